This design comes from an exercise in tuning for small area on the open sky130 flow, not from production work.
At most, simulation tests tie the RTL to the original design; equivalence was not proved.
The runs stand in the order in which they began. Some may have run side by side, so a run need not build on the results above it, and the first need not be the original design.
Some runs may be left out. An edit can pass the tests and still lose a function that they never use.
Function not checked in runs 4 and 5: the RTL went through the layout flow alone.
The flow treats the clock pin as an ideal source, which a real chip does not have.
Power is estimated from default activity; no workload was simulated.

--- flow/config.mk ---
export PLATFORM = sky130hd
export DESIGN_NAME = sd_card_controller
export DESIGN_NICKNAME = sd_card_controller
export VERILOG_FILES = /design/flow/design.v
export SDC_FILE = /design/flow/constraint.sdc
export NUM_CORES = 4
export LEC_CHECK = 0
export CAP_MARGIN = 20
export CORE_MARGIN = 2
export CORE_UTILIZATION = 40
export SLEW_MARGIN = 20
--- flow/constraint.sdc ---
create_clock -name core_clock -period 10.0 [get_ports {i_clk}]
set_input_delay 2.0000 -clock core_clock [delete_from_list [all_inputs] [get_ports {i_clk}]]
set_output_delay 2.0000 -clock core_clock [all_outputs]
set_load 0.01 [all_outputs]
--- flow/design.v ---
module clock_divider(
  input i_clk,
  input i_rst,
  output o_clk,
  output o_tick,
  input i_mode
);
localparam Clk_200KHz = 1'b0, Clk_12_5Mhz = 1'b1;
reg [7:0] r_counter_400KHz;
reg [7:0] r_counter_12_5MHz;
reg r_clk_out;
assign o_clk = r_clk_out;
assign o_tick = !r_clk_out && ((i_mode == Clk_200KHz) ? (r_counter_400KHz == 8'd125) : (r_counter_12_5MHz == 8'd1));
always @(posedge i_clk) begin
  if (i_rst) begin
    r_counter_400KHz <= 8'b0;
    r_counter_12_5MHz <= 8'b0;
    r_clk_out <= 1'b0;
  end
  else
  case (i_mode)
    Clk_200KHz: begin
      if (r_counter_400KHz == 8'd125) begin
        r_counter_400KHz <= 8'd1;
        r_clk_out <= ~r_clk_out;
      end
      else r_counter_400KHz <= r_counter_400KHz + 1'b1;
    end
    Clk_12_5Mhz: begin
      if (r_counter_12_5MHz == 8'd1) begin
        r_counter_12_5MHz <= 8'd0;
        r_clk_out <= ~r_clk_out;
      end
      else r_counter_12_5MHz <= r_counter_12_5MHz + 1'b1;
    end
  endcase
end
endmodule
module sd_card_cmd(
  input i_clk,
  input i_rst,
  input i_en,
  input i_send_cmd,
  input [2:0] i_cmd_select,
  input [31:0] i_cmd_arg,
  input io_sd_response,
  output o_confirm_pin,
  output o_CMD_OUTPUT,
  output [7:0] o_response_status
);
  reg [7:0] r_state;
  reg [47:0] r_cmd_code;
  reg [7:0] r_bit_counter;
  reg r_confirm_pin;
  reg [7:0] r_R1_response;
  reg [39:0] r_R3_response;
  reg [7:0] r_response_status;
  reg [7:0] r_rsp_type;
  reg [7:0] r_saved_rsp;
  reg r_cmd_sending;
  wire [47:0] w_cmd0 = { 2'b01, 6'd0, 32'h0 , 8'h95};
  wire [47:0] w_cmd16 = { 2'b01, 6'd16, i_cmd_arg , 8'h95};
  wire [47:0] w_cmd17 = { 2'b01, 6'd17, i_cmd_arg , 8'h95};
  wire [47:0] w_cmd41 = { 2'b01, 6'd41, 32'h0 , 8'h95};
  wire [47:0] w_cmd55 = { 2'b01, 6'd55, 32'h0 , 8'h95};
  wire [47:0] w_cmd24 = { 2'b01, 6'd24, i_cmd_arg , 8'h95};
  wire [47:0] w_cmd58 = { 2'b01, 6'd58, 32'h0 , 8'h95};
  localparam NO_CMD = 3'h0, CMD0 = 3'h1, CMD16 = 3'h2, CMD17 = 3'h3, CMD24 = 3'h4, CMD55 = 3'h5, CMD58 = 3'h6, CMD41 = 3'h7;
  localparam rsp_R1 = 8'd1, rsp_R3 = 8'd2;
  localparam Idle = 8'd0, Select_Cmd = 8'd1, Send_Cmd = 8'd2, Get_Rsp = 8'd3, Good_Rsp = 8'd4, Error = 8'd5;
  localparam No_rsp = 8'd0, No_error = 8'd1, Idle_error = 8'd2, Parameter_error = 8'd3, Address_error = 8'd4, Erase_sequence_error = 8'd5, Crc_error = 8'd6, Illegal_Command = 8'd7, Erase_reset = 8'd8;
  assign o_confirm_pin = r_confirm_pin;
  assign o_CMD_OUTPUT = r_cmd_sending ? r_cmd_code[47] : 1'b1;
  assign o_response_status = r_response_status;
  always @(posedge i_clk) begin
    if (i_rst) begin
      r_state <= 8'b0;
      r_cmd_code <= 48'b0;
      r_bit_counter <= 8'b0;
      r_confirm_pin <= 1'b0;
      r_R1_response <= 8'hFF;
      r_R3_response <= 40'hFFFFFFFFFF;
      r_response_status <= 8'b0;
      r_rsp_type <= 8'b0;
      r_saved_rsp <= 8'b0;
      r_cmd_sending <= 1'b0;
    end
    else if (i_en) begin
    if (r_confirm_pin) r_confirm_pin <= 1'b0;
    r_R1_response <= { r_R1_response[6:0], io_sd_response };
    r_R3_response <= { r_R3_response[38:0], io_sd_response };
    case (r_state)
      Idle: begin
        if (i_send_cmd) r_state <= Select_Cmd;
      end
      Select_Cmd: begin
        case (i_cmd_select)
          CMD0: begin
            r_cmd_code <= w_cmd0;
            r_rsp_type <= rsp_R1;
          end
          CMD16: begin
            r_cmd_code <= w_cmd16;
            r_rsp_type <= rsp_R1;
          end
          CMD17: begin
            r_cmd_code <= w_cmd17;
            r_rsp_type <= rsp_R1;
          end
          CMD24: begin
            r_cmd_code <= w_cmd24;
            r_rsp_type <= rsp_R1;
          end
          CMD55: begin
            r_cmd_code <= w_cmd55;
            r_rsp_type <= rsp_R1;
          end
          CMD58: begin
            r_cmd_code <= w_cmd58;
            r_rsp_type <= rsp_R3;
          end
          CMD41: begin
            r_cmd_code <= w_cmd41;
            r_rsp_type <= rsp_R1;
          end
        endcase
        r_state <= Send_Cmd;
        r_cmd_sending <= 1'b1;
      end
      Send_Cmd: begin
        if (r_bit_counter == 8'd47) begin
          r_bit_counter <= 8'b0;
          r_cmd_sending <= 1'b0;
          r_state <= Get_Rsp;
        end
        else begin
          r_bit_counter <= r_bit_counter + 1;
          r_cmd_code <= { r_cmd_code[46:0] , 1'b0};
        end
        if (r_bit_counter == 8'd46)  r_confirm_pin <= 1'b1;
      end
      Get_Rsp: begin
        case (r_rsp_type)
          rsp_R1: begin  
            if (!r_R1_response[7]) begin
              if (r_R1_response[6] || r_R1_response[5] || r_R1_response[4] || r_R1_response[3] || r_R1_response[2] || r_R1_response[1] || r_R1_response[0]) begin
                r_saved_rsp <= r_R1_response;
                r_state <= Error;
              end
              else r_state <= Good_Rsp;
              r_R1_response <= 8'hFF;
            end
          end
          rsp_R3: begin
            if (!r_R3_response[39]) begin
              if (r_R3_response[38] || r_R3_response[37] || r_R3_response[36] || r_R3_response[35] || r_R3_response[34] || r_R3_response[33] || r_R3_response[32]) begin 
                r_saved_rsp <= r_R3_response [7:0];
                r_state <= Error;  
              end
              else r_state <= Good_Rsp;
              r_R3_response <= 40'hFFFFFFFFFF;
            end
          end
        endcase
      end
      Good_Rsp: begin
        r_confirm_pin <= 1'b1;
        r_response_status <= No_error;
        r_state <= Idle;
      end
      Error: begin
        r_confirm_pin <= 1'b1;
        r_state <= Idle;
        if (r_saved_rsp[0]) r_response_status <= Idle_error;
        else if (r_saved_rsp[1]) r_response_status <= Erase_reset;
        else if (r_saved_rsp[2]) r_response_status <= Illegal_Command;
        else if (r_saved_rsp[3]) r_response_status <= Crc_error;
        else if (r_saved_rsp[4]) r_response_status <= Erase_sequence_error;
        else if (r_saved_rsp[5]) r_response_status <= Address_error;
        else if (r_saved_rsp[6]) r_response_status <= Parameter_error;
      end
    endcase
  end
  end
endmodule
module sd_card_init(
  input i_clk,
  input i_rst,
  input i_en,
  output o_init_finished,
  output o_sd_cs,
  output o_send_cmd,
  output [2:0] o_cmd_select,
  output [31:0] o_cmd_arg,
  input i_confirm_pin,
  input [7:0] i_response_status
);
  reg [7:0] r_state;
  localparam Asertcs = 8'd0, Delay75 = 8'd1, Delay16 = 8'd2, CMD0_send = 8'd3, CMD55_send = 8'd4, CMD41_send = 8'd5, CMD58_send = 8'd6, Set_clk_max = 8'd7, Init_done = 8'd8, Ups = 8'hFF;
  reg r_init_finished;
  reg r_sd_cs;
  reg [7:0] r_delay_counter; 
  reg [7:0] r_error_code;
  reg [7:0] r_cmd_send_sub_state;
  localparam Cmd_send_select = 8'd0, Cmd_send_drive_pin = 8'd2, Cmd_send_confirm_wait = 8'd3, Cmd_send_response = 8'd4, Cmd_send_done = 8'd5, Cmd_send_error = 8'd6;
  reg [2:0] r_cmd;
  reg [31:0] r_cmd_arg;
  reg r_send_cmd;
  localparam NO_CMD = 3'h0, CMD0 = 3'h1, CMD16 = 3'h2, CMD17 = 3'h3, CMD24 = 3'h4, CMD55 = 3'h5, CMD58 = 3'h6, CMD41 = 3'h7;
  localparam Rsp_no_rsp = 8'd0, Rsp_no_error = 8'd1, Rsp_idle_error = 8'd2, Rsp_Parameter_error = 8'd3, Rsp_address_error = 8'd4, Rsp_erase_sequence_error = 8'd5, Rsp_crc_error = 8'd6, Rsp_illegal_command = 8'd7, Rsp_erase_reset = 8'd8;
  assign o_init_finished = r_init_finished;
  assign o_sd_cs = r_sd_cs;
  assign o_cmd_arg = r_cmd_arg;
  assign o_send_cmd = r_send_cmd;
  assign o_cmd_select = r_cmd;
  always @(posedge i_clk) begin
    if (i_rst) begin
      r_state <= 8'd0;
      r_init_finished <= 1'b0;
      r_sd_cs <= 1'b0;
      r_delay_counter <= 8'b0;
      r_error_code <= 8'd0;
      r_cmd_send_sub_state <= 8'b0;
      r_cmd <= 3'b0;
      r_cmd_arg <= 32'b0;
      r_send_cmd <= 1'b0;
    end
    else if (i_en) begin
    case (r_state)
          Asertcs: begin
            r_sd_cs <= 1'b1;
            r_delay_counter <= 8'b0;
            r_state <= Delay75;
          end
          Delay75: begin
            if (r_delay_counter == 8'd75) begin
              r_delay_counter <= 8'b0;
              r_sd_cs <= 1'b0;
              r_state <= Delay16;
            end
            else r_delay_counter <= r_delay_counter + 8'd1;
          end
          Delay16: begin
            if (r_delay_counter == 8'd15) begin
              r_delay_counter <= 8'b0;
              r_state <= CMD0_send;
            end
            else r_delay_counter <= r_delay_counter + 8'd1;
          end
          CMD0_send: begin
            case (r_cmd_send_sub_state)
              Cmd_send_select: begin
                r_cmd <= CMD0;  
                r_cmd_arg <= 32'b0;  
                r_send_cmd <=  1'b1;
                r_cmd_send_sub_state <= Cmd_send_drive_pin;
              end
              Cmd_send_drive_pin: begin
                r_send_cmd <= 1'b0;
                r_cmd_send_sub_state <= Cmd_send_confirm_wait;
              end
              Cmd_send_confirm_wait: begin
                if (i_confirm_pin) begin
                  r_cmd <= NO_CMD;
                  r_cmd_send_sub_state <= Cmd_send_response;
                end
              end
              Cmd_send_response: begin
                if (i_confirm_pin) begin
                  if (i_response_status == Rsp_no_error) r_cmd_send_sub_state <= Cmd_send_done;
                  else begin
                    r_error_code <= i_response_status;
                    r_cmd_send_sub_state <= Cmd_send_error;
                  end
                end
              end
              Cmd_send_error: begin
                r_sd_cs <= 1'b1;
                r_cmd_send_sub_state <= Cmd_send_select;
                case (r_error_code) 
                  Rsp_idle_error: r_state <= CMD55_send;
                  Rsp_erase_reset: r_state <= Ups;
                  Rsp_illegal_command: r_state <= Ups;
                  Rsp_crc_error: r_state <= Ups;
                  Rsp_erase_sequence_error: r_state <= Ups;
                  Rsp_address_error: r_state <= Ups;
                  Rsp_Parameter_error: r_state <= Ups;
                endcase
              end
              Cmd_send_done: begin
                r_sd_cs <= 1'b1;
                r_cmd_send_sub_state <= Cmd_send_select;
                r_state <= CMD55_send;  
              end
            endcase
          end
          CMD55_send: begin
            case (r_cmd_send_sub_state)
              Cmd_send_select: begin
                r_sd_cs <= 1'b0;
                r_cmd <= CMD55;  
                r_cmd_arg <= 32'b0;  
                r_send_cmd <=  1'b1;
                r_cmd_send_sub_state <= Cmd_send_drive_pin;
              end
              Cmd_send_drive_pin: begin
                r_send_cmd <= 1'b0;
                r_cmd_send_sub_state <= Cmd_send_confirm_wait;
              end
              Cmd_send_confirm_wait: begin
                if (i_confirm_pin) begin
                  r_cmd <= NO_CMD;
                  r_cmd_send_sub_state <= Cmd_send_response;
                end
              end
              Cmd_send_response: begin
                if (i_confirm_pin) begin
                  if (i_response_status == Rsp_no_error) r_cmd_send_sub_state <= Cmd_send_done;
                  else begin
                    r_error_code <= i_response_status;
                    r_cmd_send_sub_state <= Cmd_send_error;
                  end
                end
              end
              Cmd_send_error: begin
                r_sd_cs <= 1'b1;
                r_cmd_send_sub_state <= Cmd_send_select;
                case (r_error_code) 
                  Rsp_idle_error: r_state <= CMD41_send;
                  Rsp_erase_reset: r_state <= Ups;
                  Rsp_illegal_command: r_state <= Ups;
                  Rsp_crc_error: r_state <= Ups;
                  Rsp_erase_sequence_error: r_state <= Ups;
                  Rsp_address_error: r_state <= Ups;
                  Rsp_Parameter_error: r_state <= Ups;
                endcase
              end
              Cmd_send_done: begin
                r_sd_cs <= 1'b1;
                r_cmd_send_sub_state <= Cmd_send_select;
                r_state <= CMD41_send;  
              end
            endcase
          end
          CMD41_send: begin
            case (r_cmd_send_sub_state)
              Cmd_send_select: begin
                r_sd_cs <= 1'b0;
                r_cmd <= CMD41;  
                r_cmd_arg <= 32'b0;  
                r_send_cmd <=  1'b1;
                r_cmd_send_sub_state <= Cmd_send_drive_pin;
              end
              Cmd_send_drive_pin: begin
                r_send_cmd <= 1'b0;
                r_cmd_send_sub_state <= Cmd_send_confirm_wait;
              end
              Cmd_send_confirm_wait: begin
                if (i_confirm_pin) begin
                  r_cmd <= NO_CMD;
                  r_cmd_send_sub_state <= Cmd_send_response;
                end
              end
              Cmd_send_response: begin
                if (i_confirm_pin) begin
                  if (i_response_status == Rsp_no_error) r_cmd_send_sub_state <= Cmd_send_done;
                  else begin
                    r_error_code <= i_response_status;
                    r_cmd_send_sub_state <= Cmd_send_error;
                  end
                end
              end
              Cmd_send_error: begin
                r_sd_cs <= 1'b1;
                r_cmd_send_sub_state <= Cmd_send_select;
                case (r_error_code) 
                  Rsp_idle_error: r_state <= CMD55_send;
                  Rsp_erase_reset: r_state <= Ups;
                  Rsp_illegal_command: r_state <= Ups;
                  Rsp_crc_error: r_state <= Ups;
                  Rsp_erase_sequence_error: r_state <= Ups;
                  Rsp_address_error: r_state <= Ups;
                  Rsp_Parameter_error: r_state <= Ups;
                endcase
              end
              Cmd_send_done: begin
                r_sd_cs <= 1'b1;
                r_cmd_send_sub_state <= Cmd_send_select;
                r_state <= CMD58_send;  
              end
            endcase
          end
          CMD58_send: begin
            case (r_cmd_send_sub_state)
              Cmd_send_select: begin
                r_sd_cs <= 1'b0;
                r_cmd <= CMD58;  
                r_cmd_arg <= 32'b0;  
                r_send_cmd <=  1'b1;
                r_cmd_send_sub_state <= Cmd_send_drive_pin;
              end
              Cmd_send_drive_pin: begin
                r_send_cmd <= 1'b0;
                r_cmd_send_sub_state <= Cmd_send_confirm_wait;
              end
              Cmd_send_confirm_wait: begin
                if (i_confirm_pin) begin
                  r_cmd <= NO_CMD;
                  r_cmd_send_sub_state <= Cmd_send_response;
                end
              end
              Cmd_send_response: begin
                if (i_confirm_pin) begin
                  if (i_response_status == Rsp_no_error) r_cmd_send_sub_state <= Cmd_send_done;
                  else begin
                    r_error_code <= i_response_status;
                    r_cmd_send_sub_state <= Cmd_send_error;
                  end
                end
              end
              Cmd_send_error: begin
                r_sd_cs <= 1'b1;
                r_cmd_send_sub_state <= Cmd_send_select;
                case (r_error_code) 
                  Rsp_idle_error: r_state <= Ups;
                  Rsp_erase_reset: r_state <= Ups;
                  Rsp_illegal_command: r_state <= Ups;
                  Rsp_crc_error: r_state <= Ups;
                  Rsp_erase_sequence_error: r_state <= Ups;
                  Rsp_address_error: r_state <= Ups;
                  Rsp_Parameter_error: r_state <= Ups;
                endcase
              end
              Cmd_send_done: begin
                r_sd_cs <= 1'b1;
                r_cmd_send_sub_state <= Cmd_send_select;
                r_state <= Set_clk_max;  
              end
            endcase
          end
          Set_clk_max: begin
            r_init_finished <= 1'b1;
            r_state <= Init_done;
          end
          Ups: begin
            r_state <= Ups;
          end
          Init_done: r_state <= Init_done;
    endcase
  end
  end
endmodule
module sd_card_read(
  input i_clk,
  input i_rst,
  input i_en,
  input [31:0] i_addr,
  input [7:0] i_accept_register,
  output [7:0] o_status,
  output [7:0] o_data,
  output [31:0] o_addr,
  output o_wr_nrd,
  input i_start_read,
  output o_read_done,
  output o_send_cmd,
  output [2:0] o_cmd_select,
  output [31:0] o_cmd_arg,
  input i_confirm_pin,
  input [7:0] i_response_status
);
  reg [7:0] r_statusreg;
  reg r_read_done;
  reg [7:0] r_data;
  reg [31:0] r_addr;
  reg r_wr_nrd;
  reg [7:0] r_cmd_send_sub_state;
  localparam Cmd_send_select = 8'd0, Cmd_send_drive_pin = 8'd2, Cmd_send_confirm_wait = 8'd3, Cmd_send_response = 8'd4, Cmd_send_done = 8'd5, Cmd_send_error = 8'd6;
  reg r_send_cmd;
  reg [2:0] r_cmd;
  reg [31:0] r_cmd_arg;
  localparam NO_CMD = 3'h0, CMD0 = 3'h1, CMD16 = 3'h2, CMD17 = 3'h3, CMD24 = 3'h4, CMD55 = 3'h5, CMD58 = 3'h6, CMD41 = 3'h7;
  localparam Rsp_no_rsp = 8'd0, Rsp_no_error = 8'd1, Rsp_idle_error = 8'd2, Rsp_Parameter_error = 8'd3, Rsp_address_error = 8'd4, Rsp_erase_sequence_error = 8'd5, Rsp_crc_error = 8'd6, Rsp_illegal_command = 8'd7, Rsp_erase_reset = 8'd8;
  reg [31:0] r_byte_counter;
  reg [7:0] r_shifting_one;
  reg [7:0] r_error_code;
  reg [7:0] r_error_save_register;
  reg [7:0] r_status;
  localparam R_error_card_locked = 8'd1, R_error_out_of_range = 8'd2, R_error_card_ECC_failed = 8'd3, R_error_card_controller_error = 8'd4, R_error_unspecified_error = 8'd5;
  reg [7:0] r_state;
  localparam Read_Idle = 8'd0, Read_CMD17_send = 8'd1, Read_data = 8'd2, Read_data_accept = 8'd3, Read_done = 8'd4, Read_status_done = 8'd5, Read_error = 8'hFF;
  reg [7:0] r_read_accept_state;
  assign o_status = r_status;
  assign o_data = r_data;
  assign o_addr = r_addr;
  assign o_wr_nrd = r_wr_nrd;
  assign o_send_cmd = r_send_cmd;
  assign o_cmd_arg = r_cmd_arg;
  assign o_cmd_select = r_cmd;
  assign o_read_done = r_read_done;
  always @(posedge i_clk) begin
    if (i_rst) begin
      r_statusreg <= 8'b0;
      r_read_done <= 8'b0;
      r_data <= 8'b0;
      r_addr <= 32'b0;
      r_wr_nrd <= 1'b0;
      r_cmd_send_sub_state <= 8'b0;
      r_send_cmd <= 1'b0;
      r_cmd <= 3'b0;
      r_cmd_arg <= 32'b0;
      r_byte_counter <= 32'd0;
      r_shifting_one <= 8'd0;
      r_error_code <= 8'd0;
      r_error_save_register <= 8'd0;
      r_status <= 8'd0;
      r_state <= 8'd0;
      r_read_accept_state <= 8'd0;
    end
    else if (i_en) begin
    r_shifting_one <= {r_shifting_one[6:0], r_shifting_one[7]};
    case (r_state)
      Read_Idle: begin
        if (i_start_read) r_state <= Read_CMD17_send;
      end
      Read_CMD17_send: begin
        case (r_cmd_send_sub_state)
          Cmd_send_select: begin
            r_cmd <= CMD17;  
            r_cmd_arg <= i_addr;  
            r_send_cmd <=  1'b1;
            r_cmd_send_sub_state <= Cmd_send_drive_pin;
          end
          Cmd_send_drive_pin: begin
            r_send_cmd <= 1'b0;
            r_cmd_send_sub_state <= Cmd_send_confirm_wait;
          end
          Cmd_send_confirm_wait: begin
            if (i_confirm_pin) begin
              r_cmd <= NO_CMD;
              r_cmd_send_sub_state <= Cmd_send_response;
            end
          end
          Cmd_send_response: begin
            if (i_confirm_pin) begin
              r_shifting_one <= 8'h04;
              if (i_response_status == Rsp_no_error) r_cmd_send_sub_state <= Cmd_send_done;
              else begin
                r_error_code <= i_response_status;
                r_cmd_send_sub_state <= Cmd_send_error;
              end
            end
          end
          Cmd_send_error: begin
            r_cmd_send_sub_state <= Cmd_send_select;
            case (r_error_code)  
              Rsp_idle_error: r_state <= Read_error;
              Rsp_erase_reset: r_state <= Read_error;
              Rsp_illegal_command: r_state <= Read_error;
              Rsp_crc_error: r_state <= Read_error;
              Rsp_erase_sequence_error: r_state <= Read_error;
              Rsp_address_error: r_state <= Read_error;
              Rsp_Parameter_error: r_state <= Read_error;
            endcase
          end
          Cmd_send_done: begin
            r_cmd_send_sub_state <= Cmd_send_select;
            r_state <= Read_data_accept;  
          end
        endcase
      end
      Read_data_accept: begin
        case (r_read_accept_state)
          8'd0: begin
            if (r_shifting_one[7]) begin
              if (i_accept_register == 8'hFE) begin
                r_shifting_one <= 8'd0;
                r_read_accept_state <= 8'd1;
              end
              else if (i_accept_register[7] == 1'b0 && i_accept_register[6] == 1'b0 && i_accept_register[5] == 1'b0) begin 
                r_shifting_one <= 8'd0;
                r_error_save_register <= i_accept_register;
                r_read_accept_state <= 8'd29;
              end
            end
          end
          8'd1, 8'd2, 8'd3, 8'd4, 8'd5, 8'd6, 8'd7: begin
            r_wr_nrd <= 1'b0;
            r_read_accept_state <= r_read_accept_state + 8'd1;
          end
          8'd8: begin
            r_data <= i_accept_register;
            r_addr <= r_byte_counter;
            r_wr_nrd <= 1'b1;
            if (r_byte_counter == 32'd511) begin
              r_byte_counter <= 32'd0;
              r_read_accept_state <= 8'd10;
            end
            else begin
              r_byte_counter <= r_byte_counter + 32'd1;
              r_read_accept_state <= 8'd1;
            end
          end
          8'd10: begin
            r_wr_nrd <= 1'b0;
            r_read_accept_state <= r_read_accept_state + 8'd1;
          end
          8'd11, 8'd12, 8'd13, 8'd14, 8'd15, 8'd16, 8'd17, 8'd18, 8'd19, 8'd20, 8'd21, 8'd22, 8'd23, 8'd24, 8'd25: r_read_accept_state <= r_read_accept_state + 8'd1; 
          8'd26: begin
            r_read_accept_state <= 8'd0;
            r_state <= Read_done;
          end
          8'd29: begin  
            r_error_code <= 8'd0;
            r_read_accept_state <= 8'd0;
            r_state <= Read_error;
            if (r_error_save_register[4]) r_error_code <= R_error_card_locked;
            else if (r_error_save_register[3]) r_error_code <= R_error_out_of_range;
            else if (r_error_save_register[2]) r_error_code <= R_error_card_ECC_failed;
            else if (r_error_save_register[1]) r_error_code <= R_error_card_controller_error;
            else if (r_error_save_register[0]) r_error_code <= R_error_unspecified_error;
          end
        endcase
      end
      Read_done: begin
        r_status <= 8'd1;  
        r_read_done <= 1'b1;
        r_state <= Read_status_done;
      end
      Read_status_done: begin
        r_read_done <= 1'b0;
        r_state <= Read_Idle;
      end
      Read_error: r_state <= Read_error;
    endcase
  end
  end
endmodule
module sd_card_write(
  input i_clk,
  input i_rst,
  input i_en,
  input [31:0] i_addr,
  output [7:0] o_status,
  output [31:0] o_addr,
  output o_wr_nrd,
  input [7:0] i_data,
  input [7:0] i_accept_register,
  output o_cmd_line_select,
  output o_write_data_output,
  input i_sd_DO,
  input i_start_write,
  output o_write_done,
  output o_send_cmd,
  output [2:0] o_cmd_select,
  output [31:0] o_cmd_arg,
  input i_confirm_pin,
  input [7:0] i_response_status
);
  reg [7:0] r_state;
  localparam Write_Idle = 8'd0, Write_CMD24_send = 8'd1, Write_send_data = 8'd2, Write_busy_wait = 8'd3, Write_status_done = 8'd4, Write_Error = 8'hFF;
  reg r_cmd_line_select;
  reg [7:0] r_write_data_output;
  reg [7:0] r_cmd_send_sub_state;
  localparam Cmd_send_select = 8'd0, Cmd_send_drive_pin = 8'd2, Cmd_send_confirm_wait = 8'd3, Cmd_send_response = 8'd4, Cmd_send_done = 8'd5, Cmd_send_error = 8'd6;
  reg [2:0] r_cmd;
  reg [31:0] r_cmd_arg;
  reg r_send_cmd;
  localparam NO_CMD = 3'h0, CMD0 = 3'h1, CMD16 = 3'h2, CMD17 = 3'h3, CMD24 = 3'h4, CMD55 = 3'h5, CMD58 = 3'h6, CMD41 = 3'h7;
  localparam Rsp_no_rsp = 8'd0, Rsp_no_error = 8'd1, Rsp_idle_error = 8'd2, Rsp_Parameter_error = 8'd3, Rsp_address_error = 8'd4, Rsp_erase_sequence_error = 8'd5, Rsp_crc_error = 8'd6, Rsp_illegal_command = 8'd7, Rsp_erase_reset = 8'd8;
  reg [7:0] r_error_code;
  reg [7:0] r_error_save_register;
  reg [7:0] r_status;
  localparam R_error_card_locked = 8'd1, R_error_out_of_range = 8'd2, R_error_card_ECC_failed = 8'd3, R_error_card_controller_error = 8'd4, R_error_unspecified_error = 8'd5;
  reg [31:0] r_byte_counter;
  reg [7:0] r_shifting_one;
  reg [7:0] r_statusreg;
  reg r_write_done;
  reg [7:0] r_data;
  reg [31:0] r_addr;
  reg r_wr_nrd;
  localparam Status_read_complete = 8'd1, Status_write_complete = 8'd2, Status_write_error = 8'd3;
  reg [7:0] r_write_send_data_state;
  reg [7:0] r_write_data_response_token;
  assign o_status = r_status;
  assign o_addr = r_addr;
  assign o_wr_nrd = r_wr_nrd;
  assign o_send_cmd = r_send_cmd;
  assign o_cmd_arg = r_cmd_arg;
  assign o_cmd_select = r_cmd;
  assign o_write_done = r_write_done;
  assign o_cmd_line_select = r_cmd_line_select;
  assign o_write_data_output = r_write_data_output[7];
  always @(posedge i_clk) begin
    if (i_rst) begin
      r_state <= 8'b0;
      r_cmd_line_select <= 1'b0;
      r_write_data_output <= 8'b0;
      r_cmd_send_sub_state <= 8'b0;
      r_cmd <= 3'b0;
      r_cmd_arg <= 32'b0;
      r_send_cmd <= 1'b0;
      r_error_code <= 8'd0;
      r_error_save_register <= 8'd0;
      r_status <= 8'd0;
      r_byte_counter <= 32'd0;
      r_shifting_one <= 8'd0;
      r_statusreg <= 8'b0;
      r_write_done <= 8'b0;
      r_data <= 8'b0;
      r_addr <= 32'b0;
      r_wr_nrd <= 1'b0;
      r_write_send_data_state <= 8'd0;
      r_write_data_response_token <= 8'd0;
    end
    else if (i_en) begin
    if (r_cmd_line_select) r_write_data_output <= {r_write_data_output[6:0] , r_write_data_output[7]};
    r_shifting_one <= {r_shifting_one[6:0], r_shifting_one[7]};
    case (r_state)
      Write_Idle: begin
        if (i_start_write) r_state <= Write_CMD24_send;
      end
      Write_CMD24_send: begin
        case (r_cmd_send_sub_state)
          Cmd_send_select: begin
            r_cmd <= CMD24;  
            r_cmd_arg <= i_addr;  
            r_send_cmd <=  1'b1;
            r_cmd_send_sub_state <= Cmd_send_drive_pin;
          end
          Cmd_send_drive_pin: begin
            r_send_cmd <= 1'b0;
            r_cmd_send_sub_state <= Cmd_send_confirm_wait;
          end
          Cmd_send_confirm_wait: begin
            if (i_confirm_pin) begin
              r_cmd <= NO_CMD;
              r_cmd_send_sub_state <= Cmd_send_response;
            end
          end
          Cmd_send_response: begin
            if (i_confirm_pin) begin
              r_shifting_one <= 8'h04;
              if (i_response_status == Rsp_no_error) r_cmd_send_sub_state <= Cmd_send_done;
              else begin
                r_error_code <= i_response_status;
                r_cmd_send_sub_state <= Cmd_send_error;
              end
            end
          end
          Cmd_send_error: begin
            r_cmd_send_sub_state <= Cmd_send_select;
            case (r_error_code) 
              Rsp_idle_error: r_state <= Write_Error;
              Rsp_erase_reset: r_state <= Write_Error;
              Rsp_illegal_command: r_state <= Write_Error;
              Rsp_crc_error: r_state <= Write_Error;
              Rsp_erase_sequence_error: r_state <= Write_Error;
              Rsp_address_error: r_state <= Write_Error;
              Rsp_Parameter_error: r_state <= Write_Error;
            endcase
          end
          Cmd_send_done: begin
            r_cmd_send_sub_state <= Cmd_send_select;
            r_state <= Write_send_data;  
          end
        endcase
      end
      Write_send_data: begin
        case (r_write_send_data_state)
          8'd0: begin
            if (r_shifting_one[6]) begin
              r_cmd_line_select <= 1'b1;
              r_write_data_output <= 8'hFE;
              r_write_send_data_state <= 8'd1;
              r_byte_counter <= 32'd0;
            end
          end
          8'd1: begin
            if (r_shifting_one[5]) begin
              if (r_byte_counter == 32'd512) begin  
                r_byte_counter <= 32'd0;
                r_write_send_data_state <= 8'd2;
              end
              else begin
                r_addr <= r_byte_counter;
                r_byte_counter <= r_byte_counter + 32'd1;
              end
            end
            else if (r_shifting_one[6]) r_write_data_output <= i_data;
          end
          8'd2: begin
            r_write_data_output <= 8'hFF;
            r_write_send_data_state <= 8'd3;
          end
          8'd3: if (r_shifting_one[6]) r_write_send_data_state <= 8'd4;
          8'd4: if (r_shifting_one[6]) r_write_send_data_state <= 8'd5;
          8'd5: begin
            if (r_shifting_one[6]) begin
              r_shifting_one <= 8'd0;
              r_write_data_output <= 8'd0;
              r_cmd_line_select <= 1'b0;
              r_write_send_data_state <= 8'd6;
            end
          end
          8'd6: begin
            r_write_data_response_token <= i_accept_register;
            r_write_send_data_state <= 8'd7;
          end
          8'd7: begin
            case (r_write_data_response_token[3:1])
              3'b010: begin  
                r_write_send_data_state <= 8'd0;
                r_statusreg <= Status_write_complete;
                r_state <= Write_busy_wait;
              end
              3'b101: begin  
                r_write_send_data_state <= 8'd0;
                r_statusreg <= Status_write_error;
                r_state <= Write_busy_wait;
              end
              3'b110: begin  
                r_write_send_data_state <= 8'd0;
                r_statusreg <= Status_write_error;
                r_state <= Write_busy_wait;
              end
              default: begin
                r_write_send_data_state <= 8'd0;
                r_statusreg <= Status_write_error;
                r_state <= Write_busy_wait;
              end
            endcase
          end
        endcase
      end
      Write_busy_wait: begin
        if (i_sd_DO) begin
          r_write_done <= 1'b1;
          r_state <= Write_status_done;
        end
      end
      Write_status_done: begin
        r_write_done <= 1'b0;
        r_state <= Write_Idle;
      end
      Write_Error: r_state <= Write_Error;
    endcase
  end
  end
endmodule
module sd_card_controller(
  input i_clk,
  input i_rst,
  input [31:0] i_addr,
  input [7:0] i_controlreg,
  input [7:0] i_data,
  output [7:0] o_statusreg,
  output o_write_statusreg,
  output [7:0] o_data,
  output [31:0] o_addr,
  output o_wr_nrd,
  output o_req,
  input i_SD_DAT0_DO,
  output o_SD_DAT3_nCS,
  output o_SD_DAT3_nCS_oe,
  output o_SD_CMD_DI,
  output o_SD_CMD_DI_oe,
  output o_SD_CLK,
  input i_SD_WP_N
);
  reg [7:0] r_state;
  reg [7:0] r_sub_states;
  localparam Init = 8'b0, Idle = 8'h01, Read = 8'h02, Write = 8'h03; 
  localparam ctrlreg_no_operation = 8'd0, ctrlreg_read_operation = 8'd1, ctrlreg_write_operation = 8'd2;
  wire w_cmd_line_select;
  wire w_write_data_output;
  wire w_CMD_OUTPUT;
  wire w_send_cmd;
  wire w_send_cmd_Read;
  wire w_send_cmd_Write;
  wire w_send_cmd_Init;
  wire [7:0] w_response_status;
  wire [2:0] w_cmd_select;
  wire [2:0] w_cmd_select_Read;
  wire [2:0] w_cmd_select_Write;
  wire [2:0] w_cmd_select_Init;
  wire [31:0] w_cmd_arg;
  wire [31:0] w_cmd_arg_Read;
  wire [31:0] w_cmd_arg_Write;
  wire [31:0] w_cmd_arg_Init;
  wire [7:0] w_data_Read;
  wire [7:0] w_status_Read;
  wire [7:0] w_status_Write;
  wire [31:0] w_addr_Read;
  wire [31:0] w_addr_Write;
  wire w_wr_nrd;
  wire w_wr_nrd_Read;
  wire w_wr_nrd_Write;
  wire w_mode;
  wire w_sd_tick;
  wire w_confirm_pin;
  wire w_read_done;
  wire w_write_done;
  wire w_SD_CD_init_module;
  assign o_req = 1'b1;
  assign w_send_cmd = (r_state == Init) ? w_send_cmd_Init :
                      (r_state == Read) ? w_send_cmd_Read :
                      (r_state == Write) ? w_send_cmd_Write :
                      1'b0;
  assign w_cmd_select = (r_state == Init) ? w_cmd_select_Init :
                        (r_state == Read) ? w_cmd_select_Read :
                        (r_state == Write) ? w_cmd_select_Write :
                        3'b0;
  assign w_cmd_arg = (r_state == Init) ? w_cmd_arg_Init :
                     (r_state == Read) ? w_cmd_arg_Read:
                     (r_state == Write) ? w_cmd_arg_Write :
                      32'b0;
  assign o_statusreg = (r_state == Read) ? w_status_Read :
                       (r_state == Write) ? w_status_Write :
                       8'b0;
  assign o_data = w_data_Read;
  assign o_addr = (r_state == Read) ? w_addr_Read :
                  (r_state == Write) ? w_addr_Write :
                  32'b0;
  assign o_wr_nrd = (r_state == Read) ? w_wr_nrd_Read :
                    (r_state == Write) ? w_wr_nrd_Write :
                    1'b0;
  reg r_drive_SD_DI;
  reg r_drive_SD_CS;
  wire w_SD_DI;
  wire w_SD_CS;
  assign o_SD_CMD_DI = w_SD_DI;
  assign o_SD_CMD_DI_oe = r_drive_SD_DI;
  assign o_SD_DAT3_nCS = w_SD_CS;
  assign o_SD_DAT3_nCS_oe = r_drive_SD_CS;
  assign w_SD_DI = w_cmd_line_select ? w_write_data_output : w_CMD_OUTPUT;
  assign w_SD_CS = (r_state == Init) ? w_SD_CD_init_module : 1'b0;
  reg [7:0] r_accept_register;
  reg r_start_read;
  reg r_start_write;
  reg r_write_statusreg;
  wire [7:0] w_accept_register = r_accept_register;
  wire w_start_read = r_start_read;
  wire w_start_write = r_start_write;
  assign o_write_statusreg = r_write_statusreg;
  clock_divider cd(.i_clk(i_clk),.i_rst(i_rst),.o_clk(o_SD_CLK),.o_tick(w_sd_tick),.i_mode(w_mode));
  sd_card_init sci(
    .i_clk(i_clk),
    .i_rst(i_rst),
    .i_en(w_sd_tick),
    .o_init_finished(w_mode),
    .o_sd_cs(w_SD_CD_init_module),
    .o_send_cmd(w_send_cmd_Init),
    .o_cmd_select(w_cmd_select_Init),
    .o_cmd_arg(w_cmd_arg_Init),
    .i_confirm_pin(w_confirm_pin),
    .i_response_status(w_response_status)
  );
  sd_card_read scr(
    .i_clk(i_clk),
    .i_rst(i_rst),
    .i_en(w_sd_tick),
    .i_addr(i_addr),
    .i_accept_register(w_accept_register),
    .o_status(w_status_Read),
    .o_data(w_data_Read),
    .o_addr(w_addr_Read),
    .o_wr_nrd(w_wr_nrd_Read),
    .i_start_read(w_start_read),
    .o_read_done(w_read_done),
    .o_send_cmd(w_send_cmd_Read),
    .o_cmd_select(w_cmd_select_Read),
    .o_cmd_arg(w_cmd_arg_Read),
    .i_confirm_pin(w_confirm_pin),
    .i_response_status(w_response_status)
  );
  sd_card_write scw(
    .i_clk(i_clk),
    .i_rst(i_rst),
    .i_en(w_sd_tick),
    .i_addr(i_addr),
    .o_status(w_status_Write),
    .o_addr(w_addr_Write),
    .o_wr_nrd(w_wr_nrd_Write),
    .i_data(i_data),
    .i_accept_register(w_accept_register),
    .o_cmd_line_select(w_cmd_line_select),
    .o_write_data_output(w_write_data_output),
    .i_sd_DO(i_SD_DAT0_DO),
    .i_start_write(w_start_write),
    .o_write_done(w_write_done),
    .o_send_cmd(w_send_cmd_Write),
    .o_cmd_select(w_cmd_select_Write),
    .o_cmd_arg(w_cmd_arg_Write),
    .i_confirm_pin(w_confirm_pin),
    .i_response_status(w_response_status)
  );
  sd_card_cmd scc(
    .i_clk(i_clk),
    .i_rst(i_rst),
    .i_en(w_sd_tick),
    .i_send_cmd(w_send_cmd),
    .i_cmd_select(w_cmd_select),
    .i_cmd_arg(w_cmd_arg),
    .io_sd_response(i_SD_DAT0_DO),
    .o_confirm_pin(w_confirm_pin),
    .o_CMD_OUTPUT(w_CMD_OUTPUT),
    .o_response_status(w_response_status)
  );
  always @(posedge i_clk) begin
    if (i_rst) begin
      r_state <= 8'd0;
      r_sub_states <= 8'd0;
      r_drive_SD_DI <= 1'b0;
      r_drive_SD_CS <= 1'b0;
      r_accept_register <= 8'd0;
      r_start_read <= 1'b0;
      r_start_write <= 1'b0;
      r_write_statusreg <= 1'b0;
    end
    else if (w_sd_tick) begin
    r_accept_register <= { r_accept_register[6:0], i_SD_DAT0_DO };
    case (r_state)
      Init: begin
        r_drive_SD_CS <= 1'b1;
        r_drive_SD_DI <= 1'b1;
        if (w_mode) begin
          r_drive_SD_CS <= 1'b0;
          r_drive_SD_DI <= 1'b0;
          r_state <= Idle;
        end
      end
      Idle: begin
        if (i_controlreg == ctrlreg_read_operation) r_state <= Read;
        else if(i_controlreg == ctrlreg_write_operation) r_state <= Write;
      end
      Read: begin
        case (r_sub_states)
          8'd0: begin
            r_drive_SD_CS <= 1'b1;
            r_drive_SD_DI <= 1'b1;
            r_start_read <= 1'b1;
            r_sub_states <= r_sub_states + 8'd1;
          end
          8'd1: begin
            r_start_read <= 1'b0;
            if (w_read_done) begin
              r_write_statusreg <= 1'b1;
              r_sub_states <= r_sub_states + 8'd1;
            end
          end
          8'd2: begin
            r_drive_SD_CS <= 1'b0;
            r_drive_SD_DI <= 1'b0;
            r_write_statusreg <= 1'b0;
            r_sub_states <= 8'd0;
            r_state <= Idle;
          end
        endcase
      end
      Write: begin
        case (r_sub_states)
          8'd0: begin
            r_drive_SD_CS <= 1'b1;
            r_drive_SD_DI <= 1'b1;
            r_start_write <= 1'b1;
            r_sub_states <= r_sub_states + 8'd1;
          end
          8'd1: begin
            r_start_write <= 1'b0;
            if (w_write_done) begin
              r_write_statusreg <= 1'b1;
              r_sub_states <= r_sub_states + 8'd1;
            end
          end
          8'd2: begin
            r_drive_SD_CS <= 1'b0;
            r_drive_SD_DI <= 1'b0;
            r_write_statusreg <= 1'b0;
            r_sub_states <= 8'd0;
            r_state <= Idle;
          end
        endcase
      end
    endcase
  end
  end
endmodule
--- flow/run.sh ---
#!/bin/bash
# synth_recipe.tcl (not shown) runs the flow's synth.tcl, then flattens the netlist and writes it again
# the make line also repeats each setting of config.mk as NAME=value (left out here)
make -C /OpenROAD-flow-scripts/flow DESIGN_CONFIG=/design/flow/config.mk WORK_HOME=/design/flow/orfs CLKGATE_MAP_FILE= SYNTH_SCRIPT=/design/flow/synth_recipe.tcl finish
==> results of run 1 <==
-- per-layer routing --
metal  vias up  track usage  part of all wire
met5         -            0                 0
met4         0       0.0633             0.026
met3        97       0.0294             0.046
met2       417        0.335              0.46
met1      8972        0.265              0.46
li1       9387            -                 -
-- worst max-delay path: cells and delay by family, from the launching register on --
| kind | cells | cell delay, ns |
|---|---|---|
| buffers and inverters | 2 | 1.18 |
| AND/OR/NAND/NOR | 1 | 0.09 |
| flip-flops | 1 | 0.76 |
| multiplexers | 1 | 0.43 |
-- cell usage in the layout, fill, tap and decap left out, types with 19 or more instances in the layout --
cell             instances
xnor2_1                 43
a22oi_1                 22
o21ai_0                102
mux2i_1                 96
nand2_1                391
nand4_1                 34
nand3_1                 66
a211oi_1                65
buf_4                   26
dfxtp_1                460
ha_1                    24
clkdlybuf4s50_1         97
inv_1                   41
nor4_1                  38
nor3_1                 110
a21oi_1                328
clkbuf_16               49
and3_1                  21
nor2b_1                 19
xor2_1                  38
nor2_1                 324
-- final cells by class --
type,instances,area [sq um],area share
timing repair buffer,125,1200,0.0490
sequential,461,9230,0.377
clock inverter,25,297,0.0121
clock buffer,66,1390,0.0567
inverter,44,165,0.00674
tap,688,861,0.0351
multi-input combinational,1991,11400,0.464
-- power groups by stage --
stage	clock, W	sequential, W	combinational (W)
after floorplan	0	0.00188	0.0000390
after global routing	0.00200	0.00184	0.0000755
after detailed placement	0	0.00188	0.0000696
final	0.00188	0.00184	0.0000697
after global placement	0	0.00188	0.0000688
after CTS	0.00193	0.00184	0.0000700
-- sequential cells by signal, summed over array words and instances (netlist names), 8 cells and up --
register,flops
scr.r_cmd_arg,32
scr.r_read_accept_state,8
scw.r_write_data_output,8
scr.r_data,8
scc.r_R3_response,40
scw.r_byte_counter,32
scr.r_addr,32
scc.r_bit_counter,8
scc.r_cmd_code,48
scw.r_shifting_one,8
scc.r_R1_response,8
r_sub_states,8
scr.r_shifting_one,8
scw.r_addr,32
cd.r_counter_400KHz,8
r_accept_register,8
cd.r_counter_12_5MHz,8
sci.r_delay_counter,8
scw.r_cmd_arg,32
sci.r_state,8
scr.r_byte_counter,32
-- through the flow --
| step | util | power (W) | cells |
|---|---|---|---|
| global route | 0.464 | 0.00391 | 3400 |
| global placement | 0.431 | 0.00195 | 3308 |
| CTS | 0.463 | 0.00384 | 3399 |
| detailed placement | 0.431 | 0.00195 | 3308 |
| finish | 0.464 | 0.00379 | 3400 |
| floorplan | - | 0.00192 | 2694 |
-- cells by family (layout without fill, tap and decap cells) --
group / Yosys count / after routing
AND/OR/NAND/NOR: 1126 / 1126
AO/OA/AOI/OAI: 648 / 648
flip-flops: 461 / 461
buffers and inverters: 242 / 260
multiplexers: 104 / 104
XOR/XNOR: 81 / 81
adder cells (fa/ha/maj): 24 / 24
other: 2 / 8
-- worst min-delay path by stage --
stage | start | to | slack (ns) | cells past startpoint
after floorplan | r_sub_states[3]$_SDFFE_PP0P_ | r_sub_states[3]$_SDFFE_PP0P_ | 0.42 | 1
after global placement | r_sub_states[3]$_SDFFE_PP0P_ | r_sub_states[3]$_SDFFE_PP0P_ | 0.44 | 1
after detailed placement | scr.r_addr[19]$_SDFFE_PP0P_ | scr.r_addr[19]$_SDFFE_PP0P_ | 0.45 | 2
after CTS | scr.r_cmd_arg[8]$_SDFFE_PP0P_ | scr.r_cmd_arg[8]$_SDFFE_PP0P_ | 0.45 | 2
after global routing | scr.r_cmd_arg[18]$_SDFFE_PP0P_ | scr.r_cmd_arg[18]$_SDFFE_PP0P_ | 0.47 | 2
final | scr.r_cmd_arg[18]$_SDFFE_PP0P_ | scr.r_cmd_arg[18]$_SDFFE_PP0P_ | 0.45 | 2
==> impl_metrics.py, run 1 <==
metrics = {
    "power": {
        "seqPwrFrac": 0.485,
        "switching_share": 0.217,
        "power.leakage_nw": 7.52,
        "p_per_area_mw_per_mm2": 155,
        "clockPowerShare": 0.497,
        "p_comb_frac": 0.018,
        "peakVddDrop_v": 0.000137,
        "p_int_w": 0.00297,
        "p_sw_w": 0.000822,
    },
    "die": {
        "core-area_sq_mm": 0.0529,
        "num_rows": 84,
        "die_width_microns": 236,
        "io_pins": 108,
        "die_h_microns": 236,
        "start_util": 0.406,
        "die-area_sq_mm": 0.0556,
    },
    "timing": {
        "period_share": 0.509,
        "rsz0062_at_grt": "false",
        "setup_violations": 0,
        "worst_pin_slew_ns": 1.08,
        "fin_tns_setup_ns": 0,
        "fin_ws_ns": 4.91,
        "fin_crit_ns": 5.09,
        "skew_ns": 0.0116,
        "clock.fmax_mhz": 196,
        "whs_ns": 0.452,
        "hold_viol": 0,
        "drv_slew": 0,
        "maxSlewHeadroom": 0.279,
    },
    "global_route": {
        "grt_max_degree": 137,
        "grt_pass1_wl_microns": 92800,
        "antenna_found_initial": 0,
        "grt_pass1_vias": 18000,
        "grt_overflow": 0,
        "grtUsageTotal": 0.200,
    },
    "setup_path": {
        "ff2ff_path_depth": 7,
        "r2r-start": "sci.r_init_finished$_SDFFE_PP0P_",
        "crit_fanout": 43,
        "endpoint": "o_addr[0]",
        "end_kind": "output pin",
        "arrival_ns": 3.09,
        "startpoint": "r_state[0]$_SDFFE_PP0P_",
        "crit_path_cell_trace": "buf_4 -> mux2i_1 -> nor2_1 -> clkdlybuf4s50_1",
        "crit_type": "flop to output pin",
        "cp_slowest_cell": "dfxtp_4",
        "rrSetupSlack_ns": 6.04,
        "cp-start-kind": "flop",
        "r2r_end": "scw.r_state[1]$_SDFFE_PP0P_",
        "cpPeakStageDelay_ns": 0.76,
        "cp.required_ns": 8.00,
    },
    "yosys": {
        "synth.most_common_cell": "dfxtp_1",
        "yosys.area_share.adder": 0.0140,
        "syn_inst": 2688,
        "ys_ff_latch": 461,
        "synth-edff-count": 0,
        "synthArstFlopShare": 0,
        "ys_warn_count": 6,
        "synth_top_family_by_area": "simple AND/OR/NAND/NOR gates",
        "synth-xor-area-share": 0.0330,
        "yosysSeqAreaShare": 0.430,
        "synth_simple_gate_area_frac": 0.243,
        "ys_top_cells_by_area": "dfxtp_1 (43%), a21oi_1 (7.7%), nand2_1 (6.8%)",
        "synthDistinctLibCells": 88,
        "synth_compound_area_frac": 0.186,
        "synth_area_per_cell_sq_um": 7.99,
        "synth_common_cells": "dfxtp_1 (461), nand2_1 (391), a21oi_1 (329), nor2_1 (325), clkbuf_1 (154)",
        "synth.largest_area_cell": "dfxtp_1",
        "synth_area_sq_mm": 0.0215,
        "synth_mux_area_frac": 0.0489,
        "synthFlopType": "dfxtp_1",
        "synth_top_area_frac": 0.430,
    },
    "clocking": {
        "clockBufferDepth": 3,
        "cts.sinks": 461,
        "clk_pin_slew_worst_paths_ns": 0.06,
        "clkLatencyLatePin_ns": 0.59,
        "cts_made_buffers": 49,
        "cts_tree": "yes",
        "cts-hold-fix-buffers": 0,
        "cts_root_buf": "clkbuf_16",
        "h-tree-depth": 2,
        "post_cts_buffers": 0,
        "cts_resized": 0,
    },
    "route": {
        "ant_nets": 0,
        "vias": 18900,
        "first_pass_iters": 5,
        "drc": 0,
        "vias_per_cell": 5.55,
        "avgRoutedWirePerCell_microns": 16.7,
        "first_iter_violations": 1559,
        "drt_wl_total_microns": 56800,
    },
    "run": {
        "max-cap-violations": 0,
    },
    "layout": {
        "drive_gt1_frac": 0.0631,
        "stdcell_area_sq_mm": 0.0245,
        "n_fill_cell": 5233,
        "final_nets": 2748,
        "area_growth_pct": 14.1,
        "insertedDiodeCount": 0,
    },
    "place": {
        "finalWeightedCongestion": 0.858,
        "hpwl_microns": 37300,
        "place_area_sq_mm": 0.0228,
        "dpl_worst_slack_ns": 5.43,
        "port_buffers": 98,
    },
    "status": {
        "status": "complete, no violations",
    },
    "worst_hold_path": {
        "hp-class": "flop to flop",
    },
}
==> run 2: changes to the inputs <==
==> flow/design.v (replaced) <==
module sd_card_controller(
  input i_clk,
  input i_rst,
  input [31:0] i_addr,
  input [7:0] i_controlreg,
  input [7:0] i_data,
  output [7:0] o_statusreg,
  output o_write_statusreg,
  output [7:0] o_data,
  output [31:0] o_addr,
  output o_wr_nrd,
  output o_req,
  input i_SD_DAT0_DO,
  output o_SD_DAT3_nCS,
  output o_SD_DAT3_nCS_oe,
  output o_SD_CMD_DI,
  output o_SD_CMD_DI_oe,
  output o_SD_CLK,
  input i_SD_WP_N
);
  reg r_sclk;
  reg [6:0] r_div;
  reg r_mode;                  
  wire w_tick = !r_sclk && (r_mode ? !r_div[0] : (&r_div[6:2] && r_div[0]));
  always @(posedge i_clk) begin
    if (i_rst) begin
      r_sclk <= 1'b0;
      r_div <= 7'd0;
    end
    else if (r_mode) begin
      r_div[0] <= ~r_div[0];
      if (!r_div[0]) r_sclk <= ~r_sclk;
    end
    else if (&r_div[6:2] && r_div[0]) begin
      r_div <= 7'd1;
      r_sclk <= ~r_sclk;
    end
    else r_div <= r_div + 7'd1;
  end
  assign o_SD_CLK = r_sclk;
  assign o_req = 1'b1;
  localparam S_DELAY = 5'd0, S_XACT = 5'd1, S_RSP = 5'd2, S_POST = 5'd3, S_SETCLK = 5'd4,
             S_INITDONE = 5'd5, S_IDLE = 5'd6, S_ACCEPT = 5'd7, S_RDATA = 5'd8, S_RTAIL = 5'd9,
             S_WSTART = 5'd10, S_WDATA = 5'd11, S_WTAIL = 5'd12, S_BUSY = 5'd13, S_FIN1 = 5'd14,
             S_FIN2 = 5'd15, S_STALL = 5'd16;
  reg [4:0] r_st;
  reg [11:0] r_cnt;
  reg [7:0] r_sr;           
  reg [31:0] r_a;           
  reg [7:0] r_data;
  reg [8:0] r_oaddr;
  reg r_rd_flag, r_wr_flag;
  reg r_drive, r_cs, r_wr_nrd;
  reg r_op;                 
  reg [1:0] r_ic;           
  reg r_cls_idle, r_cls_fatal;
  wire w_r3 = !r_mode && (r_ic == 2'd3);
  wire w_det = w_r3 ? !r_a[31] : !r_sr[7];
  wire w_err = w_r3 ? |r_a[30:24] : 1'b1;
  reg [5:0] w_idx;
  always @(*) begin
    if (r_mode) w_idx = r_op ? 6'd24 : 6'd17;
    else case (r_ic)
      2'd0: w_idx = 6'd0;
      2'd1: w_idx = 6'd55;
      2'd2: w_idx = 6'd41;
      default: w_idx = 6'd58;
    endcase
  end
  wire [7:0] w_hdr = {2'b01, w_idx};
  wire [7:0] w_trl = 8'h95;
  reg w_frame;
  always @(*) begin
    case (r_cnt[5:3])
      3'd1: w_frame = w_hdr[~r_cnt[2:0]];
      3'd2, 3'd3, 3'd4, 3'd5: w_frame = r_a[31];
      3'd6: w_frame = w_trl[~r_cnt[2:0]];
      default: w_frame = 1'b1;
    endcase
  end
  wire w_wline = (r_st == S_WDATA) || (r_st == S_WTAIL && r_cnt[11:3] == 9'd0);
  assign o_SD_CMD_DI = (r_st == S_XACT) ? w_frame : w_wline ? r_sr[7] : 1'b1;
  assign o_SD_CMD_DI_oe = r_drive;
  assign o_SD_DAT3_nCS = r_cs;
  assign o_SD_DAT3_nCS_oe = r_drive;
  wire w_inop = r_mode && (r_st != S_IDLE) && (r_st != S_INITDONE);
  assign o_statusreg = {7'd0, w_inop && !r_op && r_rd_flag};
  assign o_write_statusreg = (r_st == S_FIN2);
  assign o_data = r_data;
  assign o_addr = {23'd0, r_oaddr};
  assign o_wr_nrd = r_wr_nrd;
  wire w_go_rd = (i_controlreg == 8'd1);
  wire w_go_wr = (i_controlreg == 8'd2);
  always @(posedge i_clk) begin
    if (i_rst) begin
      r_st <= S_DELAY;
      r_cnt <= 12'd0;
      r_data <= 8'd0;
      r_oaddr <= 9'd0;
      r_rd_flag <= 1'b0;
      r_wr_flag <= 1'b0;
      r_drive <= 1'b0;
      r_cs <= 1'b0;
      r_wr_nrd <= 1'b0;
      r_ic <= 2'd0;
      r_mode <= 1'b0;
    end
    else if (w_tick) begin
      r_cnt <= r_cnt + 12'd1;
      r_sr <= {r_sr[6:0], i_SD_DAT0_DO};
      case (r_st)
        S_DELAY: begin
          r_drive <= 1'b1;
          if (r_cnt == 12'd0) r_cs <= 1'b1;
          if (r_cnt == 12'd76) r_cs <= 1'b0;
          if (r_cnt == 12'd92) begin
            r_cnt <= 12'd5;
            r_st <= S_XACT;
          end
        end
        S_XACT: begin
          r_drive <= 1'b1;
          if (r_cnt == 12'd5) begin
            r_a <= r_mode ? i_addr : 32'd0;
            if (!r_mode) r_cs <= 1'b0;
          end
          if (r_cnt[5] || r_cnt[4]) r_a <= {r_a[30:0], r_sr[7]};
          if (r_cnt == 12'd55) r_st <= S_RSP;
        end
        S_RSP: begin
          r_cnt <= 12'd2;
          r_a <= {r_a[30:0], r_sr[7]};
          if (w_det) begin
            r_cls_idle <= w_err && r_sr[0];
            r_cls_fatal <= w_err && !r_sr[0] && |r_sr[6:1];
            r_st <= S_POST;
          end
        end
        S_POST: begin
          if (r_cnt == 12'd4) begin
            if (!r_mode) begin
              r_cs <= 1'b1;
              if (r_cls_fatal) r_st <= S_STALL;
              else case (r_ic)
                2'd0: begin r_ic <= 2'd1; r_st <= S_XACT; end
                2'd1: begin r_ic <= 2'd2; r_st <= S_XACT; end
                2'd2: begin r_ic <= r_cls_idle ? 2'd1 : 2'd3; r_st <= S_XACT; end
                default: r_st <= r_cls_idle ? S_STALL : S_SETCLK;
              endcase
            end
            else if (r_cls_idle || r_cls_fatal) r_st <= S_STALL;
            else r_st <= r_op ? S_WSTART : S_ACCEPT;
          end
        end
        S_SETCLK: begin
          r_mode <= 1'b1;
          r_st <= S_INITDONE;
        end
        S_INITDONE: begin
          r_drive <= 1'b0;
          r_cs <= 1'b0;
          r_st <= S_IDLE;
        end
        S_IDLE: begin
          r_cnt <= 12'd3;
          if (w_go_rd) begin
            r_op <= 1'b0;
            r_oaddr <= {9{r_rd_flag}};
            r_st <= S_XACT;
          end
          else if (w_go_wr) begin
            r_op <= 1'b1;
            r_oaddr <= {9{r_wr_flag}};
            r_st <= S_XACT;
          end
        end
        S_ACCEPT: begin
          if (r_cnt[2:0] == 3'd1) begin
            if (r_sr == 8'hFE) begin
              r_cnt <= 12'd0;
              r_st <= S_RDATA;
            end
            else if (r_sr[7:5] == 3'b000) r_st <= S_STALL;
          end
        end
        S_RDATA: begin
          r_wr_nrd <= 1'b0;
          if (r_cnt[2:0] == 3'd7) begin
            r_data <= r_sr;
            r_oaddr <= r_cnt[11:3];
            r_wr_nrd <= 1'b1;
            if (r_cnt[11:3] == 9'd511) r_st <= S_RTAIL;
          end
        end
        S_RTAIL: begin
          r_wr_nrd <= 1'b0;
          if (r_cnt == 12'd17) begin
            r_rd_flag <= 1'b1;
            r_st <= S_FIN1;
          end
        end
        S_WSTART: begin
          if (r_cnt[2:0] == 3'd0) begin
            r_sr <= 8'hFE;
            r_cnt <= 12'd0;
            r_st <= S_WDATA;
          end
        end
        S_WDATA: begin
          if (r_cnt[2:0] == 3'd6) r_oaddr <= r_cnt[11:3];
          if (r_cnt[2:0] == 3'd7) begin
            r_sr <= i_data;
            if (r_cnt[11:3] == 9'd511) r_st <= S_WTAIL;
          end
        end
        S_WTAIL: begin
          if (r_cnt == 12'd33) r_st <= S_BUSY;
        end
        S_BUSY: begin
          if (i_SD_DAT0_DO) begin
            r_wr_flag <= 1'b1;
            r_st <= S_FIN1;
          end
        end
        S_FIN1: r_st <= S_FIN2;
        S_FIN2: begin
          r_drive <= 1'b0;
          r_oaddr <= 9'd0;
          r_st <= S_IDLE;
        end
        default: ;   
      endcase
    end
  end
endmodule
==> impl_metrics.py, run 2 <==
metrics = {
    "layout": {
        "n_fill_cell": 1353,
        "area_growth_pct": 16.8,
        "regMostFlops": "r_a",
        "final_common_cell": "nand2_1",
        "largest_reg_flops": 32,
        "final_nets": 749,
        "insertedDiodeCount": 0,
        "multi_input_area_sq_mm": 0.00293,
        "regArea_sq_mm": 0.00229,
        "reg_top3": "r_a (32), r_cnt (12), r_oaddr (9)",
        "drive_gt1_frac": 0.0670,
        "mostFrequentLayoutCells": "nand2_1 (95), clkdlybuf4s50_1 (75), nor2_1 (67)",
    },
    "setup_path": {
        "arrival_ns": 3.02,
        "cp.required_ns": 8.00,
        "cp_slowest_cell": "clkdlybuf4s50_1",
        "rrSetupSlack_ns": 6.70,
        "ff2ff_path_depth": 6,
        "r2r-start": "r_mode$_SDFFE_PP0P_",
        "crit_type": "flop to output pin",
        "end_kind": "output pin",
        "cpPeakStageDelay_ns": 0.59,
        "crit_fanout": 46,
        "cp-start-kind": "flop",
        "r2r_end": "r_a[7]$_DFFE_PP_",
        "crit_path_cell_trace": "buf_4 -> inv_1 -> nor3_1 -> a311oi_1 -> o22a_1 -> a311o_1 -> a32oi_1 -> clkdlybuf4s50_1",
    },
    "route": {
        "vias": 4599,
        "avgRoutedWirePerCell_microns": 15.6,
        "first_iter_violations": 397,
        "first_pass_iters": 5,
        "vias_per_cell": 5.30,
        "drt_wl_total_microns": 13500,
        "ant_nets": 0,
        "drc": 0,
    },
    "clocking": {
        "cts_root_buf": "clkbuf_16",
        "clkLatencyLatePin_ns": 0.36,
        "cts_tree": "yes",
        "h-tree-depth": 3,
        "clockBufferDepth": 2,
        "post_cts_buffers": 0,
        "clk_pin_slew_worst_paths_ns": 0.06,
        "cts_made_buffers": 9,
        "cts.sinks": 93,
        "cts-hold-fix-buffers": 0,
        "cts_resized": 0,
    },
    "die": {
        "die_h_microns": 123,
        "io_pins": 108,
        "core-area_sq_mm": 0.0139,
        "num_rows": 43,
        "die-area_sq_mm": 0.0151,
        "start_util": 0.408,
        "die_width_microns": 123,
    },
    "place": {
        "port_buffers": 75,
        "dpl_worst_slack_ns": 5.31,
        "hpwl_microns": 9340,
        "finalWeightedCongestion": 0.914,
    },
    "worst_hold_path": {
        "min_from": "r_wr_nrd$_SDFFE_PP0P_",
        "min_to": "r_wr_nrd$_SDFFE_PP0P_",
        "holdPathStages": 2,
        "hp-class": "flop to flop",
    },
    "yosys": {
        "ys_top_cells_by_area": "edfxtp_1 (23%), dfxtp_1 (18%), nand2_1 (6.4%)",
        "ys_warn_count": 1,
        "ys_ff_latch": 93,
        "syn_inst": 632,
        "synth.largest_area_cell": "edfxtp_1",
        "synth-edff-count": 43,
        "synth_area_sq_mm": 0.00566,
        "synthFlopType": "dfxtp_1",
        "synthDistinctLibCells": 78,
        "synth_common_cells": "nand2_1 (96), nor2_1 (67), dfxtp_1 (50), o21ai_0 (46), edfxtp_1 (43)",
        "synth.most_common_cell": "nand2_1",
        "synthArstFlopShare": 0,
        "yosysSeqAreaShare": 0.405,
        "synth_top_area_frac": 0.228,
        "synth_area_per_cell_sq_um": 8.96,
    },
    "power": {
        "peakVddDrop_v": 0.0000682,
        "p_per_area_mw_per_mm2": 123,
        "power.leakage_nw": 2.46,
        "total_power_w": 0.000812,
    },
    "timing": {
        "clock.fmax_mhz": 199,
        "worst_pin_slew_ns": 0.959,
        "hold_viol": 0,
        "setup_violations": 0,
        "maxSlewHeadroom": 0.359,
        "period_share": 0.502,
        "fin_crit_ns": 5.02,
        "drv_slew": 0,
        "fin_ws_ns": 4.98,
        "skew_ns": 0.0102,
        "rsz0062_at_grt": "false",
        "fin_tns_setup_ns": 0,
    },
    "global_route": {
        "grtUsageTotal": 0.183,
        "grt_pass1_wl_microns": 21800,
        "grt_overflow": 0,
        "antenna_found_initial": 0,
        "grt_pass1_vias": 4365,
        "grt_max_degree": 65,
    },
    "run": {
        "max-cap-violations": 0,
    },
    "status": {
        "status": "complete, no violations",
    },
}
-- run 2: metal layers --
metal,wire length (microns),GRT usage,vias up
met2,6340,0.287,135
met1,6160,0.248,2151
met5,0,0,-
met3,709,0.0291,22
met4,297,0.0866,0
li1,-,-,2291
-- run 2: critical path, delay by kind of cell (launching register included) --
kind / cells / cell delay (ns)
buffers and inverters: 3 / 1.26
flip-flops: 1 / 0.30
AO/OA/AOI/OAI: 4 / 0.88
AND/OR/NAND/NOR: 1 / 0.23
-- run 2: power breakdown --
part | switching (W) | internal, W
Clock | 0.000153 | 0.000228
Sequential | 0.00000162 | 0.000395
Combinational | 0.0000144 | 0.0000200
Total | 0.000169 | 0.000643
-- run 2: kinds of logic (layout without fill, tap and decap cells) --
logic type      count (synthesis)  in the layout  share of synthesized area
fa+ha+maj                      15             15                     0.0331
mux                            27             27                     0.0479
compound gates                128            128                      0.147
simple gates                  271            271                      0.248
other cells                     2             31                    0.00133
flops                          93             93                      0.405
buf+inv                        83            109                     0.0979
xor+xnor                       13             13                     0.0201
-- run 2: final cells by class --
class,instances,share of cell area
multi-input combinational,485,0.443
sequential,93,0.347
timing repair buffer,80,0.119
clock buffer,10,0.0361
tap,180,0.0341
clock inverter,6,0.0138
inverter,13,0.00738
-- run 2: through the flow --
| stage | instances | area (sq um) | util | hold slack [ns] |
|---|---|---|---|---|
| 5_1_grt | 867 | 6610 | 0.476 | 0.518 |
| 3_3_place_gp | 851 | 6280 | 0.453 | 0.473 |
| 4_1_cts | 867 | 6610 | 0.476 | 0.491 |
| 3_5_place_dp | 851 | 6280 | 0.453 | 0.481 |
| 2_1_floorplan | 661 | 5770 | - | 0.441 |
| 6_report | 867 | 6610 | 0.476 | 0.485 |
-- run 2: how the worst max path moves through the flow --
stage                        startpoint          endpoint  cells past startpoint
floorplan                         i_rst  r_a[0]$_DFFE_PP_                      3
global route        r_mode$_SDFFE_PP0P_       o_SD_CMD_DI                      8
finish              r_mode$_SDFFE_PP0P_       o_SD_CMD_DI                      8
global placement    r_mode$_SDFFE_PP0P_       o_SD_CMD_DI                      8
CTS                 r_mode$_SDFFE_PP0P_       o_SD_CMD_DI                      8
detailed placement  r_mode$_SDFFE_PP0P_       o_SD_CMD_DI                      8
==> run 3: changes to the inputs <==
--- a/flow/design.v
+++ b/flow/design.v
@@ -48,7 +48,6 @@
   reg [7:0] r_sr;           
   reg [31:0] r_a;           
   reg [7:0] r_data;
-  reg [8:0] r_oaddr;
   reg r_rd_flag, r_wr_flag;
   reg r_drive, r_cs, r_wr_nrd;
   reg r_op;                 
@@ -73,21 +72,26 @@
   always @(*) begin
     case (r_cnt[5:3])
       3'd1: w_frame = w_hdr[~r_cnt[2:0]];
-      3'd2, 3'd3, 3'd4, 3'd5: w_frame = r_a[31];
+      3'd2, 3'd3, 3'd4, 3'd5: w_frame = r_a[31] & r_mode;
       3'd6: w_frame = w_trl[~r_cnt[2:0]];
       default: w_frame = 1'b1;
     endcase
   end
-  wire w_wline = (r_st == S_WDATA) || (r_st == S_WTAIL && r_cnt[11:3] == 9'd0);
+  wire w_wline = (r_st == S_WDATA) || (r_st == S_WTAIL);
   assign o_SD_CMD_DI = (r_st == S_XACT) ? w_frame : w_wline ? r_sr[7] : 1'b1;
   assign o_SD_CMD_DI_oe = r_drive;
   assign o_SD_DAT3_nCS = r_cs;
   assign o_SD_DAT3_nCS_oe = r_drive;
   wire w_inop = r_mode && (r_st != S_IDLE) && (r_st != S_INITDONE);
+  wire w_flag = r_op ? r_wr_flag : r_rd_flag;
+  wire w_all1 = &r_cnt[11:3];
+  wire w_dp = (r_st == S_RDATA) || (r_st == S_WDATA);
+  wire [8:0] w_oaddr = w_dp ? (r_cnt[11:3] & {9{r_flag_or}}) : {9{(r_st == S_RTAIL) || (w_inop && w_flag)}};
+  wire r_flag_or = w_flag || !w_all1;
   assign o_statusreg = {7'd0, w_inop && !r_op && r_rd_flag};
   assign o_write_statusreg = (r_st == S_FIN2);
   assign o_data = r_data;
-  assign o_addr = {23'd0, r_oaddr};
+  assign o_addr = {23'd0, w_oaddr};
   assign o_wr_nrd = r_wr_nrd;
   wire w_go_rd = (i_controlreg == 8'd1);
   wire w_go_wr = (i_controlreg == 8'd2);
@@ -96,7 +100,6 @@
       r_st <= S_DELAY;
       r_cnt <= 12'd0;
       r_data <= 8'd0;
-      r_oaddr <= 9'd0;
       r_rd_flag <= 1'b0;
       r_wr_flag <= 1'b0;
       r_drive <= 1'b0;
@@ -107,25 +110,23 @@
     end
     else if (w_tick) begin
       r_cnt <= r_cnt + 12'd1;
-      r_sr <= {r_sr[6:0], i_SD_DAT0_DO};
+      r_sr <= {r_sr[6:0], w_wline | i_SD_DAT0_DO};
       case (r_st)
         S_DELAY: begin
           r_drive <= 1'b1;
-          if (r_cnt == 12'd0) r_cs <= 1'b1;
-          if (r_cnt == 12'd76) r_cs <= 1'b0;
-          if (r_cnt == 12'd92) begin
+          if (!r_cnt[6]) r_cs <= 1'b1;
+          else if (r_cnt[3] && r_cnt[2]) r_cs <= 1'b0;        
+          if (r_cnt[6] && r_cnt[4] && r_cnt[3] && r_cnt[2]) begin    
             r_cnt <= 12'd5;
             r_st <= S_XACT;
           end
         end
         S_XACT: begin
           r_drive <= 1'b1;
-          if (r_cnt == 12'd5) begin
-            r_a <= r_mode ? i_addr : 32'd0;
-            if (!r_mode) r_cs <= 1'b0;
-          end
+          r_cs <= 1'b0;
+          if (r_cnt[5:0] == 6'd5) r_a <= i_addr;
           if (r_cnt[5] || r_cnt[4]) r_a <= {r_a[30:0], r_sr[7]};
-          if (r_cnt == 12'd55) r_st <= S_RSP;
+          if (r_cnt[5] && r_cnt[4] && r_cnt[2] && r_cnt[1] && r_cnt[0]) r_st <= S_RSP;    
         end
         S_RSP: begin
           r_cnt <= 12'd2;
@@ -137,7 +138,7 @@
           end
         end
         S_POST: begin
-          if (r_cnt == 12'd4) begin
+          if (r_cnt[2]) begin
             if (!r_mode) begin
               r_cs <= 1'b1;
               if (r_cls_fatal) r_st <= S_STALL;
@@ -163,21 +164,13 @@
         end
         S_IDLE: begin
           r_cnt <= 12'd3;
-          if (w_go_rd) begin
-            r_op <= 1'b0;
-            r_oaddr <= {9{r_rd_flag}};
-            r_st <= S_XACT;
-          end
-          else if (w_go_wr) begin
-            r_op <= 1'b1;
-            r_oaddr <= {9{r_wr_flag}};
-            r_st <= S_XACT;
-          end
+          r_op <= !w_go_rd;
+          if (w_go_rd || w_go_wr) r_st <= S_XACT;
         end
         S_ACCEPT: begin
           if (r_cnt[2:0] == 3'd1) begin
             if (r_sr == 8'hFE) begin
-              r_cnt <= 12'd0;
+              r_cnt <= 12'd4088;
               r_st <= S_RDATA;
             end
             else if (r_sr[7:5] == 3'b000) r_st <= S_STALL;
@@ -187,14 +180,13 @@
           r_wr_nrd <= 1'b0;
           if (r_cnt[2:0] == 3'd7) begin
             r_data <= r_sr;
-            r_oaddr <= r_cnt[11:3];
             r_wr_nrd <= 1'b1;
-            if (r_cnt[11:3] == 9'd511) r_st <= S_RTAIL;
+            if (r_cnt[11:3] == 9'd510) r_st <= S_RTAIL;
           end
         end
         S_RTAIL: begin
           r_wr_nrd <= 1'b0;
-          if (r_cnt == 12'd17) begin
+          if (!r_cnt[11] && r_cnt[3] && r_cnt[0]) begin    
             r_rd_flag <= 1'b1;
             r_st <= S_FIN1;
           end
@@ -202,30 +194,26 @@
         S_WSTART: begin
           if (r_cnt[2:0] == 3'd0) begin
             r_sr <= 8'hFE;
-            r_cnt <= 12'd0;
+            r_cnt <= 12'd4089;
             r_st <= S_WDATA;
           end
         end
         S_WDATA: begin
-          if (r_cnt[2:0] == 3'd6) r_oaddr <= r_cnt[11:3];
-          if (r_cnt[2:0] == 3'd7) begin
+          if (r_cnt[2:0] == 3'd7 && r_cnt[11:3] == 9'd510) r_wr_flag <= 1'b1;    
+          if (r_cnt[2:0] == 3'd0) begin
             r_sr <= i_data;
-            if (r_cnt[11:3] == 9'd511) r_st <= S_WTAIL;
+            if (w_all1) r_st <= S_WTAIL;
           end
         end
         S_WTAIL: begin
-          if (r_cnt == 12'd33) r_st <= S_BUSY;
+          if (!r_cnt[11] && r_cnt[4] && r_cnt[3] && r_cnt[1]) r_st <= S_BUSY;    
         end
         S_BUSY: begin
-          if (i_SD_DAT0_DO) begin
-            r_wr_flag <= 1'b1;
-            r_st <= S_FIN1;
-          end
+          if (i_SD_DAT0_DO) r_st <= S_FIN1;
         end
         S_FIN1: r_st <= S_FIN2;
         S_FIN2: begin
           r_drive <= 1'b0;
-          r_oaddr <= 9'd0;
           r_st <= S_IDLE;
         end
         default: ;   
==> impl_metrics.py, run 3 <==
metrics = {
    "timing": {
        "period_share": 0.525,
        "skew_ns": 0.0101,
        "clock.fmax_mhz": 191,
        "fin_tns_setup_ns": 0,
        "hold_viol": 0,
        "fin_crit_ns": 5.25,
        "setup_violations": 0,
        "rsz0062_at_grt": "false",
        "drv_slew": 0,
        "maxSlewHeadroom": 0.321,
        "worst_pin_slew_ns": 1.01,
    },
    "setup_path": {
        "cp_slowest_cell": "dfxtp_1",
        "cp-start-kind": "flop",
        "end_kind": "output pin",
        "endpoint": "o_addr[5]",
        "crit_family": "simple AND/OR/NAND/NOR gates",
        "cpPeakStageDelay_ns": 0.82,
        "crit_fanout": 19,
        "cp.required_ns": 8.00,
        "cp.depth": 6,
        "arrival_ns": 3.25,
        "crit_buf_inv": 1,
        "startpoint": "r_st[1]$_SDFFE_PP0P_",
        "ff2ff_path_depth": 5,
        "crit_path_cell_trace": "or3b_1 -> nor2_1 -> nor2_1 -> a31oi_2 -> a21o_2 -> clkdlybuf4s50_1",
        "cp_common_cell": "nor2_1",
        "r2r-start": "r_st[1]$_SDFFE_PP0P_",
        "r2r_end": "r_a[17]$_DFFE_PP_",
        "crit_type": "flop to output pin",
        "rrSetupSlack_ns": 7.10,
    },
    "power": {
        "power.leakage_nw": 2.24,
        "peakVddDrop_v": 0.0000707,
        "p_per_area_mw_per_mm2": 123,
    },
    "clocking": {
        "h-tree-depth": 3,
        "cts_made_buffers": 9,
        "cts_tree": "yes",
        "clockBufferDepth": 2,
        "cts_resized": 0,
        "clkLatencyLatePin_ns": 0.35,
        "clk_pin_slew_worst_paths_ns": 0.07,
        "post_cts_buffers": 0,
        "cts-hold-fix-buffers": 0,
        "cts.sinks": 84,
        "cts_root_buf": "clkbuf_16",
    },
    "layout": {
        "largest_reg_flops": 32,
        "insertedDiodeCount": 0,
        "n_fill_cell": 1220,
        "reg_top3": "r_a (32), r_cnt (12)",
        "final_util": 0.490,
        "drive_gt1_frac": 0.129,
        "final_common_cell": "clkdlybuf4s50_1",
        "regMostFlops": "r_a",
        "final_nets": 653,
        "mostFrequentLayoutCells": "clkdlybuf4s50_1 (75), nor2_1 (52), edfxtp_1 (43)",
        "fin_cells": 768,
        "area_growth_pct": 19.3,
    },
    "die": {
        "num_rows": 41,
        "core-area_sq_mm": 0.0127,
        "start_util": 0.411,
        "io_pins": 108,
        "die_width_microns": 118,
        "die-area_sq_mm": 0.0140,
        "die_h_microns": 118,
    },
    "yosys": {
        "synthDistinctLibCells": 83,
        "syn_inst": 533,
        "synth_top_area_frac": 0.248,
        "synthFlopType": "edfxtp_1",
        "synth_area_sq_mm": 0.00521,
        "synth.most_common_cell": "nor2_1",
        "yosysSeqAreaShare": 0.405,
        "synth.largest_area_cell": "edfxtp_1",
        "synth-edff-count": 43,
        "synth_area_per_cell_sq_um": 9.78,
        "ys_ff_latch": 84,
        "synthArstFlopShare": 0,
        "ys_top_cells_by_area": "edfxtp_1 (25%), dfxtp_1 (16%), mux2_2 (6.7%)",
        "synth_common_cells": "nor2_1 (53), edfxtp_1 (43), dfxtp_1 (41), buf_4 (33), mux2_2 (31)",
        "ys_warn_count": 1,
    },
    "route": {
        "vias": 4256,
        "drc": 0,
        "drt_wl_total_microns": 13200,
        "first_pass_iters": 4,
        "ant_nets": 0,
        "vias_per_cell": 5.54,
        "first_iter_violations": 329,
        "avgRoutedWirePerCell_microns": 17.2,
    },
    "place": {
        "port_buffers": 75,
        "finalWeightedCongestion": 0.931,
        "placedCellCount": 752,
        "hpwl_microns": 9170,
    },
    "run": {
        "max-cap-violations": 0,
    },
    "global_route": {
        "grt_overflow": 0,
        "grt_max_degree": 39,
        "grtUsageTotal": 0.191,
        "grt_pass1_wl_microns": 21500,
        "antenna_found_initial": 0,
        "grt_pass1_vias": 4230,
    },
    "status": {
        "status": "complete, no violations",
    },
    "worst_hold_path": {
        "hp-class": "flop to flop",
        "holdPathStages": 2,
    },
}
-- run 3: area by class of cell --
type	instances	area, sq um	area share
multi-input combinational	398	2710	0.435
sequential	84	2110	0.340
inverter	17	63.8	0.0103
timing repair buffer	81	796	0.128
tap	172	215	0.0346
clock buffer	9	225	0.0362
clock inverter	7	97.6	0.0157
-- run 3: worst min path at each step --
stage,startpoint,end,slack [ns]
2_1_floorplan,r_wr_flag$_SDFFE_PP0P_,r_wr_flag$_SDFFE_PP0P_,0.44
3_3_place_gp,r_div[5]$_SDFFE_PP0N_,r_div[5]$_SDFFE_PP0N_,0.46
3_5_place_dp,r_wr_flag$_SDFFE_PP0P_,r_wr_flag$_SDFFE_PP0P_,0.47
4_1_cts,r_wr_flag$_SDFFE_PP0P_,r_wr_flag$_SDFFE_PP0P_,0.49
5_1_grt,r_div[1]$_SDFFE_PP0N_,r_div[1]$_SDFFE_PP0N_,0.53
6_report,r_wr_flag$_SDFFE_PP0P_,r_wr_flag$_SDFFE_PP0P_,0.49
-- run 3: kinds of logic after synthesis --
| kind of cell | after synthesis | synth area share |
|---|---|---|
| mux | 43 | 0.0900 |
| fa+ha+maj | 10 | 0.0240 |
| compound gates | 123 | 0.170 |
| buf+inv | 80 | 0.0996 |
| flops | 84 | 0.405 |
| simple gates | 183 | 0.196 |
| other cells | 2 | 0.00144 |
| xor+xnor | 8 | 0.0134 |
-- run 3: where the power goes --
part	switching (W)	total (W)	internal, W
Combinational	0.0000142	0.0000379	0.0000237
Clock	0.000144	0.000364	0.000220
Sequential	0.00000124	0.000363	0.000362
-- run 3: metal layers --
metal / part of all wire / global-route usage
met1: 0.45 / 0.250
met2: 0.47 / 0.307
met3: 0.054 / 0.0333
met4: 0.023 / 0.0843
met5: 0 / 0
-- run 3: metrics by stage --
step | setup WS, ns | hold slack, ns | instance area [sq um] | power [W]
final | 4.75 | 0.488 | 6210 | 0.000765
after CTS | 4.82 | 0.490 | 6210 | 0.000773
after global placement | 5.23 | 0.464 | 5890 | 0.000408
after floorplan | 5.88 | 0.437 | 5320 | 0.000396
after detailed placement | 5.19 | 0.474 | 5890 | 0.000408
after global routing | 4.58 | 0.530 | 6210 | 0.000791
-- run 3: tightest hold or removal path, cell delays in order, from the launching register on --
cell and delay (ns):
dfxtp_1 0.34, a21oi_1 0.04, nor2_1 0.07
==> run 4: changes to the inputs <==
--- a/flow/design.v
+++ b/flow/design.v
@@ -39,11 +39,10 @@
   end
   assign o_SD_CLK = r_sclk;
   assign o_req = 1'b1;
-  localparam S_DELAY = 5'd0, S_XACT = 5'd1, S_RSP = 5'd2, S_POST = 5'd3, S_SETCLK = 5'd4,
-             S_INITDONE = 5'd5, S_IDLE = 5'd6, S_ACCEPT = 5'd7, S_RDATA = 5'd8, S_RTAIL = 5'd9,
-             S_WSTART = 5'd10, S_WDATA = 5'd11, S_WTAIL = 5'd12, S_BUSY = 5'd13, S_FIN1 = 5'd14,
-             S_FIN2 = 5'd15, S_STALL = 5'd16;
-  reg [4:0] r_st;
+  localparam S_DELAY = 4'd0, S_XACT = 4'd1, S_RSP = 4'd2, S_SETCLK = 4'd3, S_INITDONE = 4'd4,
+             S_IDLE = 4'd5, S_ACCEPT = 4'd6, S_RDATA = 4'd7, S_RTAIL = 4'd8, S_WSTART = 4'd9,
+             S_WDATA = 4'd10, S_WTAIL = 4'd11, S_BUSY = 4'd12, S_FIN = 4'd13, S_STALL = 4'd14;
+  reg [3:0] r_st;
   reg [11:0] r_cnt;
   reg [7:0] r_sr;           
   reg [31:0] r_a;           
@@ -52,10 +51,11 @@
   reg r_drive, r_cs, r_wr_nrd;
   reg r_op;                 
   reg [1:0] r_ic;           
-  reg r_cls_idle, r_cls_fatal;
   wire w_r3 = !r_mode && (r_ic == 2'd3);
   wire w_det = w_r3 ? !r_a[31] : !r_sr[7];
   wire w_err = w_r3 ? |r_a[30:24] : 1'b1;
+  wire w_idle = w_err && r_sr[0];                        
+  wire w_fatal = w_err && !r_sr[0] && |r_sr[6:1];        
   reg [5:0] w_idx;
   always @(*) begin
     if (r_mode) w_idx = r_op ? 6'd24 : 6'd17;
@@ -86,10 +86,10 @@
   wire w_flag = r_op ? r_wr_flag : r_rd_flag;
   wire w_all1 = &r_cnt[11:3];
   wire w_dp = (r_st == S_RDATA) || (r_st == S_WDATA);
-  wire [8:0] w_oaddr = w_dp ? (r_cnt[11:3] & {9{r_flag_or}}) : {9{(r_st == S_RTAIL) || (w_inop && w_flag)}};
-  wire r_flag_or = w_flag || !w_all1;
+  wire w_flag_or = w_flag || !w_all1;
+  wire [8:0] w_oaddr = w_dp ? (r_cnt[11:3] & {9{w_flag_or}}) : {9{(r_st == S_RTAIL) || (w_inop && w_flag)}};
   assign o_statusreg = {7'd0, w_inop && !r_op && r_rd_flag};
-  assign o_write_statusreg = (r_st == S_FIN2);
+  assign o_write_statusreg = (r_st == S_FIN) && r_cnt[0];
   assign o_data = r_data;
   assign o_addr = {23'd0, w_oaddr};
   assign o_wr_nrd = r_wr_nrd;
@@ -103,7 +103,6 @@
       r_rd_flag <= 1'b0;
       r_wr_flag <= 1'b0;
       r_drive <= 1'b0;
-      r_cs <= 1'b0;
       r_wr_nrd <= 1'b0;
       r_ic <= 2'd0;
       r_mode <= 1'b0;
@@ -111,6 +110,7 @@
     else if (w_tick) begin
       r_cnt <= r_cnt + 12'd1;
       r_sr <= {r_sr[6:0], w_wline | i_SD_DAT0_DO};
+      if (!r_mode && r_st != S_DELAY && r_cnt[5:0] == 6'd4) r_cs <= 1'b1;
       case (r_st)
         S_DELAY: begin
           r_drive <= 1'b1;
@@ -123,8 +123,10 @@
         end
         S_XACT: begin
           r_drive <= 1'b1;
-          r_cs <= 1'b0;
-          if (r_cnt[5:0] == 6'd5) r_a <= i_addr;
+          if (r_cnt[5:0] == 6'd5) begin
+            r_a <= i_addr;
+            r_cs <= 1'b0;
+          end
           if (r_cnt[5] || r_cnt[4]) r_a <= {r_a[30:0], r_sr[7]};
           if (r_cnt[5] && r_cnt[4] && r_cnt[2] && r_cnt[1] && r_cnt[0]) r_st <= S_RSP;    
         end
@@ -132,30 +134,24 @@
           r_cnt <= 12'd2;
           r_a <= {r_a[30:0], r_sr[7]};
           if (w_det) begin
-            r_cls_idle <= w_err && r_sr[0];
-            r_cls_fatal <= w_err && !r_sr[0] && |r_sr[6:1];
-            r_st <= S_POST;
-          end
-        end
-        S_POST: begin
-          if (r_cnt[2]) begin
             if (!r_mode) begin
-              r_cs <= 1'b1;
-              if (r_cls_fatal) r_st <= S_STALL;
+              if (w_fatal) r_st <= S_STALL;
               else case (r_ic)
                 2'd0: begin r_ic <= 2'd1; r_st <= S_XACT; end
                 2'd1: begin r_ic <= 2'd2; r_st <= S_XACT; end
-                2'd2: begin r_ic <= r_cls_idle ? 2'd1 : 2'd3; r_st <= S_XACT; end
-                default: r_st <= r_cls_idle ? S_STALL : S_SETCLK;
+                2'd2: begin r_ic <= w_idle ? 2'd1 : 2'd3; r_st <= S_XACT; end
+                default: r_st <= w_idle ? S_STALL : S_SETCLK;
               endcase
             end
-            else if (r_cls_idle || r_cls_fatal) r_st <= S_STALL;
+            else if (w_idle || w_fatal) r_st <= S_STALL;
             else r_st <= r_op ? S_WSTART : S_ACCEPT;
           end
         end
         S_SETCLK: begin
-          r_mode <= 1'b1;
-          r_st <= S_INITDONE;
+          if (r_cnt[2] && r_cnt[0]) begin
+            r_mode <= 1'b1;
+            r_st <= S_INITDONE;
+          end
         end
         S_INITDONE: begin
           r_drive <= 1'b0;
@@ -188,7 +184,7 @@
           r_wr_nrd <= 1'b0;
           if (!r_cnt[11] && r_cnt[3] && r_cnt[0]) begin    
             r_rd_flag <= 1'b1;
-            r_st <= S_FIN1;
+            r_st <= S_FIN;
           end
         end
         S_WSTART: begin
@@ -209,12 +205,14 @@
           if (!r_cnt[11] && r_cnt[4] && r_cnt[3] && r_cnt[1]) r_st <= S_BUSY;    
         end
         S_BUSY: begin
-          if (i_SD_DAT0_DO) r_st <= S_FIN1;
-        end
-        S_FIN1: r_st <= S_FIN2;
-        S_FIN2: begin
-          r_drive <= 1'b0;
-          r_st <= S_IDLE;
+          r_cnt <= 12'd10;
+          if (i_SD_DAT0_DO) r_st <= S_FIN;
+        end
+        S_FIN: begin
+          if (r_cnt[0]) begin
+            r_drive <= 1'b0;
+            r_st <= S_IDLE;
+          end
         end
         default: ;   
       endcase
==> flow/flow/run.sh (new file) <==
#!/bin/bash
# Layout: the standard ORFS flow (standard.sh, standard synthesis unchanged) with two
# changes: port buffers use the smallest buffer cell, and the clock tree is built from
# clkbuf_8 without dummy loads. Each ORFS step keeps its full log under orfs/logs/;
# make's own output goes to orfs_make.log.
set -euo pipefail
bash standard.sh \
  "BUFFER_PORTS_ARGS=-buffer_cell sky130_fd_sc_hd__buf_1" \
  "CTS_ARGS=-sink_clustering_enable -repair_clock_nets -buf_list sky130_fd_sc_hd__clkbuf_8 -dont_use_dummy_load" \
  finish > orfs_make.log 2>&1
==> flow/standard.sh (new file) <==
#!/bin/bash
# synth_recipe.tcl (not shown) runs the flow's synth.tcl, then flattens the netlist and writes it again
# the make line also repeats each setting of config.mk as NAME=value (left out here)
make -C /OpenROAD-flow-scripts/flow DESIGN_CONFIG=/design/flow/config.mk WORK_HOME=/design/flow/orfs CLKGATE_MAP_FILE= SYNTH_SCRIPT=/design/flow/synth_recipe.tcl "${@:-finish}"
removed: flow/run.sh
==> impl_metrics.py, run 4 <==
metrics = {
    "place": {
        "finalWeightedCongestion": 0.946,
        "port_buffers": 75,
        "place_area_sq_mm": 0.00537,
        "dpl_worst_slack_ns": 5.39,
        "hpwl_microns": 9030,
    },
    "yosys": {
        "synth-edff-count": 42,
        "synthFlopType": "edfxtp_1",
        "yosysSeqAreaShare": 0.399,
        "synth_area_sq_mm": 0.00512,
        "ys_warn_count": 1,
        "ys_top_cells_by_area": "edfxtp_1 (25%), dfxtp_1 (15%), mux2_2 (7.3%)",
        "ys_ff_latch": 81,
        "synth_top_area_frac": 0.246,
        "syn_inst": 547,
        "synth_area_per_cell_sq_um": 9.36,
        "synthDistinctLibCells": 66,
        "synth_common_cells": "nor2_1 (52), edfxtp_1 (42), a21oi_1 (40), dfxtp_1 (39), nand2_1 (37)",
        "synth.largest_area_cell": "edfxtp_1",
        "synth.most_common_cell": "nor2_1",
        "synthArstFlopShare": 0,
    },
    "layout": {
        "mostFrequentLayoutCells": "buf_1 (75), nor2_1 (52), edfxtp_1 (42)",
        "largest_reg_flops": 32,
        "multi_input_area_sq_mm": 0.00276,
        "final_common_cell": "buf_1",
        "regArea_sq_mm": 0.00204,
        "area_growth_pct": 7.26,
        "reg_top3": "r_a (32), r_cnt (12)",
        "final_util": 0.437,
        "regMostFlops": "r_a",
        "n_fill_cell": 1244,
        "stdcell_area_sq_mm": 0.00549,
        "drive_gt1_frac": 0.0950,
        "insertedDiodeCount": 0,
        "final_nets": 664,
    },
    "global_route": {
        "grt_pass1_vias": 3986,
        "grtUsageTotal": 0.191,
        "grt_pass1_wl_microns": 20100,
        "grt_overflow": 0,
        "grt_max_degree": 39,
        "antenna_found_initial": 0,
    },
    "setup_path": {
        "arrival_ns": 3.07,
        "crit_buf_inv": 2,
        "startpoint": "r_st[0]$_SDFFE_PP0P_",
        "r2r_end": "r_a[5]$_DFFE_PP_",
        "end_kind": "output pin",
        "crit_path_cell_trace": "clkinv_1 -> nand2_1 -> nor2_1 -> a21oi_1 -> and3_1 -> a21o_1 -> buf_1",
        "crit_type": "flop to output pin",
        "cp_slowest_cell": "dfxtp_1",
        "crit_fanout": 25,
        "rrSetupSlack_ns": 6.94,
        "cp-start-kind": "flop",
        "crit_family": "flip-flops",
        "r2r-start": "r_mode$_SDFFE_PP0P_",
        "cpPeakStageDelay_ns": 0.90,
        "cp.required_ns": 8.00,
        "ff2ff_path_depth": 5,
    },
    "clocking": {
        "cts_made_buffers": 9,
        "cts_tree": "yes",
        "cts.sinks": 81,
        "cts-hold-fix-buffers": 0,
        "h-tree-depth": 3,
        "clkLatencyLatePin_ns": 0.37,
        "cts_root_buf": "clkbuf_8",
        "cts_resized": 0,
        "post_cts_buffers": 0,
        "clk_pin_slew_worst_paths_ns": 0.07,
        "clockBufferDepth": 2,
    },
    "timing": {
        "fin_crit_ns": 5.07,
        "skew_ns": 0.0184,
        "period_share": 0.507,
        "worst_pin_slew_ns": 0.999,
        "setup_violations": 0,
        "maxSlewHeadroom": 0.333,
        "hold_viol": 0,
        "clock.fmax_mhz": 197,
        "drv_slew": 0,
        "fin_tns_setup_ns": 0,
        "whs_ns": 0.457,
        "rsz0062_at_grt": "false",
        "fin_ws_ns": 4.93,
    },
    "die": {
        "num_rows": 41,
        "io_pins": 108,
        "die-area_sq_mm": 0.0137,
        "start_util": 0.407,
        "die_h_microns": 117,
        "core-area_sq_mm": 0.0126,
        "die_width_microns": 117,
    },
    "power": {
        "p_per_area_mw_per_mm2": 104,
        "p_int_w": 0.000443,
        "clockPowerShare": 0.333,
        "p_comb_frac": 0.049,
        "switching_share": 0.222,
        "peakVddDrop_v": 0.0000670,
        "seqPwrFrac": 0.617,
        "p_sw_w": 0.000127,
        "power.leakage_nw": 1.93,
    },
    "route": {
        "drt_wl_total_microns": 12800,
        "ant_nets": 0,
        "avgRoutedWirePerCell_microns": 16.6,
        "vias_per_cell": 5.68,
        "drc": 0,
        "first_iter_violations": 428,
        "first_pass_iters": 5,
        "vias": 4384,
    },
    "run": {
        "max-cap-violations": 0,
    },
    "worst_hold_path": {
        "min_to": "r_wr_nrd$_SDFFE_PP0P_",
        "holdPathStages": 2,
        "hp-class": "flop to flop",
        "min_from": "r_wr_nrd$_SDFFE_PP0P_",
    },
    "status": {
        "status": "complete, no violations",
    },
}
-- run 4: cell types whose count changed in the layout (fill, tap and decap cells not counted), moves of 9 or more --
cell             delta
buf_1              +75
clkdlybuf4s50_1    -75
nand2_1            +14
a21oi_1            +11
inv_1              -10
nand2b_1           +10
clkbuf_16           -9
clkbuf_8            +9
-- run 4: worst max path at each step --
stage,end,slack (ns),cells after the start
after floorplan,r_a[0]$_DFFE_PP_,5.63,3
after global placement,o_addr[2],5.47,7
after detailed placement,o_addr[2],5.39,7
after CTS,o_addr[1],5.01,7
after global routing,o_addr[2],4.64,7
final,o_addr[1],4.93,7
-- run 4: metrics by stage --
step | total power, W | instances
after floorplan | 0.000386 | 576
after global placement | 0.000386 | 763
after detailed placement | 0.000387 | 763
after CTS | 0.000577 | 772
after global routing | 0.000593 | 772
final | 0.000569 | 772
-- run 4: worst reg2reg max path, stage by stage, from the launching register on --
cell and delay (ns):
dfxtp_1 0.88, nor3b_1 0.40, a41o_1 0.15, buf_4 0.27, nand2b_1 0.18, a21oi_4 0.78
-- run 4: cell families after synthesis --
group,count (synthesis),share of synthesized area
AND/OR/NAND/NOR,180,0.186
XOR/XNOR,8,0.0137
other,2,0.00147
multiplexers,47,0.101
flip-flops,81,0.399
buffers and inverters,73,0.0846
adder cells (fa/ha/maj),10,0.0244
AO/OA/AOI/OAI,146,0.190
-- run 4: power by group through the flow --
| stage | registers (W) | clock network [W] | logic [W] |
|---|---|---|---|
| global route | 0.000352 | 0.000209 | 0.0000327 |
| global placement | 0.000359 | 0 | 0.0000276 |
| detailed placement | 0.000359 | 0 | 0.0000282 |
| finish | 0.000351 | 0.000190 | 0.0000282 |
| floorplan | 0.000358 | 0 | 0.0000281 |
| CTS | 0.000351 | 0.000198 | 0.0000284 |
-- run 4: area by class of cell --
type	count	area share
Clock buffer	9	0.0226
Inverter	9	0.00615
Multi-Input combinational cell	422	0.503
Sequential cell	81	0.372
Tap cell	172	0.0392
Timing Repair Buffer	79	0.0567
-- run 4: routing by layer --
layer / global-route usage / vias up / share of wire
met1: 0.254 / 2079 / 0.43
met4: 0.0980 / 0 / 0.034
li1: - / 2059 / -
met5: 0 / - / 0
met2: 0.297 / 211 / 0.47
met3: 0.0355 / 35 / 0.069
==> run 5: changes to the inputs <==
==> flow/flow/run.sh (replaced) <==
#!/bin/bash
# Layout: the standard ORFS flow (standard.sh, standard synthesis unchanged) with two
# changes: port buffers use the smallest buffer cell, and the clock tree is built from
# clkbuf_16 without dummy loads. Each ORFS step keeps its full log under orfs/logs/;
# make's own output goes to orfs_make.log.
set -euo pipefail
bash standard.sh \
  "BUFFER_PORTS_ARGS=-buffer_cell sky130_fd_sc_hd__buf_1" \
  "CTS_ARGS=-sink_clustering_enable -repair_clock_nets -buf_list sky130_fd_sc_hd__clkbuf_16 -dont_use_dummy_load" \
  finish > orfs_make.log 2>&1
==> impl_metrics.py, run 5 <==
metrics = {
    "status": {
        "status": "complete, no violations",
    },
    "layout": {
        "area_growth_pct": 9.24,
        "reg_top3": "r_a (32), r_cnt (12)",
        "final_nets": 664,
        "final_common_cell": "buf_1",
        "mostFrequentLayoutCells": "buf_1 (75), nor2_1 (52), edfxtp_1 (42)",
        "largest_reg_flops": 32,
        "drive_gt1_frac": 0.0950,
        "regMostFlops": "r_a",
        "insertedDiodeCount": 0,
    },
    "yosys": {
        "synthArstFlopShare": 0,
        "synth_common_cells": "nor2_1 (52), edfxtp_1 (42), a21oi_1 (40), dfxtp_1 (39), nand2_1 (37)",
        "ys_top_cells_by_area": "edfxtp_1 (25%), dfxtp_1 (15%), mux2_2 (7.3%)",
        "ys_warn_count": 1,
        "synth_mux_area_frac": 0.101,
        "synth-edff-count": 42,
        "synth_compound_area_frac": 0.190,
        "synth_area_sq_mm": 0.00512,
        "yosysSeqAreaShare": 0.399,
        "synth_area_per_cell_sq_um": 9.36,
        "synth.largest_area_cell": "edfxtp_1",
        "synthFlopType": "edfxtp_1",
        "ys_ff_latch": 81,
        "yosys.area_share.adder": 0.0244,
        "synth_top_family_by_area": "compound AO/OA/AOI/OAI gates",
        "synthDistinctLibCells": 66,
        "syn_inst": 547,
        "synth.most_common_cell": "nor2_1",
        "synth_simple_gate_area_frac": 0.186,
        "synth-xor-area-share": 0.0137,
        "synth_top_area_frac": 0.246,
    },
    "timing": {
        "drv_slew": 0,
        "fin_tns_setup_ns": 0,
        "clock.fmax_mhz": 198,
        "skew_ns": 0.0128,
        "hold_viol": 0,
        "setup_violations": 0,
        "fin_ws_ns": 4.95,
        "worst_pin_slew_ns": 0.999,
        "fin_crit_ns": 5.05,
        "period_share": 0.505,
        "maxSlewHeadroom": 0.332,
        "rsz0062_at_grt": "false",
    },
    "die": {
        "die-area_sq_mm": 0.0137,
        "start_util": 0.407,
        "core-area_sq_mm": 0.0126,
        "die_h_microns": 117,
        "num_rows": 41,
        "io_pins": 108,
        "die_width_microns": 117,
    },
    "global_route": {
        "grtUsageTotal": 0.191,
        "antenna_found_initial": 0,
        "grt_max_degree": 39,
        "grt_pass1_vias": 3969,
        "grt_overflow": 0,
        "grt_pass1_wl_microns": 20100,
    },
    "route": {
        "first_pass_iters": 5,
        "drt_wl_total_microns": 12800,
        "avgRoutedWirePerCell_microns": 16.5,
        "drc": 0,
        "ant_nets": 0,
        "vias": 4318,
        "vias_per_cell": 5.59,
        "first_iter_violations": 418,
    },
    "clocking": {
        "cts_resized": 0,
        "cts_root_buf": "clkbuf_16",
        "h-tree-depth": 3,
        "cts_made_buffers": 9,
        "clkLatencyLatePin_ns": 0.35,
        "clockBufferDepth": 2,
        "post_cts_buffers": 0,
        "cts.sinks": 81,
        "cts-hold-fix-buffers": 0,
        "clk_pin_slew_worst_paths_ns": 0.05,
        "cts_tree": "yes",
    },
    "power": {
        "peakVddDrop_v": 0.0000803,
        "p_per_area_mw_per_mm2": 118,
        "total_power_w": 0.000658,
        "power.leakage_nw": 1.98,
    },
    "run": {
        "max-cap-violations": 0,
    },
    "setup_path": {
        "arrival_ns": 3.05,
        "crit_type": "flop to output pin",
        "cp-start-kind": "flop",
        "cp_slowest_cell": "dfxtp_1",
        "crit_fanout": 25,
        "cpPeakStageDelay_ns": 0.91,
        "cp.required_ns": 8.00,
        "crit_path_cell_trace": "clkinv_1 -> nand2_1 -> nor2_1 -> a21oi_1 -> and3_1 -> a21o_1 -> buf_1",
        "end_kind": "output pin",
    },
    "place": {
        "port_buffers": 75,
        "dpl_worst_slack_ns": 5.39,
        "hpwl_microns": 9030,
        "finalWeightedCongestion": 0.946,
    },
    "worst_hold_path": {
        "hp-class": "flop to flop",
    },
}
==> run 5: cell types whose count changed in the layout (fill, tap and decap cells not counted) <==
cell,delta
clkbuf_16,+9
clkbuf_8,-9
==> run 5: kinds of logic after synthesis <==
kind of cell / after synthesis
and+or+nand+nor: 180
AOI/OAI and AO/OA: 146
DFF: 81
buffers and inverters: 73
muxes: 47
adders and majority gates: 10
xor gates and xnor gates: 8
other: 2
==> run 5: cell type report <==
class / count / area, sq um
inverter: 9 / 33.8
multi-input combinational: 422 / 2760
fill: 1228 / 6980
sequential: 81 / 2040
timing repair buffer: 79 / 312
clock buffer: 9 / 225
tap: 172 / 215
==> run 5: per-layer routing <==
metal | track usage | vias up | wire [microns]
met1 | 0.253 | 2038 | 5610
li1 | - | 2065 | -
met4 | 0.0863 | 0 | 361
met3 | 0.0391 | 29 | 808
met5 | 0 | - | 0
met2 | 0.301 | 186 | 5980
==> run 5: report_power, final <==
group,switching (W),internal (W)
Combinational,0.0000154,0.0000128
Clock,0.000119,0.000158
Sequential,0.00000193,0.000350
Total,0.000137,0.000521
==> run 5: critical path, delay by kind of cell (launching register included) <==
family                 cells  cell delay, ns
buffers and inverters      2            0.70
and+or+nand+nor            3            0.83
DFF                        1            0.91
AOI/OAI and AO/OA          2            0.27
==> run 5: final timing paths <==
check / startpoint / endpoint / slack, ns / depth (start not counted)
worst min-delay path: r_wr_nrd$_SDFFE_PP0P_ / r_wr_nrd$_SDFFE_PP0P_ / 0.45 / 2
worst max register to register: r_mode$_SDFFE_PP0P_ / r_a[0]$_DFFE_PP_ / 6.93 / 5
worst max-delay path: r_st[0]$_SDFFE_PP0P_ / o_addr[1] / 4.95 / 7
worst min register to register: r_wr_nrd$_SDFFE_PP0P_ / r_wr_nrd$_SDFFE_PP0P_ / 0.45 / 2
==> run 5: stage by stage <==
stage | hold WS (ns) | util | instances | area, sq um
floorplan | 0.435 | - | 576 | 5230
global placement | 0.449 | 0.427 | 763 | 5370
detailed placement | 0.451 | 0.427 | 763 | 5370
CTS | 0.459 | 0.445 | 772 | 5590
global route | 0.477 | 0.445 | 772 | 5590
finish | 0.454 | 0.445 | 772 | 5590
==> run 6: changes to the inputs <==
--- a/flow/design.v
+++ b/flow/design.v
@@ -19,31 +19,20 @@
   input i_SD_WP_N
 );
   reg r_sclk;
-  reg [6:0] r_div;
+  reg r_div0, r_div6;
+  reg [4:0] r_p;
+  reg [6:0] r_c;
   reg r_mode;                  
-  wire w_tick = !r_sclk && (r_mode ? !r_div[0] : (&r_div[6:2] && r_div[0]));
-  always @(posedge i_clk) begin
-    if (i_rst) begin
-      r_sclk <= 1'b0;
-      r_div <= 7'd0;
-    end
-    else if (r_mode) begin
-      r_div[0] <= ~r_div[0];
-      if (!r_div[0]) r_sclk <= ~r_sclk;
-    end
-    else if (&r_div[6:2] && r_div[0]) begin
-      r_div <= 7'd1;
-      r_sclk <= ~r_sclk;
-    end
-    else r_div <= r_div + 7'd1;
-  end
+  wire [6:0] w_div = {r_div6, r_p, r_div0};
+  wire w_div_end = r_div6 && (&r_p[4:1]) && r_div0;     
+  wire w_tick = !r_sclk && (r_mode ? !r_div0 : w_div_end);
+  wire [11:0] r_cnt = {r_p, r_c};
   assign o_SD_CLK = r_sclk;
   assign o_req = 1'b1;
   localparam S_DELAY = 4'd0, S_XACT = 4'd1, S_RSP = 4'd2, S_SETCLK = 4'd3, S_INITDONE = 4'd4,
              S_IDLE = 4'd5, S_ACCEPT = 4'd6, S_RDATA = 4'd7, S_RTAIL = 4'd8, S_WSTART = 4'd9,
              S_WDATA = 4'd10, S_WTAIL = 4'd11, S_BUSY = 4'd12, S_FIN = 4'd13, S_STALL = 4'd14;
   reg [3:0] r_st;
-  reg [11:0] r_cnt;
   reg [7:0] r_sr;           
   reg [31:0] r_a;           
   reg [7:0] r_data;
@@ -95,10 +84,15 @@
   assign o_wr_nrd = r_wr_nrd;
   wire w_go_rd = (i_controlreg == 8'd1);
   wire w_go_wr = (i_controlreg == 8'd2);
+  reg [11:0] w_cnt_nx;
   always @(posedge i_clk) begin
     if (i_rst) begin
       r_st <= S_DELAY;
-      r_cnt <= 12'd0;
+      r_sclk <= 1'b0;
+      r_div0 <= 1'b0;
+      r_div6 <= 1'b0;
+      r_p <= 5'd0;
+      r_c <= 7'd0;
       r_data <= 8'd0;
       r_rd_flag <= 1'b0;
       r_wr_flag <= 1'b0;
@@ -107,8 +101,18 @@
       r_ic <= 2'd0;
       r_mode <= 1'b0;
     end
-    else if (w_tick) begin
-      r_cnt <= r_cnt + 12'd1;
+    else begin
+    if (r_mode) begin
+      r_div0 <= ~r_div0;
+      if (!r_div0) r_sclk <= ~r_sclk;
+    end
+    else if (w_div_end) begin
+      {r_div6, r_p, r_div0} <= 7'd1;
+      r_sclk <= ~r_sclk;
+    end
+    else {r_div6, r_p, r_div0} <= w_div + 7'd1;
+    if (w_tick) begin
+      w_cnt_nx = r_cnt + 12'd1;
       r_sr <= {r_sr[6:0], w_wline | i_SD_DAT0_DO};
       if (!r_mode && r_st != S_DELAY && r_cnt[5:0] == 6'd4) r_cs <= 1'b1;
       case (r_st)
@@ -117,7 +121,7 @@
           if (!r_cnt[6]) r_cs <= 1'b1;
           else if (r_cnt[3] && r_cnt[2]) r_cs <= 1'b0;        
           if (r_cnt[6] && r_cnt[4] && r_cnt[3] && r_cnt[2]) begin    
-            r_cnt <= 12'd5;
+            w_cnt_nx = 12'd5;
             r_st <= S_XACT;
           end
         end
@@ -131,7 +135,7 @@
           if (r_cnt[5] && r_cnt[4] && r_cnt[2] && r_cnt[1] && r_cnt[0]) r_st <= S_RSP;    
         end
         S_RSP: begin
-          r_cnt <= 12'd2;
+          w_cnt_nx = 12'd2;
           r_a <= {r_a[30:0], r_sr[7]};
           if (w_det) begin
             if (!r_mode) begin
@@ -159,14 +163,14 @@
           r_st <= S_IDLE;
         end
         S_IDLE: begin
-          r_cnt <= 12'd3;
+          w_cnt_nx = 12'd3;
           r_op <= !w_go_rd;
           if (w_go_rd || w_go_wr) r_st <= S_XACT;
         end
         S_ACCEPT: begin
           if (r_cnt[2:0] == 3'd1) begin
             if (r_sr == 8'hFE) begin
-              r_cnt <= 12'd4088;
+              w_cnt_nx = 12'd4088;
               r_st <= S_RDATA;
             end
             else if (r_sr[7:5] == 3'b000) r_st <= S_STALL;
@@ -190,7 +194,7 @@
         S_WSTART: begin
           if (r_cnt[2:0] == 3'd0) begin
             r_sr <= 8'hFE;
-            r_cnt <= 12'd4089;
+            w_cnt_nx = 12'd4089;
             r_st <= S_WDATA;
           end
         end
@@ -205,7 +209,7 @@
           if (!r_cnt[11] && r_cnt[4] && r_cnt[3] && r_cnt[1]) r_st <= S_BUSY;    
         end
         S_BUSY: begin
-          r_cnt <= 12'd10;
+          w_cnt_nx = 12'd10;
           if (i_SD_DAT0_DO) r_st <= S_FIN;
         end
         S_FIN: begin
@@ -216,6 +220,9 @@
         end
         default: ;   
       endcase
+      r_c <= w_cnt_nx[6:0];
+      if (r_mode) r_p <= w_cnt_nx[11:7];
+    end
     end
   end
 endmodule
==> flow/flow/run.sh (replaced) <==
#!/bin/bash
# Layout: the standard ORFS flow (standard.sh, standard synthesis unchanged) with two
# changes: port buffers use the smallest buffer cell, and the clock tree is built from
# clkbuf_8 without dummy loads. Each ORFS step keeps its full log under orfs/logs/;
# make's own output goes to orfs_make.log.
set -euo pipefail
bash standard.sh \
  "BUFFER_PORTS_ARGS=-buffer_cell sky130_fd_sc_hd__buf_1" \
  "CTS_ARGS=-sink_clustering_enable -repair_clock_nets -buf_list sky130_fd_sc_hd__clkbuf_8 -dont_use_dummy_load" \
  finish > orfs_make.log 2>&1
==> impl_metrics.py, run 6 <==
metrics = {
    "status": {
        "status": "complete, no violations",
    },
    "power": {
        "p_per_area_mw_per_mm2": 100,
        "total_power_w": 0.000541,
        "power.leakage_nw": 1.89,
        "peakVddDrop_v": 0.0000786,
    },
    "die": {
        "die-area_sq_mm": 0.0135,
        "num_rows": 40,
        "die_h_microns": 116,
        "core-area_sq_mm": 0.0122,
        "die_width_microns": 116,
        "io_pins": 108,
        "start_util": 0.413,
    },
    "setup_path": {
        "crit_fanout": 13,
        "rrSetupSlack_ns": 6.47,
        "crit_type": "flop to output pin",
        "end_kind": "output pin",
        "cp.required_ns": 8.00,
        "cp-start-kind": "flop",
        "arrival_ns": 2.53,
    },
    "timing": {
        "rsz0062_at_grt": "false",
        "fin_tns_setup_ns": 0,
        "drv_slew": 0,
        "period_share": 0.453,
        "skew_ns": 0.0284,
        "fin_crit_ns": 4.53,
        "worst_pin_slew_ns": 1.02,
        "setup_violations": 0,
        "maxSlewHeadroom": 0.315,
        "hold_viol": 0,
        "fin_ws_ns": 5.47,
        "clock.fmax_mhz": 221,
    },
    "global_route": {
        "met2_usage": 0.299,
        "grt_max_degree": 36,
        "grt_pass1_vias": 3929,
        "busiest_layer": "met2",
        "use_met1": 0.279,
        "grtUsageTotal": 0.198,
        "antenna_found_initial": 0,
        "grt_pass1_wl_microns": 20600,
        "grtUsageMet3": 0.0343,
        "grt_overflow": 0,
    },
    "yosys": {
        "synth_area_per_cell_sq_um": 9.39,
        "ys_top_cells_by_area": "edfxtp_1 (25%), dfxtp_1 (14%), mux2_2 (7.6%)",
        "synth.largest_area_cell": "edfxtp_1",
        "synth-edff-count": 42,
        "synth.most_common_cell": "nor2_1",
        "yosysSeqAreaShare": 0.386,
        "synth_common_cells": "nor2_1 (48), edfxtp_1 (42), a21oi_1 (37), buf_4 (35)",
        "synthArstFlopShare": 0,
        "synthFlopType": "edfxtp_1",
        "ys_ff_latch": 76,
        "ys_warn_count": 1,
        "synth_area_sq_mm": 0.00503,
        "synth_top_area_frac": 0.251,
        "synthDistinctLibCells": 71,
        "syn_inst": 535,
    },
    "layout": {
        "reg_top3": "r_a (32), r_data (8), r_sr (8)",
        "final_nets": 651,
        "insertedDiodeCount": 0,
        "mostFrequentLayoutCells": "buf_1 (75), nor2_1 (48), edfxtp_1 (42)",
        "regMostFlops": "r_a",
        "stdcell_area_sq_mm": 0.00540,
        "drive_gt1_frac": 0.123,
        "fin_cells": 755,
        "largest_reg_flops": 32,
        "area_growth_pct": 7.49,
        "final_common_cell": "buf_1",
    },
    "route": {
        "first_iter_violations": 360,
        "drc": 0,
        "vias_per_cell": 5.59,
        "first_pass_iters": 6,
        "drt_wl_total_microns": 13100,
        "avgRoutedWirePerCell_microns": 17.3,
        "vias": 4218,
        "ant_nets": 0,
    },
    "place": {
        "place_area_sq_mm": 0.00528,
        "dpl_worst_slack_ns": 5.71,
        "placedCellCount": 746,
        "finalWeightedCongestion": 0.932,
        "hpwl_microns": 9410,
        "port_buffers": 75,
    },
    "clocking": {
        "cts-hold-fix-buffers": 0,
        "post_cts_buffers": 0,
        "cts_resized": 0,
        "clockBufferDepth": 2,
        "cts_tree": "yes",
        "h-tree-depth": 3,
        "cts_made_buffers": 9,
        "clkLatencyLatePin_ns": 0.36,
        "cts.sinks": 76,
        "clk_pin_slew_worst_paths_ns": 0.07,
        "cts_root_buf": "clkbuf_8",
    },
    "run": {
        "max-cap-violations": 0,
    },
    "worst_hold_path": {
        "hp-class": "flop to flop",
    },
}
[run 6: worst paths after layout]
path | to | depth (start not counted) | from
worst max-delay path | o_SD_CMD_DI | 7 | r_c[4]$_SDFFE_PP0N_
worst min-delay path | r_wr_flag$_SDFFE_PP0P_ | 2 | r_wr_flag$_SDFFE_PP0P_
worst max register to register | r_a[7]$_DFFE_PP_ | 6 | r_mode$_SDFFE_PP0P_
worst min register to register | r_wr_flag$_SDFFE_PP0P_ | 2 | r_wr_flag$_SDFFE_PP0P_
[run 6: area by class of cell]
class                   instances  area, sq um
well taps                     168          210
repair buffers                 82          334
multi-input cells             411         2760
flip-flops and latches         76         1940
fillers                      1190         6760
inverters                       9         33.8
clock buffers                   9          124
[run 6: critical path, stage by stage (launching register included)]
cell,delay [ns]
dfxtp_1,0.60
nand2_1,0.29
nor2_1,0.45
nor4_1,0.08
o21ai_0,0.16
o311ai_0,0.15
a31oi_1,0.26
buf_1,0.17
[run 6: logic make-up (layout without fill, tap and decap cells)]
logic type | Yosys count | after routing | synth area share
simple gates | 179 | 179 | 0.197
compound gates | 135 | 135 | 0.185
buf+inv | 77 | 100 | 0.0876
flops | 76 | 76 | 0.386
mux | 46 | 46 | 0.100
fa+ha+maj | 10 | 10 | 0.0249
xor+xnor | 10 | 10 | 0.0174
other cells | 2 | 31 | 0.00149
[run 6: through the flow]
stage / utilization / hold slack [ns]
CTS: 0.444 / 0.491
floorplan: - / 0.440
detailed placement: 0.434 / 0.479
finish: 0.444 / 0.488
global route: 0.444 / 0.521
global placement: 0.434 / 0.461
[run 6: layer usage]
metal	vias up	routed length [microns]
met1	2028	6130
met2	153	5890
met3	21	771
met5	-	0
met4	0	299
li1	2016	-
[run 6: where the power goes]
part           internal, W  switching [W]
sequential        0.000329     0.00000251
combinational    0.0000121      0.0000155
clock            0.0000804       0.000102
==> run 7: changes to the inputs <==
--- a/flow/design.v
+++ b/flow/design.v
@@ -37,7 +37,7 @@
   reg [31:0] r_a;           
   reg [7:0] r_data;
   reg r_rd_flag, r_wr_flag;
-  reg r_drive, r_cs, r_wr_nrd;
+  reg r_cs;
   reg r_op;                 
   reg [1:0] r_ic;           
   wire w_r3 = !r_mode && (r_ic == 2'd3);
@@ -68,9 +68,11 @@
   end
   wire w_wline = (r_st == S_WDATA) || (r_st == S_WTAIL);
   assign o_SD_CMD_DI = (r_st == S_XACT) ? w_frame : w_wline ? r_sr[7] : 1'b1;
-  assign o_SD_CMD_DI_oe = r_drive;
+  wire w_drive = !((r_st == S_IDLE) || (r_st == S_DELAY && r_cnt[6:0] == 7'd40) ||
+                   (r_st == S_XACT && r_mode && r_cnt[5:0] == 6'd3));
+  assign o_SD_CMD_DI_oe = w_drive;
   assign o_SD_DAT3_nCS = r_cs;
-  assign o_SD_DAT3_nCS_oe = r_drive;
+  assign o_SD_DAT3_nCS_oe = w_drive;
   wire w_inop = r_mode && (r_st != S_IDLE) && (r_st != S_INITDONE);
   wire w_flag = r_op ? r_wr_flag : r_rd_flag;
   wire w_all1 = &r_cnt[11:3];
@@ -81,7 +83,7 @@
   assign o_write_statusreg = (r_st == S_FIN) && r_cnt[0];
   assign o_data = r_data;
   assign o_addr = {23'd0, w_oaddr};
-  assign o_wr_nrd = r_wr_nrd;
+  assign o_wr_nrd = (r_cnt[2:0] == 3'd0) && ((r_st == S_RDATA) ? !w_all1 : ((r_st == S_RTAIL) && w_all1));
   wire w_go_rd = (i_controlreg == 8'd1);
   wire w_go_wr = (i_controlreg == 8'd2);
   reg [11:0] w_cnt_nx;
@@ -92,12 +94,10 @@
       r_div0 <= 1'b0;
       r_div6 <= 1'b0;
       r_p <= 5'd0;
-      r_c <= 7'd0;
+      r_c <= 7'd40;
       r_data <= 8'd0;
       r_rd_flag <= 1'b0;
       r_wr_flag <= 1'b0;
-      r_drive <= 1'b0;
-      r_wr_nrd <= 1'b0;
       r_ic <= 2'd0;
       r_mode <= 1'b0;
     end
@@ -117,16 +117,11 @@
       if (!r_mode && r_st != S_DELAY && r_cnt[5:0] == 6'd4) r_cs <= 1'b1;
       case (r_st)
         S_DELAY: begin
-          r_drive <= 1'b1;
-          if (!r_cnt[6]) r_cs <= 1'b1;
-          else if (r_cnt[3] && r_cnt[2]) r_cs <= 1'b0;        
-          if (r_cnt[6] && r_cnt[4] && r_cnt[3] && r_cnt[2]) begin    
-            w_cnt_nx = 12'd5;
-            r_st <= S_XACT;
-          end
+          if (r_cnt[5] && !r_cnt[6]) r_cs <= 1'b1;
+          else if (r_cnt[6] && r_cnt[5] && r_cnt[4] && r_cnt[2]) r_cs <= 1'b0;    
+          if (r_cnt[6:2] == 5'd1) r_st <= S_XACT;     
         end
         S_XACT: begin
-          r_drive <= 1'b1;
           if (r_cnt[5:0] == 6'd5) begin
             r_a <= i_addr;
             r_cs <= 1'b0;
@@ -158,7 +153,6 @@
           end
         end
         S_INITDONE: begin
-          r_drive <= 1'b0;
           r_cs <= 1'b0;
           r_st <= S_IDLE;
         end
@@ -177,15 +171,12 @@
           end
         end
         S_RDATA: begin
-          r_wr_nrd <= 1'b0;
           if (r_cnt[2:0] == 3'd7) begin
             r_data <= r_sr;
-            r_wr_nrd <= 1'b1;
             if (r_cnt[11:3] == 9'd510) r_st <= S_RTAIL;
           end
         end
         S_RTAIL: begin
-          r_wr_nrd <= 1'b0;
           if (!r_cnt[11] && r_cnt[3] && r_cnt[0]) begin    
             r_rd_flag <= 1'b1;
             r_st <= S_FIN;
@@ -214,8 +205,7 @@
         end
         S_FIN: begin
           if (r_cnt[0]) begin
-            r_drive <= 1'b0;
-            r_st <= S_IDLE;
+              r_st <= S_IDLE;
           end
         end
         default: ;   
==> flow/flow/run.sh (replaced) <==
#!/bin/bash
# Layout: the standard ORFS flow (standard.sh), with three changes that leave the design's
# registers exactly as the standard synthesis makes them:
#  - synthesis is synth_recipe.tcl, but ABC maps the combinational logic with an area-oriented
#    script (flow/abc_area.script) instead of ORFS's delay-oriented one;
#  - port buffers use the smallest buffer cell (buf_1);
#  - the clock tree is built from clkbuf_8, without dummy loads.
# Each ORFS step writes its full log under orfs/logs/; make's own output goes to orfs_make.log.
set -euo pipefail
here=$(pwd)
{
  echo 'proc abc {args} {'
  echo '  set i [lsearch -exact $args -script]'
  echo '  if {$i >= 0} { set args [lreplace $args $i [expr {$i + 1}] -script $::env(AREA_ABC_SCRIPT)] }'
  echo '  yosys abc {*}$args'
  echo '}'
  cat synth_recipe.tcl
} > area_synth.tcl
export AREA_ABC_SCRIPT="$here/flow/abc_area.script"
bash standard.sh \
  "SYNTH_SCRIPT=$here/area_synth.tcl" \
  "BUFFER_PORTS_ARGS=-buffer_cell sky130_fd_sc_hd__buf_1" \
  "CTS_ARGS=-sink_clustering_enable -repair_clock_nets -buf_list sky130_fd_sc_hd__clkbuf_8 -dont_use_dummy_load" \
  finish > orfs_make.log 2>&1
==> flow/flow/abc_area.script (new file) <==
strash
dch -f
amap
topo
stime -c
dnsize -c
==> impl_metrics.py, run 7 <==
metrics = {
    "status": {
        "status": "complete, no violations",
    },
    "route": {
        "vias_per_cell": 5.54,
        "ant_nets": 0,
        "first_iter_violations": 324,
        "drc": 0,
        "first_pass_iters": 5,
        "drt_wl_total_microns": 12200,
        "avgRoutedWirePerCell_microns": 16.7,
        "vias": 4053,
    },
    "timing": {
        "maxSlewHeadroom": 0.307,
        "skew_ns": 0.0182,
        "hold_viol": 0,
        "fin_crit_ns": 5.13,
        "fin_tns_setup_ns": 0,
        "clock.fmax_mhz": 195,
        "rsz0062_at_grt": "false",
        "drv_slew": 0,
        "worst_pin_slew_ns": 1.04,
        "setup_violations": 0,
        "period_share": 0.513,
    },
    "power": {
        "p_per_area_mw_per_mm2": 108,
        "p_int_w": 0.000407,
        "power.leakage_nw": 1.61,
        "switching_share": 0.231,
        "seqPwrFrac": 0.605,
        "p_comb_frac": 0.041,
        "p_sw_w": 0.000123,
        "peakVddDrop_v": 0.0000816,
        "clockPowerShare": 0.354,
    },
    "global_route": {
        "grtUsageTotal": 0.215,
        "grt_pass1_wl_microns": 19400,
        "antenna_found_initial": 0,
        "grt_overflow": 0,
        "grt_max_degree": 34,
        "grt_pass1_vias": 3854,
    },
    "worst_hold_path": {
        "hp-class": "flop to flop",
    },
    "setup_path": {
        "crit_type": "flop to output pin",
        "cp-start-kind": "flop",
        "arrival_ns": 3.13,
        "crit_fanout": 13,
        "cp.required_ns": 8.00,
        "end_kind": "output pin",
    },
    "yosys": {
        "synth-edff-count": 42,
        "ys_top_cells_by_area": "edfxtp_1 (28%), dfxtp_1 (14%), nor2_1 (7.3%)",
        "ys_warn_count": 1,
        "synth_common_cells": "nor2_1 (86), clkinv_1 (59), edfxtp_1 (42), o22a_1 (34)",
        "synth.most_common_cell": "nor2_1",
        "synth_area_per_cell_sq_um": 8.77,
        "ys_ff_latch": 74,
        "synthFlopType": "edfxtp_1",
        "syn_inst": 506,
        "synth_area_sq_mm": 0.00444,
        "yosysSeqAreaShare": 0.429,
        "synth_top_area_frac": 0.284,
        "synth.largest_area_cell": "edfxtp_1",
        "synthDistinctLibCells": 41,
        "synthArstFlopShare": 0,
    },
    "clocking": {
        "post_cts_buffers": 0,
        "cts-hold-fix-buffers": 0,
        "h-tree-depth": 3,
        "cts_tree": "yes",
        "clockBufferDepth": 2,
        "clkLatencyLatePin_ns": 0.37,
        "cts_resized": 0,
        "clk_pin_slew_worst_paths_ns": 0.08,
        "cts_root_buf": "clkbuf_8",
        "cts_made_buffers": 9,
        "cts.sinks": 74,
    },
    "die": {
        "die_h_microns": 109,
        "io_pins": 108,
        "core-area_sq_mm": 0.0108,
        "die_width_microns": 109,
        "die-area_sq_mm": 0.0119,
        "num_rows": 38,
        "start_util": 0.409,
    },
    "layout": {
        "multi_input_area_sq_mm": 0.00220,
        "regMostFlops": "r_a",
        "insertedDiodeCount": 0,
        "final_nets": 658,
        "drive_gt1_frac": 0.0254,
        "largest_reg_flops": 32,
        "area_growth_pct": 11.1,
        "reg_top3": "r_a (32), r_data (8), r_sr (8)",
        "final_util": 0.455,
        "final_common_cell": "nor2_1",
        "n_fill_cell": 1131,
        "mostFrequentLayoutCells": "nor2_1 (85), buf_1 (75), clkinv_1 (59)",
        "regArea_sq_mm": 0.00190,
    },
    "place": {
        "port_buffers": 75,
        "finalWeightedCongestion": 0.976,
        "hpwl_microns": 8950,
    },
    "run": {
        "max-cap-violations": 0,
    },
}
[run 7: cell types whose count changed in the layout (fill, tap and decap cells not counted), sizes merged, moves of 10 or more]
cell	delta
a21o	-11
a21oi	-13
clkinv	+59
mux2	-34
mux2i	-12
nand2b	-10
nor2	+37
nor3	+10
o221a	+11
o22a	+26
[run 7: path summary, 6_finish.rpt]
path	from	to	slack, ns	cells past startpoint
max	r_mode$_SDFFE_PP0P_	o_SD_CMD_DI	4.87	12
min	r_sclk$_SDFFE_PP0P_	r_sclk$_SDFFE_PP0P_	0.47	2
max reg2reg	r_mode$_SDFFE_PP0P_	r_a[31]$_DFFE_PP_	5.61	7
min reg2reg	r_sclk$_SDFFE_PP0P_	r_sclk$_SDFFE_PP0P_	0.47	2
[run 7: logic make-up after synthesis]
group,count (synthesis),synth area share
DFF,74,0.429
buffers and inverters,91,0.104
AOI/OAI and AO/OA,146,0.249
other,2,0.00169
adders and majority gates,13,0.0367
and+or+nand+nor,180,0.179
[run 7: layout make-up]
| class | count | area share |
|---|---|---|
| Tap cell | 140 | 0.0355 |
| Inverter | 59 | 0.0449 |
| Timing Repair Buffer | 79 | 0.0632 |
| Multi-Input combinational cell | 370 | 0.445 |
| Clock buffer | 9 | 0.0251 |
| Sequential cell | 74 | 0.386 |
[run 7: per-layer routing]
layer | track usage | vias up | part of all wire
li1 | - | 1993 | -
met1 | 0.285 | 1871 | 0.46
met2 | 0.343 | 159 | 0.45
met3 | 0.0522 | 30 | 0.069
met4 | 0.0778 | 0 | 0.024
met5 | 0 | - | 0
[run 7: critical path: stages, from the launching register on]
cell and delay, ns:
dfxtp_1 0.63, clkinv_1 0.48, nor2_1 0.34, nor3_1 0.10, a2111oi_0 0.33, nor2_1 0.10
o22ai_1 0.16, nor2_1 0.06, a31oi_1 0.14, nand2_1 0.07, nand2_1 0.06, o21ai_0 0.12
buf_1 0.17
[run 7: power by group through the flow]
stage	clock, W	sequential [W]	combinational, W
floorplan	0	0.000327	0.0000201
global placement	0	0.000328	0.0000210
detailed placement	0	0.000328	0.0000215
CTS	0.000191	0.000321	0.0000216
global route	0.000202	0.000321	0.0000253
finish	0.000187	0.000321	0.0000218
[run 7: stage by stage]
step / instances / area, sq um / hold slack, ns / power, W / worst slack [ns]
6_report: 731 / 4930 / 0.473 / 0.000530 / 4.87
5_1_grt: 731 / 4930 / 0.487 / 0.000548 / 4.44
4_1_cts: 731 / 4930 / 0.479 / 0.000533 / 4.86
3_5_place_dp: 722 / 4810 / 0.469 / 0.000349 / 5.28
3_3_place_gp: 722 / 4810 / 0.443 / 0.000349 / 5.31
2_1_floorplan: 535 / 4540 / 0.426 / 0.000347 / 4.29
==> run 8: changes to the inputs <==
--- a/flow/design.v
+++ b/flow/design.v
@@ -31,7 +31,8 @@
   assign o_req = 1'b1;
   localparam S_DELAY = 4'd0, S_XACT = 4'd1, S_RSP = 4'd2, S_SETCLK = 4'd3, S_INITDONE = 4'd4,
              S_IDLE = 4'd5, S_ACCEPT = 4'd6, S_RDATA = 4'd7, S_RTAIL = 4'd8, S_WSTART = 4'd9,
-             S_WDATA = 4'd10, S_WTAIL = 4'd11, S_BUSY = 4'd12, S_FIN = 4'd13, S_STALL = 4'd14;
+             S_WDATA = 4'd10, S_WTAIL = 4'd11, S_BUSY = 4'd12, S_FIN1 = 4'd13, S_FIN2 = 4'd14,
+             S_STALL = 4'd15;
   reg [3:0] r_st;
   reg [7:0] r_sr;           
   reg [31:0] r_a;           
@@ -80,7 +81,7 @@
   wire w_flag_or = w_flag || !w_all1;
   wire [8:0] w_oaddr = w_dp ? (r_cnt[11:3] & {9{w_flag_or}}) : {9{(r_st == S_RTAIL) || (w_inop && w_flag)}};
   assign o_statusreg = {7'd0, w_inop && !r_op && r_rd_flag};
-  assign o_write_statusreg = (r_st == S_FIN) && r_cnt[0];
+  assign o_write_statusreg = (r_st == S_FIN2);
   assign o_data = r_data;
   assign o_addr = {23'd0, w_oaddr};
   assign o_wr_nrd = (r_cnt[2:0] == 3'd0) && ((r_st == S_RDATA) ? !w_all1 : ((r_st == S_RTAIL) && w_all1));
@@ -179,7 +180,7 @@
         S_RTAIL: begin
           if (!r_cnt[11] && r_cnt[3] && r_cnt[0]) begin    
             r_rd_flag <= 1'b1;
-            r_st <= S_FIN;
+            r_st <= S_FIN1;
           end
         end
         S_WSTART: begin
@@ -200,14 +201,10 @@
           if (!r_cnt[11] && r_cnt[4] && r_cnt[3] && r_cnt[1]) r_st <= S_BUSY;    
         end
         S_BUSY: begin
-          w_cnt_nx = 12'd10;
-          if (i_SD_DAT0_DO) r_st <= S_FIN;
-        end
-        S_FIN: begin
-          if (r_cnt[0]) begin
-              r_st <= S_IDLE;
-          end
-        end
+          if (i_SD_DAT0_DO) r_st <= S_FIN1;
+        end
+        S_FIN1: r_st <= S_FIN2;
+        S_FIN2: r_st <= S_IDLE;
         default: ;   
       endcase
       r_c <= w_cnt_nx[6:0];
--- a/flow/flow/run.sh
+++ b/flow/flow/run.sh
@@ -1,10 +1,12 @@
 #!/bin/bash
-# Layout: the standard ORFS flow (standard.sh), with three changes that leave the design's
+# Layout: the standard ORFS flow (standard.sh), with four changes that leave the design's
 # registers exactly as the standard synthesis makes them:
 #  - synthesis is synth_recipe.tcl, but ABC maps the combinational logic with an area-oriented
 #    script (flow/abc_area.script) instead of ORFS's delay-oriented one;
 #  - port buffers use the smallest buffer cell (buf_1);
-#  - the clock tree is built from clkbuf_8, without dummy loads.
+#  - the clock tree is built from clkbuf_8, without dummy loads;
+#  - constant outputs share the tie cells synthesis makes (SKIP_REPAIR_TIE_FANOUT) instead of
+#    getting one tie cell each.
 # Each ORFS step writes its full log under orfs/logs/; make's own output goes to orfs_make.log.
 set -euo pipefail
 here=$(pwd)
@@ -21,4 +23,5 @@
   "SYNTH_SCRIPT=$here/area_synth.tcl" \
   "BUFFER_PORTS_ARGS=-buffer_cell sky130_fd_sc_hd__buf_1" \
   "CTS_ARGS=-sink_clustering_enable -repair_clock_nets -buf_list sky130_fd_sc_hd__clkbuf_8 -dont_use_dummy_load" \
+  SKIP_REPAIR_TIE_FANOUT=1 \
   finish > orfs_make.log 2>&1
==> flow/flow/abc_area.script (replaced) <==
strash
ifraig
dc2
dch -f
amap -m
topo
stime -c
dnsize -c
==> impl_metrics.py, run 8 <==
metrics = {
    "setup_path": {
        "end_kind": "output pin",
        "r2r_end": "r_data[3]$_SDFFE_PP0P_",
        "cp.required_ns": 8.00,
        "arrival_ns": 2.88,
        "rrSetupSlack_ns": 6.23,
        "startpoint": "r_mode$_SDFFE_PP0P_",
        "crit_fanout": 13,
        "r2r-start": "r_p[1]$_SDFF_PP0_",
        "crit_type": "flop to output pin",
        "ff2ff_path_depth": 9,
        "cp-start-kind": "flop",
    },
    "power": {
        "total_power_w": 0.000553,
        "clockPowerShare": 0.326,
        "switching_share": 0.246,
        "p_comb_frac": 0.081,
        "p_per_area_mw_per_mm2": 117,
        "power.leakage_nw": 1.57,
        "seqPwrFrac": 0.594,
        "p_sw_w": 0.000136,
        "peakVddDrop_v": 0.0000771,
        "p_int_w": 0.000416,
    },
    "clocking": {
        "cts_resized": 0,
        "cts-hold-fix-buffers": 0,
        "cts_tree": "yes",
        "clk_pin_slew_worst_paths_ns": 0.07,
        "cts_root_buf": "clkbuf_8",
        "clockBufferDepth": 2,
        "cts.sinks": 74,
        "h-tree-depth": 3,
        "post_cts_buffers": 0,
        "clkLatencyLatePin_ns": 0.37,
        "cts_made_buffers": 9,
    },
    "layout": {
        "largest_reg_flops": 32,
        "area_growth_pct": 8.62,
        "n_fill_cell": 1126,
        "insertedDiodeCount": 0,
        "final_nets": 616,
        "final_common_cell": "nor2_1",
        "regMostFlops": "r_a",
        "fin_cells": 692,
        "mostFrequentLayoutCells": "nor2_1 (77), buf_1 (75), clkinv_1 (60)",
        "drive_gt1_frac": 0.0272,
        "stdcell_area_sq_mm": 0.00473,
        "reg_top3": "r_a (32), r_data (8), r_sr (8)",
    },
    "die": {
        "core-area_sq_mm": 0.0107,
        "die_width_microns": 108,
        "num_rows": 38,
        "start_util": 0.405,
        "die-area_sq_mm": 0.0117,
        "io_pins": 108,
        "die_h_microns": 108,
    },
    "timing": {
        "skew_ns": 0.0219,
        "drv_slew": 0,
        "maxSlewHeadroom": 0.348,
        "setup_violations": 0,
        "worst_pin_slew_ns": 0.978,
        "fin_tns_setup_ns": 0,
        "clock.fmax_mhz": 205,
        "period_share": 0.488,
        "hold_viol": 0,
        "fin_crit_ns": 4.88,
        "rsz0062_at_grt": "false",
    },
    "route": {
        "first_iter_violations": 265,
        "ant_nets": 0,
        "drc": 0,
        "avgRoutedWirePerCell_microns": 17.2,
        "vias_per_cell": 5.61,
        "drt_wl_total_microns": 11900,
        "vias": 3881,
        "first_pass_iters": 5,
    },
    "yosys": {
        "synth.largest_area_cell": "edfxtp_1",
        "syn_inst": 497,
        "synth_top_area_frac": 0.290,
        "synth_area_sq_mm": 0.00435,
        "ys_ff_latch": 74,
        "ys_warn_count": 1,
        "ys_top_cells_by_area": "edfxtp_1 (29%), dfxtp_1 (15%), nor2_1 (6.7%)",
        "synth-edff-count": 42,
        "synthFlopType": "edfxtp_1",
        "synthDistinctLibCells": 39,
        "synthArstFlopShare": 0,
        "yosysSeqAreaShare": 0.437,
        "synth_area_per_cell_sq_um": 8.76,
        "synth.most_common_cell": "nor2_1",
        "synth_common_cells": "nor2_1 (78), clkinv_1 (60), edfxtp_1 (42), buf_4 (32), dfxtp_1 (32)",
    },
    "global_route": {
        "grt_pass1_vias": 3765,
        "grt_max_degree": 35,
        "antenna_found_initial": 0,
        "grt_pass1_wl_microns": 19200,
        "grtUsageTotal": 0.213,
        "grt_overflow": 0,
    },
    "worst_hold_path": {
        "holdPathStages": 2,
        "hp-class": "flop to flop",
        "min_from": "r_sclk$_SDFFE_PP0P_",
        "min_to": "r_sclk$_SDFFE_PP0P_",
    },
    "place": {
        "finalWeightedCongestion": 0.881,
        "place_area_sq_mm": 0.00460,
        "hpwl_microns": 8860,
        "port_buffers": 75,
        "placedCellCount": 683,
    },
    "run": {
        "max-cap-violations": 0,
    },
    "status": {
        "status": "complete, no violations",
    },
}
## run 8: changes by cell type after synthesis, sizes merged, moves of 8 or more
cell   previous run  this run
nor2             86        78
a22o              0        31
o21ai            19        30
o22a             34         0
## run 8: final cells by class
cell class                      count  area [sq um]  share of cell area
Multi-Input combinational cell    331          2000               0.423
Tap cell                          140           175              0.0370
Inverter                           60           225              0.0476
Sequential cell                    74          1900               0.402
Clock buffer                        9           124              0.0262
Timing Repair Buffer               78           304              0.0643
## run 8: worst max-delay path by stage
stage          cells past startpoint          endpoint
2_1_floorplan                      3  r_a[0]$_DFFE_PP_
3_3_place_gp                       9       o_SD_CMD_DI
3_5_place_dp                       9       o_SD_CMD_DI
4_1_cts                            9       o_SD_CMD_DI
5_1_grt                            9         o_addr[3]
6_report                           9       o_SD_CMD_DI
## run 8: cell families (layout without fill, tap and decap cells)
family | after synthesis | count (layout) | synth area share
flops | 74 | 74 | 0.437
compound gates | 154 | 154 | 0.261
buf+inv | 92 | 147 | 0.107
other cells | 2 | 2 | 0.00173
simple gates | 165 | 165 | 0.164
fa+ha+maj | 10 | 10 | 0.0287
## run 8: power groups by stage
stage          Combinational, W  Clock, W  Sequential (W)
2_1_floorplan         0.0000363         0        0.000333
3_3_place_gp          0.0000436         0        0.000335
3_5_place_dp          0.0000440         0        0.000335
4_1_cts               0.0000443  0.000186        0.000328
5_1_grt               0.0000499  0.000198        0.000328
6_report              0.0000445  0.000180        0.000328
## run 8: routing by layer
layer / GRT usage / wire length, microns / vias up
met4: 0.0458 / 106 / 0
met3: 0.0627 / 832 / 9
met5: 0 / 0 / -
met2: 0.327 / 5330 / 136
met1: 0.298 / 5660 / 1805
li1: - / - / 1931
## run 8: critical path, cell delays in order (launching register included)
cell      delay (ns)
dfxtp_1         0.62
clkinv_1        0.56
nor2_1          0.37
nor3_1          0.11
a311oi_1        0.28
o21ai_0         0.12
nand3_1         0.10
o211ai_1        0.10
o21a_1          0.15
buf_1           0.12
## run 8: metrics by stage
stage / hold WS, ns / worst slack (ns) / utilization
floorplan: 0.439 / 4.45 / -
global placement: 0.457 / 5.52 / 0.428
detailed placement: 0.463 / 5.55 / 0.428
CTS: 0.480 / 5.16 / 0.440
global route: 0.497 / 4.94 / 0.440
finish: 0.485 / 5.12 / 0.440
==> run 9: changes to the inputs <==
==> flow/flow/run.sh (replaced) <==
#!/bin/bash
# Layout: the standard ORFS flow (standard.sh), with these changes, none of which touches the
# design's registers as the standard synthesis makes them:
#  - synthesis is synth_recipe.tcl, but ABC maps the combinational logic with an area-oriented
#    script (flow/abc_area.script) instead of ORFS's delay-oriented one;
#  - port buffers use the smallest buffer cell (buf_1);
#  - the clock tree is four clkbuf_16 buffers, each driving the flip-flops of one area of the
#    layout straight from the clock port (flow/clock_buffer.tcl,
#    run as ORFS's PRE_CTS_TCL hook, so TritonCTS finds nothing left to build);
#  - constant outputs share the tie cells synthesis makes (SKIP_REPAIR_TIE_FANOUT) instead of
#    getting one tie cell each.
# Each ORFS step writes its full log under orfs/logs/; make's own output goes to orfs_make.log.
set -euo pipefail
here=$(pwd)
{
  echo 'proc abc {args} {'
  echo '  set i [lsearch -exact $args -script]'
  echo '  if {$i >= 0} { set args [lreplace $args $i [expr {$i + 1}] -script $::env(AREA_ABC_SCRIPT)] }'
  echo '  yosys abc {*}$args'
  echo '}'
  cat synth_recipe.tcl
} > area_synth.tcl
export AREA_ABC_SCRIPT="$here/flow/abc_area.script"
export CLOCK_LEAF_CELL=sky130_fd_sc_hd__clkbuf_16
bash standard.sh \
  "SYNTH_SCRIPT=$here/area_synth.tcl" \
  "BUFFER_PORTS_ARGS=-buffer_cell sky130_fd_sc_hd__buf_1" \
  "PRE_CTS_TCL=$here/flow/clock_buffer.tcl" \
  "CTS_ARGS=-clk_nets i_clk -repair_clock_nets -buf_list sky130_fd_sc_hd__clkbuf_8 -dont_use_dummy_load" \
  SKIP_REPAIR_TIE_FANOUT=1 \
  finish > orfs_make.log 2>&1
==> flow/flow/clock_buffer.tcl (new file) <==
# Clock distribution: the flip-flops are split by position into four groups (k-means), and each
# group gets one clock buffer at its centroid, driven straight from the clock port.
set cell $::env(CLOCK_LEAF_CELL)
set ngroups 4
set block [ord::get_db_block]
set db [ord::get_db]
set clk [$block findNet i_clk]
set m [$db findMaster $cell]
set sinks {}
set xs {}
set ys {}
foreach it [$clk getITerms] {
  set bb [[$it getInst] getBBox]
  lappend sinks $it
  lappend xs [expr {([$bb xMin] + [$bb xMax]) / 2.0}]
  lappend ys [expr {([$bb yMin] + [$bb yMax]) / 2.0}]
}
set n [llength $sinks]
# initial centres: sinks spread through the list sorted by x+y
set order [lsort -real -indices [lmap x $xs y $ys {expr {$x + $y}}]]
set cx {}
set cy {}
for {set g 0} {$g < $ngroups} {incr g} {
  set i [lindex $order [expr {int(($g + 0.5) * $n / $ngroups)}]]
  lappend cx [lindex $xs $i]
  lappend cy [lindex $ys $i]
}
for {set iter 0} {$iter < 30} {incr iter} {
  set assign {}
  for {set i 0} {$i < $n} {incr i} {
    set best 0
    set bd 1e30
    for {set g 0} {$g < $ngroups} {incr g} {
      set d [expr {abs([lindex $xs $i] - [lindex $cx $g]) + abs([lindex $ys $i] - [lindex $cy $g])}]
      if {$d < $bd} { set bd $d; set best $g }
    }
    lappend assign $best
  }
  for {set g 0} {$g < $ngroups} {incr g} {
    set sx 0.0; set sy 0.0; set k 0
    for {set i 0} {$i < $n} {incr i} {
      if {[lindex $assign $i] == $g} {
        set sx [expr {$sx + [lindex $xs $i]}]
        set sy [expr {$sy + [lindex $ys $i]}]
        incr k
      }
    }
    if {$k > 0} { lset cx $g [expr {$sx / $k}]; lset cy $g [expr {$sy / $k}] }
  }
}
for {set g 0} {$g < $ngroups} {incr g} {
  set buf [odb::dbInst_create $block $m clkleaf_buf_$g]
  set net [odb::dbNet_create $block clkleaf_net_$g]
  $net setSigType CLOCK
  set k 0
  for {set i 0} {$i < $n} {incr i} {
    if {[lindex $assign $i] == $g} {
      set it [lindex $sinks $i]
      $it disconnect
      $it connect $net
      incr k
    }
  }
  [$buf findITerm A] connect $clk
  [$buf findITerm X] connect $net
  $buf setLocation [expr {int([lindex $cx $g])}] [expr {int([lindex $cy $g])}]
  $buf setPlacementStatus PLACED
  puts "clock buffer $g ($cell): $k flip-flops"
}
==> impl_metrics.py, run 9 <==
metrics = {
    "status": {
        "status": "complete, no violations",
    },
    "place": {
        "finalWeightedCongestion": 0.881,
        "hpwl_microns": 8860,
        "port_buffers": 75,
    },
    "global_route": {
        "antenna_found_initial": 0,
        "grt_overflow": 0,
        "grtUsageTotal": 0.204,
        "grt_max_degree": 35,
        "grt_pass1_wl_microns": 19100,
        "grt_pass1_vias": 3781,
    },
    "yosys": {
        "synth-edff-count": 42,
        "yosysSeqAreaShare": 0.437,
        "ys_top_cells_by_area": "edfxtp_1 (29%), dfxtp_1 (15%), nor2_1 (6.7%)",
        "synth_area_per_cell_sq_um": 8.76,
        "ys_warn_count": 1,
        "synthArstFlopShare": 0,
        "synthDistinctLibCells": 39,
        "synthFlopType": "edfxtp_1",
        "synth.most_common_cell": "nor2_1",
        "synth_top_area_frac": 0.290,
        "syn_inst": 497,
        "synth_common_cells": "nor2_1 (78), clkinv_1 (60), edfxtp_1 (42), buf_4 (32), dfxtp_1 (32)",
        "synth_area_sq_mm": 0.00435,
        "synth.largest_area_cell": "edfxtp_1",
        "ys_ff_latch": 74,
    },
    "setup_path": {
        "cp.required_ns": 8.00,
        "cp-start-kind": "flop",
        "crit_path_cell_trace": "clkinv_1 -> nor2_1 -> nor3_1 -> a311oi_1 -> o21ai_0 -> nand3_1 -> o211ai_1 -> o21a_1 -> buf_1",
        "crit_type": "flop to output pin",
        "crit_family": "buffers and inverters",
        "cpPeakStageDelay_ns": 0.61,
        "crit_fanout": 13,
        "crit_buf_inv": 2,
        "end_kind": "output pin",
        "cp_slowest_cell": "dfxtp_1",
        "arrival_ns": 2.91,
    },
    "die": {
        "die_h_microns": 108,
        "die_width_microns": 108,
        "core-area_sq_mm": 0.0107,
        "num_rows": 38,
        "die-area_sq_mm": 0.0117,
        "start_util": 0.405,
        "io_pins": 108,
    },
    "layout": {
        "area_growth_pct": 9.03,
        "drive_gt1_frac": 0.0236,
        "regMostFlops": "r_a",
        "final_nets": 614,
        "reg_top3": "r_a (32), r_data (8), r_sr (8)",
        "largest_reg_flops": 32,
        "insertedDiodeCount": 0,
        "final_util": 0.442,
        "final_common_cell": "nor2_1",
        "mostFrequentLayoutCells": "nor2_1 (77), buf_1 (75), clkinv_1 (60)",
    },
    "timing": {
        "fin_crit_ns": 4.91,
        "worst_pin_slew_ns": 0.939,
        "fin_tns_setup_ns": 0,
        "maxSlewHeadroom": 0.374,
        "clock.fmax_mhz": 204,
        "drv_slew": 0,
        "rsz0062_at_grt": "false",
        "period_share": 0.491,
        "hold_viol": 0,
        "whs_ns": 0.484,
        "skew_ns": 0.0362,
        "setup_violations": 0,
    },
    "power": {
        "p_sw_w": 0.000135,
        "p_comb_frac": 0.078,
        "switching_share": 0.237,
        "peakVddDrop_v": 0.0000980,
        "p_per_area_mw_per_mm2": 120,
        "total_power_w": 0.000569,
        "clockPowerShare": 0.346,
        "p_int_w": 0.000434,
        "seqPwrFrac": 0.576,
        "power.leakage_nw": 1.58,
    },
    "run": {
        "max-cap-violations": 0,
    },
    "route": {
        "drt_wl_total_microns": 11800,
        "first_iter_violations": 219,
        "drc": 0,
        "vias": 3909,
        "vias_per_cell": 5.67,
        "ant_nets": 0,
        "first_pass_iters": 5,
        "avgRoutedWirePerCell_microns": 17.2,
    },
    "clocking": {
        "cts_resized": 0,
        "cts-hold-fix-buffers": 0,
        "post_cts_buffers": 0,
        "cts_made_buffers": 3,
        "clkLatencyLatePin_ns": 0.44,
        "cts_tree": "yes",
        "clk_pin_slew_worst_paths_ns": 0.07,
    },
    "worst_hold_path": {
        "hp-class": "flop to flop",
    },
}
## run 9: through the flow
step	instance area, sq um	setup WS, ns	cells
3_3_place_gp	4600	5.52	683
6_report	4750	5.09	690
3_5_place_dp	4600	5.55	683
2_1_floorplan	4350	4.45	497
4_1_cts	4740	5.10	690
5_1_grt	4750	4.89	690
## run 9: kinds of logic after synthesis
kind of cell / Yosys count / share of synthesized area
AO/OA/AOI/OAI: 154 / 0.261
adder cells (fa/ha/maj): 10 / 0.0287
buffers and inverters: 92 / 0.107
flip-flops: 74 / 0.437
other: 2 / 0.00173
AND/OR/NAND/NOR: 165 / 0.164
## run 9: path summary, 6_finish.rpt
kind	from	endpoint	slack, ns	depth (start not counted)
worst min-delay path	r_sclk$_SDFFE_PP0P_	r_sclk$_SDFFE_PP0P_	0.48	2
worst max register to register	r_p[1]$_SDFF_PP0_	r_data[3]$_SDFFE_PP0P_	6.21	9
worst min register to register	r_sclk$_SDFFE_PP0P_	r_sclk$_SDFFE_PP0P_	0.48	2
worst max-delay path	r_mode$_SDFFE_PP0P_	o_SD_CMD_DI	5.09	9
## run 9: layout make-up, without the clock buffers
class | count | area [sq um]
flip-flops and latches | 74 | 1900
inverters | 60 | 225
fillers | 1118 | 6000
well taps | 140 | 175
repair buffers | 78 | 304
plain buffers | 4 | 100
multi-input cells | 331 | 2000
## run 9: metal layers
layer  global-route usage  vias to the layer above  wire length [microns]
met4               0.0394                        0                    189
met2                0.323                      139                   5290
li1                     -                     1933                      -
met5                    0                        -                      0
met1                0.298                     1818                   5650
met3               0.0319                       19                    709
## run 9: tightest hold or removal path, delay by kind of cell (launching register included)
family / cells / cell delay [ns]
AO/OA/AOI/OAI: 1 / 0.05
flip-flops: 1 / 0.33
AND/OR/NAND/NOR: 1 / 0.06
## run 9: power by group through the flow
stage	registers, W	logic (W)	clock network [W]
2_1_floorplan	0.000333	0.0000363	0
3_3_place_gp	0.000335	0.0000436	0
3_5_place_dp	0.000335	0.0000440	0
4_1_cts	0.000328	0.0000443	0.000203
5_1_grt	0.000328	0.0000499	0.000213
6_report	0.000328	0.0000444	0.000197
==> run 10: changes to the inputs <==
==> flow/flow/run.sh (replaced) <==
#!/bin/bash
# Layout: the standard ORFS flow (standard.sh), with four changes that leave the design's
# registers exactly as the standard synthesis makes them:
#  - synthesis is synth_recipe.tcl, but ABC maps the combinational logic with an area-oriented
#    script (flow/abc_area.script: deep AIG optimisation, then area mapping) instead of ORFS's
#    delay-oriented one;
#  - port buffers use the smallest buffer cell (buf_1);
#  - the clock tree is built from clkbuf_8, without dummy loads;
#  - constant outputs share the tie cells synthesis makes (SKIP_REPAIR_TIE_FANOUT) instead of
#    getting one tie cell each.
# Each ORFS step writes its full log under orfs/logs/; make's own output goes to orfs_make.log.
set -euo pipefail
here=$(pwd)
{
  echo 'proc abc {args} {'
  echo '  set i [lsearch -exact $args -script]'
  echo '  if {$i >= 0} { set args [lreplace $args $i [expr {$i + 1}] -script $::env(AREA_ABC_SCRIPT)] }'
  echo '  yosys abc {*}$args'
  echo '}'
  cat synth_recipe.tcl
} > area_synth.tcl
export AREA_ABC_SCRIPT="$here/flow/abc_area.script"
bash standard.sh \
  "SYNTH_SCRIPT=$here/area_synth.tcl" \
  "BUFFER_PORTS_ARGS=-buffer_cell sky130_fd_sc_hd__buf_1" \
  "CTS_ARGS=-sink_clustering_enable -repair_clock_nets -buf_list sky130_fd_sc_hd__clkbuf_8 -dont_use_dummy_load" \
  SKIP_REPAIR_TIE_FANOUT=1 \
  finish > orfs_make.log 2>&1
==> flow/flow/abc_area.script (replaced) <==
strash
&get -n
&deepsyn -J 200 -T 120
&put
dch -f
amap -m
topo
stime -c
dnsize -c
removed: flow/flow/clock_buffer.tcl
==> impl_metrics.py, run 10 <==
metrics = {
    "timing": {
        "period_share": 0.512,
        "rsz0062_at_grt": "false",
        "worst_pin_slew_ns": 0.960,
        "fin_crit_ns": 5.12,
        "maxSlewHeadroom": 0.353,
        "skew_ns": 0.0299,
        "fin_tns_setup_ns": 0,
        "clock.fmax_mhz": 195,
        "hold_viol": 0,
        "drv_slew": 0,
        "setup_violations": 0,
        "whs_ns": 0.439,
    },
    "place": {
        "finalWeightedCongestion": 0.938,
        "port_buffers": 75,
        "hpwl_microns": 8120,
    },
    "setup_path": {
        "cp.required_ns": 8.00,
        "crit_fanout": 9,
        "arrival_ns": 3.12,
        "cp-start-kind": "flop",
        "crit_type": "flop to output pin",
        "end_kind": "output pin",
    },
    "die": {
        "start_util": 0.416,
        "die-area_sq_mm": 0.0111,
        "num_rows": 36,
        "io_pins": 108,
        "die_h_microns": 105,
        "core-area_sq_mm": 0.00986,
        "die_width_microns": 105,
    },
    "route": {
        "vias": 3623,
        "first_iter_violations": 223,
        "ant_nets": 0,
        "avgRoutedWirePerCell_microns": 16.7,
        "vias_per_cell": 5.64,
        "drt_wl_total_microns": 10700,
        "drc": 0,
        "first_pass_iters": 7,
    },
    "clocking": {
        "cts-hold-fix-buffers": 0,
        "cts.sinks": 74,
        "post_cts_buffers": 0,
        "cts_tree": "yes",
        "cts_made_buffers": 9,
        "h-tree-depth": 3,
        "cts_root_buf": "clkbuf_8",
        "clockBufferDepth": 2,
        "cts_resized": 0,
        "clkLatencyLatePin_ns": 0.35,
        "clk_pin_slew_worst_paths_ns": 0.06,
    },
    "layout": {
        "n_fill_cell": 978,
        "regArea_sq_mm": 0.00190,
        "final_common_cell": "buf_1",
        "multi_input_area_sq_mm": 0.00178,
        "reg_top3": "r_a (32), r_data (8), r_sr (8)",
        "regMostFlops": "r_a",
        "drive_gt1_frac": 0.0295,
        "largest_reg_flops": 32,
        "mostFrequentLayoutCells": "buf_1 (75), nor2_1 (57), clkinv_1 (50)",
        "final_nets": 573,
        "insertedDiodeCount": 0,
        "area_growth_pct": 8.93,
    },
    "yosys": {
        "synth_area_sq_mm": 0.00410,
        "synthDistinctLibCells": 41,
        "ys_ff_latch": 74,
        "synth.largest_area_cell": "edfxtp_1",
        "synthArstFlopShare": 0,
        "yosysSeqAreaShare": 0.463,
        "synth_top_area_frac": 0.307,
        "synth-edff-count": 42,
        "synth_common_cells": "nor2_1 (59), clkinv_1 (50), edfxtp_1 (42), o22a_1 (39), o21ai_0 (35)",
        "ys_top_cells_by_area": "edfxtp_1 (31%), dfxtp_1 (16%), o22a_1 (8.3%)",
        "ys_warn_count": 1,
        "synth.most_common_cell": "nor2_1",
        "synth_area_per_cell_sq_um": 9.06,
        "synthFlopType": "edfxtp_1",
        "syn_inst": 453,
    },
    "global_route": {
        "antenna_found_initial": 0,
        "grt_pass1_vias": 3497,
        "grt_pass1_wl_microns": 17400,
        "grtUsageTotal": 0.198,
        "grt_max_degree": 34,
        "grt_overflow": 0,
    },
    "power": {
        "p_per_area_mw_per_mm2": 120,
        "power.leakage_nw": 1.39,
        "peakVddDrop_v": 0.0000607,
    },
    "run": {
        "max-cap-violations": 0,
    },
    "worst_hold_path": {
        "hp-class": "flop to flop",
    },
    "status": {
        "status": "complete, no violations",
    },
}
==> run 10: changes by cell type in the layout (fill, tap and decap cells not counted), moves of 9 or more <==
cell / change
a22o_1: -31
a31o_1: -9
clkinv_1: -10
nor2_1: -20
o22a_1: +39
==> run 10: logic make-up after synthesis <==
logic type | after synthesis | synth area share
xor+xnor | 1 | 0.00213
fa+ha+maj | 10 | 0.0305
simple gates | 148 | 0.162
other cells | 2 | 0.00183
compound gates | 136 | 0.236
buf+inv | 82 | 0.104
flops | 74 | 0.463
==> run 10: worst max-delay path, cell delays in order, from the launching register on <==
cell      delay, ns
dfxtp_1        0.52
clkinv_1       0.30
nor3_1         0.48
clkinv_1       0.19
nor2_1         0.23
nor2_1         0.11
a31oi_1        0.57
o21ai_0        0.21
buf_1          0.17
==> run 10: worst paths after layout <==
kind         depth (start not counted)                     end  slack (ns)                   start
max reg2reg                          9  r_data[6]$_SDFFE_PP0P_        5.84     r_mode$_SDFFE_PP0P_
max                                  8               o_addr[6]        4.88    r_st[1]$_SDFFE_PP0P_
min reg2reg                          2  r_wr_flag$_SDFFE_PP0P_        0.44  r_wr_flag$_SDFFE_PP0P_
min                                  2  r_wr_flag$_SDFFE_PP0P_        0.44  r_wr_flag$_SDFFE_PP0P_
==> run 10: cell type report <==
class	instances	area share
Tap cell	133	0.0372
Sequential cell	74	0.425
Clock buffer	9	0.0277
Inverter	50	0.0420
Multi-Input combinational cell	297	0.398
Timing Repair Buffer	79	0.0697
==> run 10: where the power goes <==
group	switching, W	internal, W	total, W	leakage, nW
registers	0.00000326	0.000321	0.000324	0.636
clock network	0.0000950	0.0000803	0.000175	0.0647
logic	0.0000246	0.0000135	0.0000381	0.693
total	0.000123	0.000415	0.000538	1.39
==> run 10: routing by layer <==
layer  part of all wire  GRT usage  vias up
met5                  0          0        -
li1                   -          -     1762
met2               0.45      0.298      170
met3              0.090     0.0482       22
met4              0.021     0.0762        0
met1               0.44      0.273     1669
==> run 10: stage by stage <==
step / power [W] / setup WS, ns / utilization / std cells / cell area [sq um]
2_1_floorplan: 0.000363 / 5.26 / - / 453 / 4100
3_3_place_gp: 0.000368 / 5.31 / 0.441 / 633 / 4350
3_5_place_dp: 0.000368 / 5.24 / 0.441 / 633 / 4350
4_1_cts: 0.000543 / 4.87 / 0.453 / 642 / 4470
5_1_grt: 0.000559 / 4.52 / 0.453 / 642 / 4470
6_report: 0.000538 / 4.88 / 0.453 / 642 / 4470
==> run 11: changes to the inputs <==
--- a/flow/design.v
+++ b/flow/design.v
@@ -41,7 +41,7 @@
   reg r_cs;
   reg r_op;                 
   reg [1:0] r_ic;           
-  wire w_r3 = !r_mode && (r_ic == 2'd3);
+  wire w_r3 = !r_mode && (r_ic == 2'd2);
   wire w_det = w_r3 ? !r_a[31] : !r_sr[7];
   wire w_err = w_r3 ? |r_a[30:24] : 1'b1;
   wire w_idle = w_err && r_sr[0];                        
@@ -52,7 +52,7 @@
     else case (r_ic)
       2'd0: w_idx = 6'd0;
       2'd1: w_idx = 6'd55;
-      2'd2: w_idx = 6'd41;
+      2'd3: w_idx = 6'd41;
       default: w_idx = 6'd58;
     endcase
   end
@@ -135,13 +135,10 @@
           r_a <= {r_a[30:0], r_sr[7]};
           if (w_det) begin
             if (!r_mode) begin
-              if (w_fatal) r_st <= S_STALL;
-              else case (r_ic)
-                2'd0: begin r_ic <= 2'd1; r_st <= S_XACT; end
-                2'd1: begin r_ic <= 2'd2; r_st <= S_XACT; end
-                2'd2: begin r_ic <= w_idle ? 2'd1 : 2'd3; r_st <= S_XACT; end
-                default: r_st <= w_idle ? S_STALL : S_SETCLK;
-              endcase
+              if (!w_fatal) r_ic <= {r_ic[0] & (!r_ic[1] | !w_idle), !r_ic[1] | w_idle};
+              if (w_fatal || (r_ic == 2'd2 && w_idle)) r_st <= S_STALL;
+              else if (r_ic == 2'd2) r_st <= S_SETCLK;
+              else r_st <= S_XACT;
             end
             else if (w_idle || w_fatal) r_st <= S_STALL;
             else r_st <= r_op ? S_WSTART : S_ACCEPT;
@@ -159,7 +156,7 @@
         end
         S_IDLE: begin
           w_cnt_nx = 12'd3;
-          r_op <= !w_go_rd;
+          r_op <= i_controlreg[1];    
           if (w_go_rd || w_go_wr) r_st <= S_XACT;
         end
         S_ACCEPT: begin
==> impl_metrics.py, run 11 <==
metrics = {
    "status": {
        "status": "complete, no violations",
    },
    "setup_path": {
        "cp-start-kind": "flop",
        "end_kind": "output pin",
        "arrival_ns": 3.12,
        "cp.required_ns": 8.00,
        "crit_fanout": 9,
        "crit_type": "flop to output pin",
    },
    "route": {
        "ant_nets": 0,
        "drt_wl_total_microns": 10500,
        "vias": 3582,
        "drc": 0,
        "first_pass_iters": 5,
        "vias_per_cell": 5.54,
        "avgRoutedWirePerCell_microns": 16.2,
        "first_iter_violations": 234,
    },
    "yosys": {
        "synth_simple_gate_area_frac": 0.165,
        "synth_compound_area_frac": 0.228,
        "synth_area_per_cell_sq_um": 8.93,
        "synth_top_family_by_area": "compound AO/OA/AOI/OAI gates",
        "synthArstFlopShare": 0,
        "yosys.area_share.adder": 0.0306,
        "synth.most_common_cell": "nor2_1",
        "synth.largest_area_cell": "edfxtp_1",
        "synth-xor-area-share": 0,
        "synthDistinctLibCells": 40,
        "synthFlopType": "edfxtp_1",
        "ys_warn_count": 1,
        "ys_ff_latch": 74,
        "synth_top_area_frac": 0.308,
        "syn_inst": 458,
        "synth_area_sq_mm": 0.00409,
        "synth-edff-count": 42,
        "ys_top_cells_by_area": "edfxtp_1 (31%), dfxtp_1 (16%), nor2_1 (6.7%)",
        "synth_common_cells": "nor2_1 (73), clkinv_1 (55), edfxtp_1 (42), nand2_1 (33)",
        "yosysSeqAreaShare": 0.465,
        "synth_mux_area_frac": 0,
    },
    "layout": {
        "mostFrequentLayoutCells": "buf_1 (75), nor2_1 (71), clkinv_1 (55)",
        "insertedDiodeCount": 0,
        "regArea_sq_mm": 0.00190,
        "largest_reg_flops": 32,
        "final_common_cell": "buf_1",
        "area_growth_pct": 8.78,
        "regMostFlops": "r_a",
        "fin_cells": 646,
        "drive_gt1_frac": 0.0273,
        "final_nets": 577,
        "multi_input_area_sq_mm": 0.00175,
        "n_fill_cell": 1027,
        "reg_top3": "r_a (32), r_data (8), r_sr (8)",
    },
    "clocking": {
        "clkLatencyLatePin_ns": 0.35,
        "clk_pin_slew_worst_paths_ns": 0.06,
        "cts_made_buffers": 9,
        "cts_resized": 0,
        "post_cts_buffers": 0,
        "cts-hold-fix-buffers": 0,
        "cts_root_buf": "clkbuf_8",
        "cts_tree": "yes",
        "h-tree-depth": 3,
        "clockBufferDepth": 2,
        "cts.sinks": 74,
    },
    "die": {
        "io_pins": 108,
        "die-area_sq_mm": 0.0110,
        "start_util": 0.415,
        "core-area_sq_mm": 0.00986,
        "die_h_microns": 105,
        "num_rows": 36,
        "die_width_microns": 105,
    },
    "global_route": {
        "grt_pass1_wl_microns": 16800,
        "grt_max_degree": 35,
        "antenna_found_initial": 0,
        "grt_overflow": 0,
        "grtUsageTotal": 0.191,
        "grt_pass1_vias": 3370,
    },
    "power": {
        "power.leakage_nw": 1.53,
        "p_sw_w": 0.000115,
        "peakVddDrop_v": 0.0000666,
        "p_per_area_mw_per_mm2": 117,
        "p_comb_frac": 0.041,
        "p_int_w": 0.000407,
        "switching_share": 0.221,
        "clockPowerShare": 0.346,
        "seqPwrFrac": 0.613,
    },
    "timing": {
        "fin_tns_setup_ns": 0,
        "fin_crit_ns": 5.12,
        "rsz0062_at_grt": "false",
        "skew_ns": 0.0278,
        "worst_pin_slew_ns": 1.01,
        "period_share": 0.512,
        "hold_viol": 0,
        "setup_violations": 0,
        "maxSlewHeadroom": 0.323,
        "drv_slew": 0,
        "clock.fmax_mhz": 195,
    },
    "worst_hold_path": {
        "hp-class": "flop to flop",
    },
    "place": {
        "finalWeightedCongestion": 0.953,
        "hpwl_microns": 7640,
        "port_buffers": 75,
        "placedCellCount": 637,
    },
    "run": {
        "max-cap-violations": 0,
    },
}
[run 11: worst max-delay path, cell delays in order (launching register included)]
cell and delay (ns):
dfxtp_1 0.46, clkinv_1 0.15, nor2_1 0.18, clkinv_1 0.17, nor2_1 0.16, clkinv_1 0.14, or3_1 0.41, nor2_1 0.18
clkinv_1 0.15, o22ai_1 0.45, o21ai_0 0.16, buf_1 0.16
[run 11: routing by layer]
metal / track usage / share of wire / up-vias
met2: 0.291 / 0.45 / 149
met4: 0.0505 / 0.011 / 0
met3: 0.0524 / 0.076 / 14
met1: 0.268 / 0.46 / 1650
li1: - / - / 1769
met5: 0 / 0 / -
[run 11: logic make-up (layout without fill, tap and decap cells)]
kind of cell	Yosys count	count (layout)
AOI/OAI and AO/OA	130	130
other	2	2
adders and majority gates	10	10
DFF	74	74
and+or+nand+nor	155	155
buffers and inverters	87	142
[run 11: area by class of cell]
cell class,instances,area share
Multi-Input combinational cell,297,0.392
Clock buffer,9,0.0278
Sequential cell,74,0.428
Inverter,55,0.0464
Tap cell,133,0.0374
Timing Repair Buffer,78,0.0684
[run 11: path summary, 6_finish.rpt]
check | to | depth (start not counted) | slack [ns] | startpoint
max | o_addr[5] | 11 | 4.88 | r_c[4]$_SDFFE_PP0N_
min | r_div6$_SDFFE_PP0N_ | 1 | 0.47 | r_div6$_SDFFE_PP0N_
min reg2reg | r_div6$_SDFFE_PP0N_ | 1 | 0.47 | r_div6$_SDFFE_PP0N_
max reg2reg | r_data[5]$_SDFFE_PP0P_ | 11 | 5.01 | r_mode$_SDFFE_PP0P_
[run 11: stage by stage]
| step | total power (W) | instance area (sq um) | util | hold WS (ns) | setup WS, ns |
|---|---|---|---|---|---|
| 5_1_grt | 0.000544 | 4450 | 0.451 | 0.506 | 4.54 |
| 4_1_cts | 0.000530 | 4450 | 0.451 | 0.471 | 4.86 |
| 3_3_place_gp | 0.000348 | 4320 | 0.438 | 0.457 | 4.94 |
| 2_1_floorplan | 0.000347 | 4090 | - | 0.432 | 5.41 |
| 6_report | 0.000522 | 4450 | 0.451 | 0.472 | 4.88 |
| 3_5_place_dp | 0.000348 | 4320 | 0.438 | 0.457 | 4.86 |
[run 11: power groups by stage]
stage | Clock, W | Combinational, W | Sequential (W)
after floorplan | 0 | 0.0000200 | 0.000327
after global placement | 0 | 0.0000212 | 0.000327
after detailed placement | 0 | 0.0000215 | 0.000327
after CTS | 0.000188 | 0.0000216 | 0.000320
after global routing | 0.000199 | 0.0000243 | 0.000320
final | 0.000181 | 0.0000216 | 0.000320
==> run 12: changes to the inputs <==
--- a/flow/design.v
+++ b/flow/design.v
@@ -101,6 +101,7 @@
       r_wr_flag <= 1'b0;
       r_ic <= 2'd0;
       r_mode <= 1'b0;
+      r_cs <= 1'b0;
     end
     else begin
     if (r_mode) begin
==> impl_metrics.py, run 12 <==
metrics = {
    "die": {
        "die_width_microns": 105,
        "die-area_sq_mm": 0.0111,
        "num_rows": 36,
        "start_util": 0.415,
        "die_h_microns": 105,
        "core-area_sq_mm": 0.00986,
        "io_pins": 108,
    },
    "setup_path": {
        "crit_path_cell_trace": "clkinv_1 -> nor2_1 -> clkinv_1 -> or4_1 -> or2_0 -> o22ai_1 -> o21ai_0 -> buf_1",
        "cp-start-kind": "flop",
        "end_kind": "output pin",
        "crit_fanout": 9,
        "cp.required_ns": 8.00,
        "cp_common_cell": "clkinv_1",
        "arrival_ns": 3.13,
        "cpPeakStageDelay_ns": 0.59,
        "crit_type": "flop to output pin",
        "cp_slowest_cell": "or4_1",
    },
    "global_route": {
        "antenna_found_initial": 0,
        "grt_max_degree": 34,
        "grtUsageTotal": 0.197,
        "grt_pass1_vias": 3478,
        "grt_overflow": 0,
        "grt_pass1_wl_microns": 17400,
    },
    "yosys": {
        "synth.most_common_cell": "nor2_1",
        "synth_top_area_frac": 0.301,
        "synth_mux_area_frac": 0,
        "synthArstFlopShare": 0,
        "synth_area_per_cell_sq_um": 9.07,
        "synth.largest_area_cell": "edfxtp_1",
        "yosysSeqAreaShare": 0.463,
        "ys_top_cells_by_area": "edfxtp_1 (30%), dfxtp_1 (16%), o22a_1 (8.8%)",
        "syn_inst": 451,
        "synth_compound_area_frac": 0.241,
        "ys_warn_count": 1,
        "synthDistinctLibCells": 40,
        "synth-edff-count": 41,
        "synth_simple_gate_area_frac": 0.163,
        "synth_top_family_by_area": "compound AO/OA/AOI/OAI gates",
        "synth_area_sq_mm": 0.00409,
        "synthFlopType": "edfxtp_1",
        "ys_ff_latch": 74,
        "synth_common_cells": "nor2_1 (77), clkinv_1 (46), edfxtp_1 (41), o22a_1 (41), dfxtp_1 (33)",
        "yosys.area_share.adder": 0.0306,
        "synth-xor-area-share": 0,
    },
    "layout": {
        "mostFrequentLayoutCells": "nor2_1 (76), buf_1 (75), clkinv_1 (46)",
        "reg_top3": "r_a (32), r_data (8), r_sr (8)",
        "stdcell_area_sq_mm": 0.00446,
        "regMostFlops": "r_a",
        "area_growth_pct": 8.99,
        "fin_cells": 639,
        "final_common_cell": "nor2_1",
        "drive_gt1_frac": 0.0277,
        "final_nets": 570,
        "insertedDiodeCount": 0,
        "largest_reg_flops": 32,
    },
    "route": {
        "drc": 0,
        "ant_nets": 0,
        "first_pass_iters": 6,
        "vias": 3605,
        "drt_wl_total_microns": 10400,
        "avgRoutedWirePerCell_microns": 16.3,
        "vias_per_cell": 5.64,
        "first_iter_violations": 191,
    },
    "place": {
        "placedCellCount": 630,
        "hpwl_microns": 7630,
        "port_buffers": 75,
        "dpl_worst_slack_ns": 5.20,
        "finalWeightedCongestion": 0.925,
        "place_area_sq_mm": 0.00433,
    },
    "power": {
        "p_comb_frac": 0.046,
        "power.leakage_nw": 1.38,
        "p_int_w": 0.000408,
        "peakVddDrop_v": 0.0000711,
        "seqPwrFrac": 0.607,
        "clockPowerShare": 0.347,
        "p_per_area_mw_per_mm2": 118,
        "p_sw_w": 0.000120,
        "total_power_w": 0.000528,
        "switching_share": 0.227,
    },
    "timing": {
        "clock.fmax_mhz": 195,
        "maxSlewHeadroom": 0.330,
        "fin_ws_ns": 4.87,
        "drv_slew": 0,
        "worst_pin_slew_ns": 1.00,
        "period_share": 0.513,
        "setup_violations": 0,
        "fin_crit_ns": 5.13,
        "rsz0062_at_grt": "false",
        "fin_tns_setup_ns": 0,
        "skew_ns": 0.0226,
        "hold_viol": 0,
    },
    "clocking": {
        "post_cts_buffers": 0,
        "cts.sinks": 74,
        "cts_made_buffers": 9,
        "cts_resized": 0,
        "clk_pin_slew_worst_paths_ns": 0.07,
        "h-tree-depth": 3,
        "cts_tree": "yes",
        "clockBufferDepth": 2,
        "cts_root_buf": "clkbuf_8",
        "cts-hold-fix-buffers": 0,
        "clkLatencyLatePin_ns": 0.35,
    },
    "run": {
        "max-cap-violations": 0,
    },
    "worst_hold_path": {
        "hp-class": "flop to flop",
    },
    "status": {
        "status": "complete, no violations",
    },
}
-- run 12: cell types whose count changed in the layout (fill, tap and decap cells not counted), sizes merged, moves of 3 or more --
cell / before / now
nor4: 4 / 8
o21a: 1 / 5
nor2: 73 / 77
nand2: 33 / 28
a31oi: 9 / 0
nand4: 7 / 4
o22a: 9 / 41
a22o: 31 / 1
clkinv: 55 / 46
-- run 12: worst paths after layout --
kind | cells after the start | slack, ns | start | endpoint
max reg2reg | 12 | 5.67 | r_mode$_SDFFE_PP0P_ | r_data[2]$_SDFFE_PP0P_
max | 8 | 4.87 | r_c[4]$_SDFFE_PP0N_ | o_addr[7]
min reg2reg | 1 | 0.49 | r_div6$_SDFFE_PP0N_ | r_div6$_SDFFE_PP0N_
min | 1 | 0.49 | r_div6$_SDFFE_PP0N_ | r_div6$_SDFFE_PP0N_
-- run 12: layer usage --
layer	up-vias	share of wire	global-route usage
li1	1747	-	-
met4	0	0.015	0.0619
met3	16	0.079	0.0437
met2	146	0.45	0.309
met1	1696	0.45	0.271
met5	-	0	0
-- run 12: kinds of logic after synthesis --
kind of cell | count (synthesis)
other | 2
flip-flops | 74
AO/OA/AOI/OAI | 133
AND/OR/NAND/NOR | 154
buffers and inverters | 78
adder cells (fa/ha/maj) | 10
-- run 12: power groups by stage --
stage               Combinational [W]  Clock, W  Sequential [W]
global placement            0.0000237         0        0.000327
CTS                         0.0000242  0.000190        0.000320
global route                0.0000277  0.000201        0.000321
detailed placement          0.0000241         0        0.000327
finish                      0.0000241  0.000183        0.000320
floorplan                   0.0000224         0        0.000327
-- run 12: final cells by class --
type | count | area (sq um)
clock buffers | 9 | 124
flip-flops and latches | 74 | 1890
fillers | 995 | 5410
well taps | 133 | 166
repair buffers | 78 | 304
inverters | 46 | 173
multi-input cells | 299 | 1800
-- run 12: critical path: cells and delay by family (launching register included) --
family	cells	cell delay (ns)
simple gates	3	1.19
flops	1	0.46
buf+inv	3	0.53
compound gates	2	0.63
-- run 12: metrics by stage --
step	hold WS, ns	util
finish	0.486	0.452
global route	0.519	0.452
CTS	0.489	0.452
detailed placement	0.475	0.439
global placement	0.462	0.439
floorplan	0.439	-
==> run 13: changes to the inputs <==
--- a/flow/flow/run.sh
+++ b/flow/flow/run.sh
@@ -5,7 +5,9 @@
 #    script (flow/abc_area.script: deep AIG optimisation, then area mapping) instead of ORFS's
 #    delay-oriented one;
 #  - port buffers use the smallest buffer cell (buf_1);
-#  - the clock tree is built from clkbuf_8, without dummy loads;
+#  - the clock tree is one clkbuf_8 root driving 9 clkbuf_4 leaves, each leaf driving the
+#    flip-flops of one area of the layout (flow/clock_buffer.tcl, run as ORFS's PRE_CTS_TCL
+#    hook, so TritonCTS finds nothing left to build);
 #  - constant outputs share the tie cells synthesis makes (SKIP_REPAIR_TIE_FANOUT) instead of
 #    getting one tie cell each.
 # Each ORFS step writes its full log under orfs/logs/; make's own output goes to orfs_make.log.
@@ -20,9 +22,11 @@
   cat synth_recipe.tcl
 } > area_synth.tcl
 export AREA_ABC_SCRIPT="$here/flow/abc_area.script"
+export CLOCK_ROOT_CELL=sky130_fd_sc_hd__clkbuf_8 CLOCK_LEAF_CELL=sky130_fd_sc_hd__clkbuf_4 CLOCK_GROUPS=9
 bash standard.sh \
   "SYNTH_SCRIPT=$here/area_synth.tcl" \
   "BUFFER_PORTS_ARGS=-buffer_cell sky130_fd_sc_hd__buf_1" \
-  "CTS_ARGS=-sink_clustering_enable -repair_clock_nets -buf_list sky130_fd_sc_hd__clkbuf_8 -dont_use_dummy_load" \
+  "PRE_CTS_TCL=$here/flow/clock_buffer.tcl" \
+  "CTS_ARGS=-clk_nets i_clk -repair_clock_nets -buf_list sky130_fd_sc_hd__clkbuf_8 -dont_use_dummy_load" \
   SKIP_REPAIR_TIE_FANOUT=1 \
   finish > orfs_make.log 2>&1
==> flow/flow/clock_buffer.tcl (new file) <==
# Clock distribution: the flip-flops are split by position into groups (k-means); each group
# gets one leaf clock buffer at its centroid, and one root buffer at the centre of the leaves,
# driven from the clock port, drives the leaves.
set cell $::env(CLOCK_LEAF_CELL)
set ngroups $::env(CLOCK_GROUPS)
set block [ord::get_db_block]
set db [ord::get_db]
set clk [$block findNet i_clk]
set m [$db findMaster $cell]
set sinks {}
set xs {}
set ys {}
foreach it [$clk getITerms] {
  set bb [[$it getInst] getBBox]
  lappend sinks $it
  lappend xs [expr {([$bb xMin] + [$bb xMax]) / 2.0}]
  lappend ys [expr {([$bb yMin] + [$bb yMax]) / 2.0}]
}
set n [llength $sinks]
# initial centres: sinks spread through the list sorted by x+y
set order [lsort -real -indices [lmap x $xs y $ys {expr {$x + $y}}]]
set cx {}
set cy {}
for {set g 0} {$g < $ngroups} {incr g} {
  set i [lindex $order [expr {int(($g + 0.5) * $n / $ngroups)}]]
  lappend cx [lindex $xs $i]
  lappend cy [lindex $ys $i]
}
for {set iter 0} {$iter < 30} {incr iter} {
  set assign {}
  for {set i 0} {$i < $n} {incr i} {
    set best 0
    set bd 1e30
    for {set g 0} {$g < $ngroups} {incr g} {
      set d [expr {abs([lindex $xs $i] - [lindex $cx $g]) + abs([lindex $ys $i] - [lindex $cy $g])}]
      if {$d < $bd} { set bd $d; set best $g }
    }
    lappend assign $best
  }
  for {set g 0} {$g < $ngroups} {incr g} {
    set sx 0.0; set sy 0.0; set k 0
    for {set i 0} {$i < $n} {incr i} {
      if {[lindex $assign $i] == $g} {
        set sx [expr {$sx + [lindex $xs $i]}]
        set sy [expr {$sy + [lindex $ys $i]}]
        incr k
      }
    }
    if {$k > 0} { lset cx $g [expr {$sx / $k}]; lset cy $g [expr {$sy / $k}] }
  }
}
set root [odb::dbInst_create $block [$db findMaster $::env(CLOCK_ROOT_CELL)] clkroot_buf]
set rnet [odb::dbNet_create $block clkroot_net]
$rnet setSigType CLOCK
[$root findITerm A] connect $clk
[$root findITerm X] connect $rnet
set rx 0.0
set ry 0.0
for {set g 0} {$g < $ngroups} {incr g} {
  set rx [expr {$rx + [lindex $cx $g] / $ngroups}]
  set ry [expr {$ry + [lindex $cy $g] / $ngroups}]
}
$root setLocation [expr {int($rx)}] [expr {int($ry)}]
$root setPlacementStatus PLACED
for {set g 0} {$g < $ngroups} {incr g} {
  set buf [odb::dbInst_create $block $m clkleaf_buf_$g]
  set net [odb::dbNet_create $block clkleaf_net_$g]
  $net setSigType CLOCK
  set k 0
  for {set i 0} {$i < $n} {incr i} {
    if {[lindex $assign $i] == $g} {
      set it [lindex $sinks $i]
      $it disconnect
      $it connect $net
      incr k
    }
  }
  [$buf findITerm A] connect $rnet
  [$buf findITerm X] connect $net
  $buf setLocation [expr {int([lindex $cx $g])}] [expr {int([lindex $cy $g])}]
  $buf setPlacementStatus PLACED
  puts "clock buffer $g ($cell): $k flip-flops"
}
==> impl_metrics.py, run 13 <==
metrics = {
    "yosys": {
        "synthArstFlopShare": 0,
        "synth_area_sq_mm": 0.00409,
        "synthFlopType": "edfxtp_1",
        "synth.most_common_cell": "nor2_1",
        "synth_top_area_frac": 0.301,
        "synth_area_per_cell_sq_um": 9.07,
        "synth_common_cells": "nor2_1 (77), clkinv_1 (46), edfxtp_1 (41), o22a_1 (41), dfxtp_1 (33)",
        "ys_ff_latch": 74,
        "syn_inst": 451,
        "synth-edff-count": 41,
        "yosysSeqAreaShare": 0.463,
        "ys_warn_count": 1,
        "synth.largest_area_cell": "edfxtp_1",
        "ys_top_cells_by_area": "edfxtp_1 (30%), dfxtp_1 (16%), o22a_1 (8.8%)",
        "synthDistinctLibCells": 40,
    },
    "layout": {
        "final_common_cell": "nor2_1",
        "final_util": 0.448,
        "largest_reg_flops": 32,
        "regMostFlops": "r_a",
        "drive_gt1_frac": 0.0296,
        "area_growth_pct": 7.95,
        "insertedDiodeCount": 0,
        "mostFrequentLayoutCells": "nor2_1 (76), buf_1 (75), clkinv_1 (46)",
        "reg_top3": "r_a (32), r_data (8), r_sr (8)",
        "final_nets": 571,
    },
    "place": {
        "hpwl_microns": 7630,
        "finalWeightedCongestion": 0.925,
        "dpl_worst_slack_ns": 5.20,
        "port_buffers": 75,
    },
    "timing": {
        "fin_crit_ns": 5.19,
        "skew_ns": 0.0247,
        "fin_ws_ns": 4.81,
        "clock.fmax_mhz": 193,
        "hold_viol": 0,
        "worst_pin_slew_ns": 0.996,
        "period_share": 0.519,
        "fin_tns_setup_ns": 0,
        "drv_slew": 0,
        "maxSlewHeadroom": 0.335,
        "rsz0062_at_grt": "false",
        "setup_violations": 0,
    },
    "power": {
        "clockPowerShare": 0.298,
        "power.leakage_nw": 1.36,
        "p_int_w": 0.000378,
        "total_power_w": 0.000491,
        "switching_share": 0.229,
        "peakVddDrop_v": 0.0000659,
        "seqPwrFrac": 0.652,
        "p_per_area_mw_per_mm2": 111,
        "p_sw_w": 0.000113,
        "p_comb_frac": 0.049,
    },
    "global_route": {
        "grtUsageTotal": 0.187,
        "grt_overflow": 0,
        "antenna_found_initial": 0,
        "grt_pass1_wl_microns": 17300,
        "grt_pass1_vias": 3476,
        "grt_max_degree": 34,
    },
    "setup_path": {
        "cp-start-kind": "flop",
        "arrival_ns": 3.19,
        "crit_fanout": 9,
        "cp_slowest_cell": "or4_1",
        "ff2ff_path_depth": 12,
        "cp_common_cell": "clkinv_1",
        "cp.required_ns": 8.00,
        "crit_path_cell_trace": "clkinv_1 -> nor2_1 -> clkinv_1 -> or4_1 -> or2_0 -> o22ai_1 -> o21ai_0 -> buf_1",
        "end_kind": "output pin",
        "crit_type": "flop to output pin",
        "cpPeakStageDelay_ns": 0.59,
    },
    "clocking": {
        "cts_resized": 0,
        "clkLatencyLatePin_ns": 0.38,
        "clk_pin_slew_worst_paths_ns": 0.10,
        "cts-hold-fix-buffers": 0,
        "post_cts_buffers": 0,
    },
    "die": {
        "die_width_microns": 105,
        "die-area_sq_mm": 0.0111,
        "core-area_sq_mm": 0.00986,
        "num_rows": 36,
        "io_pins": 108,
        "start_util": 0.415,
        "die_h_microns": 105,
    },
    "worst_hold_path": {
        "holdPathStages": 1,
        "hp-class": "flop to flop",
    },
    "route": {
        "vias_per_cell": 5.62,
        "vias": 3595,
        "avgRoutedWirePerCell_microns": 16.2,
        "first_pass_iters": 5,
        "drt_wl_total_microns": 10400,
        "drc": 0,
        "ant_nets": 0,
        "first_iter_violations": 240,
    },
    "run": {
        "max-cap-violations": 0,
    },
    "status": {
        "status": "complete, no violations",
    },
}
[run 13: cell counts after synthesis]
No cell type changed its count.
[run 13: cell type report]
| class | instances | area, sq um |
|---|---|---|
| Timing Repair Buffer | 78 | 304 |
| Multi-Input combinational cell | 299 | 1800 |
| Inverter | 46 | 173 |
| Sequential cell | 74 | 1890 |
| Tap cell | 133 | 166 |
| Fill cell | 999 | 5450 |
| Buffer | 10 | 81.3 |
[run 13: final timing paths]
check	start	endpoint	slack [ns]
setup / recovery	r_c[4]$_SDFFE_PP0N_	o_addr[7]	4.81
hold / removal	r_div6$_SDFFE_PP0N_	r_div6$_SDFFE_PP0N_	0.49
setup reg to reg	r_mode$_SDFFE_PP0P_	r_data[5]$_SDFFE_PP0P_	5.68
hold reg to reg	r_div6$_SDFFE_PP0N_	r_div6$_SDFFE_PP0N_	0.49
[run 13: critical path: cells and delay by family, from the launching register on]
| kind | cells | cell delay, ns |
|---|---|---|
| buffers and inverters | 3 | 0.53 |
| AO/OA/AOI/OAI | 2 | 0.63 |
| flip-flops | 1 | 0.47 |
| AND/OR/NAND/NOR | 3 | 1.19 |
[run 13: layer usage]
metal / routed length, microns / vias up / GRT usage
met2: 4600 / 139 / 0.304
met5: 0 / - / 0
met1: 4720 / 1682 / 0.268
met3: 849 / 16 / 0.0256
met4: 196 / 0 / 0.0381
li1: - / 1758 / -
[run 13: cell families after synthesis]
kind of cell	count (synthesis)	synth area share
AO/OA/AOI/OAI	133	0.241
AND/OR/NAND/NOR	154	0.163
adder cells (fa/ha/maj)	10	0.0306
buffers and inverters	78	0.101
flip-flops	74	0.463
other	2	0.00184
[run 13: metrics by stage]
stage          hold slack [ns]  cells  area, sq um
2_1_floorplan            0.439    451         4090
3_3_place_gp             0.462    630         4330
3_5_place_dp             0.475    630         4330
4_1_cts                  0.480    640         4420
5_1_grt                  0.525    640         4420
6_report                 0.490    640         4420
[run 13: power groups by stage]
| stage | logic, W | clock network, W | registers [W] |
|---|---|---|---|
| floorplan | 0.0000224 | 0 | 0.000327 |
| global placement | 0.0000237 | 0 | 0.000327 |
| detailed placement | 0.0000241 | 0 | 0.000327 |
| CTS | 0.0000242 | 0.000102 | 0.000327 |
| global route | 0.0000277 | 0.000167 | 0.000321 |
| finish | 0.0000242 | 0.000147 | 0.000320 |

what the ideal ports hide:
In the flow no input, the clock included, has a driving cell. The finished layouts below were timed again as built, in two steps.
Step 1, drivers: a clkbuf_16 drives i_clk and a buf_2 each remaining input, both assumed.
Step 2 times the ports against the registers' clock, not the clock port: input delays grow and output delays shrink by t, the midpoint of the rising clock arrivals with the driver on.
a / b / c = no drivers / after step 1 / after step 2; a / b = the first two.
run | t (ns) | setup slack, ns | hold WS [ns] | worst register clock-pin slew, ns
run 1 | 0.640 | 4.905 / 4.851 / 5.491 | 0.452 / 0.452 / 0.452 | 0.06 / 0.06
run 2 | 0.390 | 4.982 / 4.942 / 5.332 | 0.485 / 0.485 / 0.485 | 0.07 / 0.07
run 3 | 0.380 | 4.751 / 4.715 / 5.095 | 0.488 / 0.488 / 0.488 | 0.07 / 0.07
run 4 | 0.397 | 4.933 / 4.899 / 5.296 | 0.457 / 0.457 / 0.457 | 0.09 / 0.09
run 5 | 0.379 | 4.952 / 4.913 / 5.291 | 0.454 / 0.454 / 0.454 | 0.06 / 0.06
run 6 | 0.385 | 5.474 / 5.437 / 5.717 | 0.488 / 0.488 / 0.488 | 0.09 / 0.09
run 7 | 0.400 | 4.866 / 4.831 / 5.231 | 0.473 / 0.473 / 0.473 | 0.08 / 0.08
run 8 | 0.387 | 5.124 / 5.092 / 5.479 | 0.485 / 0.485 / 0.485 | 0.08 / 0.08
run 9 | 0.449 | 5.094 / 5.062 / 5.511 | 0.484 / 0.484 / 0.484 | 0.10 / 0.10
run 10 | 0.371 | 4.882 / 4.850 / 5.221 | 0.439 / 0.439 / 0.439 | 0.09 / 0.09
run 11 | 0.372 | 4.881 / 4.848 / 4.750 | 0.472 / 0.472 / 0.472 | 0.09 / 0.09
run 12 | 0.371 | 4.866 / 4.834 / 5.205 | 0.486 / 0.486 / 0.486 | 0.09 / 0.09
run 13 | 0.400 | 4.807 / 4.776 / 5.177 | 0.490 / 0.490 / 0.490 | 0.10 / 0.10
After both steps every run listed still meets setup and hold. The setup slack of run 11, which loses most, moves by -0.033 ns with the drivers and by -0.131 ns with both steps.
